This design comes from an exercise in tuning for small area, a short achievable clock period and few clock cycles per item on the open sky130 flow, not from production work.
RTL that was checked went through simulation tests only; none was proved equivalent to the original.
Order is by start time. A run may have started before the one above it ended, and the first run may already hold edits.
The series may have gaps, and a smaller design here may also do less where the tests do not look.
No functional check of the RTL was part of runs 2 to 7, 10 to 14, 16 and 21.
Power figures rest on the tool's default switching activity, not on a simulated workload.

`flow/design.v`:
```
`timescale 1ns / 1ps
module SHA256(
  input clk,
  input [2:0] P,
  input [255:0] passwd_hash,  
  input [71:0] start,  
  output [71:0] hash,
  output done  
    );
localparam [2:0] S_MAIN_INIT = 0, S_MAIN_BTN = 1, S_MAIN_CALCULATE = 2,
                 S_MAIN_SHOW = 3;
reg [31:0] H0;
reg [31:0] H1;
reg [31:0] H2;
reg [31:0] H3;
reg [31:0] H4;
reg [31:0] H5;
reg [31:0] H6;
reg [31:0] H7;
reg [31:0] K [0:63];
reg [31:0] W [0:63];
reg [31:0] a, b, c, d, e, f, g, h;
reg [31:0] temp1, temp2;
reg cnt;
reg [71:0] curnum;
reg [255:0] H_out;
integer i;
assign done = (i==131);
assign hash = curnum;
always @(posedge clk) begin
  if (P == S_MAIN_INIT) begin
    curnum <= start;
    i <= 0;
    a <= 32'h6a09e667; b <= 32'hbb67ae85; c <= 32'h3c6ef372; d <= 32'ha54ff53a;
    e <= 32'h510e527f; f <= 32'h9b05688c; g <= 32'h1f83d9ab; h <= 32'h5be0cd19;
    cnt <= 0;
    H_out <= 0;
    H0 <= 32'h6a09e667;
    H1 <= 32'hbb67ae85;
    H2 <= 32'h3c6ef372;
    H3 <= 32'ha54ff53a;
    H4 <= 32'h510e527f;
    H5 <= 32'h9b05688c;
    H6 <= 32'h1f83d9ab;
    H7 <= 32'h5be0cd19;
    K[ 0] <= 32'h428a2f98;
    K[ 1] <= 32'h71374491;
    K[ 2] <= 32'hb5c0fbcf;
    K[ 3] <= 32'he9b5dba5;
    K[ 4] <= 32'h3956c25b;
    K[ 5] <= 32'h59f111f1;
    K[ 6] <= 32'h923f82a4;
    K[ 7] <= 32'hab1c5ed5;
    K[ 8] <= 32'hd807aa98;
    K[ 9] <= 32'h12835b01;
    K[10] <= 32'h243185be;
    K[11] <= 32'h550c7dc3;
    K[12] <= 32'h72be5d74;
    K[13] <= 32'h80deb1fe;
    K[14] <= 32'h9bdc06a7;
    K[15] <= 32'hc19bf174;
    K[16] <= 32'he49b69c1;
    K[17] <= 32'hefbe4786;
    K[18] <= 32'h0fc19dc6;
    K[19] <= 32'h240ca1cc;
    K[20] <= 32'h2de92c6f;
    K[21] <= 32'h4a7484aa;
    K[22] <= 32'h5cb0a9dc;
    K[23] <= 32'h76f988da;
    K[24] <= 32'h983e5152;
    K[25] <= 32'ha831c66d;
    K[26] <= 32'hb00327c8;
    K[27] <= 32'hbf597fc7;
    K[28] <= 32'hc6e00bf3;
    K[29] <= 32'hd5a79147;
    K[30] <= 32'h06ca6351;
    K[31] <= 32'h14292967;
    K[32] <= 32'h27b70a85;
    K[33] <= 32'h2e1b2138;
    K[34] <= 32'h4d2c6dfc;
    K[35] <= 32'h53380d13;
    K[36] <= 32'h650a7354;
    K[37] <= 32'h766a0abb;
    K[38] <= 32'h81c2c92e;
    K[39] <= 32'h92722c85;
    K[40] <= 32'ha2bfe8a1;
    K[41] <= 32'ha81a664b;
    K[42] <= 32'hc24b8b70;
    K[43] <= 32'hc76c51a3;
    K[44] <= 32'hd192e819;
    K[45] <= 32'hd6990624;
    K[46] <= 32'hf40e3585;
    K[47] <= 32'h106aa070;
    K[48] <= 32'h19a4c116;
    K[49] <= 32'h1e376c08;
    K[50] <= 32'h2748774c;
    K[51] <= 32'h34b0bcb5;
    K[52] <= 32'h391c0cb3;
    K[53] <= 32'h4ed8aa4a;
    K[54] <= 32'h5b9cca4f;
    K[55] <= 32'h682e6ff3;
    K[56] <= 32'h748f82ee;
    K[57] <= 32'h78a5636f;
    K[58] <= 32'h84c87814;
    K[59] <= 32'h8cc70208;
    K[60] <= 32'h90befffa;
    K[61] <= 32'ha4506ceb;
    K[62] <= 32'hbef9a3f7;
    K[63] <= 32'hc67178f2;
  end else if(P == S_MAIN_CALCULATE && i<16) begin  
    W[0] <= curnum[71:40];
    W[1] <= curnum[39:8];
    W[2] <= {curnum[7:0],24'b100000000000000000000000};
    W[3] <= 32'd0;
    W[4] <= 32'd0;
    W[5] <= 32'd0;
    W[6] <= 32'd0;
    W[7] <= 32'd0;
    W[8] <= 32'd0;
    W[9] <= 32'd0;
    W[10] <= 32'd0;
    W[11] <= 32'd0;
    W[12] <= 32'd0;
    W[13] <= 32'd0;
    W[14] <= 32'd0;
    W[15] <= 32'b00000000_00000000_00000000_01001000;  
    i <= 16;
  end else if(P == S_MAIN_CALCULATE && i<64) begin  
    W[i] <= W[i-16] + 
            ({W[i-15][ 6:0], W[i-15][31: 7]} ^ {W[i-15][17:0], W[i-15][31:18]} ^ ((W[i-15] >>  3))) +  
            W[i- 7] +
            ({W[i- 2][16:0], W[i- 2][31:17]} ^ {W[i- 2][18:0], W[i- 2][31:19]} ^ ((W[i- 2] >> 10)));   
    i <= i+1;
  end else if(P == S_MAIN_CALCULATE && i<128) begin
    case(cnt)
    0:begin
      temp1 <= h + 
              ({e[5:0], e[31:6]} ^ {e[10:0], e[31:11]} ^ {e[24:0], e[31:25]}) +  
              ((e & f) ^ (~e & g)) +  
              W[i-64] + K[i-64];
      temp2 <= ({a[1:0], a[31:2]} ^ {a[12:0], a[31:13]} ^ {a[21:0], a[31:22]}) +  
              ((a & b) ^ (a & c) ^ (b & c));  
      cnt <= 1;
    end
    1:begin
      a <= temp1 + temp2;
      b <= a;
      c <= b;
      d <= c;
      e <= d + temp1;
      f <= e;
      g <= f;
      h <= g;
      cnt <= 0;
      i <= i+1;
    end
    endcase
  end else if(P == S_MAIN_CALCULATE && i==128) begin
            H0 <= H0 + a;
            H1 <= H1 + b;
            H2 <= H2 + c;
            H3 <= H3 + d;
            H4 <= H4 + e;
            H5 <= H5 + f;
            H6 <= H6 + g;
            H7 <= H7 + h;
            i  <= i+1;
  end else if(P == S_MAIN_CALCULATE && i==129) begin
    H_out <= {H0, H1, H2, H3, H4, H5, H6, H7};
    i <= i+1;
  end else if(P == S_MAIN_CALCULATE && i==130) begin
    if(passwd_hash == H_out) i <= 131;
    else begin
      i <= 0;
      H0 <= 32'h6a09e667;
      H1 <= 32'hbb67ae85;
      H2 <= 32'h3c6ef372;
      H3 <= 32'ha54ff53a;
      H4 <= 32'h510e527f;
      H5 <= 32'h9b05688c;
      H6 <= 32'h1f83d9ab;
      H7 <= 32'h5be0cd19;
      a <= 32'h6a09e667;
      b <= 32'hbb67ae85;
      c <= 32'h3c6ef372;
      d <= 32'ha54ff53a;
      e <= 32'h510e527f;
      f <= 32'h9b05688c;
      g <= 32'h1f83d9ab;
      h <= 32'h5be0cd19;
      cnt <= 0;
      if(curnum[7:0] == "9") begin  
        curnum[7:0] <= "0";
        if(curnum[15:8] == "9") begin
          curnum[15:8] <= "0";
            if(curnum[23:16] == "9") begin
            curnum[23:16] <= "0";
              if(curnum[31:24] == "9") begin
              curnum[31:24] <= "0";
                if(curnum[39:32] == "9") begin
                curnum[39:32] <= "0";
                  if(curnum[47:40] == "9") begin
                  curnum[47:40] <= "0";
                    if(curnum[55:48] == "9") begin
                    curnum[55:48] <= "0";
                      if(curnum[63:56] == "9") begin
                      curnum[63:56] <= "0";
                        if(curnum[71:64] == "9") begin
                        curnum[71:64] <= "0";
                      end else
                        curnum[71:64] <= curnum[71:64]+1;
                    end else
                      curnum[63:56] <= curnum[63:56]+1;
                  end else
                    curnum[55:48] <= curnum[55:48]+1;
                end else
                  curnum[47:40] <= curnum[47:40]+1;
              end else
                curnum[39:32] <= curnum[39:32]+1;
            end else
              curnum[31:24] <= curnum[31:24]+1;
          end else
            curnum[23:16] <= curnum[23:16]+1;
        end else
          curnum[15:8] <= curnum[15:8]+1;
      end else 
        curnum <= curnum+1;
    end 
  end
end
endmodule
```
`flow/run.sh`:
```
#!/bin/bash
# synth_recipe.tcl (not shown) runs the flow's synth.tcl, then flattens the netlist and writes it again
# the make line also repeats each setting of config.mk as NAME=value (left out here)
make -C /OpenROAD-flow-scripts/flow DESIGN_CONFIG=/design/flow/config.mk WORK_HOME=/design/flow/orfs CLKGATE_MAP_FILE= SYNTH_SCRIPT=/design/flow/synth_recipe.tcl finish
```
`flow/config.mk`:
```
export PLATFORM = sky130hd
export DESIGN_NAME = SHA256
export DESIGN_NICKNAME = SHA256
export VERILOG_FILES = /design/flow/design.v
export SDC_FILE = /design/flow/constraint.sdc
export NUM_CORES = 4
export LEC_CHECK = 0
export CAP_MARGIN = 20
export CORE_MARGIN = 2
export CORE_UTILIZATION = 40
export SLEW_MARGIN = 20
export SYNTH_MEMORY_MAX_BITS = 8192
```
`flow/constraint.sdc`:
```
create_clock -name core_clock -period 15.0 [get_ports {clk}]
set_input_delay 3.0000 -clock core_clock [delete_from_list [all_inputs] [get_ports {clk}]]
set_output_delay 3.0000 -clock core_clock [all_outputs]
set_load 0.01 [all_outputs]
```
==> results of run 1 <==
## cell families after synthesis
family / synth area share
and+or+nand+nor: 0.0706
AOI/OAI and AO/OA: 0.0793
buffers and inverters: 0.0318
xor gates and xnor gates: 0.0433
adders and majority gates: 0.0505
DFF: 0.453
muxes: 0.272
## placed cells by master, fill, tap and decap left out, types with 44 or more instances in the layout
| cell | count |
|---|---|
| o21bai_1 | 44 |
| nor2_4 | 49 |
| o22a_1 | 103 |
| xor2_1 | 285 |
| nand2_1 | 1196 |
| mux2i_1 | 306 |
| and3_1 | 70 |
| clkdlybuf4s50_1 | 404 |
| a22o_1 | 80 |
| a211oi_1 | 63 |
| nand4_1 | 118 |
| nor3_1 | 89 |
| nand2b_1 | 68 |
| clkinv_2 | 62 |
| a21oi_1 | 747 |
| nand3_1 | 115 |
| edfxtp_1 | 2184 |
| fa_1 | 165 |
| a21o_1 | 206 |
| ha_1 | 435 |
| o21a_1 | 61 |
| clkbuf_16 | 337 |
| a22oi_1 | 67 |
| nor2b_1 | 62 |
| mux4_2 | 2003 |
| nor2_1 | 889 |
| buf_4 | 296 |
| inv_1 | 336 |
| xnor2_1 | 556 |
| nor4_1 | 63 |
| o22ai_1 | 95 |
| dfxtp_1 | 795 |
| a31oi_1 | 60 |
| o21ai_0 | 436 |
## final cells by class
type                            count  area [µm²]
Inverter                          352        1330
Tap cell                         5952        7450
Antenna cell                       12        30.0
Clock buffer                      390        8810
Timing Repair Buffer              730        6860
Multi-Input combinational cell   9042       93900
Sequential cell                  2985       81600
Clock inverter                    207        2240
Fill cell                       39985      247000
## per-layer routing
layer	up-vias	global-route usage	wire, µm
met3	1819	0.0739	82900
met2	8999	0.451	305000
met5	-	0	144
met1	65990	0.388	253000
li1	52607	-	-
met4	22	0.212	61600
## worst reg2reg max path, stage by stage (launching register included)
cell	delay [ns]
dfxtp_4	0.94
buf_12	0.56
buf_4	1.07
buf_4	0.84
mux4_2	0.65
mux4_2	0.50
mux4_2	0.61
xor2_1	0.20
xnor2_1	0.33
fa_1	0.50
fa_1	0.49
inv_1	0.04
ha_1	0.34
nor2b_1	0.17
o2111a_1	0.25
o31ai_1	0.26
a21oi_1	0.27
a31oi_1	0.46
o21ai_1	0.18
o311a_1	0.34
a31o_2	0.29
o41ai_2	0.33
xor2_2	0.93
inv_1	0.68
buf_16	0.35
## per-stage QoR
step	area [µm²]	instances	hold WS (ns)	util
2_1_floorplan	180000	13334	0.430	-
3_3_place_gp	191000	19053	0.446	0.426
3_5_place_dp	191000	19058	0.452	0.426
4_1_cts	202000	19655	0.461	0.450
5_1_grt	202000	19662	0.483	0.451
6_report	202000	19670	0.459	0.451
## path summary, 6_finish.rpt
path / start / end / cells after the start
worst min register to register: H_out[237]$_SDFFE_PP0P_ / H_out[237]$_SDFFE_PP0P_ / 2
worst max register to register: i[0]$_SDFFE_PP0P_ / W[54][29]$_DFFE_PP_ / 24
worst min-delay path: H_out[237]$_SDFFE_PP0P_ / H_out[237]$_SDFFE_PP0P_ / 2
worst max-delay path: i[0]$_SDFFE_PP0P_ / W[54][29]$_DFFE_PP_ / 24
==> impl_metrics.csv, run 1 <==
group,metric,value,unit
placed_design,dp_hpwl,479000,µm
route,drtIter0Drc,18023,
route,drt-pass1-iter-count,7,
synth,synth.top_cell.area_share,0.364,
synth,synth-seq-area-share,0.453,
cts,clockBufferDepth,4,
cts,cts_made_buffers,329,
sta,tightest_slew,1.28,ns
critical_path,cp_top_family,"buffers and inverters",
cts,cts_sinks,2985,
synth,syn-instance-count,13334,
route,vias,129437,
synth,synth.area.top_cells,"edfxtp_1 (36%), mux4_2 (25%), dfxtp_1 (8.9%), ha_1 (3.0%), xnor2_1 (2.8%)",
global_routing,antenna_found_initial,26,
sta,finClkSkew,0.0500,ns
sta,setup_tns,0,ns
placed_design,place.gp.congestion,1.00,
synth,synth.top_cells.by_count,"edfxtp_1 (2184), mux4_2 (2003), nand2_1 (1216)",
critical_path,cp_common_cell,"mux4_2",
hold_path,hold_class,"flop to flop",
sta,fmax,84.6,MHz
floorplanning,die-width,675,µm
route,wire_per_inst,35.7,µm
sta,min_period,11.83,ns
synth,synth_edf_count,2184,
critical_path,crit_path_start_kind,"flop",
global_routing,track_usage,0.302,
layout,drive_gt1_frac,0.228,
cts,cts_root_buf,"clkbuf_16",
run_status,status,"timing/DRC/antenna clean",
global_routing,grt_pass1_wl,973000,µm
layout,largest_reg_flops,2048,
synth,async_flop_share,0,
synth,synthMostInstantiatedCell,"edfxtp_1",
synth,syn_avg_cell_area,13.5,µm²
critical_path,cp_cell_sequence,"buf_12, buf_4, buf_4, mux4_2, mux4_2, mux4_2, xor2_1, xnor2_1, fa_1, fa_1, inv_1, ha_1, nor2b_1, o2111a_1, o31ai_1, a21oi_1, a31oi_1, o21ai_1, o311a_1, a31o_2, o41ai_2, xor2_2, inv_1, buf_16",
sta,min_period_over_period,0.788,
placed_design,port_buffers,404,
route,drc_errors,0,
sta,slew_headroom,0.147,
critical_path,path_buf_inv,6,
synth,ys_warn_count,2,
critical_path,path_max_fanout,89,
critical_path,required,15.71,ns
cts,cts_tree,"yes",
layout,reg_top3,"W: 2048 flops, H_out: 256 flops, curnum: 72 flops",
floorplanning,die_h,675,µm
cts,hold_buffers,0,
floorplanning,ioPinCount,405,
cts,clkLatencyLatePin,0.99,ns
layout,area_growth,12.2,%
cts,postCtsSetupBuffers,0,
route,wirelength,703000,µm
placed_design,place_ws,3.28,ns
floorplanning,core_area,449000,µm²
floorplanning,dieArea,456000,µm²
critical_path,slowest_stage,"dfxtp_4",
cts,cts_max_level,5,
critical_path,r2r_slack,3.17,ns
global_routing,grt_pass1_vias,122570,
global_routing,grt-ovfl-total,0,
critical_path,cp-end-kind,"flop",
synth,synth-seq-cells,2985,
synth,yosys.area.top_type,"edfxtp_1",
cts,cts.clk_slew.worst_paths,0.06,ns
layout,regMostFlops,"W",
flow_run,cap_violations,0,
floorplanning,start_util,0.402,
sta,slew_violations,0,
synth,synth.distinct_cells,97,
synth,synth_ff_type,"edfxtp_1",
sta,rsz0062_at_grt,"no",
sta,hold_viol_final,0,
cts,post_cts_resized,0,
sta,setup_viol,0,
layout,fin_nets,14375,
route,viasPerCell,6.58,
sta,finalWorstSetupSlack,3.17,ns
global_routing,grt_max_degree,204,
critical_path,arrival,12.54,ns
synth,synth_area,180000,µm²
critical_path,cpPeakStageDelay,0.94,ns
route,ant_nets,0,
floorplanning,fp-row-count,246,
critical_path,crit_type,"flop to flop",
Testbench counts, summed over its fixed seeds: cycles 579,252, items 3,217.
Power of run 1 is not shown: default switching activity piles up to over one toggle a cycle in this logic, so the estimate is an artifact.
==> run 2: changes to the inputs <==
==> flow/design.v (replaced) <==
`timescale 1ns / 1ps
module SHA256(
  input clk,
  input [2:0] P,
  input [255:0] passwd_hash,
  input [71:0] start,
  output [71:0] hash,
  output done
);
localparam [31:0] IV0 = 32'h6a09e667, IV1 = 32'hbb67ae85, IV2 = 32'h3c6ef372, IV3 = 32'ha54ff53a,
                  IV4 = 32'h510e527f, IV5 = 32'h9b05688c, IV6 = 32'h1f83d9ab, IV7 = 32'h5be0cd19;
localparam [1:0] S_LOAD = 2'd0, S_RUN = 2'd1, S_DONE = 2'd2;
function [31:0] kconst(input [5:0] n);
  case (n)
    6'd0: kconst = 32'h9e6afcb1;
    6'd1: kconst = 32'h71374491; 6'd2: kconst = 32'hb5c0fbcf; 6'd3: kconst = 32'he9b5dba5;
    6'd4: kconst = 32'h3956c25b; 6'd5: kconst = 32'h59f111f1; 6'd6: kconst = 32'h923f82a4; 6'd7: kconst = 32'hab1c5ed5;
    6'd8: kconst = 32'hd807aa98; 6'd9: kconst = 32'h12835b01; 6'd10: kconst = 32'h243185be; 6'd11: kconst = 32'h550c7dc3;
    6'd12: kconst = 32'h72be5d74; 6'd13: kconst = 32'h80deb1fe; 6'd14: kconst = 32'h9bdc06a7; 6'd15: kconst = 32'hc19bf174;
    6'd16: kconst = 32'he49b69c1; 6'd17: kconst = 32'hefbe4786; 6'd18: kconst = 32'h0fc19dc6; 6'd19: kconst = 32'h240ca1cc;
    6'd20: kconst = 32'h2de92c6f; 6'd21: kconst = 32'h4a7484aa; 6'd22: kconst = 32'h5cb0a9dc; 6'd23: kconst = 32'h76f988da;
    6'd24: kconst = 32'h983e5152; 6'd25: kconst = 32'ha831c66d; 6'd26: kconst = 32'hb00327c8; 6'd27: kconst = 32'hbf597fc7;
    6'd28: kconst = 32'hc6e00bf3; 6'd29: kconst = 32'hd5a79147; 6'd30: kconst = 32'h06ca6351; 6'd31: kconst = 32'h14292967;
    6'd32: kconst = 32'h27b70a85; 6'd33: kconst = 32'h2e1b2138; 6'd34: kconst = 32'h4d2c6dfc; 6'd35: kconst = 32'h53380d13;
    6'd36: kconst = 32'h650a7354; 6'd37: kconst = 32'h766a0abb; 6'd38: kconst = 32'h81c2c92e; 6'd39: kconst = 32'h92722c85;
    6'd40: kconst = 32'ha2bfe8a1; 6'd41: kconst = 32'ha81a664b; 6'd42: kconst = 32'hc24b8b70; 6'd43: kconst = 32'hc76c51a3;
    6'd44: kconst = 32'hd192e819; 6'd45: kconst = 32'hd6990624; 6'd46: kconst = 32'hf40e3585; 6'd47: kconst = 32'h106aa070;
    6'd48: kconst = 32'h19a4c116; 6'd49: kconst = 32'h1e376c08; 6'd50: kconst = 32'h2748774c; 6'd51: kconst = 32'h34b0bcb5;
    6'd52: kconst = 32'h391c0cb3; 6'd53: kconst = 32'h4ed8aa4a; 6'd54: kconst = 32'h5b9cca4f; 6'd55: kconst = 32'h682e6ff3;
    6'd56: kconst = 32'h748f82ee; 6'd57: kconst = 32'h78a5636f; 6'd58: kconst = 32'h84c87814; 6'd59: kconst = 32'h8cc70208;
    6'd60: kconst = 32'h90befffa; 6'd61: kconst = 32'ha4506ceb; 6'd62: kconst = 32'hbef9a3f7; default: kconst = 32'hc67178f2;
  endcase
endfunction
function eqsum(input [31:0] x, input [31:0] y, input [31:0] p);
  reg [31:0] cy;
  begin
    cy = (x & y) | ((x | y) & ~p);
    eqsum = ((x ^ y ^ p) == {cy[30:0], 1'b0});
  end
endfunction
function [35:0] incdig(input [35:0] x);
  integer k;
  reg cyin;
  begin
    cyin = 1'b1;
    for (k = 0; k < 9; k = k + 1) begin
      if (cyin) begin
        if (x[4*k +: 4] == 4'd9) incdig[4*k +: 4] = 4'd0;
        else begin incdig[4*k +: 4] = x[4*k +: 4] + 4'd1; cyin = 1'b0; end
      end else incdig[4*k +: 4] = x[4*k +: 4];
    end
  end
endfunction
reg [35:0] dig;            
reg [31:0] a, b, c, d, e, f, g, hk;
reg [511:0] w;             
reg [6:0] n;               
reg [5:0] rc;              
reg [1:0] st;
reg first;
reg done_r;
assign done = done_r;
assign hash = {4'h3, dig[35:32], 4'h3, dig[31:28], 4'h3, dig[27:24], 4'h3, dig[23:20],
               4'h3, dig[19:16], 4'h3, dig[15:12], 4'h3, dig[11:8], 4'h3, dig[7:4],
               4'h3, dig[3:0]};
wire init = (P == 3'd0);
wire step = (P == 3'd2) && (rc == 6'd0);
wire rot  = !init && !step;
wire ld   = (st == S_LOAD);
wire [35:0] nxt = first ? dig : incdig(dig);
wire [31:0] w0n = {4'h3, nxt[35:32], 4'h3, nxt[31:28], 4'h3, nxt[27:24], 4'h3, nxt[23:20]};
wire [31:0] w1  = {4'h3, dig[19:16], 4'h3, dig[15:12], 4'h3, dig[11:8], 4'h3, dig[7:4]};
wire [31:0] w2  = {4'h3, dig[3:0], 24'h800000};
wire [31:0] wm16 = w[31:0], wm15 = w[63:32], wm7 = w[319:288], wm2 = w[479:448];
wire [31:0] sg0 = {wm15[6:0], wm15[31:7]} ^ {wm15[17:0], wm15[31:18]} ^ (wm15 >> 3);
wire [31:0] sg1 = {wm2[16:0], wm2[31:17]} ^ {wm2[18:0], wm2[31:19]} ^ (wm2 >> 10);
wire [31:0] sch = sg1 + wm7 + sg0 + wm16;
reg [31:0] msg;
always @(*) begin
  case (n)
    7'd1: msg = w1;
    7'd2: msg = w2;
    7'd15: msg = 32'h00000048;
    default: msg = 32'd0;
  endcase
end
wire [31:0] went = ld ? w0n : (n < 7'd16 ? msg : sch);
wire [31:0] gm = ld ? 32'd0 : g;
wire [31:0] hk_sum = gm + kconst(ld ? 6'd0 : n[5:0]) + went;
wire [31:0] S1 = {e[5:0], e[31:6]} ^ {e[10:0], e[31:11]} ^ {e[24:0], e[31:25]};
wire [31:0] S0 = {a[1:0], a[31:2]} ^ {a[12:0], a[31:13]} ^ {a[21:0], a[31:22]};
wire [31:0] ch = (e & f) ^ (~e & g);
wire [31:0] mj = (a & b) ^ (a & c) ^ (b & c);
wire [31:0] t1 = hk + S1 + ch;
wire [31:0] e_new = d + t1;
wire [31:0] a_new = t1 + S0 + mj;
reg [31:0] pa, pe, ia, ie;
always @(*) begin
  case (n[1:0])
    2'd2: begin pa = passwd_hash[159:128]; ia = IV3; pe = passwd_hash[31:0];   ie = IV7; end
    2'd3: begin pa = passwd_hash[191:160]; ia = IV2; pe = passwd_hash[63:32];  ie = IV6; end
    2'd0: begin pa = passwd_hash[223:192]; ia = IV1; pe = passwd_hash[95:64];  ie = IV5; end
    default: begin pa = passwd_hash[255:224]; ia = IV0; pe = passwd_hash[127:96]; ie = IV4; end
  endcase
end
wire hit = eqsum(a, ia, pa) && eqsum(e, ie, pe);
always @(posedge clk) begin
  a <= ld ? IV0 : (rot ? d : a_new);
  b <= ld ? IV1 : a;
  c <= ld ? IV2 : b;
  d <= ld ? IV3 : c;
  e <= ld ? IV4 : (rot ? g : e_new);
  f <= ld ? IV5 : e;
  g <= ld ? IV6 : f;
  if (!rot) hk <= hk_sum;
  w <= {(rot ? w[31:0] : went), w[511:32]};
  if (init) rc <= 6'd0;
  else if (rot) rc <= (rc == 6'd47) ? 6'd0 : rc + 6'd1;
  if (init) begin
    dig <= {start[67:64], start[59:56], start[51:48], start[43:40], start[35:32],
            start[27:24], start[19:16], start[11:8], start[3:0]};
    first <= 1'b1;
    st <= S_LOAD;
    done_r <= 1'b0;
  end else if (step) begin
    case (st)
      S_LOAD: begin
        dig <= nxt;
        first <= 1'b0;
        n <= 7'd1;
        st <= S_RUN;
      end
      S_RUN: begin
        n <= n + 7'd1;
        if (n >= 7'd62) begin
          if (!hit) st <= S_LOAD;
          else if (n == 7'd65) begin
            st <= S_DONE;
            done_r <= 1'b1;
          end
        end
      end
      default: ;
    endcase
  end
end
endmodule
==> impl_metrics.csv, run 2 <==
group,metric,value,unit
run_status,status,"timing/DRC/antenna clean",
floorplanning,die_h,331,µm
critical_path,cp_common_cell,"inv_1",
critical_path,path_max_fanout,50,
synth,synth.top_cells.by_count,"dfxtp_1 (746), inv_1 (438), nand2_1 (378)",
route,drt-pass1-iter-count,6,
layout,area_growth,17.8,%
cts,cts_made_buffers,87,
layout,drive_gt1_frac,0.0532,
layout,final_common_cell,"dfxtp_1",
synth,syn-instance-count,4495,
critical_path,cp_cell_sequence,"or2_4, nand2_1, inv_1, ha_1, inv_1, ha_1, a211oi_1, a21oi_1, o21ai_0, fa_1, inv_1, ha_1, inv_1, fa_1, nor2b_1, o31a_1, o21bai_1, a31oi_1, a221o_1, a21oi_1, a311oi_1, a211oi_1, xnor2_1, xnor2_1",
global_routing,grt_pass1_wl,218000,µm
sta,min_period,8.43,ns
synth,synth_area,42900,µm²
sta,tightest_slew,1.18,ns
floorplanning,start_util,0.402,
layout,reg_top3,"w: 512 flops, dig: 36 flops",
floorplanning,ioPinCount,405,
layout,largest_reg_flops,512,
placed_design,port_buffers,332,
cts,cts_sinks,821,
layout,regMostFlops,"w",
route,drc_errors,0,
placed_design,dp_hpwl,120000,µm
cts,postCtsSetupBuffers,0,
floorplanning,dieArea,110000,µm²
sta,finalWorstSetupSlack,6.57,ns
layout,ff_latch_area,17200,µm²
sta,rsz0062_at_grt,"no",
synth,synth.top_cell.area_share,0.348,
cts,cts_max_level,3,
cts,clkLatencyLatePin,0.69,ns
hold_path,hold_class,"flop to flop",
floorplanning,fp-row-count,120,
sta,slew_violations,0,
sta,slew_headroom,0.203,
synth,synth-seq-cells,821,
sta,fmax,119,MHz
global_routing,grt_pass1_vias,31413,
floorplanning,core_area,107000,µm²
flow_run,cap_violations,0,
synth,synth.distinct_cells,91,
synth,synthMuxAreaShare,0.0118,
critical_path,cp_top_family,"compound AO/OA/AOI/OAI gates",
synth,synth-simple-area-share,0.112,
synth,synth-seq-area-share,0.401,
critical_path,arrival,8.86,ns
sta,hold_viol_final,0,
synth,syn_avg_cell_area,9.53,µm²
critical_path,crit_type,"flop to flop",
synth,synth-compound-area-share,0.151,
route,viasPerCell,5.41,
critical_path,crit_path_start_kind,"flop",
layout,fillerInstances,10152,
placed_design,place_area,47400,µm²
route,ant_nets,0,
sta,setup_tns,0,ns
route,drtIter0Drc,4247,
layout,fin_area,50500,µm²
sta,finClkSkew,0.0522,ns
global_routing,antenna_found_initial,19,
synth,yosys.area.top_type,"dfxtp_1",
global_routing,grt-ovfl-total,0,
route,vias,33747,
placed_design,place.gp.congestion,0.982,
synth,synth.area.top_cells,"dfxtp_1 (35%), fa_1 (9.9%), xnor2_1 (6.6%), ha_1 (6.2%), edfxtp_1 (5.3%)",
synth,synth_top_family_by_area,"adder cells",
synth,synthAdderAreaFrac,0.163,
cts,clockBufferDepth,3,
global_routing,grt_max_degree,130,
synth,synth_edf_count,75,
synth,synthMostInstantiatedCell,"dfxtp_1",
sta,min_period_over_period,0.562,
synth,async_flop_share,0,
cts,post_cts_resized,0,
layout,final_cell_mix,"dfxtp_1 (746), inv_1 (436), nand2_1 (377), clkdlybuf4s50_1 (332), xnor2_1 (321)",
route,wirelength,153000,µm
critical_path,path_buf_inv,4,
sta,hold_ws,0.310,ns
cts,hold_buffers,0,
global_routing,track_usage,0.271,
synth,yosys.area_share.xor_xnor,0.0978,
synth,synth_ff_type,"dfxtp_1",
placed_design,place_ws,6.77,ns
floorplanning,die-width,331,µm
layout,multiInputGateArea,23200,µm²
route,wire_per_inst,24.5,µm
cts,cts_root_buf,"clkbuf_16",
sta,setup_viol,0,
cts,cts_tree,"yes",
critical_path,cp-end-kind,"flop",
synth,ys_warn_count,1,
critical_path,slowest_stage,"o21ai_0",
layout,fin_nets,5513,
cts,cts.clk_slew.worst_paths,0.06,ns
critical_path,required,15.44,ns
critical_path,cpPeakStageDelay,0.76,ns
-- run 2: cell types whose count changed in the layout (fill, tap and decap cells not counted), moves of 269 or more --
cell	delta
mux4_2	-2002
nor2_1	-626
nand2_1	-819
mux2i_1	-269
edfxtp_1	-2109
a21oi_1	-455
-- run 2: logic make-up (layout without fill, tap and decap cells) --
| kind of cell | count (synthesis) | count (layout) |
|---|---|---|
| XOR/XNOR | 477 | 477 |
| AO/OA/AOI/OAI | 1007 | 1007 |
| buffers and inverters | 681 | 981 |
| flip-flops | 821 | 821 |
| AND/OR/NAND/NOR | 1026 | 1026 |
| other | 2 | 44 |
| adder cells (fa/ha/maj) | 434 | 434 |
| multiplexers | 47 | 47 |
-- run 2: path summary, 6_finish.rpt --
kind / from / endpoint / slack [ns] / depth (start not counted)
worst min-delay path: w[117]$_DFF_P_ / w[85]$_DFF_P_ / 0.31 / 0
worst max register to register: st[0]$_SDFFE_PP0P_ / hk[31]$_DFFE_PN_ / 6.57 / 24
worst max-delay path: st[0]$_SDFFE_PP0P_ / hk[31]$_DFFE_PN_ / 6.57 / 24
worst min register to register: w[117]$_DFF_P_ / w[85]$_DFF_P_ / 0.31 / 0
-- run 2: routing by layer --
layer	part of all wire	GRT usage
met5	0.00022	0
met4	0.021	0.0556
met3	0.10	0.0662
met2	0.40	0.383
met1	0.47	0.415
-- run 2: layout make-up --
type,count,area share
clock buffer,114,0.0473
antenna,8,0.000397
multi-input combinational,3027,0.459
inverter,440,0.0328
clock inverter,49,0.0128
sequential,821,0.340
timing repair buffer,378,0.0729
tap,1403,0.0348
-- run 2: worst reg2reg max path, cell delays in order, from the launching register on --
cell,delay [ns]
dfxtp_1,0.62
or2_4,0.59
nand2_1,0.43
inv_1,0.43
ha_1,0.56
inv_1,0.26
ha_1,0.45
a211oi_1,0.26
a21oi_1,0.07
o21ai_0,0.76
fa_1,0.53
inv_1,0.07
ha_1,0.16
inv_1,0.06
fa_1,0.46
nor2b_1,0.19
o31a_1,0.21
o21bai_1,0.10
a31oi_1,0.38
a221o_1,0.40
a21oi_1,0.17
a311oi_1,0.53
a211oi_1,0.20
xnor2_1,0.18
xnor2_1,0.13
-- run 2: metrics by stage --
step,util,instances
floorplan,-,4529
global placement,0.445,6068
detailed placement,0.445,6068
CTS,0.473,6231
global route,0.473,6233
finish,0.474,6240
Power of run 2 is left out for the same reason.
==> run 3: changes to the inputs <==
==> flow/design.v (replaced) <==
`timescale 1ns / 1ps
module SHA256(
  input clk,
  input [2:0] P,
  input [255:0] passwd_hash,
  input [71:0] start,
  output [71:0] hash,
  output done
);
localparam [31:0] IV0 = 32'h6a09e667, IV1 = 32'hbb67ae85, IV2 = 32'h3c6ef372, IV3 = 32'ha54ff53a,
                  IV4 = 32'h510e527f, IV5 = 32'h9b05688c, IV6 = 32'h1f83d9ab, IV7 = 32'h5be0cd19;
localparam [1:0] S_LOAD = 2'd0, S_RUN = 2'd1, S_DONE = 2'd2;
localparam [2047:0] KT = {
  32'hc67178f2, 32'hbef9a3f7, 32'ha4506ceb, 32'h90befffa,
  32'h8cc70208, 32'h84c87814, 32'h78a5636f, 32'h748f82ee,
  32'h682e6ff3, 32'h5b9cca4f, 32'h4ed8aa4a, 32'h391c0cb3,
  32'h34b0bcb5, 32'h2748774c, 32'h1e376c08, 32'h19a4c116,
  32'h106aa070, 32'hf40e3585, 32'hd6990624, 32'hd192e819,
  32'hc76c51a3, 32'hc24b8b70, 32'ha81a664b, 32'ha2bfe8a1,
  32'h92722c85, 32'h81c2c92e, 32'h766a0abb, 32'h650a7354,
  32'h53380d13, 32'h4d2c6dfc, 32'h2e1b2138, 32'h27b70a85,
  32'h14292967, 32'h06ca6351, 32'hd5a79147, 32'hc6e00bf3,
  32'hbf597fc7, 32'hb00327c8, 32'ha831c66d, 32'h983e5152,
  32'h76f988da, 32'h5cb0a9dc, 32'h4a7484aa, 32'h2de92c6f,
  32'h240ca1cc, 32'h0fc19dc6, 32'hefbe4786, 32'he49b69c1,
  32'hc19bf174, 32'h9bdc06a7, 32'h80deb1fe, 32'h72be5d74,
  32'h550c7dc3, 32'h243185be, 32'h12835b01, 32'hd807aa98,
  32'hab1c5ed5, 32'h923f82a4, 32'h59f111f1, 32'h3956c25b,
  32'he9b5dba5, 32'hb5c0fbcf, 32'h71374491, 32'h9e6afcb1};
function eqsum(input [31:0] x, input [31:0] y, input [31:0] p);
  reg [31:0] cy;
  begin
    cy = (x & y) | ((x | y) & ~p);
    eqsum = ((x ^ y ^ p) == {cy[30:0], 1'b0});
  end
endfunction
function [35:0] incdig(input [35:0] x);
  integer k;
  reg cyin;
  begin
    cyin = 1'b1;
    for (k = 0; k < 9; k = k + 1) begin
      if (cyin) begin
        if (x[4*k +: 4] == 4'd9) incdig[4*k +: 4] = 4'd0;
        else begin incdig[4*k +: 4] = x[4*k +: 4] + 4'd1; cyin = 1'b0; end
      end else incdig[4*k +: 4] = x[4*k +: 4];
    end
  end
endfunction
reg [35:0] dig;            
reg [31:0] a, b, c, d, e, f, g, hk;
reg [511:0] w;             
reg [6:0] n;               
reg [5:0] rc;              
reg [1:0] st;
reg first;
reg done_r;
assign done = done_r;
assign hash = {4'h3, dig[35:32], 4'h3, dig[31:28], 4'h3, dig[27:24], 4'h3, dig[23:20],
               4'h3, dig[19:16], 4'h3, dig[15:12], 4'h3, dig[11:8], 4'h3, dig[7:4],
               4'h3, dig[3:0]};
wire init = (P == 3'd0);
wire step = (P == 3'd2) && (rc == 6'd0);
wire rot  = !init && !step;
wire ld   = (st == S_LOAD);
wire [35:0] nxt = first ? dig : incdig(dig);
wire [31:0] w0n = {4'h3, nxt[35:32], 4'h3, nxt[31:28], 4'h3, nxt[27:24], 4'h3, nxt[23:20]};
wire [31:0] w1n = {4'h3, nxt[19:16], 4'h3, nxt[15:12], 4'h3, nxt[11:8], 4'h3, nxt[7:4]};
wire [31:0] w2  = {4'h3, dig[3:0], 24'h800000};
wire [31:0] wm15 = w[31:0], wm14 = w[63:32], wm6 = w[319:288], wm1 = w[479:448];
wire [31:0] sg0 = {wm14[6:0], wm14[31:7]} ^ {wm14[17:0], wm14[31:18]} ^ (wm14 >> 3);
wire [31:0] sg1 = {wm1[16:0], wm1[31:17]} ^ {wm1[18:0], wm1[31:19]} ^ (wm1 >> 10);
wire [31:0] sch = sg1 + wm6 + sg0 + wm15;
reg [31:0] msg;
always @(*) begin
  case (n)
    7'd1: msg = w2;
    7'd14: msg = 32'h00000048;
    default: msg = 32'd0;
  endcase
end
wire [31:0] went = ld ? w1n : (n < 7'd15 ? msg : sch);
wire [31:0] gm = ld ? 32'd0 : g;
wire [31:0] wn = ld ? w0n : w[511:480];
wire [31:0] hk_sum = gm + KT[{n[5:0], 5'd0} +: 32] + wn;
wire [31:0] S1 = {e[5:0], e[31:6]} ^ {e[10:0], e[31:11]} ^ {e[24:0], e[31:25]};
wire [31:0] S0 = {a[1:0], a[31:2]} ^ {a[12:0], a[31:13]} ^ {a[21:0], a[31:22]};
wire [31:0] ch = (e & f) ^ (~e & g);
wire [31:0] mj = (a & b) ^ (a & c) ^ (b & c);
wire [31:0] t1s = hk ^ S1 ^ ch;
wire [31:0] t1c = {(hk[30:0] & S1[30:0]) | (hk[30:0] & ch[30:0]) | (S1[30:0] & ch[30:0]), 1'b0};
wire [31:0] es = t1s ^ t1c ^ d;
wire [31:0] ec = {(t1s[30:0] & t1c[30:0]) | (t1s[30:0] & d[30:0]) | (t1c[30:0] & d[30:0]), 1'b0};
wire [31:0] e_new = es + ec;
wire [31:0] x2s = t1s ^ t1c ^ S0;
wire [31:0] x2c = {(t1s[30:0] & t1c[30:0]) | (t1s[30:0] & S0[30:0]) | (t1c[30:0] & S0[30:0]), 1'b0};
wire [31:0] x3s = x2s ^ x2c ^ mj;
wire [31:0] x3c = {(x2s[30:0] & x2c[30:0]) | (x2s[30:0] & mj[30:0]) | (x2c[30:0] & mj[30:0]), 1'b0};
wire [31:0] a_new = x3s + x3c;
reg [31:0] pa, pe, ia, ie;
always @(*) begin
  case (n[1:0])
    2'd2: begin pa = passwd_hash[159:128]; ia = IV3; pe = passwd_hash[31:0];   ie = IV7; end
    2'd3: begin pa = passwd_hash[191:160]; ia = IV2; pe = passwd_hash[63:32];  ie = IV6; end
    2'd0: begin pa = passwd_hash[223:192]; ia = IV1; pe = passwd_hash[95:64];  ie = IV5; end
    default: begin pa = passwd_hash[255:224]; ia = IV0; pe = passwd_hash[127:96]; ie = IV4; end
  endcase
end
wire hit = eqsum(a, ia, pa) && eqsum(e, ie, pe);
always @(posedge clk) begin
  a <= ld ? IV0 : (rot ? d : a_new);
  b <= ld ? IV1 : a;
  c <= ld ? IV2 : b;
  d <= ld ? IV3 : c;
  e <= ld ? IV4 : (rot ? g : e_new);
  f <= ld ? IV5 : e;
  g <= ld ? IV6 : f;
  if (!rot) hk <= hk_sum;
  w[511:480] <= rot ? w[31:0] : went;
  w[479:448] <= ld ? w0n : w[511:480];
  w[447:0] <= w[479:32];
  if (init) rc <= 6'd0;
  else if (rot) rc <= (rc == 6'd47) ? 6'd0 : rc + 6'd1;
  if (init) begin
    dig <= {start[67:64], start[59:56], start[51:48], start[43:40], start[35:32],
            start[27:24], start[19:16], start[11:8], start[3:0]};
    first <= 1'b1;
    n <= 7'd0;
    st <= S_LOAD;
    done_r <= 1'b0;
  end else if (step) begin
    case (st)
      S_LOAD: begin
        dig <= nxt;
        first <= 1'b0;
        n <= 7'd1;
        st <= S_RUN;
      end
      S_RUN: begin
        if (n >= 7'd62 && !hit) begin
          st <= S_LOAD;
          n <= 7'd0;
        end else begin
          n <= n + 7'd1;
          if (n == 7'd65) begin
            st <= S_DONE;
            done_r <= 1'b1;
          end
        end
      end
      default: ;
    endcase
  end
end
endmodule
==> impl_metrics.csv, run 3 <==
group,metric,value,unit
placed_design,place_ws,8.04,ns
layout,fin_nets,5293,
synth,synth_area,42300,µm²
synth,synthMostInstantiatedCell,"dfxtp_1",
floorplanning,ioPinCount,405,
cts,cts_max_level,3,
sta,fmax,143,MHz
layout,final_common_cell,"dfxtp_1",
synth,async_flop_share,0,
critical_path,path_max_fanout,27,
synth,ys_warn_count,1,
route,drtIter0Drc,2999,
route,vias,32191,
synth,synthAdderAreaFrac,0.181,
cts,postCtsSetupBuffers,0,
sta,hold_viol_final,0,
synth,yosys.area_share.xor_xnor,0.0894,
global_routing,antenna_found_initial,7,
synth,synth-seq-cells,821,
sta,setup_tns,0,ns
floorplanning,dieArea,108000,µm²
critical_path,cp_top_family,"adder cells",
floorplanning,die-width,329,µm
critical_path,crit_type,"flop to flop",
synth,synth.top_cells.by_count,"dfxtp_1 (753), inv_1 (369), xnor2_1 (321)",
floorplanning,die_h,329,µm
critical_path,path_buf_inv,3,
placed_design,post-place-cells,5838,
cts,cts_made_buffers,85,
critical_path,cp_cell_sequence,"buf_4, inv_1, ha_2, nor2_1, nor3_1, a211oi_1, nor4_2, fa_1, inv_1, ha_1, fa_1, a21o_1, a21oi_2, o21ai_0, a31o_2, o2111a_1, nor4_2, o31ai_1, a21oi_1, xnor2_1",
layout,drive_gt1_frac,0.0504,
synth,synth_top_family_by_area,"adder cells",
synth,synth.area.top_cells,"dfxtp_1 (36%), fa_1 (13%), xnor2_1 (6.6%), edfxtp_1 (4.8%), ha_1 (4.7%)",
cts,clkLatencyLatePin,0.67,ns
synth,synth.distinct_cells,92,
global_routing,grt_pass1_vias,31611,
global_routing,grt_max_degree,204,
layout,area_growth,17.2,%
sta,min_period,6.97,ns
cts,cts.clk_slew.worst_paths,0.07,ns
cts,cts_tree,"yes",
cts,clockBufferDepth,3,
global_routing,track_usage,0.265,
sta,finClkSkew,0.0565,ns
layout,reg_top3,"w: 512 flops, dig: 36 flops",
route,wl_met2,68300,µm
cts,post_cts_resized,0,
synth,synth_edf_count,68,
hold_path,hold_class,"flop to flop",
synth,synth-compound-area-share,0.141,
route,drc_errors,0,
synth,syn_avg_cell_area,9.84,µm²
critical_path,arrival,7.36,ns
flow_run,cap_violations,0,
layout,largest_reg_flops,512,
route,wl_met3,10800,µm
synth,synth-seq-area-share,0.404,
placed_design,port_buffers,332,
sta,min_period_over_period,0.465,
cts,cts_sinks,821,
route,wirelength,146000,µm
route,maxUsedRoutingLayer,"met4",
route,wire_per_inst,24.3,µm
synth,synth_ff_type,"dfxtp_1",
floorplanning,core_area,105000,µm²
layout,regMostFlops,"w",
route,viasPerCell,5.37,
global_routing,grt_pass1_wl,210000,µm
layout,layout.cells.non_filler,5994,
route,ant_nets,0,
cts,cts_root_buf,"clkbuf_16",
sta,tightest_slew,1.07,ns
synth,syn-instance-count,4301,
sta,finalWorstSetupSlack,8.03,ns
layout,final_cell_mix,"dfxtp_1 (750), inv_1 (369), clkdlybuf4s50_1 (332), xnor2_1 (321), nand2_1 (320)",
global_routing,grt-ovfl-total,0,
floorplanning,fp-row-count,119,
sta,slew_headroom,0.283,
critical_path,crit_path_start_kind,"flop",
route,met1_length,62500,µm
synth,yosys.area.top_type,"dfxtp_1",
floorplanning,start_util,0.403,
placed_design,dp_hpwl,114000,µm
synth,synthMuxAreaShare,0.0118,
synth,synth.top_cell.area_share,0.356,
sta,slew_violations,0,
critical_path,cp-end-kind,"flop",
critical_path,cpPeakStageDelay,0.96,ns
cts,hold_buffers,0,
route,drt-pass1-iter-count,6,
critical_path,required,15.39,ns
critical_path,slowest_stage,"ha_2",
run_status,status,"timing/DRC/antenna clean",
placed_design,place.gp.congestion,0.980,
sta,rsz0062_at_grt,"no",
sta,setup_viol,0,
synth,synth-simple-area-share,0.113,
==> run 3: changes by cell type after synthesis, moves of 17 or more <==
cell	delta
o21ai_0	-77
o21bai_1	-18
nor2_1	-17
ha_1	-56
nand2_1	-58
xor2_1	-44
maj3_1	+23
nand2b_1	+27
fa_1	+57
inv_1	-69
==> run 3: cell type report <==
type                    instances  area, µm²
fillers                      9956      55500
flip-flops and latches        821      17100
repair buffers                371       3630
multi-input cells            2880      22900
inverters                     375       1410
diodes                          4       10.0
well taps                    1391       1740
clock buffers                 113       2350
clock inverters                39        478
==> run 3: path summary, 6_finish.rpt <==
| kind | start | cells past startpoint | to | slack, ns |
|---|---|---|---|---|
| min | w[373]$_DFF_P_ | 0 | w[341]$_DFF_P_ | 0.31 |
| max | n[0]$_SDFFE_PP0P_ | 20 | hk[29]$_DFFE_PN_ | 8.03 |
| max reg2reg | n[0]$_SDFFE_PP0P_ | 20 | hk[29]$_DFFE_PN_ | 8.03 |
| min reg2reg | w[373]$_DFF_P_ | 0 | w[341]$_DFF_P_ | 0.31 |
==> run 3: logic make-up (layout without fill, tap and decap cells) <==
kind of cell | Yosys count | after routing
AOI/OAI and AO/OA | 910 | 910
buffers and inverters | 634 | 898
other | 2 | 40
xor gates and xnor gates | 432 | 432
muxes | 45 | 45
adders and majority gates | 458 | 458
DFF | 821 | 821
and+or+nand+nor | 999 | 999
==> run 3: per-stage QoR <==
| step | util | hold slack [ns] | instance area, µm² |
|---|---|---|---|
| 2_1_floorplan | - | 0.310 | 42500 |
| 3_3_place_gp | 0.445 | 0.310 | 46800 |
| 4_1_cts | 0.472 | 0.302 | 49600 |
| 3_5_place_dp | 0.445 | 0.312 | 46800 |
| 5_1_grt | 0.472 | 0.305 | 49600 |
| 6_report | 0.472 | 0.308 | 49600 |
==> run 3: layer usage <==
layer  vias up  GRT usage
met5         -          0
met3       209     0.0403
met4         0     0.0752
met1     15722      0.358
li1      14890          -
met2      1370      0.439
Power of run 3 is left out for the same reason.
==> run 4: changes to the inputs <==
--- a/flow/design.v
+++ b/flow/design.v
@@ -52,17 +52,15 @@
 reg [511:0] w;             
 reg [6:0] n;               
 reg [5:0] rc;              
-reg [1:0] st;
-reg first;
+reg mv;                    
+reg ld, run, dn, first;
 reg done_r;
 assign done = done_r;
 assign hash = {4'h3, dig[35:32], 4'h3, dig[31:28], 4'h3, dig[27:24], 4'h3, dig[23:20],
                4'h3, dig[19:16], 4'h3, dig[15:12], 4'h3, dig[11:8], 4'h3, dig[7:4],
                4'h3, dig[3:0]};
 wire init = (P == 3'd0);
-wire step = (P == 3'd2) && (rc == 6'd0);
-wire rot  = !init && !step;
-wire ld   = (st == S_LOAD);
+wire srch = (P == 3'd2);
 wire [35:0] nxt = first ? dig : incdig(dig);
 wire [31:0] w0n = {4'h3, nxt[35:32], 4'h3, nxt[31:28], 4'h3, nxt[27:24], 4'h3, nxt[23:20]};
 wire [31:0] w1n = {4'h3, nxt[19:16], 4'h3, nxt[15:12], 4'h3, nxt[11:8], 4'h3, nxt[7:4]};
@@ -107,49 +105,55 @@
   endcase
 end
 wire hit = eqsum(a, ia, pa) && eqsum(e, ie, pe);
+wire fin = mv && run && (n == 7'd65) && hit;
 always @(posedge clk) begin
-  a <= ld ? IV0 : (rot ? d : a_new);
+  a <= ld ? IV0 : (mv ? a_new : d);
   b <= ld ? IV1 : a;
   c <= ld ? IV2 : b;
   d <= ld ? IV3 : c;
-  e <= ld ? IV4 : (rot ? g : e_new);
+  e <= ld ? IV4 : (mv ? e_new : g);
   f <= ld ? IV5 : e;
   g <= ld ? IV6 : f;
-  if (!rot) hk <= hk_sum;
-  w[511:480] <= rot ? w[31:0] : went;
+  if (mv) hk <= hk_sum;
+  w[511:480] <= mv ? went : w[31:0];
   w[479:448] <= ld ? w0n : w[511:480];
   w[447:0] <= w[479:32];
-  if (init) rc <= 6'd0;
-  else if (rot) rc <= (rc == 6'd47) ? 6'd0 : rc + 6'd1;
   if (init) begin
+    rc <= 6'd47;
+    mv <= 1'b0;
     dig <= {start[67:64], start[59:56], start[51:48], start[43:40], start[35:32],
             start[27:24], start[19:16], start[11:8], start[3:0]};
     first <= 1'b1;
     n <= 7'd0;
-    st <= S_LOAD;
+    ld <= 1'b1;
+    run <= 1'b0;
+    dn <= 1'b0;
     done_r <= 1'b0;
-  end else if (step) begin
-    case (st)
-      S_LOAD: begin
+  end else begin
+    mv <= srch && (mv || rc == 6'd47);
+    if (!mv) rc <= (rc == 6'd47) ? 6'd0 : rc + 6'd1;
+    if (srch && (dn || fin)) done_r <= 1'b1;
+    if (mv) begin
+      if (ld) begin
         dig <= nxt;
         first <= 1'b0;
         n <= 7'd1;
-        st <= S_RUN;
-      end
-      S_RUN: begin
+        ld <= 1'b0;
+        run <= 1'b1;
+      end else if (run) begin
         if (n >= 7'd62 && !hit) begin
-          st <= S_LOAD;
+          ld <= 1'b1;
+          run <= 1'b0;
           n <= 7'd0;
         end else begin
           n <= n + 7'd1;
           if (n == 7'd65) begin
-            st <= S_DONE;
-            done_r <= 1'b1;
+            run <= 1'b0;
+            dn <= 1'b1;
           end
         end
       end
-      default: ;
-    endcase
+    end
   end
 end
 endmodule
==> flow/flow/run.sh (new file) <==
#!/bin/bash
# Standard ORFS layout, with repair_timing aiming for more setup slack than the clock needs.
set -euo pipefail
bash standard.sh SETUP_SLACK_MARGIN=10 finish > standard.log 2>&1
==> flow/standard.sh (new file) <==
#!/bin/bash
# synth_recipe.tcl (not shown) runs the flow's synth.tcl, then flattens the netlist and writes it again
# the make line also repeats each setting of config.mk as NAME=value (left out here)
make -C /OpenROAD-flow-scripts/flow DESIGN_CONFIG=/design/flow/config.mk WORK_HOME=/design/flow/orfs CLKGATE_MAP_FILE= SYNTH_SCRIPT=/design/flow/synth_recipe.tcl "${@:-finish}"
removed: flow/run.sh
==> impl_metrics.csv, run 4 <==
group,metric,value,unit
global_routing,grt-ovfl-total,0,
run_status,status,"timing/DRC/antenna clean",
synth,syn_avg_cell_area,9.86,µm²
route,vias,32930,
layout,drive_gt1_frac,0.126,
sta,slew_headroom,0.267,
critical_path,arrival,6.81,ns
cts,cts.clk_slew.worst_paths,0.07,ns
critical_path,required,15.60,ns
cts,cts_max_level,3,
critical_path,rr_worst_depth,16,
sta,setup_viol,0,
sta,min_period,6.22,ns
power,power.density,240,nW/µm²
synth,synth.top_cell.area_share,0.355,
sta,setup_tns,0,ns
placed_design,post-place-cells,5866,
floorplanning,dieArea,109000,µm²
synth,synth.top_cells.by_count,"dfxtp_1 (755), inv_1 (376), nand2_1 (303)",
layout,reg_top3,"w: 512 flops, dig: 36 flops",
hold_path,hold_class,"flop to flop",
critical_path,cp-end-kind,"flop",
route,wirelength,146000,µm
floorplanning,ioPinCount,405,
critical_path,cp-startpoint,"passwd_hash[46]",
layout,final_cell_mix,"dfxtp_1 (728), inv_1 (355), clkdlybuf4s50_1 (318), nand2_1 (302), xnor2_1 (274)",
power,irDropWorstVdd,0.000221,V
route,wire_per_inst,24.0,µm
synth,synth.distinct_cells,101,
cts,clockBufferDepth,3,
synth,ys_warn_count,1,
global_routing,track_usage,0.262,
synth,synth_edf_count,68,
floorplanning,core_area,105000,µm²
critical_path,crit_path_start_kind,"input port",
placed_design,dp_hpwl,111000,µm
layout,final_common_cell,"dfxtp_1",
global_routing,grt_pass1_wl,209000,µm
cts,cts_sinks,823,
synth,yosys.area.top_type,"dfxtp_1",
global_routing,antenna_found_initial,10,
critical_path,reg2reg_from,"n[1]$_SDFFE_PP0P_",
sta,finClkSkew,0.0417,ns
synth,syn-instance-count,4321,
route,drt-pass1-iter-count,20,
layout,largest_reg_flops,512,
layout,regMostFlops,"w",
layout,fin_nets,5384,
route,drc_errors,0,
cts,cts_tree,"yes",
sta,min_period_over_period,0.414,
cts,cts_root_buf,"clkbuf_16",
critical_path,r2r-end,"n[6]$_SDFFE_PP0P_",
route,ant_nets,0,
floorplanning,fp-row-count,119,
synth,synth-seq-cells,823,
sta,rsz0062_at_grt,"yes",
floorplanning,die-width,330,µm
synth,async_flop_share,0,
power,p_total,12.4,mW
placed_design,port_buffers,332,
global_routing,grt_pass1_vias,31599,
synth,synth_area,42600,µm²
synth,synth-seq-area-share,0.403,
floorplanning,die_h,330,µm
sta,fmax,161,MHz
layout,layout.cells.non_filler,6089,
cts,clkLatencyLatePin,0.67,ns
flow_run,cap_violations,0,
critical_path,setup.worst_path.end,"n[6]$_SDFFE_PP0P_",
sta,hold_viol_final,0,
hold_path,worstHoldPathCells,0,
placed_design,place.gp.congestion,1.00,
power,power_leakage,21.0,nW
route,drtIter0Drc,3060,
floorplanning,start_util,0.404,
sta,slew_violations,0,
sta,tightest_slew,1.10,ns
critical_path,crit_type,"input port to flop",
sta,hold_ws,0.314,ns
critical_path,r2r_slack,9.43,ns
synth,synth_ff_type,"dfxtp_1",
critical_path,path_max_fanout,4,
synth,synthMostInstantiatedCell,"dfxtp_1",
layout,area_growth,21.4,%
synth,synth.area.top_cells,"dfxtp_1 (35%), fa_1 (13%), xnor2_1 (5.9%), edfxtp_1 (4.8%), ha_1 (4.5%)",
global_routing,grt_max_degree,109,
cts,cts_made_buffers,85,
route,viasPerCell,5.41,
[run 4: cell types whose count changed after synthesis, moves of 12 or more]
cell | before | now
xnor2_1 | 321 | 287
nand3_1 | 64 | 44
mux2i_1 | 41 | 68
a21o_1 | 60 | 47
xor2_1 | 111 | 123
nor2_1 | 249 | 267
clkbuf_1 | 192 | 174
nand2_1 | 320 | 303
nand2b_1 | 112 | 36
and2_1 | 72 | 10
or2_2 | 4 | 92
buf_1 | 30 | 44
nor2b_1 | 24 | 92
[run 4: cells by family after synthesis]
family,after synthesis,share of synthesized area
other,2,0.000176
muxes,78,0.0199
buffers and inverters,646,0.0606
xor gates and xnor gates,411,0.0847
and+or+nand+nor,993,0.113
adders and majority gates,453,0.179
DFF,823,0.403
AOI/OAI and AO/OA,915,0.140
[run 4: worst min path at each step]
| stage | start | endpoint |
|---|---|---|
| floorplan | w[132]$_DFF_P_ | w[100]$_DFF_P_ |
| global placement | w[204]$_DFF_P_ | w[172]$_DFF_P_ |
| detailed placement | w[165]$_DFF_P_ | w[133]$_DFF_P_ |
| CTS | w[91]$_DFF_P_ | w[59]$_DFF_P_ |
| global route | w[84]$_DFF_P_ | w[52]$_DFF_P_ |
| finish | w[91]$_DFF_P_ | w[59]$_DFF_P_ |
[run 4: per-stage QoR]
step / cell area (µm²) / utilization / setup WS, ns
floorplan: 42800 / - / 9.07
global placement: 47100 / 0.447 / 7.42
detailed placement: 47100 / 0.447 / 7.43
CTS: 51100 / 0.485 / 8.82
global route: 51700 / 0.491 / 8.70
finish: 51700 / 0.491 / 8.78
[run 4: metal layers]
metal | GRT usage | routed length (µm)
met3 | 0.0499 | 12300
met2 | 0.406 | 64600
met1 | 0.372 | 65200
met5 | 0 | 12
met4 | 0.0756 | 3700
[run 4: what timing repair did]
item                                    4_1_cts  5_1_grt
resized for setup                           193      118
endpoints found under the setup margin       60       47
pin swaps                                    57       87
hold buffers                                  0        0
gates cloned                                  2        0
setup buffers                                43       23
[run 4: layout make-up]
| type | instances | area [µm²] |
|---|---|---|
| fill | 9801 | 53700 |
| antenna | 3 | 7.51 |
| sequential | 823 | 17200 |
| timing repair buffer | 450 | 4440 |
| clock buffer | 118 | 2520 |
| multi-input combinational | 2886 | 24000 |
| clock inverter | 34 | 268 |
| inverter | 384 | 1490 |
| tap | 1391 | 1740 |
[run 4: critical path, stage by stage]
cell and delay [ns]:
clkdlybuf4s50_1 0.41, a222oi_1 0.76, a21oi_1 0.21, ha_1 0.35
xor2_1 0.14, nor4_1 0.33, nand2_1 0.15, nor4_4 0.33
a31oi_4 0.21, or2_4 0.30, or4_1 0.46, a21oi_1 0.14
[run 4: where the power goes]
| group | internal, mW | switching (mW) | total [mW] | leakage (nW) |
|---|---|---|---|---|
| combinational | 3.14 | 4.39 | 7.54 | 12.8 |
| sequential | 2.52 | 0.247 | 2.77 | 6.83 |
| clock | 1.20 | 0.899 | 2.10 | 1.38 |
| total | 6.86 | 5.54 | 12.4 | 21.0 |
==> run 5: changes to the inputs <==
==> flow/flow/run.sh (replaced) <==
#!/bin/bash
# Standard ORFS layout, with repair_timing aiming for more setup slack than the clock needs.
set -euo pipefail
bash standard.sh SETUP_SLACK_MARGIN=11 finish > standard.log 2>&1
==> impl_metrics.csv, run 5 <==
group,metric,value,unit
hold_path,worstHoldPathCells,0,
critical_path,required,15.57,ns
synth,synthMuxAreaShare,0.0199,
global_routing,antenna_found_initial,8,
floorplanning,dieArea,109000,µm²
layout,final_cell_mix,"dfxtp_1 (700), inv_1 (340), nand2_1 (298), fa_1 (252)",
route,wirelength,151000,µm
synth,async_flop_share,0,
synth,synth_edf_count,68,
synth,synthAdderAreaFrac,0.179,
floorplanning,die_h,330,µm
synth,synth.top_cell.area_share,0.355,
sta,min_period_over_period,0.403,
synth,synth-simple-area-share,0.113,
placed_design,place.gp.congestion,0.964,
placed_design,port_buffers,332,
route,wire_per_inst,24.1,µm
critical_path,slowest_stage,"a222oi_1",
layout,reg_top3,"w: 512 flops, dig: 36 flops",
critical_path,cp-end-kind,"flop",
critical_path,cp_common_cell,"nor4_4",
synth,synth-seq-cells,823,
cts,clockBufferDepth,3,
route,drt-pass1-iter-count,29,
cts,clkLatencyLatePin,0.66,ns
global_routing,track_usage,0.270,
critical_path,path_max_fanout,3,
synth,synth_top_family_by_area,"adder cells",
global_routing,grt_pass1_vias,32618,
layout,regMostFlops,"w",
placed_design,place_ws,7.45,ns
route,vias,33796,
synth,syn-instance-count,4321,
floorplanning,fp-row-count,119,
cts,cts.clk_slew.worst_paths,0.07,ns
cts,hold_buffers,0,
critical_path,rr_worst_depth,21,
synth,synthMostInstantiatedCell,"dfxtp_1",
floorplanning,core_area,105000,µm²
cts,cts_max_level,3,
layout,drive_gt1_frac,0.221,
synth,synth.top_cells.by_count,"dfxtp_1 (755), inv_1 (376), nand2_1 (303)",
sta,finalWorstSetupSlack,8.96,ns
cts,cts_sinks,823,
sta,min_period,6.04,ns
synth,synth-compound-area-share,0.140,
hold_path,hold_class,"flop to flop",
critical_path,cpPeakStageDelay,0.76,ns
sta,slew_headroom,0.244,
synth,yosys.area.top_type,"dfxtp_1",
route,ant_nets,0,
synth,synth-seq-area-share,0.403,
synth,ys_warn_count,1,
sta,setup_tns,0,ns
sta,slew_violations,0,
global_routing,grt_max_degree,86,
synth,synth_area,42600,µm²
cts,cts_tree,"yes",
sta,setup_viol,0,
global_routing,grt_pass1_wl,215000,µm
critical_path,cp_cell_sequence,"buf_2, a222oi_1, a21oi_2, fa_2, xnor2_2, nor4_4, nand4_1, nor4_4, a31oi_4, or2_4, or4_1, a21oi_1",
route,drc_errors,0,
route,viasPerCell,5.41,
layout,fin_nets,5539,
cts,cts_root_buf,"clkbuf_16",
cts,cts_made_buffers,80,
sta,fmax,166,MHz
critical_path,arrival,6.62,ns
sta,tightest_slew,1.13,ns
run_status,status,"timing/DRC/antenna clean",
floorplanning,ioPinCount,405,
synth,synth.distinct_cells,101,
floorplanning,start_util,0.404,
layout,area_growth,29.1,%
synth,syn_avg_cell_area,9.86,µm²
layout,final_common_cell,"dfxtp_1",
placed_design,dp_hpwl,111000,µm
sta,hold_viol_final,0,
critical_path,crit_path_start_kind,"input port",
synth,synth.area.top_cells,"dfxtp_1 (35%), fa_1 (13%), xnor2_1 (5.9%), edfxtp_1 (4.8%), ha_1 (4.5%)",
global_routing,grt-ovfl-total,0,
critical_path,crit_type,"input port to flop",
critical_path,r2r_slack,9.56,ns
route,drtIter0Drc,3407,
synth,synth_ff_type,"dfxtp_1",
synth,yosys.area_share.xor_xnor,0.0847,
sta,finClkSkew,0.0456,ns
sta,rsz0062_at_grt,"yes",
layout,largest_reg_flops,512,
floorplanning,die-width,330,µm
flow_run,cap_violations,0,
## run 5: cell counts after synthesis
No cell type changed its count.
## run 5: worst max-delay path, delay by kind of cell
family                   cells  cell delay (ns)
buffers and inverters        1             0.13
AND/OR/NAND/NOR              5             1.60
AO/OA/AOI/OAI                4             1.25
adder cells (fa/ha/maj)      1             0.42
XOR/XNOR                     1             0.17
## run 5: layout make-up
class / count / area [µm²]
Antenna cell: 9 / 22.5
Clock buffer: 110 / 2330
Clock inverter: 33 / 343
Fill cell: 9431 / 50400
Inverter: 384 / 1510
Multi-Input combinational cell: 2888 / 25700
Sequential cell: 823 / 17300
Tap cell: 1391 / 1740
Timing Repair Buffer: 608 / 5990
## run 5: routing by layer
layer  share of wire  global-route usage  vias to the layer above
li1                -                   -                    15485
met1            0.43               0.370                    16526
met2            0.45               0.422                     1517
met3           0.090              0.0614                      266
met4           0.031              0.0845                        2
met5        0.000080                   0                        -
## run 5: path summary, 6_finish.rpt
| path | from | to |
|---|---|---|
| hold reg to reg | w[91]$_DFF_P_ | w[59]$_DFF_P_ |
| hold / removal | w[91]$_DFF_P_ | w[59]$_DFF_P_ |
| setup reg to reg | n[0]$_SDFFE_PP0P_ | hk[28]$_DFFE_PP_ |
| setup / recovery | passwd_hash[54] | n[6]$_SDFFE_PP0P_ |
## run 5: repair_timing
item                       in CTS  in global routing
gates cloned                    6                  0
setup endpoints to repair     222                168
buffers inserted              167                 61
resized for setup             617                321
pin swaps                     213                229
hold endpoints to repair        0                  0
## run 5: cell families (layout without fill, tap and decap cells)
family / after synthesis / count (layout)
adders and majority gates: 453 / 453
and+or+nand+nor: 993 / 995
xor gates and xnor gates: 411 / 411
other: 2 / 45
buffers and inverters: 646 / 1135
muxes: 78 / 78
AOI/OAI and AO/OA: 915 / 915
DFF: 823 / 823
## run 5: per-stage QoR
step | std cells | util | instance area (µm²) | hold slack (ns)
4_1_cts | 6176 | 0.506 | 53300 | 0.322
3_3_place_gp | 5860 | 0.450 | 47500 | 0.310
5_1_grt | 6239 | 0.521 | 55000 | 0.323
2_1_floorplan | 4355 | - | 43400 | 0.310
6_report | 6246 | 0.522 | 55000 | 0.321
3_5_place_dp | 5860 | 0.450 | 47500 | 0.312
Power of run 5 is not shown: the default activity estimate is doubtful for this run.
==> run 6: changes to the inputs <==
--- a/flow/design.v
+++ b/flow/design.v
@@ -53,7 +53,10 @@
 reg [6:0] n;               
 reg [5:0] rc;              
 reg mv;                    
-reg ld, run, dn, first;
+reg [5:0] cr;              
+reg ld;                    
+reg run, dn, first, vok;
+reg [7:0] hp;              
 reg done_r;
 assign done = done_r;
 assign hash = {4'h3, dig[35:32], 4'h3, dig[31:28], 4'h3, dig[27:24], 4'h3, dig[23:20],
@@ -61,6 +64,8 @@
                4'h3, dig[3:0]};
 wire init = (P == 3'd0);
 wire srch = (P == 3'd2);
+wire hit = &hp;            
+wire lq = ld || (run && n == 7'd63 && !hit);
 wire [35:0] nxt = first ? dig : incdig(dig);
 wire [31:0] w0n = {4'h3, nxt[35:32], 4'h3, nxt[31:28], 4'h3, nxt[27:24], 4'h3, nxt[23:20]};
 wire [31:0] w1n = {4'h3, nxt[19:16], 4'h3, nxt[15:12], 4'h3, nxt[11:8], 4'h3, nxt[7:4]};
@@ -77,10 +82,11 @@
     default: msg = 32'd0;
   endcase
 end
-wire [31:0] went = ld ? w1n : (n < 7'd15 ? msg : sch);
-wire [31:0] gm = ld ? 32'd0 : g;
-wire [31:0] wn = ld ? w0n : w[511:480];
-wire [31:0] hk_sum = gm + KT[{n[5:0], 5'd0} +: 32] + wn;
+wire [31:0] went = lq ? w1n : (n < 7'd15 ? msg : sch);
+wire [31:0] gm = lq ? 32'd0 : g;
+wire [31:0] wn = lq ? w0n : w[511:480];
+wire [5:0] ki = lq ? 6'd0 : n[5:0];
+wire [31:0] hk_sum = gm + KT[{ki, 5'd0} +: 32] + wn;
 wire [31:0] S1 = {e[5:0], e[31:6]} ^ {e[10:0], e[31:11]} ^ {e[24:0], e[31:25]};
 wire [31:0] S0 = {a[1:0], a[31:2]} ^ {a[12:0], a[31:13]} ^ {a[21:0], a[31:22]};
 wire [31:0] ch = (e & f) ^ (~e & g);
@@ -104,23 +110,27 @@
     default: begin pa = passwd_hash[255:224]; ia = IV0; pe = passwd_hash[127:96]; ie = IV4; end
   endcase
 end
-wire hit = eqsum(a, ia, pa) && eqsum(e, ie, pe);
-wire fin = mv && run && (n == 7'd65) && hit;
+wire [31:0] cya = (a & ia) | ((a | ia) & ~pa);
+wire [31:0] ma = ~(a ^ ia ^ pa ^ {cya[30:0], 1'b0});
+wire [31:0] cye = (e & ie) | ((e | ie) & ~pe);
+wire [31:0] me = ~(e ^ ie ^ pe ^ {cye[30:0], 1'b0});
 always @(posedge clk) begin
-  a <= ld ? IV0 : (mv ? a_new : d);
-  b <= ld ? IV1 : a;
-  c <= ld ? IV2 : b;
-  d <= ld ? IV3 : c;
-  e <= ld ? IV4 : (mv ? e_new : g);
-  f <= ld ? IV5 : e;
-  g <= ld ? IV6 : f;
+  a <= lq ? IV0 : (mv ? a_new : d);
+  b <= lq ? IV1 : a;
+  c <= lq ? IV2 : b;
+  d <= lq ? IV3 : c;
+  e <= lq ? IV4 : (mv ? e_new : g);
+  f <= lq ? IV5 : e;
+  g <= lq ? IV6 : f;
   if (mv) hk <= hk_sum;
   w[511:480] <= mv ? went : w[31:0];
-  w[479:448] <= ld ? w0n : w[511:480];
+  w[479:448] <= lq ? w0n : w[511:480];
   w[447:0] <= w[479:32];
+  if (mv) hp <= {&ma[31:24], &ma[23:16], &ma[15:8], &ma[7:0], &me[31:24], &me[23:16], &me[15:8], &me[7:0]};
   if (init) begin
     rc <= 6'd47;
     mv <= 1'b0;
+    cr <= 6'd0;
     dig <= {start[67:64], start[59:56], start[51:48], start[43:40], start[35:32],
             start[27:24], start[19:16], start[11:8], start[3:0]};
     first <= 1'b1;
@@ -130,26 +140,27 @@
     dn <= 1'b0;
     done_r <= 1'b0;
   end else begin
-    mv <= srch && (mv || rc == 6'd47);
+    cr <= cr + {5'd0, srch} - {5'd0, mv};
+    mv <= (mv || rc == 6'd47) && (srch || cr > {5'd0, mv});
     if (!mv) rc <= (rc == 6'd47) ? 6'd0 : rc + 6'd1;
-    if (srch && (dn || fin)) done_r <= 1'b1;
+    if (srch && (dn || (mv && run && n == 7'd66 && vok && hit))) done_r <= 1'b1;
     if (mv) begin
-      if (ld) begin
+      if (lq) begin
         dig <= nxt;
         first <= 1'b0;
         n <= 7'd1;
         ld <= 1'b0;
         run <= 1'b1;
       end else if (run) begin
-        if (n >= 7'd62 && !hit) begin
-          ld <= 1'b1;
+        n <= n + 7'd1;
+        if (n == 7'd64) vok <= hit;
+        else vok <= vok && hit;
+        if (n == 7'd66) begin
           run <= 1'b0;
-          n <= 7'd0;
-        end else begin
-          n <= n + 7'd1;
-          if (n == 7'd65) begin
-            run <= 1'b0;
-            dn <= 1'b1;
+          if (vok && hit) dn <= 1'b1;
+          else begin
+            ld <= 1'b1;
+            n <= 7'd0;
           end
         end
       end
==> flow/run.sh (new file) <==
#!/bin/bash
# synth_recipe.tcl (not shown) runs the flow's synth.tcl, then flattens the netlist and writes it again
# the make line also repeats each setting of config.mk as NAME=value (left out here)
make -C /OpenROAD-flow-scripts/flow DESIGN_CONFIG=/design/flow/config.mk WORK_HOME=/design/flow/orfs CLKGATE_MAP_FILE= SYNTH_SCRIPT=/design/flow/synth_recipe.tcl finish
removed: flow/flow/run.sh
removed: flow/standard.sh
==> impl_metrics.csv, run 6 <==
group,metric,value,unit
synth,syn_avg_cell_area,9.78,µm²
synth,synth_edf_count,77,
layout,reg_top3,"w: 512 flops, dig: 36 flops",
synth,async_flop_share,0,
synth,synth-seq-cells,838,
synth,synthMostInstantiatedCell,"dfxtp_1",
sta,hold_viol_final,0,
placed_design,place.gp.congestion,0.977,
placed_design,dp_hpwl,119000,µm
global_routing,grt_pass1_vias,32889,
layout,layout.cells.non_filler,6172,
cts,postCtsSetupBuffers,0,
sta,finalWorstSetupSlack,6.58,ns
layout,multiInputGateArea,23600,µm²
critical_path,cp-end-kind,"flop",
floorplanning,start_util,0.402,
synth,synth-simple-area-share,0.112,
sta,slew_headroom,0.234,
cts,clockBufferDepth,3,
sta,slew_violations,0,
global_routing,grt-ovfl-total,0,
sta,min_period_over_period,0.561,
floorplanning,ioPinCount,405,
synth,synth.top_cell.area_share,0.350,
placed_design,post-place-cells,6005,
layout,fillerInstances,10215,
sta,rsz0062_at_grt,"no",
synth,synth-seq-area-share,0.403,
synth,synthAdderAreaFrac,0.179,
route,wirelength,156000,µm
layout,final_common_cell,"dfxtp_1",
sta,tightest_slew,1.14,ns
synth,yosys.area.top_type,"dfxtp_1",
flow_run,cap_violations,0,
cts,cts_tree,"yes",
layout,largest_reg_flops,512,
cts,cts.clk_slew.worst_paths,0.06,ns
run_status,status,"timing/DRC/antenna clean",
route,viasPerCell,5.62,
layout,drive_gt1_frac,0.0529,
synth,synth_ff_type,"dfxtp_1",
layout,fin_nets,5448,
floorplanning,die_h,334,µm
global_routing,grt_pass1_wl,226000,µm
route,ant_nets,0,
critical_path,arrival,8.83,ns
sta,setup_viol,0,
sta,setup_tns,0,ns
critical_path,required,15.41,ns
route,drtIter0Drc,3899,
cts,clkLatencyLatePin,0.67,ns
route,vias,34682,
sta,min_period,8.42,ns
cts,post_cts_resized,0,
synth,synth.top_cells.by_count,"dfxtp_1 (761), inv_1 (365), xnor2_1 (309)",
cts,cts_max_level,3,
synth,synth.area.top_cells,"dfxtp_1 (35%), fa_1 (12%), xnor2_1 (6.2%), edfxtp_1 (5.3%), ha_1 (4.8%)",
synth,syn-instance-count,4452,
cts,cts_made_buffers,86,
route,drc_errors,0,
placed_design,port_buffers,332,
critical_path,crit_type,"flop to flop",
floorplanning,core_area,108000,µm²
synth,synth_top_family_by_area,"adder cells",
global_routing,track_usage,0.276,
synth,ys_warn_count,1,
hold_path,hold_class,"flop to flop",
cts,hold_buffers,0,
sta,finClkSkew,0.0222,ns
floorplanning,die-width,334,µm
synth,synth_area,43600,µm²
placed_design,place_ws,6.87,ns
global_routing,grt_max_degree,82,
route,wire_per_inst,25.3,µm
layout,regMostFlops,"w",
cts,cts_root_buf,"clkbuf_16",
sta,fmax,119,MHz
synth,synth-compound-area-share,0.142,
layout,ff_latch_area,17600,µm²
critical_path,crit_path_start_kind,"flop",
synth,synthMuxAreaShare,0.0131,
global_routing,antenna_found_initial,14,
floorplanning,dieArea,112000,µm²
layout,final_cell_mix,"dfxtp_1 (757), inv_1 (362), clkdlybuf4s50_1 (332), xnor2_1 (309), nand2_1 (297)",
cts,cts_sinks,838,
route,drt-pass1-iter-count,7,
synth,yosys.area_share.xor_xnor,0.0895,
floorplanning,fp-row-count,121,
layout,area_growth,17.3,%
critical_path,path_max_fanout,46,
synth,synth.distinct_cells,88,
[run 6: cell types whose count changed after synthesis, sizes merged, moves of 21 or more]
cell	change
buf	-24
xnor2	+21
nand3	+25
or2	-88
or3	+68
clkbuf	+56
nor2b	-68
and3	+71
nor2	+21
[run 6: path summary, 6_finish.rpt]
path | slack, ns | endpoint | depth (start not counted) | from
worst max-delay path | 6.58 | hk[29]$_DFFE_PP_ | 26 | hp[0]$_DFFE_PP_
worst min-delay path | 0.32 | w[372]$_DFF_P_ | 0 | w[404]$_DFF_P_
worst max register to register | 6.58 | hk[29]$_DFFE_PP_ | 26 | hp[0]$_DFFE_PP_
worst min register to register | 0.32 | w[372]$_DFF_P_ | 0 | w[404]$_DFF_P_
[run 6: area by class of cell]
type                            count  area share
Clock inverter                     35     0.00788
Multi-Input combinational cell   2983       0.461
Timing Repair Buffer              399      0.0749
Sequential cell                   838       0.344
Antenna cell                       12    0.000588
Clock buffer                      120      0.0499
Inverter                          371      0.0273
Tap cell                         1414      0.0346
[run 6: kinds of logic after synthesis]
kind of cell | after synthesis
DFF | 838
and+or+nand+nor | 1023
adders and majority gates | 469
buffers and inverters | 665
other | 2
xor gates and xnor gates | 445
muxes | 57
AOI/OAI and AO/OA | 953
[run 6: critical path: stages, from the launching register on]
cell and delay, ns:
edfxtp_1 0.33, nand4_1 0.49, o211a_2 0.50, nor2_4 0.09, buf_4 0.55, nand2_1 0.39, buf_4 0.35, clkinv_1 0.07
buf_4 0.39, nand2_1 0.14, a21oi_1 0.38, nor2_1 0.10, nor3_1 0.21, a31oi_1 0.20, fa_1 0.64, inv_1 0.04
ha_1 0.21, fa_1 0.48, a211oi_1 0.35, o211ai_1 0.24, a32o_1 0.32, a221o_1 0.40, o22ai_1 0.36, o21ai_0 0.30
a21oi_1 0.31, o21ai_0 0.13, xnor2_1 0.13
[run 6: layer usage]
| layer | up-vias | GRT usage | wire, µm |
|---|---|---|---|
| met5 | - | 0 | 48 |
| met4 | 6 | 0.0746 | 4020 |
| met3 | 214 | 0.0493 | 15000 |
| met2 | 1628 | 0.400 | 65500 |
| met1 | 17222 | 0.416 | 71600 |
| li1 | 15612 | - | - |
[run 6: per-stage QoR]
step / area [µm²] / hold slack, ns / utilization
2_1_floorplan: 43700 / 0.310 / -
3_3_place_gp: 48100 / 0.310 / 0.444
3_5_place_dp: 48100 / 0.312 / 0.444
4_1_cts: 51100 / 0.314 / 0.471
5_1_grt: 51100 / 0.321 / 0.471
6_report: 51100 / 0.319 / 0.471
Power of run 6 is left out: the tool's default activity adds up to more than one toggle a clock period on the data nets, which glitch-free logic cannot reach.
==> run 7: changes to the inputs <==
==> flow/flow/run.sh (new file) <==
#!/bin/bash
# Standard ORFS layout, with repair_timing aiming for more setup slack than the clock needs.
set -euo pipefail
bash standard.sh SETUP_SLACK_MARGIN=10 finish > standard.log 2>&1
==> flow/standard.sh (new file) <==
#!/bin/bash
# synth_recipe.tcl (not shown) runs the flow's synth.tcl, then flattens the netlist and writes it again
# the make line also repeats each setting of config.mk as NAME=value (left out here)
make -C /OpenROAD-flow-scripts/flow DESIGN_CONFIG=/design/flow/config.mk WORK_HOME=/design/flow/orfs CLKGATE_MAP_FILE= SYNTH_SCRIPT=/design/flow/synth_recipe.tcl "${@:-finish}"
removed: flow/run.sh
==> impl_metrics.csv, run 7 <==
group,metric,value,unit
cts,cts.clk_slew.worst_paths,0.06,ns
synth,synthMostInstantiatedCell,"dfxtp_1",
synth,synth.top_cells.by_count,"dfxtp_1 (761), inv_1 (365), xnor2_1 (309)",
sta,min_period_over_period,0.406,
synth,async_flop_share,0,
route,drtIter0Drc,4154,
synth,synth_ff_type,"dfxtp_1",
sta,slew_violations,0,
floorplanning,ioPinCount,405,
placed_design,dp_hpwl,116000,µm
route,viasPerCell,5.60,
critical_path,arrival,6.49,ns
global_routing,track_usage,0.276,
synth,synth_edf_count,77,
layout,utilization,0.490,
synth,syn_avg_cell_area,9.78,µm²
critical_path,path_max_fanout,6,
critical_path,cp-end-kind,"flop",
synth,synth-seq-cells,838,
layout,final_common_cell,"dfxtp_1",
route,wire_per_inst,25.1,µm
route,wirelength,157000,µm
layout,final_cell_mix,"dfxtp_1 (738), inv_1 (350), clkdlybuf4s50_1 (332), xnor2_1 (302), nand2_1 (289)",
cts,clockBufferDepth,3,
critical_path,crit_path_start_kind,"flop",
layout,area_growth,21.9,%
hold_path,hold_class,"flop to flop",
layout,fin_nets,5529,
synth,synth.area.top_cells,"dfxtp_1 (35%), fa_1 (12%), xnor2_1 (6.2%), edfxtp_1 (5.3%), ha_1 (4.8%)",
floorplanning,fp-row-count,121,
global_routing,grt_pass1_wl,227000,µm
global_routing,grt-ovfl-total,0,
route,met1_length,69700,µm
run_status,status,"timing/DRC/antenna clean",
cts,cts_made_buffers,87,
cts,hold_buffers,0,
sta,fmax,164,MHz
global_routing,grt_pass1_vias,33489,
route,drt-pass1-iter-count,9,
cts,cts_max_level,3,
layout,regMostFlops,"w",
floorplanning,die_h,334,µm
global_routing,grt_max_degree,84,
synth,syn-instance-count,4452,
critical_path,required,15.40,ns
layout,ff_latch_area,17600,µm²
flow_run,cap_violations,0,
layout,fillerInstances,10003,
route,wl_met2,66500,µm
synth,synth_area,43600,µm²
floorplanning,start_util,0.402,
synth,synth.distinct_cells,88,
layout,multiInputGateArea,24400,µm²
floorplanning,die-width,334,µm
layout,reg_top3,"w: 512 flops, dig: 36 flops",
synth,synth.top_cell.area_share,0.350,
layout,drive_gt1_frac,0.105,
sta,hold_viol_final,0,
cts,cts_tree,"yes",
route,ant_nets,0,
layout,layout.cells.non_filler,6252,
placed_design,post-place-cells,5999,
sta,min_period,6.09,ns
placed_design,place.gp.congestion,0.979,
route,vias,35026,
floorplanning,core_area,108000,µm²
cts,clkLatencyLatePin,0.68,ns
sta,setup_viol,0,
sta,rsz0062_at_grt,"yes",
route,drc_errors,0,
synth,yosys.area.top_type,"dfxtp_1",
cts,cts_root_buf,"clkbuf_16",
cts,cts_sinks,838,
sta,finClkSkew,0.0409,ns
critical_path,crit_type,"flop to flop",
layout,largest_reg_flops,512,
sta,tightest_slew,1.09,ns
floorplanning,dieArea,112000,µm²
sta,slew_headroom,0.270,
global_routing,antenna_found_initial,14,
sta,setup_tns,0,ns
route,wl_met3,15600,µm
placed_design,port_buffers,332,
synth,synth-seq-area-share,0.403,
route,maxUsedRoutingLayer,"met5",
synth,ys_warn_count,1,
[run 7: cell counts after synthesis]
No cell type changed its count.
[run 7: worst paths after layout]
path,startpoint,end,slack [ns],cells past startpoint
setup / recovery,n[1]$_SDFFE_PP0P_,hk[27]$_DFFE_PP_,8.91,27
hold / removal,w[130]$_DFF_P_,w[98]$_DFF_P_,0.31,0
setup reg to reg,n[1]$_SDFFE_PP0P_,hk[27]$_DFFE_PP_,8.91,27
hold reg to reg,w[130]$_DFF_P_,w[98]$_DFF_P_,0.31,0
[run 7: repair_timing]
action	CTS	global route
buffers inserted	62	22
resized for setup	149	83
gates cloned	2	0
endpoints found under the setup margin	49	36
pin swaps	42	42
[run 7: routing by layer]
metal | vias to the layer above | global-route usage
met3 | 286 | 0.0631
met2 | 1698 | 0.403
li1 | 15758 | -
met5 | - | 0
met1 | 17280 | 0.400
met4 | 4 | 0.0891
[run 7: worst max-delay path, cell delays in order, from the launching register on]
cell and delay, ns:
dfxtp_4 0.35, buf_12 0.12, ha_4 0.15, and3b_1 0.18
o211a_4 0.18, nor2_4 0.35, nand2_8 0.12, ha_4 0.32
buf_12 0.15, nor2_4 0.11, nand2_2 0.09, nand3_2 0.09
a21oi_2 0.06, nor3_2 0.26, a31oi_4 0.11, fa_1 0.60
inv_2 0.05, ha_4 0.16, fa_2 0.38, a211oi_4 0.29
o211ai_1 0.17, a32o_2 0.33, a221o_1 0.41, o22ai_4 0.29
o21ai_4 0.11, a21oi_2 0.19, buf_4 0.14, xnor2_1 0.05
[run 7: kinds of logic (layout without fill, tap and decap cells)]
family | Yosys count | in the layout | synth area share
and+or+nand+nor | 1023 | 1023 | 0.112
AOI/OAI and AO/OA | 953 | 953 | 0.142
DFF | 838 | 838 | 0.403
buffers and inverters | 665 | 1010 | 0.0604
adders and majority gates | 469 | 469 | 0.179
xor gates and xnor gates | 445 | 445 | 0.0895
muxes | 57 | 57 | 0.0131
other | 2 | 43 | 0.000172
[run 7: metrics by stage]
step | instance area [µm²] | hold slack [ns] | setup slack, ns
6_report | 53100 | 0.309 | 8.91
3_5_place_dp | 48200 | 0.312 | 7.22
2_1_floorplan | 43900 | 0.310 | 9.61
3_3_place_gp | 48200 | 0.310 | 7.16
4_1_cts | 52600 | 0.316 | 9.12
5_1_grt | 53100 | 0.313 | 8.74
[run 7: layout make-up]
| class | instances | area share |
|---|---|---|
| Inverter | 371 | 0.0268 |
| Antenna cell | 7 | 0.000330 |
| Clock inverter | 50 | 0.0113 |
| Multi-Input combinational cell | 2983 | 0.461 |
| Clock buffer | 110 | 0.0471 |
| Sequential cell | 838 | 0.332 |
| Tap cell | 1414 | 0.0333 |
| Timing Repair Buffer | 479 | 0.0889 |
Power of run 7 is left out for the same reason.
==> run 8: changes to the inputs <==
--- a/flow/design.v
+++ b/flow/design.v
@@ -26,7 +26,7 @@
   32'hc19bf174, 32'h9bdc06a7, 32'h80deb1fe, 32'h72be5d74,
   32'h550c7dc3, 32'h243185be, 32'h12835b01, 32'hd807aa98,
   32'hab1c5ed5, 32'h923f82a4, 32'h59f111f1, 32'h3956c25b,
-  32'he9b5dba5, 32'hb5c0fbcf, 32'h71374491, 32'h9e6afcb1};
+  32'he9b5dba5, 32'hb5c0fbcf, 32'h71374491, 32'h428a2f98};
 function eqsum(input [31:0] x, input [31:0] y, input [31:0] p);
   reg [31:0] cy;
   begin
@@ -83,10 +83,8 @@
   endcase
 end
 wire [31:0] went = lq ? w1n : (n < 7'd15 ? msg : sch);
-wire [31:0] gm = lq ? 32'd0 : g;
-wire [31:0] wn = lq ? w0n : w[511:480];
-wire [5:0] ki = lq ? 6'd0 : n[5:0];
-wire [31:0] hk_sum = gm + KT[{ki, 5'd0} +: 32] + wn;
+wire [31:0] hk_sum = g + KT[{n[5:0], 5'd0} +: 32] + w[511:480];
+wire [31:0] hk_ld = {4'h0, nxt[35:32], 4'h0, nxt[31:28], 4'h0, nxt[27:24], 4'h0, nxt[23:20]} + 32'hce9b2ce1;
 wire [31:0] S1 = {e[5:0], e[31:6]} ^ {e[10:0], e[31:11]} ^ {e[24:0], e[31:25]};
 wire [31:0] S0 = {a[1:0], a[31:2]} ^ {a[12:0], a[31:13]} ^ {a[21:0], a[31:22]};
 wire [31:0] ch = (e & f) ^ (~e & g);
@@ -122,7 +120,7 @@
   e <= lq ? IV4 : (mv ? e_new : g);
   f <= lq ? IV5 : e;
   g <= lq ? IV6 : f;
-  if (mv) hk <= hk_sum;
+  if (mv) hk <= lq ? hk_ld : hk_sum;
   w[511:480] <= mv ? went : w[31:0];
   w[479:448] <= lq ? w0n : w[511:480];
   w[447:0] <= w[479:32];
==> flow/flow/run.sh (replaced) <==
#!/bin/bash
# Standard ORFS layout, with repair_timing aiming for more setup slack than the clock needs.
set -euo pipefail
bash standard.sh SETUP_SLACK_MARGIN=10.5 finish > standard.log 2>&1
--- a/flow/config.mk
+++ b/flow/config.mk
@@ -7,6 +7,6 @@
 export LEC_CHECK = 0
 export CAP_MARGIN = 20
 export CORE_MARGIN = 2
-export CORE_UTILIZATION = 40
+export CORE_UTILIZATION = 55
 export SLEW_MARGIN = 20
 export SYNTH_MEMORY_MAX_BITS = 8192
==> impl_metrics.csv, run 8 <==
group,metric,value,unit
run_status,status,"timing/DRC/antenna clean",
critical_path,arrival,5.48,ns
synth,synth.distinct_cells,85,
layout,fillerInstances,6130,
critical_path,cp-end-kind,"flop",
cts,cts_made_buffers,84,
layout,largest_reg_flops,512,
floorplanning,dieArea,80800,µm²
global_routing,grt-ovfl-total,0,
synth,synthMostInstantiatedCell,"dfxtp_1",
critical_path,required,15.36,ns
hold_path,hold_class,"flop to flop",
placed_design,post-place-cells,5582,
sta,fmax,195,MHz
layout,regMostFlops,"w",
sta,rsz0062_at_grt,"yes",
layout,final_cell_mix,"dfxtp_1 (706), xnor2_1 (309), inv_1 (308), nor2_1 (293), nand2_1 (262)",
sta,tightest_slew,1.18,ns
floorplanning,fp-row-count,102,
route,drt-pass1-iter-count,8,
layout,fin_nets,5544,
floorplanning,core_area,77600,µm²
floorplanning,ioPinCount,405,
hold_path,worstHoldPathCells,0,
synth,synth-seq-cells,838,
route,drtIter0Drc,3758,
placed_design,dp_hpwl,112000,µm
route,wirelength,153000,µm
route,vias,34803,
flow_run,cap_violations,0,
synth,synth_ff_type,"dfxtp_1",
synth,synth.top_cells.by_count,"dfxtp_1 (761), xnor2_1 (351), inv_1 (326)",
synth,synth.top_cell.area_share,0.353,
cts,hold_buffers,0,
sta,slew_violations,0,
synth,syn_avg_cell_area,9.82,µm²
cts,cts.clk_slew.worst_paths,0.07,ns
cts,cts_root_buf,"clkbuf_16",
route,drc_errors,0,
sta,slew_headroom,0.195,
global_routing,grt_pass1_wl,218000,µm
global_routing,grt_pass1_vias,32951,
synth,yosys.area.top_type,"dfxtp_1",
route,viasPerCell,5.89,
global_routing,antenna_found_initial,8,
cts,cts_tree,"yes",
cts,clockBufferDepth,3,
global_routing,grt_max_degree,81,
synth,synth.area.top_cells,"dfxtp_1 (35%), fa_1 (11%), xnor2_1 (7.1%), edfxtp_1 (5.4%), ha_1 (5.1%)",
layout,layout.cells.non_filler,5904,
cts,cts_max_level,3,
critical_path,crit_path_start_kind,"flop",
sta,setup_tns,0,ns
sta,min_period_over_period,0.341,
synth,ys_warn_count,1,
placed_design,port_buffers,332,
floorplanning,die_h,284,µm
cts,cts_sinks,838,
layout,final_common_cell,"dfxtp_1",
critical_path,path_max_fanout,4,
synth,synth-seq-area-share,0.406,
layout,area_growth,25.1,%
layout,drive_gt1_frac,0.153,
route,wire_per_inst,26.0,µm
synth,async_flop_share,0,
synth,syn-instance-count,4400,
sta,min_period,5.12,ns
sta,setup_viol,0,
sta,hold_viol_final,0,
floorplanning,start_util,0.557,
global_routing,track_usage,0.367,
route,ant_nets,0,
sta,finClkSkew,0.0350,ns
synth,synth_edf_count,77,
critical_path,crit_type,"flop to flop",
cts,clkLatencyLatePin,0.66,ns
placed_design,place.gp.congestion,1.03,
synth,synth_area,43200,µm²
layout,reg_top3,"w: 512 flops, dig: 36 flops",
critical_path,rr_worst_depth,21,
floorplanning,die-width,284,µm
[run 8: changes by cell type after synthesis, sizes merged, moves of 33 or more]
| cell | delta |
|---|---|
| or3 | -81 |
| clkbuf | -41 |
| xnor2 | +42 |
| nand2b | +74 |
| and3 | -67 |
| inv | -38 |
| o21ai | +33 |
| and2 | +60 |
[run 8: worst max-delay path, cell delays in order (launching register included)]
cell and delay, ns:
dfxtp_4 0.38, buf_6 0.13, ha_4 0.17, clkinvlp_4 0.08, buf_12 0.15, buf_4 0.18
ha_4 0.20, o22ai_1 0.10, a221oi_2 0.52, o21ai_2 0.15, fa_1 0.55, ha_4 0.22
a21oi_2 0.23, nor2b_2 0.11, o311ai_4 0.34, a32oi_2 0.23, a32o_2 0.37, o21ai_4 0.21
a21oi_4 0.10, a31oi_2 0.16, xor2_1 0.16, nand2_1 0.07
[run 8: per-layer routing]
| layer | up-vias | wire [µm] | track usage |
|---|---|---|---|
| met2 | 1897 | 64300 | 0.534 |
| li1 | 15647 | - | - |
| met3 | 278 | 19000 | 0.108 |
| met1 | 16975 | 64300 | 0.520 |
| met5 | - | 38 | 0 |
| met4 | 6 | 5630 | 0.125 |
[run 8: area by class of cell]
class	instances	area, µm²	share of cell area
sequential	838	17700	0.327
multi-input combinational	3003	25600	0.473
inverter	331	1340	0.0248
clock inverter	32	443	0.00819
timing repair buffer	535	5290	0.0979
antenna	4	10.0	0.000185
timing repair inverter	1	8.76	0.000162
tap	1040	1300	0.0241
clock buffer	120	2420	0.0448
[run 8: worst paths after layout]
| check | to | slack, ns | start |
|---|---|---|---|
| setup / recovery | hk[23]$_SDFFCE_PN1P_ | 9.88 | n[1]$_SDFFE_PP0P_ |
| hold reg to reg | w[332]$_DFF_P_ | 0.30 | w[364]$_DFF_P_ |
| setup reg to reg | hk[23]$_SDFFCE_PN1P_ | 9.88 | n[1]$_SDFFE_PP0P_ |
| hold / removal | w[332]$_DFF_P_ | 0.30 | w[364]$_DFF_P_ |
[run 8: timing repair]
item,4_1_cts,5_1_grt
setup endpoints to repair,168,74
pin swaps,134,203
cloned,6,0
hold endpoints to repair,0,0
resized for setup,378,268
setup buffers,123,37
[run 8: logic make-up (layout without fill, tap and decap cells)]
| family | count (synthesis) | in the layout | synth area share |
|---|---|---|---|
| simple gates | 993 | 994 | 0.109 |
| compound gates | 953 | 953 | 0.142 |
| flops | 838 | 838 | 0.406 |
| buf+inv | 594 | 1019 | 0.0549 |
| xor+xnor | 492 | 492 | 0.0997 |
| fa+ha+maj | 466 | 466 | 0.174 |
| mux | 62 | 62 | 0.0144 |
| other cells | 2 | 40 | 0.000174 |
[run 8: metrics by stage]
stage / util / instance area (µm²) / setup WS, ns / hold WS [ns]
2_1_floorplan: - / 43800 / 10.41 / 0.310
3_3_place_gp: 0.612 / 47500 / 8.83 / 0.309
3_5_place_dp: 0.612 / 47500 / 8.83 / 0.312
4_1_cts: 0.679 / 52700 / 10.05 / 0.310
5_1_grt: 0.697 / 54100 / 9.84 / 0.307
6_report: 0.697 / 54100 / 9.88 / 0.303
Testbench counts for the RTL of run 8, summed over its fixed seeds: cycles 203,823, items 3,217.
Power of run 8 is left out for the same reason.
==> run 9: changes to the inputs <==
--- a/flow/config.mk
+++ b/flow/config.mk
@@ -7,6 +7,6 @@
 export LEC_CHECK = 0
 export CAP_MARGIN = 20
 export CORE_MARGIN = 2
-export CORE_UTILIZATION = 55
+export CORE_UTILIZATION = 40
 export SLEW_MARGIN = 20
 export SYNTH_MEMORY_MAX_BITS = 8192
==> impl_metrics.csv, run 9 <==
group,metric,value,unit
run_status,status,"timing/DRC/antenna clean",
synth,synth-seq-cells,838,
layout,drive_gt1_frac,0.155,
sta,min_period,5.02,ns
route,wl_met3,13200,µm
hold_path,hold_class,"flop to flop",
global_routing,antenna_found_initial,3,
layout,final_common_cell,"dfxtp_1",
critical_path,path_buf_inv,5,
route,maxUsedRoutingLayer,"met5",
global_routing,track_usage,0.253,
layout,reg_top3,"w: 512 flops, dig: 36 flops",
floorplanning,die_h,333,µm
cts,clockBufferDepth,3,
cts,cts_tree,"yes",
sta,min_period_over_period,0.335,
route,drc_errors,0,
floorplanning,dieArea,111000,µm²
synth,syn_avg_cell_area,9.82,µm²
floorplanning,core_area,107000,µm²
route,drt-pass1-iter-count,8,
global_routing,grt_max_degree,184,
route,wirelength,145000,µm
route,ant_nets,0,
sta,hold_ws,0.308,ns
layout,regMostFlops,"w",
placed_design,port_buffers,332,
route,viasPerCell,5.44,
cts,cts_made_buffers,81,
global_routing,grt_pass1_wl,209000,µm
route,vias,34161,
critical_path,crit_path_start_kind,"flop",
synth,synth_area,43200,µm²
cts,cts_root_buf,"clkbuf_16",
layout,final_cell_mix,"dfxtp_1 (704), xnor2_1 (315), inv_1 (305), nor2_1 (301), clkdlybuf4s50_1 (271)",
critical_path,cpPeakStageDelay,0.57,ns
route,met1_length,65600,µm
synth,yosys.area.top_type,"dfxtp_1",
critical_path,cp_top_family,"compound AO/OA/AOI/OAI gates",
floorplanning,ioPinCount,405,
sta,setup_viol,0,
route,wire_per_inst,23.1,µm
sta,slew_violations,0,
flow_run,cap_violations,0,
cts,cts_sinks,838,
critical_path,path_max_fanout,8,
synth,synth_edf_count,77,
sta,tightest_slew,1.12,ns
global_routing,grt_pass1_vias,32316,
synth,ys_warn_count,1,
cts,cts_max_level,3,
placed_design,dp_hpwl,107000,µm
synth,synth.area.top_cells,"dfxtp_1 (35%), fa_1 (11%), xnor2_1 (7.1%), edfxtp_1 (5.4%), ha_1 (5.1%)",
floorplanning,start_util,0.404,
floorplanning,die-width,333,µm
sta,slew_headroom,0.251,
synth,synth.top_cells.by_count,"dfxtp_1 (761), xnor2_1 (351), inv_1 (326)",
critical_path,crit_type,"flop to flop",
layout,fillerInstances,9718,
route,wl_met2,62100,µm
critical_path,required,15.37,ns
route,drtIter0Drc,3109,
synth,synth_ff_type,"dfxtp_1",
global_routing,grt-ovfl-total,0,
critical_path,cp_cell_sequence,"buf_12, inv_12, ha_4, clkinvlp_4, buf_12, buf_12, ha_4, nor3_2, a21oi_1, a32oi_2, o21ai_4, fa_1, ha_4, a21oi_2, o22ai_2, or4_1, a31oi_4, o41ai_4, a21o_1, nand4_1, nand2_2, a2111oi_2, o31ai_2",
critical_path,slowest_stage,"fa_1",
layout,fin_nets,5553,
layout,area_growth,25.9,%
placed_design,place.gp.congestion,0.938,
critical_path,arrival,5.40,ns
cts,cts.clk_slew.worst_paths,0.06,ns
sta,hold_viol_final,0,
synth,synth-seq-area-share,0.406,
critical_path,cp-end-kind,"flop",
sta,rsz0062_at_grt,"yes",
synth,async_flop_share,0,
synth,synthMostInstantiatedCell,"dfxtp_1",
synth,synth.top_cell.area_share,0.353,
layout,largest_reg_flops,512,
sta,setup_tns,0,ns
synth,syn-instance-count,4400,
floorplanning,fp-row-count,120,
sta,finClkSkew,0.0590,ns
synth,synth.distinct_cells,85,
sta,fmax,199,MHz
cts,clkLatencyLatePin,0.68,ns
run 9: cell types whose count changed in the layout (fill, tap and decap cells not counted), moves of 6 or more:
| cell | delta |
|---|---|
| a21oi_2 | +8 |
| clkdlybuf4s50_1 | +23 |
| nor2_2 | -10 |
| nor2_1 | +8 |
| buf_4 | +15 |
| xnor2_1 | +6 |
| clkbuf_1 | -6 |
| a21oi_1 | -8 |
| dlymetal6s2s_1 | -16 |
run 9: logic make-up after synthesis:
kind of cell | count (synthesis) | synth area share
AO/OA/AOI/OAI | 953 | 0.142
XOR/XNOR | 492 | 0.0997
adder cells (fa/ha/maj) | 466 | 0.174
buffers and inverters | 594 | 0.0549
flip-flops | 838 | 0.406
multiplexers | 62 | 0.0144
other | 2 | 0.000174
AND/OR/NAND/NOR | 993 | 0.109
run 9: what timing repair did:
action,in CTS,in global routing
endpoints found under the setup margin,155,115
hold buffers,0,0
pin swaps,130,158
gates cloned,3,2
setup buffers,121,54
hold endpoints to repair,0,0
gates resized for setup,358,235
run 9: layer usage:
layer / GRT usage / vias to the layer above
li1: - / 15700
met5: 0 / -
met3: 0.0497 / 236
met4: 0.0695 / 2
met2: 0.380 / 1483
met1: 0.369 / 16740
run 9: stage by stage:
stage	worst slack [ns]	util	area (µm²)	std cells
floorplan	10.41	-	43800	4434
finish	9.98	0.508	54400	6274
detailed placement	8.73	0.448	48000	5943
CTS	9.97	0.495	53000	6216
global placement	8.68	0.448	48000	5943
global route	9.87	0.508	54400	6272
run 9: final cells by class:
class,count,area [µm²],share of cell area
Antenna cell,2,5.00,0.0000920
Clock buffer,112,2320,0.0427
Clock inverter,37,490,0.00902
Inverter,331,1340,0.0246
Multi-Input combinational cell,3004,25500,0.469
Sequential cell,838,17700,0.325
Tap cell,1403,1760,0.0323
Timing Repair Buffer,546,5260,0.0968
Timing Repair inverter,1,8.76,0.000161
run 9: path summary, 6_finish.rpt:
path                                   startpoint                    to  slack [ns]  cells past startpoint
worst max-delay path            n[0]$_SDFFE_PP0P_  hk[30]$_SDFFCE_PN1P_        9.98                     23
worst min-delay path               w[244]$_DFF_P_        w[212]$_DFF_P_        0.31                      0
worst max register to register  n[0]$_SDFFE_PP0P_  hk[30]$_SDFFCE_PN1P_        9.98                     23
worst min register to register     w[244]$_DFF_P_        w[212]$_DFF_P_        0.31                      0
Power of run 9 is left out for the same reason.
==> run 10: changes to the inputs <==
--- a/flow/design.v
+++ b/flow/design.v
@@ -48,7 +48,7 @@
   end
 endfunction
 reg [35:0] dig;            
-reg [31:0] a, b, c, d, e, f, g, hk;
+reg [31:0] a, b, c, d, e, f, g, hk, kr;
 reg [511:0] w;             
 reg [6:0] n;               
 reg [5:0] rc;              
@@ -83,7 +83,8 @@
   endcase
 end
 wire [31:0] went = lq ? w1n : (n < 7'd15 ? msg : sch);
-wire [31:0] hk_sum = g + KT[{n[5:0], 5'd0} +: 32] + w[511:480];
+wire [31:0] hk_sum = g + kr + w[511:480];
+wire [5:0] kn = mv ? (lq ? 6'd1 : n[5:0] + 6'd1) : n[5:0];
 wire [31:0] hk_ld = {4'h0, nxt[35:32], 4'h0, nxt[31:28], 4'h0, nxt[27:24], 4'h0, nxt[23:20]} + 32'hce9b2ce1;
 wire [31:0] S1 = {e[5:0], e[31:6]} ^ {e[10:0], e[31:11]} ^ {e[24:0], e[31:25]};
 wire [31:0] S0 = {a[1:0], a[31:2]} ^ {a[12:0], a[31:13]} ^ {a[21:0], a[31:22]};
@@ -121,6 +122,7 @@
   f <= lq ? IV5 : e;
   g <= lq ? IV6 : f;
   if (mv) hk <= lq ? hk_ld : hk_sum;
+  kr <= KT[{kn, 5'd0} +: 32];
   w[511:480] <= mv ? went : w[31:0];
   w[479:448] <= lq ? w0n : w[511:480];
   w[447:0] <= w[479:32];
==> impl_metrics.csv, run 10 <==
group,metric,value,unit
global_routing,track_usage,0.257,
cts,cts.clk_slew.worst_paths,0.07,ns
flow_run,cap_violations,0,
placed_design,port_buffers,332,
synth,synth.area.top_cells,"dfxtp_1 (36%), fa_1 (11%), xnor2_1 (6.9%), edfxtp_1 (5.2%), ha_1 (4.9%)",
layout,drive_gt1_frac,0.121,
critical_path,r2r-end,"a[31]$_SDFF_PN0_",
hold_path,hold_class,"flop to flop",
critical_path,rr_worst_depth,20,
critical_path,required,15.51,ns
critical_path,slowest_stage,"fa_2",
cts,hold_buffers,0,
route,vias,34177,
sta,setup_viol,0,
synth,synth_area,44100,µm²
layout,reg_top3,"w: 512 flops, dig: 36 flops",
sta,hold_viol_final,0,
sta,min_period_over_period,0.317,
synth,async_flop_share,0,
global_routing,grt_pass1_vias,32655,
synth,synth.top_cells.by_count,"dfxtp_1 (793), xnor2_1 (347), nor2_1 (330)",
cts,cts_made_buffers,89,
route,wire_per_inst,23.4,µm
synth,synth_ff_type,"dfxtp_1",
cts,cts_root_buf,"clkbuf_16",
cts,cts_sinks,870,
placed_design,place.gp.congestion,0.957,
critical_path,cp_top_family,"adder cells",
critical_path,path_buf_inv,2,
floorplanning,start_util,0.404,
global_routing,antenna_found_initial,5,
hold_path,hold_end,"w[79]$_DFF_P_",
layout,fin_nets,5537,
synth,synth.distinct_cells,92,
critical_path,cp_cell_sequence,"xnor2_4, xnor2_2, fa_2, xnor2_2, xor2_1, fa_1, inv_2, ha_4, inv_2, fa_2, nor2b_4, o31ai_4, a211oi_4, a211o_1, a21oi_4, a211oi_4, o41ai_4, mux2i_1, xnor2_1, a21oi_1",
route,ant_nets,0,
cts,cts_tree,"yes",
route,drtIter0Drc,3385,
critical_path,cpPeakStageDelay,0.51,ns
synth,yosys.area.top_type,"dfxtp_1",
layout,final_cell_mix,"dfxtp_1 (742), nor2_1 (324), xnor2_1 (318), inv_1 (300), a21oi_1 (280)",
layout,fillerInstances,9990,
placed_design,dp_hpwl,109000,µm
cts,clockBufferDepth,3,
global_routing,grt-ovfl-total,0,
synth,ys_warn_count,1,
hold_path,hold_start,"w[111]$_DFF_P_",
global_routing,grt_pass1_wl,215000,µm
floorplanning,fp-row-count,121,
sta,min_period,4.75,ns
synth,synthMostInstantiatedCell,"dfxtp_1",
synth,synth-seq-cells,870,
sta,rsz0062_at_grt,"yes",
floorplanning,die_h,336,µm
sta,tightest_slew,1.06,ns
critical_path,r2r_slack,10.25,ns
synth,syn_avg_cell_area,9.89,µm²
floorplanning,ioPinCount,405,
critical_path,crit_path_start_kind,"flop",
sta,finClkSkew,0.0546,ns
hold_path,worstHoldPathCells,0,
cts,cts_max_level,3,
sta,setup_tns,0,ns
critical_path,path_max_fanout,3,
critical_path,crit_type,"flop to flop",
sta,slew_violations,0,
route,drc_errors,0,
global_routing,grt_max_degree,111,
sta,slew_headroom,0.290,
layout,largest_reg_flops,512,
critical_path,reg2reg_from,"e[12]$_SDFF_PN1_",
route,drt-pass1-iter-count,6,
critical_path,cp-end-kind,"flop",
layout,area_growth,22.6,%
synth,synth-seq-area-share,0.413,
sta,fmax,210,MHz
layout,regMostFlops,"w",
cts,clkLatencyLatePin,0.69,ns
synth,synth_edf_count,77,
critical_path,arrival,5.26,ns
synth,syn-instance-count,4460,
floorplanning,core_area,109000,µm²
synth,synth.top_cell.area_share,0.360,
run_status,status,"timing/DRC/antenna clean",
route,wirelength,148000,µm
floorplanning,dieArea,113000,µm²
route,viasPerCell,5.38,
floorplanning,die-width,336,µm
layout,final_common_cell,"dfxtp_1",
-- run 10: metal layers --
layer  GRT usage  part of all wire
met4      0.0915             0.037
met3      0.0438             0.092
met1       0.368              0.45
met2       0.389              0.43
met5           0           0.00018
-- run 10: cell families after synthesis --
family,Yosys count,share of synthesized area
simple gates,1032,0.113
compound gates,977,0.143
other cells,2,0.000170
buf+inv,574,0.0532
fa+ha+maj,458,0.168
flops,870,0.413
xor+xnor,489,0.0971
mux,58,0.0132
-- run 10: final cells by class --
| class | instances | area [µm²] | share of cell area |
|---|---|---|---|
| multi-input cells | 3051 | 25000 | 0.463 |
| flip-flops and latches | 870 | 18300 | 0.339 |
| repair buffers | 467 | 4460 | 0.0826 |
| clock buffers | 128 | 2720 | 0.0504 |
| well taps | 1476 | 1850 | 0.0342 |
| inverters | 314 | 1200 | 0.0222 |
| clock inverters | 37 | 458 | 0.00847 |
| diodes | 4 | 10.0 | 0.000185 |
-- run 10: timing repair --
action / in CTS / in global routing
gates cloned: 2 / 2
pin swaps: 80 / 149
gates resized for setup: 237 / 204
setup endpoints to repair: 173 / 108
buffers inserted: 63 / 36
-- run 10: through the flow --
stage	utilization	hold WS [ns]	instance area [µm²]	std cells	worst slack, ns
finish	0.495	0.304	54000	6347	10.25
global route	0.495	0.303	54000	6345	10.17
CTS	0.486	0.306	53000	6305	10.18
detailed placement	0.446	0.312	48600	6075	9.13
global placement	0.446	0.310	48600	6075	9.18
floorplan	-	0.310	44300	4494	10.44
-- run 10: worst max-delay path by stage --
stage                                start                to  slack, ns  cells after the start
after floorplan           passwd_hash[222]   hp[7]$_DFFE_PP_      10.44                      7
after global placement    e[27]$_SDFF_PN0_  a[28]$_SDFF_PN0_       9.18                     17
after detailed placement  e[27]$_SDFF_PN0_  a[28]$_SDFF_PN0_       9.13                     17
after CTS                 e[26]$_SDFF_PN0_  a[31]$_SDFF_PN0_      10.18                     20
after global routing      e[15]$_SDFF_PN0_  a[17]$_SDFF_PN0_      10.17                     18
final                     e[12]$_SDFF_PN1_  a[31]$_SDFF_PN0_      10.25                     20
Power of run 10 is left out for the same reason.
==> run 11: changes to the inputs <==
--- a/flow/design.v
+++ b/flow/design.v
@@ -73,7 +73,12 @@
 wire [31:0] wm15 = w[31:0], wm14 = w[63:32], wm6 = w[319:288], wm1 = w[479:448];
 wire [31:0] sg0 = {wm14[6:0], wm14[31:7]} ^ {wm14[17:0], wm14[31:18]} ^ (wm14 >> 3);
 wire [31:0] sg1 = {wm1[16:0], wm1[31:17]} ^ {wm1[18:0], wm1[31:19]} ^ (wm1 >> 10);
-wire [31:0] sch = sg1 + wm6 + sg0 + wm15;
+wire [31:0] q1s = sg1 ^ wm6 ^ sg0;
+wire [31:0] q1c = {(sg1[30:0] & wm6[30:0]) | (sg1[30:0] & sg0[30:0]) | (wm6[30:0] & sg0[30:0]), 1'b0};
+wire [31:0] q2s = q1s ^ q1c ^ wm15;
+wire [31:0] q2c = {(q1s[30:0] & q1c[30:0]) | (q1s[30:0] & wm15[30:0]) | (q1c[30:0] & wm15[30:0]), 1'b0};
+wire [31:0] sch;
+add32 u_sch (.x(q2s), .y(q2c), .s(sch));
 reg [31:0] msg;
 always @(*) begin
   case (n)
@@ -83,7 +88,11 @@
   endcase
 end
 wire [31:0] went = lq ? w1n : (n < 7'd15 ? msg : sch);
-wire [31:0] hk_sum = g + kr + w[511:480];
+wire [31:0] wk = w[511:480];
+wire [31:0] hs = g ^ kr ^ wk;
+wire [31:0] hc = {(g[30:0] & kr[30:0]) | (g[30:0] & wk[30:0]) | (kr[30:0] & wk[30:0]), 1'b0};
+wire [31:0] hk_sum;
+add32 u_hk (.x(hs), .y(hc), .s(hk_sum));
 wire [5:0] kn = mv ? (lq ? 6'd1 : n[5:0] + 6'd1) : n[5:0];
 wire [31:0] hk_ld = {4'h0, nxt[35:32], 4'h0, nxt[31:28], 4'h0, nxt[27:24], 4'h0, nxt[23:20]} + 32'hce9b2ce1;
 wire [31:0] S1 = {e[5:0], e[31:6]} ^ {e[10:0], e[31:11]} ^ {e[24:0], e[31:25]};
@@ -94,12 +103,14 @@
 wire [31:0] t1c = {(hk[30:0] & S1[30:0]) | (hk[30:0] & ch[30:0]) | (S1[30:0] & ch[30:0]), 1'b0};
 wire [31:0] es = t1s ^ t1c ^ d;
 wire [31:0] ec = {(t1s[30:0] & t1c[30:0]) | (t1s[30:0] & d[30:0]) | (t1c[30:0] & d[30:0]), 1'b0};
-wire [31:0] e_new = es + ec;
+wire [31:0] e_new;
+add32 u_e (.x(es), .y(ec), .s(e_new));
 wire [31:0] x2s = t1s ^ t1c ^ S0;
 wire [31:0] x2c = {(t1s[30:0] & t1c[30:0]) | (t1s[30:0] & S0[30:0]) | (t1c[30:0] & S0[30:0]), 1'b0};
 wire [31:0] x3s = x2s ^ x2c ^ mj;
 wire [31:0] x3c = {(x2s[30:0] & x2c[30:0]) | (x2s[30:0] & mj[30:0]) | (x2c[30:0] & mj[30:0]), 1'b0};
-wire [31:0] a_new = x3s + x3c;
+wire [31:0] a_new;
+add32 u_a (.x(x3s), .y(x3c), .s(a_new));
 reg [31:0] pa, pe, ia, ie;
 always @(*) begin
   case (n[1:0])
@@ -168,3 +179,27 @@
   end
 end
 endmodule
+module add32(
+  input [31:0] x,
+  input [31:0] y,
+  output [31:0] s
+);
+wire [31:0] p0 = x ^ y;
+wire [31:0] g0 = x & y;
+reg [31:0] gg, pp, gn, pn;
+integer i, l;
+always @(*) begin
+  gg = g0; pp = p0;
+  for (l = 0; l < 5; l = l + 1) begin
+    gn = gg; pn = pp;
+    for (i = 0; i < 32; i = i + 1) begin
+      if ((i >> l) & 1) begin
+        gn[i] = gg[i] | (pp[i] & gg[((i >> l) << l) - 1]);
+        pn[i] = pp[i] & pp[((i >> l) << l) - 1];
+      end
+    end
+    gg = gn; pp = pn;
+  end
+end
+assign s = p0 ^ {gg[30:0], 1'b0};
+endmodule
==> flow/flow/run.sh (replaced) <==
#!/bin/bash
# Standard ORFS layout, with repair_timing aiming for more setup slack than the clock needs.
set -euo pipefail
bash standard.sh SETUP_SLACK_MARGIN=11 finish > standard.log 2>&1
--- a/flow/config.mk
+++ b/flow/config.mk
@@ -9,4 +9,5 @@
 export CORE_MARGIN = 2
 export CORE_UTILIZATION = 40
 export SLEW_MARGIN = 20
+export SYNTH_HIERARCHICAL = 1
 export SYNTH_MEMORY_MAX_BITS = 8192
==> impl_metrics.csv, run 11 <==
group,metric,value,unit
run_status,status,"timing/DRC/antenna clean",
sta,fmax,218,MHz
floorplanning,dieArea,112000,µm²
layout,reg_top3,"w: 512 flops, dig: 36 flops",
layout,area_growth,24.7,%
layout,fin_nets,5315,
layout,fin_area,54400,µm²
sta,tightest_slew,1.05,ns
floorplanning,ioPinCount,405,
critical_path,required,15.52,ns
synth,synth-seq-cells,870,
route,viasPerCell,5.41,
synth,synth.top_cell.area_share,0.364,
global_routing,track_usage,0.243,
cts,cts_made_buffers,91,
global_routing,grt_pass1_vias,30728,
synth,syn_avg_cell_area,10.5,µm²
layout,final_cell_mix,"dfxtp_1 (708), nor2_1 (281), fa_1 (260), xnor2_1 (256), nand2_1 (248)",
synth,yosys.area.top_type,"dfxtp_1",
layout,utilization,0.501,
route,ant_nets,0,
synth,synth.top_cells.by_count,"dfxtp_1 (793), xnor2_1 (333), nor2_1 (298)",
hold_path,hold_end,"w[54]$_DFF_P_",
global_routing,grt_max_degree,94,
sta,min_period,4.59,ns
hold_path,worstHoldPathCells,0,
layout,drive_gt1_frac,0.199,
global_routing,grt_pass1_wl,203000,µm
sta,setup_viol,0,
critical_path,r2r_slack,10.41,ns
floorplanning,die-width,334,µm
floorplanning,fp-row-count,121,
synth,synth_area,43600,µm²
synth,synth_edf_count,77,
synth,synth.area.top_cells,"dfxtp_1 (36%), fa_1 (13%), xnor2_1 (6.7%), edfxtp_1 (5.3%), ha_1 (5.0%)",
placed_design,place.gp.congestion,0.979,
critical_path,r2r-end,"w[507]$_DFF_P_",
placed_design,dp_hpwl,102000,µm
sta,rsz0062_at_grt,"yes",
route,drt-pass1-iter-count,8,
cts,clkLatencyLatePin,0.69,ns
synth,syn-instance-count,4172,
route,wirelength,140000,µm
flow_run,cap_violations,0,
floorplanning,core_area,109000,µm²
placed_design,port_buffers,332,
cts,cts_sinks,870,
cts,cts_root_buf,"clkbuf_16",
layout,regMostFlops,"w",
critical_path,reg2reg_from,"w[475]$_DFF_P_",
sta,hold_viol_final,0,
hold_path,hold_class,"flop to flop",
synth,synth_ff_type,"dfxtp_1",
hold_path,hold_start,"w[86]$_DFF_P_",
sta,min_period_over_period,0.306,
synth,synth-seq-area-share,0.417,
critical_path,arrival,5.11,ns
sta,setup_tns,0,ns
route,drc_errors,0,
critical_path,path_max_fanout,4,
cts,cts_tree,"yes",
layout,final_common_cell,"dfxtp_1",
floorplanning,die_h,334,µm
critical_path,crit_path_start_kind,"flop",
layout,largest_reg_flops,512,
synth,async_flop_share,0,
sta,hold_ws,0.311,ns
cts,hold_buffers,0,
sta,slew_headroom,0.297,
cts,cts.clk_slew.worst_paths,0.06,ns
cts,cts_max_level,3,
placed_design,place_area,48200,µm²
critical_path,cp-end-kind,"flop",
floorplanning,start_util,0.402,
synth,ys_warn_count,8,
sta,slew_violations,0,
global_routing,grt-ovfl-total,0,
layout,fillerInstances,9662,
route,vias,32525,
route,drtIter0Drc,3417,
critical_path,rr_worst_depth,15,
synth,synthMostInstantiatedCell,"dfxtp_1",
cts,clockBufferDepth,3,
route,wire_per_inst,23.3,µm
critical_path,crit_type,"flop to flop",
sta,finClkSkew,0.0454,ns
global_routing,antenna_found_initial,6,
synth,synth.distinct_cells,90,
[run 11: metrics by stage]
step,std cells,setup slack (ns)
final,6013,10.41
after global routing,6012,10.35
after CTS,5938,10.37
after detailed placement,5698,9.42
after global placement,5698,9.44
after floorplan,4210,10.43
[run 11: per-layer routing]
metal  GRT usage  part of all wire
met3      0.0404             0.077
met5           0           0.00014
met4      0.0729             0.033
met2       0.368              0.44
met1       0.352              0.45
[run 11: kinds of logic after synthesis]
group / after synthesis / synth area share
compound gates: 800 / 0.127
simple gates: 935 / 0.104
xor+xnor: 450 / 0.0903
other cells: 2 / 0.000172
buf+inv: 514 / 0.0486
fa+ha+maj: 491 / 0.188
flops: 870 / 0.417
mux: 110 / 0.0253
[run 11: timing repair]
| item | in CTS | in global routing |
|---|---|---|
| gates cloned | 1 | 0 |
| gates resized for setup | 665 | 286 |
| setup buffers | 73 | 74 |
| endpoints found under the setup margin | 234 | 149 |
| pin swaps | 249 | 246 |
[run 11: layout make-up]
| type | instances | area (µm²) | area share |
|---|---|---|---|
| Tap cell | 1414 | 1770 | 0.0325 |
| Timing Repair Buffer | 515 | 4570 | 0.0839 |
| Inverter | 220 | 848 | 0.0156 |
| Multi-Input combinational cell | 2827 | 25500 | 0.469 |
| Clock inverter | 40 | 562 | 0.0103 |
| Sequential cell | 870 | 18400 | 0.339 |
| Clock buffer | 126 | 2710 | 0.0499 |
| Antenna cell | 1 | 2.50 | 0.0000460 |
[run 11: modules after synthesis, one instance, submodules excluded]
module | area (µm²) | flip-flops and latches | cells inside | times used
add32 | 1270 | 0 | 152 | 4
SHA256 | 38500 | 870 | 3564 | 1
[run 11: how the worst max path moves through the flow]
| stage | startpoint | endpoint | slack (ns) | cells past startpoint |
|---|---|---|---|---|
| 3_5_place_dp | passwd_hash[90] | hp[3]$_DFFE_PP_ | 9.42 | 7 |
| 6_report | w[475]$_DFF_P_ | w[507]$_DFF_P_ | 10.41 | 15 |
| 4_1_cts | w[468]$_SDFF_PN1_ | w[507]$_DFF_P_ | 10.37 | 15 |
| 2_1_floorplan | passwd_hash[222] | hp[7]$_DFFE_PP_ | 10.43 | 7 |
| 3_3_place_gp | passwd_hash[90] | hp[3]$_DFFE_PP_ | 9.44 | 7 |
| 5_1_grt | e[22]$_SDFF_PN0_ | a[31]$_SDFF_PN0_ | 10.35 | 17 |
[run 11: critical path, cell delays in order, from the launching register on]
cell,delay (ns)
dfxtp_4,0.41
xnor2_2,0.16
xnor2_2,0.21
fa_1,0.47
fa_1,0.45
ha_1,0.35
and3_1,0.25
and3_1,0.20
a32oi_2,0.26
o21ai_4,0.13
a21boi_2,0.17
inv_1,0.07
a41o_1,0.24
xor2_1,0.15
a222oi_1,0.68
o21ai_1,0.20
Power of run 11 is left out for the same reason.
==> run 12: changes to the inputs <==
--- a/flow/design.v
+++ b/flow/design.v
@@ -184,22 +184,5 @@
   input [31:0] y,
   output [31:0] s
 );
-wire [31:0] p0 = x ^ y;
-wire [31:0] g0 = x & y;
-reg [31:0] gg, pp, gn, pn;
-integer i, l;
-always @(*) begin
-  gg = g0; pp = p0;
-  for (l = 0; l < 5; l = l + 1) begin
-    gn = gg; pn = pp;
-    for (i = 0; i < 32; i = i + 1) begin
-      if ((i >> l) & 1) begin
-        gn[i] = gg[i] | (pp[i] & gg[((i >> l) << l) - 1]);
-        pn[i] = pp[i] & pp[((i >> l) << l) - 1];
-      end
-    end
-    gg = gn; pp = pn;
-  end
-end
-assign s = p0 ^ {gg[30:0], 1'b0};
+assign s = x + y;
 endmodule
==> impl_metrics.csv, run 12 <==
group,metric,value,unit
sta,slew_violations,0,
layout,final_common_cell,"dfxtp_1",
sta,min_period,4.45,ns
cts,clockBufferDepth,3,
layout,fin_nets,5605,
sta,hold_viol_final,0,
global_routing,antenna_found_initial,9,
global_routing,grt-ovfl-total,0,
sta,finClkSkew,0.0383,ns
synth,synth_edf_count,77,
hold_path,hold_class,"flop to flop",
critical_path,cp-end-kind,"flop",
placed_design,place.gp.congestion,0.920,
placed_design,port_buffers,332,
synth,ys_warn_count,7,
layout,area_growth,23.8,%
route,drt-pass1-iter-count,9,
global_routing,groute.layer.met1.usage,0.378,
layout,ff_latch_area,18400,µm²
cts,cts_max_level,3,
cts,hold_buffers,0,
global_routing,track_usage,0.264,
synth,synth-seq-area-share,0.400,
cts,cts_sinks,870,
layout,largest_reg_flops,512,
cts,cts_root_buf,"clkbuf_16",
cts,cts_made_buffers,90,
global_routing,grt_max_degree,87,
synth,synth.top_cell.area_share,0.349,
layout,regMostFlops,"w",
critical_path,crit_path_start_kind,"input port",
synth,synth_ff_type,"dfxtp_1",
route,wirelength,157000,µm
floorplanning,start_util,0.403,
floorplanning,ioPinCount,405,
floorplanning,fp-row-count,123,
floorplanning,core_area,113000,µm²
floorplanning,die-width,341,µm
layout,fin_area,56300,µm²
cts,clkLatencyLatePin,0.70,ns
sta,fmax,225,MHz
synth,syn_avg_cell_area,10.1,µm²
sta,slew_headroom,0.389,
global_routing,top_usage_layer,"met2",
synth,synth_area,45400,µm²
cts,cts_tree,"yes",
critical_path,path_max_fanout,1,
global_routing,grt_pass1_wl,228000,µm
global_routing,use_met2,0.401,
synth,syn-instance-count,4503,
layout,reg_top3,"w: 512 flops, dig: 36 flops",
route,ant_nets,0,
synth,async_flop_share,0,
layout,fillerInstances,10265,
placed_design,place_area,49900,µm²
flow_run,cap_violations,0,
synth,synth.distinct_cells,103,
layout,multiInputGateArea,27800,µm²
route,viasPerCell,5.50,
placed_design,post-place-cells,6105,
route,drtIter0Drc,3680,
critical_path,crit_type,"input port to flop",
sta,min_period_over_period,0.296,
layout,layout.cells.non_filler,6410,
cts,cts.clk_slew.worst_paths,0.06,ns
critical_path,required,15.44,ns
sta,setup_viol,0,
floorplanning,dieArea,116000,µm²
synth,synth-seq-cells,870,
global_routing,grt_pass1_vias,33724,
synth,synthMostInstantiatedCell,"dfxtp_1",
layout,drive_gt1_frac,0.193,
sta,tightest_slew,0.913,ns
synth,synth.top_cells.by_count,"dfxtp_1 (793), nor2_1 (332), xnor2_1 (332)",
placed_design,dp_hpwl,119000,µm
synth,synth.area.top_cells,"dfxtp_1 (35%), fa_1 (12%), xnor2_1 (6.4%), edfxtp_1 (5.1%), ha_1 (4.8%)",
run_status,status,"timing/DRC/antenna clean",
sta,setup_tns,0,ns
route,vias,35225,
synth,yosys.area.top_type,"dfxtp_1",
layout,final_cell_mix,"dfxtp_1 (710), nor2_1 (323), nand2_1 (315), xnor2_1 (288), a21oi_1 (257)",
route,wire_per_inst,24.5,µm
route,drc_errors,0,
global_routing,use_met3,0.0432,
critical_path,arrival,4.88,ns
sta,rsz0062_at_grt,"yes",
floorplanning,die_h,341,µm
-- run 12: cell types whose count changed in the layout (fill, tap and decap cells not counted), moves of 41 or more --
cell | previous run | this run
or3_1 | 94 | 5
nand2b_1 | 12 | 98
and3_1 | 96 | 21
and2_1 | 7 | 74
nand2_1 | 248 | 315
a21oi_1 | 197 | 257
nor2_1 | 281 | 323
inv_1 | 183 | 142
-- run 12: cells by family after synthesis --
group	count (synthesis)	synth area share
adder cells (fa/ha/maj)	477	0.174
AND/OR/NAND/NOR	1113	0.118
buffers and inverters	481	0.0458
flip-flops	870	0.400
AO/OA/AOI/OAI	983	0.148
other	2	0.000165
multiplexers	114	0.0252
XOR/XNOR	463	0.0892
-- run 12: Yosys stat by module (local to each module, per instance) --
module | flip-flops and latches | cells | cell area [µm²]
SHA256 | 870 | 3531 | 38500
add32 | 0 | 243 | 1750
-- run 12: per-layer routing --
| layer | share of wire | vias up | routed length, µm |
|---|---|---|---|
| met2 | 0.43 | 1323 | 68400 |
| met5 | 0.000083 | - | 13 |
| met3 | 0.071 | 301 | 11100 |
| li1 | - | 16169 | - |
| met1 | 0.45 | 17430 | 70800 |
| met4 | 0.044 | 2 | 6960 |
-- run 12: worst max-delay path, stage by stage --
cell and delay, ns:
buf_6 0.09, a222oi_1 0.80, a21oi_1 0.23, fa_1 0.51
xnor2_1 0.14, nand4_1 0.07, nor2_1 0.04
-- run 12: what timing repair did --
action,in CTS,in global routing
gates cloned,1,0
endpoints found under the setup margin,299,201
pin swaps,287,265
resized for setup,802,319
setup buffers,88,42
-- run 12: path summary, 6_finish.rpt --
path	to	slack (ns)	start	depth (start not counted)
worst max-delay path	hp[1]$_DFFE_PP_	10.55	passwd_hash[77]	7
worst min-delay path	w[77]$_DFF_P_	0.31	w[109]$_DFF_P_	0
worst max register to register	a[31]$_SDFF_PN0_	10.58	e[13]$_SDFF_PN0_	17
worst min register to register	w[77]$_DFF_P_	0.31	w[109]$_DFF_P_	0
-- run 12: per-stage QoR --
step | hold WS (ns) | utilization | worst slack, ns
after global placement | 0.310 | 0.443 | 9.26
after CTS | 0.309 | 0.487 | 10.55
after global routing | 0.325 | 0.499 | 10.46
after floorplan | 0.310 | - | 10.43
after detailed placement | 0.312 | 0.443 | 9.38
final | 0.305 | 0.499 | 10.55
-- run 12: area by class of cell --
cell class / count / area share
Multi-Input combinational cell: 3191 / 0.494
Sequential cell: 870 / 0.327
Timing Repair Buffer: 495 / 0.0774
Clock buffer: 120 / 0.0460
Tap cell: 1500 / 0.0334
Inverter: 180 / 0.0125
Clock inverter: 50 / 0.00979
Antenna cell: 4 / 0.000178
Power of run 12 is left out for the same reason.
==> run 13: changes to the inputs <==
--- a/flow/design.v
+++ b/flow/design.v
@@ -184,5 +184,22 @@
   input [31:0] y,
   output [31:0] s
 );
-assign s = x + y;
+wire [31:0] p0 = x ^ y;
+wire [31:0] g0 = x & y;
+reg [31:0] gg, pp, gn, pn;
+integer i, l;
+always @(*) begin
+  gg = g0; pp = p0;
+  for (l = 0; l < 5; l = l + 1) begin
+    gn = gg; pn = pp;
+    for (i = 0; i < 32; i = i + 1) begin
+      if ((i >> l) & 1) begin
+        gn[i] = gg[i] | (pp[i] & gg[((i >> l) << l) - 1]);
+        pn[i] = pp[i] & pp[((i >> l) << l) - 1];
+      end
+    end
+    gg = gn; pp = pn;
+  end
+end
+assign s = p0 ^ {gg[30:0], 1'b0};
 endmodule
==> flow/flow/run.sh (replaced) <==
#!/bin/bash
# Standard ORFS layout, with repair_timing aiming for more setup slack than the clock needs,
# and clock tree synthesis without dummy loads.
set -euo pipefail
bash standard.sh SETUP_SLACK_MARGIN=11 "CTS_ARGS=-sink_clustering_enable -repair_clock_nets -dont_use_dummy_load" finish > standard.log 2>&1
==> impl_metrics.csv, run 13 <==
group,metric,value,unit
route,wirelength,139000,µm
layout,final_common_cell,"dfxtp_1",
route,viasPerCell,5.45,
layout,fillerInstances,9742,
floorplanning,core_area,109000,µm²
critical_path,crit_type,"input port to flop",
floorplanning,start_util,0.402,
critical_path,cp-end-kind,"flop",
placed_design,place.gp.congestion,0.979,
global_routing,grt_pass1_wl,202000,µm
synth,synth.top_cell.area_share,0.364,
sta,slew_violations,0,
sta,finClkSkew,0.0774,ns
layout,reg_top3,"w: 512 flops, dig: 36 flops",
synth,synth_ff_type,"dfxtp_1",
route,ant_nets,0,
layout,fin_nets,5318,
sta,min_period,4.55,ns
critical_path,cp_cell_sequence,"buf_6, a222oi_1, a21oi_2, fa_2, xor2_1, nand4_1, nor2_1",
synth,async_flop_share,0,
placed_design,port_buffers,332,
cts,cts_tree,"yes",
layout,largest_reg_flops,512,
critical_path,cp_top_family,"compound AO/OA/AOI/OAI gates",
cts,clkLatencyLatePin,0.68,ns
cts,cts_max_level,3,
synth,synth.top_cells.by_count,"dfxtp_1 (793), xnor2_1 (333), nor2_1 (298)",
critical_path,required,15.48,ns
route,drc_errors,0,
critical_path,arrival,5.03,ns
global_routing,track_usage,0.242,
layout,drive_gt1_frac,0.186,
floorplanning,die-width,334,µm
layout,regMostFlops,"w",
global_routing,grt_pass1_vias,30709,
sta,rsz0062_at_grt,"yes",
synth,synth-seq-cells,870,
global_routing,grt_max_degree,94,
cts,cts_made_buffers,91,
floorplanning,ioPinCount,405,
critical_path,crit_path_start_kind,"input port",
route,wire_per_inst,23.5,µm
synth,synth-seq-area-share,0.417,
critical_path,slowest_stage,"a222oi_1",
cts,cts.clk_slew.worst_paths,0.06,ns
layout,final_cell_mix,"dfxtp_1 (711), nor2_1 (279), xnor2_1 (269), fa_1 (261), nand2_1 (247)",
critical_path,path_buf_inv,1,
synth,syn-instance-count,4172,
hold_path,hold_class,"flop to flop",
cts,cts_root_buf,"clkbuf_16",
sta,fmax,220,MHz
synth,synth.distinct_cells,90,
critical_path,cpPeakStageDelay,0.87,ns
synth,synthMostInstantiatedCell,"dfxtp_1",
sta,setup_viol,0,
synth,synth.area.top_cells,"dfxtp_1 (36%), fa_1 (13%), xnor2_1 (6.7%), edfxtp_1 (5.3%), ha_1 (5.0%)",
route,vias,32351,
route,drt-pass1-iter-count,10,
sta,tightest_slew,1.03,ns
critical_path,path_max_fanout,1,
flow_run,cap_violations,0,
sta,hold_viol_final,0,
floorplanning,die_h,334,µm
synth,ys_warn_count,8,
cts,cts_sinks,870,
placed_design,dp_hpwl,102000,µm
synth,synth_edf_count,77,
sta,setup_tns,0,ns
floorplanning,fp-row-count,121,
floorplanning,dieArea,112000,µm²
run_status,status,"timing/DRC/antenna clean",
route,drtIter0Drc,3504,
synth,yosys.area.top_type,"dfxtp_1",
sta,slew_headroom,0.313,
global_routing,grt-ovfl-total,0,
sta,min_period_over_period,0.303,
cts,hold_buffers,0,
synth,synth_area,43600,µm²
cts,clockBufferDepth,3,
layout,area_growth,22.5,%
synth,syn_avg_cell_area,10.5,µm²
global_routing,antenna_found_initial,7,
[run 13: cell types whose count changed in the layout (fill, tap and decap cells not counted), sizes merged, moves of 34 or more]
| cell | delta |
|---|---|
| or3 | +88 |
| nand2b | -87 |
| and3 | +74 |
| a21oi | -71 |
| and2 | -66 |
| nand2 | -65 |
| clkbuf | -48 |
| nor2 | -38 |
| nor3 | -34 |
[run 13: path summary, 6_finish.rpt]
check | to | start | slack [ns] | cells after the start
max reg2reg | w[507]$_DFF_P_ | w[468]$_SDFF_PN1_ | 10.47 | 16
min reg2reg | w[293]$_DFF_P_ | w[325]$_DFF_P_ | 0.28 | 0
max | hp[1]$_DFFE_PP_ | passwd_hash[79] | 10.45 | 7
min | w[293]$_DFF_P_ | w[325]$_DFF_P_ | 0.28 | 0
[run 13: per-layer routing]
metal	share of wire	wire length [µm]	vias up	global-route usage
li1	-	-	14927	-
met1	0.45	63100	15849	0.352
met2	0.44	61800	1321	0.371
met3	0.074	10300	246	0.0393
met4	0.030	4180	8	0.0680
met5	0.00033	46	-	0
[run 13: layout make-up]
cell class,count,area [µm²],area share
antenna,1,2.50,0.0000468
multi-input combinational,2827,25500,0.477
timing repair buffer,518,4660,0.0872
sequential,870,18400,0.345
inverter,220,846,0.0158
tap,1414,1770,0.0331
clock buffer,91,2280,0.0426
[run 13: cell families (layout without fill, tap and decap cells)]
kind of cell    after synthesis  in the layout  synth area share
compound gates              800            800             0.127
buf+inv                     514            829            0.0486
other cells                   2             41          0.000172
mux                         110            110            0.0253
simple gates                935            936             0.104
xor+xnor                    450            450            0.0903
fa+ha+maj                   491            491             0.188
flops                       870            870             0.417
[run 13: what timing repair did]
item,CTS,global route
setup endpoints to repair,235,142
buffers inserted,94,56
gates cloned,1,0
pin swaps,267,242
gates resized for setup,690,247
[run 13: modules after synthesis (local to each module, per instance)]
module  cell area (µm²)  copies in the design  flip-flops and latches
add32              1270                     4                       0
SHA256            38500                     1                     870
[run 13: per-stage QoR]
step,util,setup WS [ns],hold slack [ns],cells,area (µm²)
2_1_floorplan,-,10.43,0.310,4210,44100
3_3_place_gp,0.444,9.44,0.310,5698,48200
3_5_place_dp,0.444,9.42,0.312,5698,48200
4_1_cts,0.480,10.44,0.269,5884,52100
5_1_grt,0.492,10.35,0.268,5940,53500
6_report,0.492,10.45,0.283,5941,53500
Power of run 13 is left out for the same reason.
==> run 14: changes to the inputs <==
==> flow/flow/run.sh (replaced) <==
#!/bin/bash
# Standard ORFS layout, with repair_timing aiming for more setup slack than the clock needs,
# and clock tree synthesis without dummy loads.
set -euo pipefail
bash standard.sh SETUP_SLACK_MARGIN=11 "CTS_ARGS=-sink_clustering_enable -repair_clock_nets -dont_use_dummy_load -sink_clustering_size 30 -sink_clustering_max_diameter 50" finish > standard.log 2>&1
==> impl_metrics.csv, run 14 <==
group,metric,value,unit
run_status,status,"timing/DRC/antenna clean",
sta,hold_viol_final,0,
critical_path,setup.worst_path.end,"w[507]$_DFF_P_",
global_routing,grt_max_degree,94,
cts,cts_tree,"yes",
layout,regMostFlops,"w",
route,wirelength,139000,µm
layout,largest_reg_flops,512,
sta,fmax,212,MHz
floorplanning,ioPinCount,405,
sta,slew_headroom,0.304,
global_routing,grt-ovfl-total,0,
flow_run,cap_violations,0,
synth,synth.top_cells.by_count,"dfxtp_1 (793), xnor2_1 (333), nor2_1 (298)",
sta,hold_ws,0.263,ns
placed_design,place.gp.congestion,0.979,
synth,async_flop_share,0,
sta,finClkSkew,0.124,ns
critical_path,cpPeakStageDelay,0.68,ns
layout,area_growth,20.7,%
placed_design,port_buffers,332,
cts,clkLatencyLatePin,0.72,ns
cts,clockBufferDepth,3,
synth,syn-instance-count,4172,
synth,synth.distinct_cells,90,
global_routing,antenna_found_initial,7,
synth,synth-seq-cells,870,
sta,min_period_over_period,0.314,
floorplanning,start_util,0.402,
route,drt-pass1-iter-count,7,
critical_path,cp_common_cell,"fa_1",
layout,reg_top3,"w: 512 flops, dig: 36 flops",
synth,synth_area,43600,µm²
layout,n_antenna_cell,0,
critical_path,slowest_stage,"a222oi_1",
critical_path,cp-startpoint,"w[40]$_DFF_P_",
layout,layout.cells.non_filler,5914,
sta,setup_viol,0,
critical_path,required,15.46,ns
route,drc_errors,0,
critical_path,r2r-end,"w[507]$_DFF_P_",
placed_design,place_area,48200,µm²
cts,cts_max_level,3,
route,wire_per_inst,23.5,µm
floorplanning,core_area,109000,µm²
critical_path,crit_path_start_kind,"flop",
cts,hold_buffers,0,
synth,synth.area.top_cells,"dfxtp_1 (36%), fa_1 (13%), xnor2_1 (6.7%), edfxtp_1 (5.3%), ha_1 (5.0%)",
synth,syn_avg_cell_area,10.5,µm²
route,viasPerCell,5.47,
floorplanning,die-width,334,µm
layout,final_cell_mix,"dfxtp_1 (717), xnor2_1 (292), nor2_1 (282), fa_1 (266), nand2_1 (250)",
placed_design,post-place-cells,5698,
global_routing,track_usage,0.241,
placed_design,dp_hpwl,102000,µm
sta,rsz0062_at_grt,"yes",
critical_path,r2r_slack,10.29,ns
sta,min_period,4.71,ns
sta,tightest_slew,1.04,ns
synth,ys_warn_count,8,
layout,final_common_cell,"dfxtp_1",
synth,synth-seq-area-share,0.417,
synth,synthMostInstantiatedCell,"dfxtp_1",
critical_path,rr_worst_depth,15,
hold_path,hold_class,"flop to flop",
critical_path,cp_cell_sequence,"xnor2_4, xnor2_2, fa_1, fa_1, fa_2, a211oi_2, o211ai_1, a32oi_1, o21ai_2, a21boi_2, inv_2, a41o_1, xor2_1, a222oi_1, o21ai_1",
global_routing,grt_pass1_wl,202000,µm
synth,yosys.area.top_type,"dfxtp_1",
route,ant_nets,0,
route,drtIter0Drc,3503,
layout,drive_gt1_frac,0.168,
critical_path,cp-end-kind,"flop",
layout,fin_area,52700,µm²
global_routing,grt_pass1_vias,30504,
route,vias,32334,
critical_path,crit_type,"flop to flop",
cts,cts_sinks,870,
critical_path,path_max_fanout,3,
sta,slew_violations,0,
critical_path,arrival,5.17,ns
floorplanning,fp-row-count,121,
floorplanning,die_h,334,µm
synth,synth_edf_count,77,
cts,cts_made_buffers,93,
sta,setup_tns,0,ns
synth,synth.top_cell.area_share,0.364,
floorplanning,dieArea,112000,µm²
synth,synth_ff_type,"dfxtp_1",
cts,cts_root_buf,"clkbuf_16",
layout,fin_nets,5292,
critical_path,reg2reg_from,"w[40]$_DFF_P_",
cts,cts.clk_slew.worst_paths,0.08,ns
==> run 14: cell types whose count changed in the layout (fill, tap and decap cells not counted), sizes merged <==
cell / delta
buf: -25
clkbuf: +3
clkdlybuf4s15: +1
clkdlybuf4s50: -5
clkinv: -1
diode: -1
dlygate4sd2: +8
dlymetal6s2s: -8
inv: +1
==> run 14: per-layer routing <==
layer  GRT usage  share of wire
met4      0.0707          0.032
met2       0.369           0.44
met3      0.0368          0.072
met1       0.351           0.46
met5           0        0.00024
==> run 14: worst max-delay path: cells and delay by family, from the launching register on <==
kind	cells	cell delay, ns
buffers and inverters	1	0.06
XOR/XNOR	3	0.50
AO/OA/AOI/OAI	8	2.11
adder cells (fa/ha/maj)	3	1.39
flip-flops	1	0.39
==> run 14: what timing repair did <==
item,4_1_cts,5_1_grt
resized for setup,661,199
pin swaps,272,245
cloned,1,0
setup endpoints to repair,234,139
setup buffers,79,43
==> run 14: cell families (layout without fill, tap and decap cells) <==
group                    count (synthesis)  in the layout  synth area share
multiplexers                           110            110            0.0253
other                                    2             40          0.000172
XOR/XNOR                               450            450            0.0903
flip-flops                             870            870             0.417
buffers and inverters                  514            803            0.0486
adder cells (fa/ha/maj)                491            491             0.188
AO/OA/AOI/OAI                          800            800             0.127
AND/OR/NAND/NOR                        935            936             0.104
==> run 14: per-module statistics from Yosys (local to each module, per instance) <==
module	cells inside	times used	area, µm²	flip-flops and latches
SHA256	3564	1	38500	870
add32	152	4	1270	0
==> run 14: worst min path at each step <==
stage	from	to	slack, ns	depth (start not counted)
after floorplan	w[132]$_DFF_P_	w[100]$_DFF_P_	0.31	0
after global placement	w[112]$_DFF_P_	w[80]$_DFF_P_	0.31	0
after detailed placement	w[418]$_DFF_P_	w[386]$_DFF_P_	0.31	0
after CTS	w[427]$_DFF_P_	w[395]$_DFF_P_	0.26	0
after global routing	w[427]$_DFF_P_	w[395]$_DFF_P_	0.27	0
final	w[443]$_DFF_P_	w[411]$_DFF_P_	0.26	0
==> run 14: area by class of cell <==
cell class | count | area [µm²]
clock buffer | 93 | 2330
fill | 9829 | 55900
inverter | 220 | 843
multi-input combinational | 2827 | 25000
sequential | 870 | 18400
tap | 1414 | 1770
timing repair buffer | 490 | 4350
==> run 14: through the flow <==
stage | utilization | setup slack, ns
2_1_floorplan | - | 10.43
3_3_place_gp | 0.444 | 9.44
3_5_place_dp | 0.444 | 9.42
4_1_cts | 0.476 | 10.32
5_1_grt | 0.485 | 10.13
6_report | 0.485 | 10.29
Power of run 14 is left out for the same reason.
==> run 15: changes to the inputs <==
--- a/flow/design.v
+++ b/flow/design.v
@@ -64,8 +64,7 @@
                4'h3, dig[3:0]};
 wire init = (P == 3'd0);
 wire srch = (P == 3'd2);
-wire hit = &hp;            
-wire lq = ld || (run && n == 7'd63 && !hit);
+wire lq = ld || (run && n == 7'd62 && !hite);
 wire [35:0] nxt = first ? dig : incdig(dig);
 wire [31:0] w0n = {4'h3, nxt[35:32], 4'h3, nxt[31:28], 4'h3, nxt[27:24], 4'h3, nxt[23:20]};
 wire [31:0] w1n = {4'h3, nxt[19:16], 4'h3, nxt[15:12], 4'h3, nxt[11:8], 4'h3, nxt[7:4]};
@@ -114,16 +113,20 @@
 reg [31:0] pa, pe, ia, ie;
 always @(*) begin
   case (n[1:0])
-    2'd2: begin pa = passwd_hash[159:128]; ia = IV3; pe = passwd_hash[31:0];   ie = IV7; end
-    2'd3: begin pa = passwd_hash[191:160]; ia = IV2; pe = passwd_hash[63:32];  ie = IV6; end
-    2'd0: begin pa = passwd_hash[223:192]; ia = IV1; pe = passwd_hash[95:64];  ie = IV5; end
-    default: begin pa = passwd_hash[255:224]; ia = IV0; pe = passwd_hash[127:96]; ie = IV4; end
+    2'd1: begin pe = passwd_hash[31:0];  ie = IV7; pa = passwd_hash[255:224]; ia = IV0; end
+    2'd2: begin pe = passwd_hash[63:32]; ie = IV6; pa = passwd_hash[159:128]; ia = IV3; end
+    2'd3: begin pe = passwd_hash[95:64]; ie = IV5; pa = passwd_hash[191:160]; ia = IV2; end
+    default: begin pe = passwd_hash[127:96]; ie = IV4; pa = passwd_hash[223:192]; ia = IV1; end
   endcase
 end
 wire [31:0] cya = (a & ia) | ((a | ia) & ~pa);
 wire [31:0] ma = ~(a ^ ia ^ pa ^ {cya[30:0], 1'b0});
-wire [31:0] cye = (e & ie) | ((e | ie) & ~pe);
-wire [31:0] me = ~(e ^ ie ^ pe ^ {cye[30:0], 1'b0});
+wire [31:0] zs = es ^ ec ^ ie;
+wire [31:0] zc = {(es[30:0] & ec[30:0]) | (es[30:0] & ie[30:0]) | (ec[30:0] & ie[30:0]), 1'b0};
+wire [31:0] cye = (zs & zc) | ((zs | zc) & ~pe);
+wire [31:0] me = ~(zs ^ zc ^ pe ^ {cye[30:0], 1'b0});
+wire hite = &hp[3:0];      
+wire hita = &hp[7:4];      
 always @(posedge clk) begin
   a <= lq ? IV0 : (mv ? a_new : d);
   b <= lq ? IV1 : a;
@@ -154,7 +157,7 @@
     cr <= cr + {5'd0, srch} - {5'd0, mv};
     mv <= (mv || rc == 6'd47) && (srch || cr > {5'd0, mv});
     if (!mv) rc <= (rc == 6'd47) ? 6'd0 : rc + 6'd1;
-    if (srch && (dn || (mv && run && n == 7'd66 && vok && hit))) done_r <= 1'b1;
+    if (srch && (dn || (mv && run && n == 7'd66 && vok && hita))) done_r <= 1'b1;
     if (mv) begin
       if (lq) begin
         dig <= nxt;
@@ -164,11 +167,11 @@
         run <= 1'b1;
       end else if (run) begin
         n <= n + 7'd1;
-        if (n == 7'd64) vok <= hit;
-        else vok <= vok && hit;
+        if (n == 7'd62) vok <= 1'b1;
+        else if (n <= 7'd65) vok <= vok && hite && hita;
         if (n == 7'd66) begin
           run <= 1'b0;
-          if (vok && hit) dn <= 1'b1;
+          if (vok && hita) dn <= 1'b1;
           else begin
             ld <= 1'b1;
             n <= 7'd0;
@@ -184,22 +187,17 @@
   input [31:0] y,
   output [31:0] s
 );
+wire [31:0] g0 = x & y;
 wire [31:0] p0 = x ^ y;
-wire [31:0] g0 = x & y;
-reg [31:0] gg, pp, gn, pn;
-integer i, l;
-always @(*) begin
-  gg = g0; pp = p0;
-  for (l = 0; l < 5; l = l + 1) begin
-    gn = gg; pn = pp;
-    for (i = 0; i < 32; i = i + 1) begin
-      if ((i >> l) & 1) begin
-        gn[i] = gg[i] | (pp[i] & gg[((i >> l) << l) - 1]);
-        pn[i] = pp[i] & pp[((i >> l) << l) - 1];
-      end
-    end
-    gg = gn; pp = pn;
-  end
-end
-assign s = p0 ^ {gg[30:0], 1'b0};
+wire [31:0] g1 = g0 | (32'haaaaaaaa & p0 & {g0[30], 1'b0, g0[28], 1'b0, g0[26], 1'b0, g0[24], 1'b0, g0[22], 1'b0, g0[20], 1'b0, g0[18], 1'b0, g0[16], 1'b0, g0[14], 1'b0, g0[12], 1'b0, g0[10], 1'b0, g0[8], 1'b0, g0[6], 1'b0, g0[4], 1'b0, g0[2], 1'b0, g0[0], 1'b0});
+wire [31:0] p1 = p0 & (~32'haaaaaaaa | {p0[30], 1'b0, p0[28], 1'b0, p0[26], 1'b0, p0[24], 1'b0, p0[22], 1'b0, p0[20], 1'b0, p0[18], 1'b0, p0[16], 1'b0, p0[14], 1'b0, p0[12], 1'b0, p0[10], 1'b0, p0[8], 1'b0, p0[6], 1'b0, p0[4], 1'b0, p0[2], 1'b0, p0[0], 1'b0});
+wire [31:0] g2 = g1 | (32'hcccccccc & p1 & {g1[29], g1[29], 1'b0, 1'b0, g1[25], g1[25], 1'b0, 1'b0, g1[21], g1[21], 1'b0, 1'b0, g1[17], g1[17], 1'b0, 1'b0, g1[13], g1[13], 1'b0, 1'b0, g1[9], g1[9], 1'b0, 1'b0, g1[5], g1[5], 1'b0, 1'b0, g1[1], g1[1], 1'b0, 1'b0});
+wire [31:0] p2 = p1 & (~32'hcccccccc | {p1[29], p1[29], 1'b0, 1'b0, p1[25], p1[25], 1'b0, 1'b0, p1[21], p1[21], 1'b0, 1'b0, p1[17], p1[17], 1'b0, 1'b0, p1[13], p1[13], 1'b0, 1'b0, p1[9], p1[9], 1'b0, 1'b0, p1[5], p1[5], 1'b0, 1'b0, p1[1], p1[1], 1'b0, 1'b0});
+wire [31:0] g3 = g2 | (32'hf0f0f0f0 & p2 & {g2[27], g2[27], g2[27], g2[27], 1'b0, 1'b0, 1'b0, 1'b0, g2[19], g2[19], g2[19], g2[19], 1'b0, 1'b0, 1'b0, 1'b0, g2[11], g2[11], g2[11], g2[11], 1'b0, 1'b0, 1'b0, 1'b0, g2[3], g2[3], g2[3], g2[3], 1'b0, 1'b0, 1'b0, 1'b0});
+wire [31:0] p3 = p2 & (~32'hf0f0f0f0 | {p2[27], p2[27], p2[27], p2[27], 1'b0, 1'b0, 1'b0, 1'b0, p2[19], p2[19], p2[19], p2[19], 1'b0, 1'b0, 1'b0, 1'b0, p2[11], p2[11], p2[11], p2[11], 1'b0, 1'b0, 1'b0, 1'b0, p2[3], p2[3], p2[3], p2[3], 1'b0, 1'b0, 1'b0, 1'b0});
+wire [31:0] g4 = g3 | (32'hff00ff00 & p3 & {g3[23], g3[23], g3[23], g3[23], g3[23], g3[23], g3[23], g3[23], 1'b0, 1'b0, 1'b0, 1'b0, 1'b0, 1'b0, 1'b0, 1'b0, g3[7], g3[7], g3[7], g3[7], g3[7], g3[7], g3[7], g3[7], 1'b0, 1'b0, 1'b0, 1'b0, 1'b0, 1'b0, 1'b0, 1'b0});
+wire [31:0] p4 = p3 & (~32'hff00ff00 | {p3[23], p3[23], p3[23], p3[23], p3[23], p3[23], p3[23], p3[23], 1'b0, 1'b0, 1'b0, 1'b0, 1'b0, 1'b0, 1'b0, 1'b0, p3[7], p3[7], p3[7], p3[7], p3[7], p3[7], p3[7], p3[7], 1'b0, 1'b0, 1'b0, 1'b0, 1'b0, 1'b0, 1'b0, 1'b0});
+wire [31:0] g5 = g4 | (32'hffff0000 & p4 & {g4[15], g4[15], g4[15], g4[15], g4[15], g4[15], g4[15], g4[15], g4[15], g4[15], g4[15], g4[15], g4[15], g4[15], g4[15], g4[15], 1'b0, 1'b0, 1'b0, 1'b0, 1'b0, 1'b0, 1'b0, 1'b0, 1'b0, 1'b0, 1'b0, 1'b0, 1'b0, 1'b0, 1'b0, 1'b0});
+wire [31:0] p5 = p4 & (~32'hffff0000 | {p4[15], p4[15], p4[15], p4[15], p4[15], p4[15], p4[15], p4[15], p4[15], p4[15], p4[15], p4[15], p4[15], p4[15], p4[15], p4[15], 1'b0, 1'b0, 1'b0, 1'b0, 1'b0, 1'b0, 1'b0, 1'b0, 1'b0, 1'b0, 1'b0, 1'b0, 1'b0, 1'b0, 1'b0, 1'b0});
+assign s = p0 ^ {g5[30:0], 1'b0};
 endmodule
==> flow/flow/run.sh (replaced) <==
#!/bin/bash
# Standard ORFS layout, with repair_timing aiming for more setup slack than the clock needs,
# and clock tree synthesis without dummy loads.
set -euo pipefail
bash standard.sh SETUP_SLACK_MARGIN=11 "CTS_ARGS=-sink_clustering_enable -repair_clock_nets -dont_use_dummy_load" finish > standard.log 2>&1
==> impl_metrics.csv, run 15 <==
group,metric,value,unit
flow_run,cap_violations,0,
cts,cts_max_level,3,
layout,final_common_cell,"dfxtp_1",
sta,min_period_over_period,0.313,
sta,setup_viol,0,
floorplanning,fp-row-count,122,
sta,finClkSkew,0.0843,ns
synth,synth.top_cell.area_share,0.357,
critical_path,reg2reg_from,"e[12]$_SDFF_PN1_",
layout,regMostFlops,"w",
route,drtIter0Drc,3297,
synth,synth-seq-cells,870,
route,drc_errors,0,
cts,cts_made_buffers,89,
floorplanning,core_area,111000,µm²
floorplanning,ioPinCount,405,
sta,hold_ws,0.291,ns
synth,syn_avg_cell_area,10.6,µm²
route,wire_per_inst,24.0,µm
synth,syn-instance-count,4204,
floorplanning,die-width,338,µm
synth,synth.distinct_cells,105,
cts,clockBufferDepth,3,
hold_path,hold_end,"w[371]$_DFF_P_",
global_routing,grt_pass1_vias,31837,
route,vias,32688,
synth,async_flop_share,0,
layout,drive_gt1_frac,0.190,
layout,fillerInstances,10213,
sta,slew_headroom,0.283,
critical_path,required,15.52,ns
sta,rsz0062_at_grt,"yes",
global_routing,track_usage,0.253,
global_routing,grt-ovfl-total,0,
placed_design,place.gp.congestion,0.954,
sta,tightest_slew,1.08,ns
layout,area_growth,21.9,%
synth,synth_edf_count,77,
synth,ys_warn_count,7,
route,ant_nets,0,
synth,synth.top_cells.by_count,"dfxtp_1 (793), xnor2_1 (314), fa_1 (313)",
global_routing,grt_max_degree,138,
global_routing,antenna_found_initial,6,
cts,hold_buffers,0,
hold_path,hold_class,"flop to flop",
critical_path,r2r_slack,10.31,ns
sta,setup_tns,0,ns
layout,largest_reg_flops,512,
route,drt-pass1-iter-count,10,
route,wirelength,146000,µm
critical_path,crit_path_start_kind,"flop",
critical_path,arrival,5.22,ns
placed_design,dp_hpwl,108000,µm
floorplanning,die_h,338,µm
placed_design,port_buffers,332,
layout,final_cell_mix,"dfxtp_1 (717), fa_1 (279), nor2_1 (271), xnor2_1 (264), inv_1 (259)",
cts,clkLatencyLatePin,0.68,ns
route,viasPerCell,5.37,
sta,fmax,213,MHz
synth,synth_ff_type,"dfxtp_1",
floorplanning,start_util,0.403,
critical_path,cp-end-kind,"flop",
critical_path,r2r-end,"a[31]$_SDFF_PN0_",
synth,synth_area,44500,µm²
hold_path,worstHoldPathCells,0,
layout,fin_nets,5414,
cts,cts.clk_slew.worst_paths,0.07,ns
layout,reg_top3,"w: 512 flops, dig: 36 flops",
sta,hold_viol_final,0,
synth,synth-seq-area-share,0.409,
sta,slew_violations,0,
cts,cts_tree,"yes",
synth,synth.area.top_cells,"dfxtp_1 (36%), fa_1 (14%), xnor2_1 (6.2%), edfxtp_1 (5.2%), ha_1 (4.9%)",
cts,cts_root_buf,"clkbuf_16",
hold_path,hold_start,"w[403]$_DFF_P_",
synth,synthMostInstantiatedCell,"dfxtp_1",
synth,yosys.area.top_type,"dfxtp_1",
sta,min_period,4.69,ns
critical_path,rr_worst_depth,18,
run_status,status,"timing/DRC/antenna clean",
cts,cts_sinks,870,
critical_path,path_max_fanout,4,
critical_path,crit_type,"flop to flop",
floorplanning,dieArea,114000,µm²
global_routing,grt_pass1_wl,212000,µm
-- run 15: worst max-delay path by stage --
stage                                 start                to  slack (ns)  cells after the start
final                      e[12]$_SDFF_PN1_  a[31]$_SDFF_PN0_       10.31                     18
after global routing        e[8]$_SDFF_PN0_  a[31]$_SDFF_PN0_       10.19                     20
after CTS                   e[7]$_SDFF_PN0_  a[30]$_SDFF_PN1_       10.45                     20
after detailed placement    passwd_hash[68]   hp[0]$_DFFE_PP_        9.41                      7
after global placement    n[0]$_SDFFE_PP0P_     kr[1]$_DFF_P_        9.39                     13
after floorplan             passwd_hash[94]   hp[3]$_DFFE_PP_       10.36                      8
-- run 15: layout make-up --
class,instances,area (µm²),area share
inverter,286,1080,0.0200
timing repair buffer,527,4650,0.0858
tap,1488,1860,0.0343
multi-input combinational,2822,26000,0.480
clock buffer,89,2230,0.0411
sequential,870,18400,0.339
antenna,3,7.51,0.000138
-- run 15: worst max-delay path, cell delays in order (launching register included) --
cell,delay (ns)
dfxtp_4,0.37
xnor2_2,0.16
xnor2_2,0.24
fa_2,0.54
fa_1,0.52
fa_1,0.43
fa_2,0.39
a211oi_4,0.25
o211ai_1,0.13
buf_4,0.19
a32oi_4,0.26
o21ai_4,0.13
buf_4,0.16
a21boi_4,0.19
o21ai_2,0.12
a211oi_2,0.22
xnor2_1,0.09
mux2i_1,0.13
nor2_1,0.05
-- run 15: kinds of logic after synthesis --
kind of cell | after synthesis | synth area share
adders and majority gates | 518 | 0.197
xor gates and xnor gates | 452 | 0.0890
and+or+nand+nor | 928 | 0.103
other | 2 | 0.000169
AOI/OAI and AO/OA | 776 | 0.125
muxes | 104 | 0.0243
DFF | 870 | 0.409
buffers and inverters | 554 | 0.0536
-- run 15: what timing repair did --
item	in CTS	in global routing
endpoints found under the setup margin	306	135
pin swaps	373	230
gates resized for setup	800	184
buffers inserted	115	46
gates cloned	6	0
-- run 15: per-stage QoR --
step                utilization  setup slack [ns]  area, µm²  cells
CTS                       0.481             10.45      53100   6036
global route              0.491             10.19      54200   6082
finish                    0.491             10.31      54200   6085
global placement          0.445              9.39      49200   5826
detailed placement        0.445              9.41      49200   5826
floorplan                     -             10.36      45200   4242
-- run 15: per-module statistics from Yosys, one instance, submodules excluded --
module / cell area, µm² / cells inside
SHA256: 39400 / 3600
add32: 1270 / 151
-- run 15: layer usage --
layer / global-route usage / vias to the layer above / share of wire
li1: - / 14903 / -
met1: 0.363 / 16230 / 0.45
met2: 0.395 / 1298 / 0.45
met3: 0.0345 / 255 / 0.072
met4: 0.0804 / 2 / 0.034
met5: 0 / - / 0.000068
Testbench counts for the RTL of run 15, summed over its fixed seeds: cycles 200,798, items 3,217.
Power of run 15 is left out for the same reason.
==> run 16: changes to the inputs <==
--- a/flow/design.v
+++ b/flow/design.v
@@ -187,17 +187,5 @@
   input [31:0] y,
   output [31:0] s
 );
-wire [31:0] g0 = x & y;
-wire [31:0] p0 = x ^ y;
-wire [31:0] g1 = g0 | (32'haaaaaaaa & p0 & {g0[30], 1'b0, g0[28], 1'b0, g0[26], 1'b0, g0[24], 1'b0, g0[22], 1'b0, g0[20], 1'b0, g0[18], 1'b0, g0[16], 1'b0, g0[14], 1'b0, g0[12], 1'b0, g0[10], 1'b0, g0[8], 1'b0, g0[6], 1'b0, g0[4], 1'b0, g0[2], 1'b0, g0[0], 1'b0});
-wire [31:0] p1 = p0 & (~32'haaaaaaaa | {p0[30], 1'b0, p0[28], 1'b0, p0[26], 1'b0, p0[24], 1'b0, p0[22], 1'b0, p0[20], 1'b0, p0[18], 1'b0, p0[16], 1'b0, p0[14], 1'b0, p0[12], 1'b0, p0[10], 1'b0, p0[8], 1'b0, p0[6], 1'b0, p0[4], 1'b0, p0[2], 1'b0, p0[0], 1'b0});
-wire [31:0] g2 = g1 | (32'hcccccccc & p1 & {g1[29], g1[29], 1'b0, 1'b0, g1[25], g1[25], 1'b0, 1'b0, g1[21], g1[21], 1'b0, 1'b0, g1[17], g1[17], 1'b0, 1'b0, g1[13], g1[13], 1'b0, 1'b0, g1[9], g1[9], 1'b0, 1'b0, g1[5], g1[5], 1'b0, 1'b0, g1[1], g1[1], 1'b0, 1'b0});
-wire [31:0] p2 = p1 & (~32'hcccccccc | {p1[29], p1[29], 1'b0, 1'b0, p1[25], p1[25], 1'b0, 1'b0, p1[21], p1[21], 1'b0, 1'b0, p1[17], p1[17], 1'b0, 1'b0, p1[13], p1[13], 1'b0, 1'b0, p1[9], p1[9], 1'b0, 1'b0, p1[5], p1[5], 1'b0, 1'b0, p1[1], p1[1], 1'b0, 1'b0});
-wire [31:0] g3 = g2 | (32'hf0f0f0f0 & p2 & {g2[27], g2[27], g2[27], g2[27], 1'b0, 1'b0, 1'b0, 1'b0, g2[19], g2[19], g2[19], g2[19], 1'b0, 1'b0, 1'b0, 1'b0, g2[11], g2[11], g2[11], g2[11], 1'b0, 1'b0, 1'b0, 1'b0, g2[3], g2[3], g2[3], g2[3], 1'b0, 1'b0, 1'b0, 1'b0});
-wire [31:0] p3 = p2 & (~32'hf0f0f0f0 | {p2[27], p2[27], p2[27], p2[27], 1'b0, 1'b0, 1'b0, 1'b0, p2[19], p2[19], p2[19], p2[19], 1'b0, 1'b0, 1'b0, 1'b0, p2[11], p2[11], p2[11], p2[11], 1'b0, 1'b0, 1'b0, 1'b0, p2[3], p2[3], p2[3], p2[3], 1'b0, 1'b0, 1'b0, 1'b0});
-wire [31:0] g4 = g3 | (32'hff00ff00 & p3 & {g3[23], g3[23], g3[23], g3[23], g3[23], g3[23], g3[23], g3[23], 1'b0, 1'b0, 1'b0, 1'b0, 1'b0, 1'b0, 1'b0, 1'b0, g3[7], g3[7], g3[7], g3[7], g3[7], g3[7], g3[7], g3[7], 1'b0, 1'b0, 1'b0, 1'b0, 1'b0, 1'b0, 1'b0, 1'b0});
-wire [31:0] p4 = p3 & (~32'hff00ff00 | {p3[23], p3[23], p3[23], p3[23], p3[23], p3[23], p3[23], p3[23], 1'b0, 1'b0, 1'b0, 1'b0, 1'b0, 1'b0, 1'b0, 1'b0, p3[7], p3[7], p3[7], p3[7], p3[7], p3[7], p3[7], p3[7], 1'b0, 1'b0, 1'b0, 1'b0, 1'b0, 1'b0, 1'b0, 1'b0});
-wire [31:0] g5 = g4 | (32'hffff0000 & p4 & {g4[15], g4[15], g4[15], g4[15], g4[15], g4[15], g4[15], g4[15], g4[15], g4[15], g4[15], g4[15], g4[15], g4[15], g4[15], g4[15], 1'b0, 1'b0, 1'b0, 1'b0, 1'b0, 1'b0, 1'b0, 1'b0, 1'b0, 1'b0, 1'b0, 1'b0, 1'b0, 1'b0, 1'b0, 1'b0});
-wire [31:0] p5 = p4 & (~32'hffff0000 | {p4[15], p4[15], p4[15], p4[15], p4[15], p4[15], p4[15], p4[15], p4[15], p4[15], p4[15], p4[15], p4[15], p4[15], p4[15], p4[15], 1'b0, 1'b0, 1'b0, 1'b0, 1'b0, 1'b0, 1'b0, 1'b0, 1'b0, 1'b0, 1'b0, 1'b0, 1'b0, 1'b0, 1'b0, 1'b0});
-assign s = p0 ^ {g5[30:0], 1'b0};
+assign s = x + y;
 endmodule
==> impl_metrics.csv, run 16 <==
group,metric,value,unit
placed_design,port_buffers,332,
layout,final_cell_mix,"dfxtp_1 (702), nor2_1 (310), nand2_1 (283), xnor2_1 (264), fa_1 (261)",
sta,setup_tns,0,ns
placed_design,dp_hpwl,125000,µm
critical_path,cpPeakStageDelay,0.73,ns
critical_path,slowest_stage,"a222oi_1",
critical_path,worst-path-stages,7,
critical_path,required,15.43,ns
hold_path,hold_class,"flop to flop",
critical_path,crit_path_start_kind,"input port",
critical_path,arrival,5.21,ns
synth,syn-instance-count,4589,
route,drc_errors,0,
synth,ys_warn_count,7,
run_status,status,"timing/DRC/antenna clean",
layout,area_growth,24.9,%
route,drtIter0Drc,4179,
cts,cts_made_buffers,89,
layout,regMostFlops,"w",
synth,synth_ff_type,"dfxtp_1",
floorplanning,fp-row-count,124,
layout,drive_gt1_frac,0.196,
synth,synth.area.top_cells,"dfxtp_1 (34%), fa_1 (13%), xnor2_1 (6.1%), edfxtp_1 (5.0%), ha_1 (4.8%)",
placed_design,place.gp.congestion,0.968,
sta,finClkSkew,0.0646,ns
synth,yosys.area.top_type,"dfxtp_1",
route,ant_nets,0,
sta,hold_viol_final,0,
synth,synthMostInstantiatedCell,"dfxtp_1",
synth,synth.top_cells.by_count,"dfxtp_1 (793), nor2_1 (326), a21oi_1 (324)",
sta,min_period_over_period,0.319,
synth,synth.top_cell.area_share,0.343,
global_routing,use_met3,0.0427,
floorplanning,die_h,344,µm
route,viasPerCell,5.57,
global_routing,top_usage_layer,"met2",
sta,fmax,209,MHz
cts,cts.clk_slew.worst_paths,0.06,ns
route,vias,36313,
floorplanning,ioPinCount,405,
sta,min_period,4.79,ns
layout,utilization,0.504,
synth,synth-seq-cells,870,
critical_path,path_buf_inv,1,
floorplanning,dieArea,118000,µm²
critical_path,cp_cell_sequence,"buf_8, a222oi_1, a21oi_2, fa_1, xor2_2, nand4_1, nor2_4",
flow_run,cap_violations,0,
global_routing,grt_pass1_vias,35200,
global_routing,grt-ovfl-total,0,
critical_path,cp-end-kind,"flop",
route,drt-pass1-iter-count,11,
global_routing,grt_pass1_wl,238000,µm
layout,reg_top3,"w: 512 flops, dig: 36 flops",
cts,clkLatencyLatePin,0.66,ns
synth,async_flop_share,0,
cts,cts_max_level,3,
global_routing,track_usage,0.273,
route,wire_per_inst,25.3,µm
cts,cts_root_buf,"clkbuf_16",
sta,slew_headroom,0.338,
route,wirelength,165000,µm
cts,cts_sinks,870,
synth,synth_edf_count,77,
synth,syn_avg_cell_area,10.1,µm²
cts,hold_buffers,0,
cts,cts_tree,"yes",
floorplanning,core_area,115000,µm²
global_routing,grt_max_degree,168,
sta,tightest_slew,0.979,ns
sta,rsz0062_at_grt,"yes",
hold_path,worstHoldPathCells,0,
synth,synth-seq-area-share,0.393,
global_routing,antenna_found_initial,6,
sta,slew_violations,0,
global_routing,use_met2,0.417,
layout,fin_nets,5817,
synth,synth_area,46200,µm²
critical_path,rr_worst_depth,16,
synth,synth.distinct_cells,93,
floorplanning,die-width,344,µm
sta,setup_viol,0,
critical_path,cp_top_family,"compound AO/OA/AOI/OAI gates",
floorplanning,start_util,0.404,
global_routing,groute.layer.met1.usage,0.396,
layout,final_common_cell,"dfxtp_1",
cts,clockBufferDepth,3,
critical_path,path_max_fanout,1,
critical_path,crit_type,"input port to flop",
layout,largest_reg_flops,512,
==> run 16: cell types whose count changed in the layout (fill, tap and decap cells not counted), moves of 25 or more <==
cell and delta:
clkdlybuf4s50_1 +58, dlymetal6s2s_1 +71, nand2_1 +71, dlygate4sd2_1 -55, nor2_1 +39, nand4_1 +31
buf_4 +38, o21ai_0 +41, ha_1 -25, clkdlybuf4s15_1 -39, a21oi_1 +72
==> run 16: metal layers <==
metal	up-vias	wire length [µm]	part of all wire
met5	-	26	0.00016
met4	4	5710	0.035
met3	272	12100	0.073
met2	1527	72400	0.44
met1	18028	74700	0.45
li1	16482	-	-
==> run 16: through the flow <==
step / hold WS, ns / instances / instance area (µm²) / setup WS [ns]
global placement: 0.309 / 6220 / 50900 / 9.05
finish: 0.307 / 6525 / 57700 / 10.21
detailed placement: 0.312 / 6220 / 50900 / 9.09
global route: 0.309 / 6521 / 57700 / 10.31
floorplan: 0.310 / 4627 / 46800 / 10.36
CTS: 0.305 / 6455 / 55800 / 10.33
==> run 16: final cells by class <==
type | instances | area, µm²
diodes | 4 | 10.0
clock buffers | 89 | 2230
fillers | 10336 | 56800
inverters | 267 | 1020
multi-input cells | 3202 | 28700
flip-flops and latches | 870 | 18400
well taps | 1512 | 1890
repair buffers | 581 | 5450
==> run 16: kinds of logic (layout without fill, tap and decap cells) <==
kind of cell | Yosys count | in the layout | synth area share
AO/OA/AOI/OAI | 991 | 992 | 0.147
XOR/XNOR | 464 | 464 | 0.0879
adder cells (fa/ha/maj) | 506 | 506 | 0.183
buffers and inverters | 557 | 937 | 0.0503
flip-flops | 870 | 870 | 0.393
multiplexers | 108 | 108 | 0.0246
other | 2 | 44 | 0.000162
AND/OR/NAND/NOR | 1091 | 1092 | 0.114
==> run 16: Yosys stat by module, one instance, submodules excluded <==
module	area [µm²]	cells inside	times used	flip-flops and latches
add32	1750	243	4	0
SHA256	39200	3617	1	870
==> run 16: final timing paths <==
kind / startpoint / to / slack (ns)
max reg2reg: e[12]$_SDFF_PN1_ / a[24]$_SDFF_PN0_ / 10.52
max: passwd_hash[43] / hp[1]$_DFFE_PP_ / 10.21
min: w[80]$_DFF_P_ / w[48]$_DFF_P_ / 0.31
min reg2reg: w[80]$_DFF_P_ / w[48]$_DFF_P_ / 0.31
==> run 16: what timing repair did <==
item	in CTS	in global routing
hold endpoints to repair	0	0
gates resized for setup	682	366
cloned	2	0
pin swaps	211	313
endpoints found under the setup margin	236	131
buffers inserted	144	66
==> run 16: worst reg2reg max path, cell delays in order (launching register included) <==
cell      delay (ns)
dfxtp_4         0.39
xnor2_4         0.15
xnor2_2         0.23
fa_2            0.54
fa_1            0.50
fa_1            0.53
fa_2            0.45
a211oi_4        0.32
o21bai_4        0.10
a21oi_4         0.22
a21o_4          0.21
buf_6           0.12
o31ai_4         0.08
a21oi_2         0.19
xnor2_1         0.15
mux2i_1         0.10
nor2_1          0.13
Power of run 16 is left out for the same reason.
==> run 17: changes to the inputs <==
==> flow/design.v: back to that of run 15 <==
==> flow/flow/run.sh (replaced) <==
#!/bin/bash
# Standard ORFS layout, with repair_timing aiming for more setup slack than the clock needs,
# and clock tree synthesis without dummy loads.
set -euo pipefail
bash standard.sh SETUP_SLACK_MARGIN=10.6 "CTS_ARGS=-sink_clustering_enable -repair_clock_nets -dont_use_dummy_load" finish > standard.log 2>&1
==> impl_metrics.csv, run 17 <==
group,metric,value,unit
run_status,status,"timing/DRC/antenna clean",
global_routing,groute.layer.met1.usage,0.366,
cts,clockBufferDepth,3,
synth,yosys.area_share.xor_xnor,0.0890,
synth,synth_top_family_by_area,"adder cells",
global_routing,use_met2,0.389,
global_routing,grt-ovfl-total,0,
floorplanning,start_util,0.403,
cts,hold_buffers,0,
layout,final_common_cell,"dfxtp_1",
sta,min_period_over_period,0.309,
layout,ff_latch_area,18300,µm²
route,wirelength,145000,µm
global_routing,antenna_found_initial,3,
synth,synth.top_cell.area_share,0.357,
layout,utilization,0.483,
hold_path,hold_start,"w[365]$_DFF_P_",
global_routing,grt_max_degree,156,
floorplanning,dieArea,114000,µm²
synth,synth-seq-area-share,0.409,
synth,syn_avg_cell_area,10.6,µm²
cts,cts_sinks,870,
cts,cts_made_buffers,90,
sta,finClkSkew,0.0659,ns
synth,synth-seq-cells,870,
layout,reg_top3,"w: 512 flops, dig: 36 flops",
global_routing,use_met3,0.0368,
route,drc_errors,0,
layout,fillerInstances,10242,
synth,synth_edf_count,77,
synth,synth_area,44500,µm²
synth,syn-instance-count,4204,
route,vias,32319,
flow_run,cap_violations,0,
sta,rsz0062_at_grt,"yes",
layout,multiInputGateArea,25300,µm²
global_routing,grt_pass1_wl,210000,µm
sta,fmax,216,MHz
cts,cts_tree,"yes",
synth,synth-compound-area-share,0.125,
route,drt-pass1-iter-count,6,
floorplanning,ioPinCount,405,
critical_path,crit_type,"flop to flop",
global_routing,grt_pass1_vias,31322,
critical_path,cp-end-kind,"flop",
sta,setup_tns,0,ns
critical_path,cp-startpoint,"e[9]$_SDFF_PN1_",
critical_path,crit_path_start_kind,"flop",
global_routing,track_usage,0.251,
layout,largest_reg_flops,512,
synth,async_flop_share,0,
layout,area_growth,20.0,%
synth,synthAdderAreaFrac,0.197,
synth,synth.area.top_cells,"dfxtp_1 (36%), fa_1 (14%), xnor2_1 (6.2%), edfxtp_1 (5.2%), ha_1 (4.9%)",
floorplanning,die-width,338,µm
floorplanning,fp-row-count,122,
cts,clkLatencyLatePin,0.67,ns
cts,cts.clk_slew.worst_paths,0.06,ns
synth,ys_warn_count,7,
layout,final_cell_mix,"dfxtp_1 (721), fa_1 (297), xnor2_1 (286), nor2_1 (271), inv_1 (268)",
layout,n_antenna_cell,0,
route,drtIter0Drc,3158,
placed_design,dp_hpwl,109000,µm
sta,setup_viol,0,
placed_design,place_area,48900,µm²
floorplanning,core_area,111000,µm²
synth,synth.top_cells.by_count,"dfxtp_1 (793), xnor2_1 (314), fa_1 (313)",
layout,fin_nets,5349,
sta,min_period,4.64,ns
route,wire_per_inst,24.0,µm
floorplanning,die_h,338,µm
layout,drive_gt1_frac,0.140,
layout,layout.cells.non_filler,6017,
placed_design,port_buffers,332,
sta,hold_viol_final,0,
synth,yosys.area.top_type,"dfxtp_1",
critical_path,arrival,5.18,ns
synth,synthMostInstantiatedCell,"dfxtp_1",
synth,synth_ff_type,"dfxtp_1",
global_routing,top_usage_layer,"met2",
critical_path,reg2reg_from,"e[9]$_SDFF_PN1_",
sta,slew_headroom,0.253,
hold_path,hold_class,"flop to flop",
route,viasPerCell,5.37,
sta,slew_violations,0,
placed_design,place.gp.congestion,0.967,
synth,synth.distinct_cells,105,
cts,cts_root_buf,"clkbuf_16",
route,ant_nets,0,
synth,synthMuxAreaShare,0.0243,
cts,cts_max_level,3,
critical_path,required,15.54,ns
sta,tightest_slew,1.12,ns
critical_path,path_max_fanout,5,
synth,synth-simple-area-share,0.103,
layout,regMostFlops,"w",
placed_design,post-place-cells,5827,
layout,fin_area,53400,µm²
## run 17: kinds of logic (layout without fill, tap and decap cells)
family | count (synthesis) | count (layout)
and+or+nand+nor | 928 | 930
DFF | 870 | 870
AOI/OAI and AO/OA | 776 | 776
buffers and inverters | 554 | 839
adders and majority gates | 518 | 518
xor gates and xnor gates | 452 | 452
muxes | 104 | 104
other | 2 | 40
## run 17: metal layers
metal	routed length [µm]	up-vias
met5	32	-
met4	4170	4
met3	10400	212
met2	64400	1241
met1	65700	16119
li1	-	14743
## run 17: worst max-delay path, cell delays in order (launching register included)
cell and delay (ns):
dfxtp_4 0.40, mux2_2 0.37, fa_1 0.57, inv_1 0.07
fa_1 0.47, inv_1 0.05, fa_1 0.50, ha_4 0.33
nand2_2 0.09, a2111oi_4 0.46, a32oi_2 0.21, o21ai_4 0.15
and4_1 0.25, o21a_2 0.16, o21ai_2 0.06, a221oi_2 0.27
nand2_1 0.09, o211ai_1 0.08
## run 17: Yosys stat by module (local to each module, per instance)
module	times used	flops+latches	cells	cell area [µm²]
SHA256	1	870	3600	39400
add32	4	0	151	1270
## run 17: layout make-up
type                            count  area share
Multi-Input combinational cell   2820       0.474
Tap cell                         1488      0.0349
Sequential cell                   870       0.344
Timing Repair Buffer              463      0.0848
Inverter                          286      0.0205
Clock buffer                       90      0.0422
## run 17: what timing repair did
action                                  CTS  global route
endpoints found under the setup margin  162            78
gates resized for setup                 290           294
setup buffers                            60            38
pin swaps                               122           285
cloned                                    2             0
## run 17: per-stage QoR
step           hold WS [ns]  setup WS, ns
2_1_floorplan         0.310         10.36
3_3_place_gp          0.310          9.52
3_5_place_dp          0.312          9.50
4_1_cts               0.306         10.38
5_1_grt               0.305         10.17
6_report              0.302         10.37
## run 17: path summary, 6_finish.rpt
| check | cells after the start | slack, ns | to |
|---|---|---|---|
| setup reg to reg | 17 | 10.37 | a[30]$_SDFF_PN1_ |
| hold / removal | 0 | 0.30 | w[333]$_DFF_P_ |
| setup / recovery | 17 | 10.37 | a[30]$_SDFF_PN1_ |
| hold reg to reg | 0 | 0.30 | w[333]$_DFF_P_ |
Testbench counts for the RTL of run 17, summed over its fixed seeds: cycles 200,798, items 3,217.
Power of run 17 is left out for the same reason.
==> run 18: changes to the inputs <==
==> flow/flow/run.sh (replaced) <==
#!/bin/bash
# Standard ORFS layout, with repair_timing aiming for more setup slack than the clock needs,
# and clock tree synthesis without dummy loads.
set -euo pipefail
bash standard.sh SETUP_SLACK_MARGIN=10.3 "CTS_ARGS=-sink_clustering_enable -repair_clock_nets -dont_use_dummy_load" finish > standard.log 2>&1
==> impl_metrics.csv, run 18 <==
group,metric,value,unit
floorplanning,fp-row-count,122,
synth,synth.top_cells.by_count,"dfxtp_1 (793), xnor2_1 (314), fa_1 (313)",
critical_path,cp-startpoint,"passwd_hash[77]",
synth,synthMostInstantiatedCell,"dfxtp_1",
cts,cts_root_buf,"clkbuf_16",
sta,min_period_over_period,0.315,
cts,clockBufferDepth,3,
global_routing,grt_max_degree,178,
synth,async_flop_share,0,
cts,hold_buffers,0,
critical_path,reg2reg_from,"e[8]$_SDFF_PN0_",
sta,slew_headroom,0.311,
route,drc_errors,0,
floorplanning,die-width,338,µm
placed_design,place.gp.congestion,0.952,
floorplanning,core_area,111000,µm²
cts,cts_sinks,870,
critical_path,cp-end-kind,"flop",
synth,synth_ff_type,"dfxtp_1",
critical_path,arrival,5.22,ns
sta,rsz0062_at_grt,"yes",
critical_path,setup.worst_path.end,"hp[1]$_DFFE_PP_",
sta,finClkSkew,0.0683,ns
layout,reg_top3,"w: 512 flops, dig: 36 flops",
synth,synth.area.top_cells,"dfxtp_1 (36%), fa_1 (14%), xnor2_1 (6.2%), edfxtp_1 (5.2%), ha_1 (4.9%)",
sta,slew_violations,0,
cts,cts_tree,"yes",
layout,area_growth,16.9,%
hold_path,hold_class,"flop to flop",
sta,tightest_slew,1.03,ns
synth,synth.top_cell.area_share,0.357,
synth,syn-instance-count,4204,
layout,drive_gt1_frac,0.0912,
synth,synth-seq-area-share,0.409,
route,drt-pass1-iter-count,11,
critical_path,crit_type,"input port to flop",
sta,min_period,4.73,ns
synth,ys_warn_count,7,
cts,clkLatencyLatePin,0.66,ns
placed_design,port_buffers,332,
route,drtIter0Drc,2936,
sta,hold_viol_final,0,
global_routing,antenna_found_initial,6,
floorplanning,start_util,0.403,
cts,cts_made_buffers,90,
route,viasPerCell,5.33,
synth,synth-seq-cells,870,
layout,regMostFlops,"w",
route,ant_nets,0,
critical_path,required,15.50,ns
cts,cts.clk_slew.worst_paths,0.06,ns
critical_path,rr_worst_depth,18,
route,wirelength,143000,µm
layout,fin_nets,5293,
layout,final_common_cell,"dfxtp_1",
sta,setup_tns,0,ns
flow_run,cap_violations,0,
critical_path,path_max_fanout,1,
global_routing,track_usage,0.248,
global_routing,grt_pass1_vias,30935,
layout,fillerInstances,10372,
run_status,status,"timing/DRC/antenna clean",
global_routing,grt_pass1_wl,206000,µm
global_routing,grt-ovfl-total,0,
critical_path,r2r-end,"a[30]$_SDFF_PN1_",
floorplanning,die_h,338,µm
placed_design,dp_hpwl,109000,µm
layout,final_cell_mix,"dfxtp_1 (748), xnor2_1 (306), fa_1 (302), clkdlybuf4s50_1 (300), inv_1 (281)",
critical_path,r2r_slack,10.29,ns
layout,largest_reg_flops,512,
floorplanning,dieArea,114000,µm²
synth,synth.distinct_cells,105,
synth,yosys.area.top_type,"dfxtp_1",
cts,cts_max_level,3,
critical_path,crit_path_start_kind,"input port",
synth,syn_avg_cell_area,10.6,µm²
sta,fmax,212,MHz
route,wire_per_inst,23.9,µm
synth,synth_edf_count,77,
route,vias,31793,
sta,setup_viol,0,
synth,synth_area,44500,µm²
floorplanning,ioPinCount,405,
## run 18: cell count changes in the layout (fill, tap and decap cells not counted), sizes merged
cell,delta
nand2,-2
buf,-64
dlymetal6s2s,-83
clkinvlp,-1
bufinv,-1
clkdlybuf4s50,+138
clkdlybuf4s15,-28
clkinv,+1
clkbuf,-14
diode,+3
inv,+1
dlygate4sd2,-3
## run 18: how the worst min path moves through the flow
stage	from	endpoint	slack, ns	depth (start not counted)
after detailed placement	w[165]$_DFF_P_	w[133]$_DFF_P_	0.31	0
after floorplan	w[132]$_DFF_P_	w[100]$_DFF_P_	0.31	0
final	w[382]$_DFF_P_	w[350]$_DFF_P_	0.31	0
after CTS	w[425]$_DFF_P_	w[393]$_DFF_P_	0.31	0
after global routing	w[373]$_DFF_P_	w[341]$_DFF_P_	0.32	0
after global placement	w[256]$_DFF_P_	w[224]$_DFF_P_	0.31	0
## run 18: cell type report
cell class,count,area [µm²],share of cell area
Clock buffer,90,2250,0.0433
Multi-Input combinational cell,2818,24600,0.472
Antenna cell,3,7.51,0.000144
Sequential cell,870,18300,0.351
Tap cell,1488,1860,0.0358
Inverter,286,1080,0.0207
Timing Repair Buffer,409,3970,0.0763
## run 18: timing repair
action,in CTS,in global routing
pin swaps,16,94
setup buffers,27,20
setup endpoints to repair,117,50
resized for setup,80,101
## run 18: stage by stage
stage / std cells / setup WS (ns) / hold slack [ns] / area, µm² / util
6_report: 5964 / 10.27 / 0.308 / 52000 / 0.471
5_1_grt: 5962 / 10.13 / 0.317 / 52000 / 0.471
4_1_cts: 5941 / 10.29 / 0.310 / 51500 / 0.466
3_5_place_dp: 5824 / 9.11 / 0.312 / 48800 / 0.442
3_3_place_gp: 5824 / 9.13 / 0.310 / 48800 / 0.442
2_1_floorplan: 4242 / 10.34 / 0.310 / 44700 / -
## run 18: logic make-up (layout without fill, tap and decap cells)
logic type | after synthesis | count (layout) | share of synthesized area
simple gates | 928 | 928 | 0.103
flops | 870 | 870 | 0.409
compound gates | 776 | 776 | 0.125
buf+inv | 554 | 785 | 0.0536
fa+ha+maj | 518 | 518 | 0.197
xor+xnor | 452 | 452 | 0.0890
mux | 104 | 104 | 0.0243
other cells | 2 | 43 | 0.000169
## run 18: Yosys stat by module (local to each module, per instance)
| module | cells | copies in the design |
|---|---|---|
| SHA256 | 3600 | 1 |
| add32 | 151 | 4 |
## run 18: worst max-delay path: stages
cell	delay, ns
clkdlybuf4s50_1	0.40
a222oi_1	0.70
a21oi_1	0.21
fa_1	0.57
xor2_1	0.13
nand4_1	0.09
nor2_1	0.12
## run 18: layer usage
| layer | routed length (µm) | vias to the layer above | track usage |
|---|---|---|---|
| met2 | 63400 | 1159 | 0.385 |
| met3 | 10800 | 237 | 0.0420 |
| li1 | - | 14626 | - |
| met5 | 41 | - | 0 |
| met4 | 4250 | 6 | 0.0689 |
| met1 | 64300 | 15765 | 0.354 |
Power of run 18 is left out for the same reason.
==> run 19: changes to the inputs <==
==> flow/flow/run.sh (replaced) <==
#!/bin/bash
# Standard ORFS layout, with repair_timing aiming for more setup slack than the clock needs,
# and clock tree synthesis without dummy loads.
set -euo pipefail
bash standard.sh SETUP_SLACK_MARGIN=10.1 "CTS_ARGS=-sink_clustering_enable -repair_clock_nets -dont_use_dummy_load" finish > standard.log 2>&1
==> impl_metrics.csv, run 19 <==
group,metric,value,unit
synth,synth_ff_type,"dfxtp_1",
layout,ff_latch_area,18200,µm²
synth,yosys.area.top_type,"dfxtp_1",
route,ant_nets,0,
critical_path,cpPeakStageDelay,0.60,ns
synth,synth-seq-cells,870,
global_routing,grt_pass1_wl,207000,µm
placed_design,place.gp.congestion,0.958,
cts,cts_made_buffers,93,
synth,synth.area.top_cells,"dfxtp_1 (36%), fa_1 (14%), xnor2_1 (6.2%), edfxtp_1 (5.2%), ha_1 (4.9%)",
route,viasPerCell,5.32,
global_routing,grt-ovfl-total,0,
synth,synth-seq-area-share,0.409,
critical_path,path_buf_inv,1,
critical_path,slowest_stage,"fa_1",
synth,synthMostInstantiatedCell,"dfxtp_1",
flow_run,cap_violations,0,
sta,rsz0062_at_grt,"yes",
critical_path,cp_top_family,"adder cells",
route,drtIter0Drc,3060,
synth,synth_edf_count,77,
layout,drive_gt1_frac,0.0734,
route,drt-pass1-iter-count,7,
cts,cts_tree,"yes",
sta,tightest_slew,1.04,ns
critical_path,crit_type,"input port to flop",
synth,synth_area,44500,µm²
floorplanning,fp-row-count,122,
critical_path,cp_cell_sequence,"clkdlybuf4s50_1, a222oi_1, a21oi_1, fa_1, xor2_1, nand3_1, nor3_1",
sta,min_period_over_period,0.326,
floorplanning,dieArea,114000,µm²
sta,min_period,4.89,ns
layout,regMostFlops,"w",
cts,cts_max_level,3,
layout,reg_top3,"w: 512 flops, dig: 36 flops",
layout,final_cell_mix,"dfxtp_1 (760), clkdlybuf4s50_1 (328), xnor2_1 (306), fa_1 (306)",
cts,cts.clk_slew.worst_paths,0.06,ns
layout,fillerInstances,10360,
cts,cts_root_buf,"clkbuf_16",
synth,syn_avg_cell_area,10.6,µm²
synth,syn-instance-count,4204,
route,wirelength,143000,µm
route,wire_per_inst,24.1,µm
cts,clockBufferDepth,3,
sta,fmax,205,MHz
layout,fin_nets,5262,
sta,slew_violations,0,
critical_path,path_max_fanout,1,
critical_path,r2r_slack,10.21,ns
sta,hold_viol_final,0,
floorplanning,die_h,338,µm
layout,largest_reg_flops,512,
floorplanning,die-width,338,µm
floorplanning,start_util,0.403,
sta,setup_tns,0,ns
cts,clkLatencyLatePin,0.68,ns
synth,synth.top_cells.by_count,"dfxtp_1 (793), xnor2_1 (314), fa_1 (313)",
placed_design,dp_hpwl,110000,µm
run_status,status,"timing/DRC/antenna clean",
floorplanning,ioPinCount,405,
cts,cts_sinks,870,
placed_design,port_buffers,332,
global_routing,track_usage,0.248,
global_routing,antenna_found_initial,10,
sta,slew_headroom,0.307,
layout,multiInputGateArea,24300,µm²
sta,hold_ws,0.303,ns
sta,setup_viol,0,
synth,synth.distinct_cells,105,
critical_path,arrival,5.33,ns
global_routing,grt_pass1_vias,30606,
route,vias,31531,
floorplanning,core_area,111000,µm²
sta,finClkSkew,0.0990,ns
layout,area_growth,15.7,%
synth,synth.top_cell.area_share,0.357,
synth,ys_warn_count,7,
global_routing,grt_max_degree,167,
route,drc_errors,0,
hold_path,hold_class,"flop to flop",
critical_path,required,15.44,ns
layout,final_common_cell,"dfxtp_1",
critical_path,crit_path_start_kind,"input port",
synth,async_flop_share,0,
critical_path,cp-end-kind,"flop",
==> run 19: cell count changes in the layout (fill, tap and decap cells not counted), moves of 4 or more <==
| cell | change |
|---|---|
| ha_4 | -10 |
| ha_1 | +8 |
| dfxtp_2 | -6 |
| buf_4 | -33 |
| dlygate4sd2_1 | -13 |
| clkdlybuf4s50_1 | +28 |
| dfxtp_1 | +12 |
| dfxtp_4 | -6 |
| a21oi_2 | -12 |
| dlymetal6s2s_1 | -15 |
| fa_1 | +4 |
| fa_2 | -4 |
| a21oi_1 | +13 |
==> run 19: modules after synthesis (local to each module, per instance) <==
module / copies in the design / cells / flip-flops and latches / cell area [µm²]
add32: 4 / 151 / 0 / 1270
SHA256: 1 / 3600 / 870 / 39400
==> run 19: worst paths after layout <==
check,start,to,cells past startpoint
worst max-delay path,passwd_hash[26],hp[3]$_DFFE_PP_,7
worst min-delay path,w[179]$_DFF_P_,w[147]$_DFF_P_,0
worst max register to register,e[9]$_SDFF_PN1_,a[23]$_SDFF_PN0_,17
worst min register to register,w[179]$_DFF_P_,w[147]$_DFF_P_,0
==> run 19: per-layer routing <==
layer,vias up,GRT usage,share of wire
li1,14573,-,-
met1,15553,0.357,0.46
met2,1200,0.384,0.44
met3,199,0.0422,0.071
met4,6,0.0680,0.026
met5,-,0,0.00030
==> run 19: cell families after synthesis <==
family | share of synthesized area
other | 0.000169
multiplexers | 0.0243
flip-flops | 0.409
adder cells (fa/ha/maj) | 0.197
AO/OA/AOI/OAI | 0.125
XOR/XNOR | 0.0890
buffers and inverters | 0.0536
AND/OR/NAND/NOR | 0.103
==> run 19: cell type report <==
class / count / area share
multi-input cells: 2819 / 0.472
flip-flops and latches: 870 / 0.354
repair buffers: 374 / 0.0713
clock buffers: 93 / 0.0452
well taps: 1488 / 0.0362
inverters: 286 / 0.0210
diodes: 1 / 0.0000486
==> run 19: repair_timing <==
action / in CTS / in global routing
gates cloned: 0 / 1
pin swaps: 4 / 20
setup endpoints to repair: 54 / 65
resized for setup: 11 / 72
buffers inserted: 6 / 4
hold buffers: 0 / 0
==> run 19: stage by stage <==
step / std cells / area, µm² / util / setup WS [ns]
after global routing: 5930 / 51500 / 0.466 / 10.08
after floorplan: 4242 / 44600 / - / 10.12
after CTS: 5925 / 51200 / 0.464 / 9.98
final: 5931 / 51500 / 0.466 / 10.11
after global placement: 5826 / 48800 / 0.442 / 9.32
after detailed placement: 5826 / 48800 / 0.442 / 9.31
Power of run 19 is left out for the same reason.
==> run 20: changes to the inputs <==
==> flow/flow/run.sh (replaced) <==
#!/bin/bash
# Standard ORFS layout, with repair_timing aiming for more setup slack than the clock needs,
# and clock tree synthesis without dummy loads.
set -euo pipefail
bash standard.sh SETUP_SLACK_MARGIN=10.3 "CTS_ARGS=-sink_clustering_enable -repair_clock_nets -dont_use_dummy_load" finish > standard.log 2>&1
--- a/flow/config.mk
+++ b/flow/config.mk
@@ -7,7 +7,7 @@
 export LEC_CHECK = 0
 export CAP_MARGIN = 20
 export CORE_MARGIN = 2
-export CORE_UTILIZATION = 40
+export CORE_UTILIZATION = 50
 export SLEW_MARGIN = 20
 export SYNTH_HIERARCHICAL = 1
 export SYNTH_MEMORY_MAX_BITS = 8192
==> impl_metrics.csv, run 20 <==
group,metric,value,unit
cts,cts_max_level,3,
cts,cts_made_buffers,91,
critical_path,cp-startpoint,"e[12]$_SDFF_PN1_",
cts,cts_tree,"yes",
synth,synth_area,44500,µm²
sta,hold_ws,0.266,ns
global_routing,antenna_found_initial,4,
synth,synth.distinct_cells,105,
global_routing,track_usage,0.304,
layout,area_growth,16.6,%
synth,synth-seq-area-share,0.409,
floorplanning,core_area,88200,µm²
cts,clkLatencyLatePin,0.67,ns
critical_path,path_buf_inv,3,
placed_design,place.gp.congestion,0.945,
synth,ys_warn_count,7,
layout,final_cell_mix,"dfxtp_1 (730), clkdlybuf4s50_1 (310), xnor2_1 (298), fa_1 (293), nor2_1 (280)",
global_routing,grt_pass1_vias,30985,
critical_path,crit_path_start_kind,"flop",
placed_design,dp_hpwl,107000,µm
sta,finClkSkew,0.0836,ns
hold_path,hold_start,"w[283]$_DFF_P_",
synth,synth_ff_type,"dfxtp_1",
sta,rsz0062_at_grt,"yes",
cts,cts_sinks,870,
global_routing,grt_pass1_wl,204000,µm
synth,synthMostInstantiatedCell,"dfxtp_1",
floorplanning,ioPinCount,405,
layout,fin_area,51900,µm²
layout,final_common_cell,"dfxtp_1",
layout,fin_nets,5298,
sta,hold_viol_final,0,
critical_path,cp_common_cell,"fa_1",
critical_path,slowest_stage,"fa_2",
route,vias,31887,
route,wirelength,140000,µm
route,viasPerCell,5.65,
flow_run,cap_violations,0,
critical_path,required,15.53,ns
global_routing,grt-ovfl-total,0,
global_routing,grt_max_degree,147,
critical_path,cp_cell_sequence,"mux2_4, fa_2, inv_2, fa_1, inv_1, fa_1, ha_4, nand4_4, a2111oi_4, buf_4, a32oi_4, o21ai_4, and4_1, o21a_2, o21ai_2, a221oi_2, nand2_1, o211ai_1",
sta,tightest_slew,1.00,ns
sta,fmax,214,MHz
layout,drive_gt1_frac,0.101,
synth,synth-seq-cells,870,
floorplanning,fp-row-count,109,
floorplanning,dieArea,91400,µm²
critical_path,cp-end-kind,"flop",
critical_path,cp_top_family,"adder cells",
cts,clockBufferDepth,3,
placed_design,post-place-cells,5500,
route,wire_per_inst,24.7,µm
route,drt-pass1-iter-count,7,
sta,min_period,4.68,ns
floorplanning,die_h,302,µm
critical_path,reg2reg_from,"e[12]$_SDFF_PN1_",
floorplanning,start_util,0.504,
synth,synth.top_cell.area_share,0.357,
floorplanning,die-width,302,µm
critical_path,crit_type,"flop to flop",
synth,synth.top_cells.by_count,"dfxtp_1 (793), xnor2_1 (314), fa_1 (313)",
critical_path,cpPeakStageDelay,0.67,ns
cts,cts.clk_slew.worst_paths,0.06,ns
route,ant_nets,0,
sta,setup_tns,0,ns
placed_design,port_buffers,332,
synth,synth.area.top_cells,"dfxtp_1 (36%), fa_1 (14%), xnor2_1 (6.2%), edfxtp_1 (5.2%), ha_1 (4.9%)",
sta,slew_violations,0,
route,drc_errors,0,
placed_design,place_area,48400,µm²
sta,min_period_over_period,0.312,
synth,syn-instance-count,4204,
layout,layout.cells.non_filler,5645,
layout,fillerInstances,7543,
layout,largest_reg_flops,512,
synth,async_flop_share,0,
sta,setup_viol,0,
synth,syn_avg_cell_area,10.6,µm²
run_status,status,"timing/DRC/antenna clean",
cts,cts_root_buf,"clkbuf_16",
critical_path,path_max_fanout,3,
sta,slew_headroom,0.331,
critical_path,arrival,5.21,ns
hold_path,hold_class,"flop to flop",
layout,reg_top3,"w: 512 flops, dig: 36 flops",
route,drtIter0Drc,3256,
layout,regMostFlops,"w",
synth,yosys.area.top_type,"dfxtp_1",
synth,synth_edf_count,77,
run 20: stage by stage:
step | util | worst slack, ns
floorplan | - | 10.34
detailed placement | 0.549 | 9.45
global placement | 0.549 | 9.47
global route | 0.588 | 10.14
CTS | 0.580 | 10.30
finish | 0.588 | 10.32
run 20: final timing paths:
path / to / slack (ns) / depth (start not counted)
min reg2reg: w[251]$_DFF_P_ / 0.27 / 0
max: a[30]$_SDFF_PN1_ / 10.32 / 18
max reg2reg: a[30]$_SDFF_PN1_ / 10.32 / 18
min: w[251]$_DFF_P_ / 0.27 / 0
run 20: kinds of logic after synthesis:
| group | synth area share |
|---|---|
| and+or+nand+nor | 0.103 |
| DFF | 0.409 |
| AOI/OAI and AO/OA | 0.125 |
| buffers and inverters | 0.0536 |
| adders and majority gates | 0.197 |
| xor gates and xnor gates | 0.0890 |
| muxes | 0.0243 |
| other | 0.000169 |
run 20: final cells by class:
| type | instances | area [µm²] | area share |
|---|---|---|---|
| flip-flops and latches | 870 | 18300 | 0.353 |
| clock buffers | 91 | 2280 | 0.0439 |
| diodes | 2 | 5.00 | 0.0000964 |
| repair buffers | 413 | 4030 | 0.0777 |
| inverters | 286 | 1080 | 0.0209 |
| well taps | 1165 | 1460 | 0.0281 |
| multi-input cells | 2818 | 24700 | 0.476 |
run 20: worst register-to-register path, stage by stage (launching register included):
cell       delay, ns
dfxtp_4         0.37
mux2_4          0.31
fa_2            0.67
inv_2           0.05
fa_1            0.48
inv_1           0.06
fa_1            0.51
ha_4            0.31
nand4_4         0.12
a2111oi_4       0.33
buf_4           0.21
a32oi_4         0.12
o21ai_4         0.16
and4_1          0.27
o21a_2          0.17
o21ai_2         0.06
a221oi_2        0.21
nand2_1         0.08
o211ai_1        0.11
run 20: what timing repair did:
action / in CTS / in global routing
buffers inserted: 28 / 24
cloned: 0 / 0
gates resized for setup: 95 / 134
pin swaps: 21 / 70
hold buffers: 0 / 0
endpoints found under the setup margin: 72 / 58
run 20: modules after synthesis, one instance, submodules excluded:
module  copies in the design  cells  flops+latches  area [µm²]
add32                      4    151              0        1270
SHA256                     1   3600            870       39400
run 20: layer usage:
layer	global-route usage	routed length (µm)	vias to the layer above	share of wire
li1	-	-	14628	-
met1	0.437	63200	15765	0.45
met2	0.466	61400	1264	0.44
met3	0.0557	10400	226	0.075
met4	0.0932	4610	4	0.033
met5	0	29	-	0.00021
Power of run 20 is left out for the same reason.
==> run 21: changes to the inputs <==
--- a/flow/design.v
+++ b/flow/design.v
@@ -98,16 +98,18 @@
 wire [31:0] S0 = {a[1:0], a[31:2]} ^ {a[12:0], a[31:13]} ^ {a[21:0], a[31:22]};
 wire [31:0] ch = (e & f) ^ (~e & g);
 wire [31:0] mj = (a & b) ^ (a & c) ^ (b & c);
-wire [31:0] t1s = hk ^ S1 ^ ch;
-wire [31:0] t1c = {(hk[30:0] & S1[30:0]) | (hk[30:0] & ch[30:0]) | (S1[30:0] & ch[30:0]), 1'b0};
-wire [31:0] es = t1s ^ t1c ^ d;
-wire [31:0] ec = {(t1s[30:0] & t1c[30:0]) | (t1s[30:0] & d[30:0]) | (t1c[30:0] & d[30:0]), 1'b0};
+wire [31:0] u1s = hk ^ ch ^ d;
+wire [31:0] u1c = {(hk[30:0] & ch[30:0]) | (hk[30:0] & d[30:0]) | (ch[30:0] & d[30:0]), 1'b0};
+wire [31:0] es = u1s ^ u1c ^ S1;
+wire [31:0] ec = {(u1s[30:0] & u1c[30:0]) | (u1s[30:0] & S1[30:0]) | (u1c[30:0] & S1[30:0]), 1'b0};
 wire [31:0] e_new;
 add32 u_e (.x(es), .y(ec), .s(e_new));
-wire [31:0] x2s = t1s ^ t1c ^ S0;
-wire [31:0] x2c = {(t1s[30:0] & t1c[30:0]) | (t1s[30:0] & S0[30:0]) | (t1c[30:0] & S0[30:0]), 1'b0};
-wire [31:0] x3s = x2s ^ x2c ^ mj;
-wire [31:0] x3c = {(x2s[30:0] & x2c[30:0]) | (x2s[30:0] & mj[30:0]) | (x2c[30:0] & mj[30:0]), 1'b0};
+wire [31:0] v1s = hk ^ ch ^ mj;
+wire [31:0] v1c = {(hk[30:0] & ch[30:0]) | (hk[30:0] & mj[30:0]) | (ch[30:0] & mj[30:0]), 1'b0};
+wire [31:0] x2s = v1s ^ v1c ^ S1;
+wire [31:0] x2c = {(v1s[30:0] & v1c[30:0]) | (v1s[30:0] & S1[30:0]) | (v1c[30:0] & S1[30:0]), 1'b0};
+wire [31:0] x3s = x2s ^ x2c ^ S0;
+wire [31:0] x3c = {(x2s[30:0] & x2c[30:0]) | (x2s[30:0] & S0[30:0]) | (x2c[30:0] & S0[30:0]), 1'b0};
 wire [31:0] a_new;
 add32 u_a (.x(x3s), .y(x3c), .s(a_new));
 reg [31:0] pa, pe, ia, ie;
==> impl_metrics.csv, run 21 <==
group,metric,value,unit
cts,hold_buffers,0,
sta,min_period_over_period,0.315,
synth,synth-seq-area-share,0.403,
sta,slew_violations,0,
synth,synth_top_family_by_area,"adder cells",
run_status,status,"timing/DRC/antenna clean",
cts,cts_sinks,870,
cts,cts_made_buffers,90,
placed_design,dp_hpwl,114000,µm
synth,yosys.area_share.xor_xnor,0.0887,
layout,largest_reg_flops,512,
layout,final_common_cell,"dfxtp_1",
global_routing,grt_max_degree,99,
cts,cts_tree,"yes",
sta,fmax,212,MHz
layout,final_cell_mix,"dfxtp_1 (727), fa_1 (340), xnor2_1 (325), inv_1 (305), clkdlybuf4s50_1 (299)",
cts,cts_root_buf,"clkbuf_16",
synth,synthAdderAreaFrac,0.207,
global_routing,grt_pass1_wl,213000,µm
route,vias,31903,
layout,regMostFlops,"w",
synth,synth.distinct_cells,94,
critical_path,arrival,5.19,ns
critical_path,path_buf_inv,1,
floorplanning,die_h,304,µm
floorplanning,dieArea,92700,µm²
cts,clockBufferDepth,3,
critical_path,crit_type,"input port to flop",
synth,synth-simple-area-share,0.102,
cts,cts_max_level,3,
layout,fin_nets,5398,
global_routing,track_usage,0.314,
synth,synth_area,45100,µm²
layout,area_growth,15.6,%
sta,finClkSkew,0.0756,ns
synth,async_flop_share,0,
synth,yosys.area.top_type,"dfxtp_1",
floorplanning,core_area,89700,µm²
synth,synth.top_cells.by_count,"dfxtp_1 (793), fa_1 (344), xnor2_1 (332)",
route,drc_errors,0,
layout,reg_top3,"w: 512 flops, dig: 36 flops",
synth,synth_ff_type,"dfxtp_1",
route,wirelength,146000,µm
floorplanning,fp-row-count,110,
sta,tightest_slew,1.06,ns
sta,hold_viol_final,0,
synth,syn-instance-count,4295,
synth,synthMuxAreaShare,0.0252,
synth,synth-seq-cells,870,
synth,synthMostInstantiatedCell,"dfxtp_1",
sta,rsz0062_at_grt,"yes",
placed_design,port_buffers,332,
sta,slew_headroom,0.292,
synth,synth.top_cell.area_share,0.352,
route,viasPerCell,5.57,
critical_path,crit_path_start_kind,"input port",
critical_path,cpPeakStageDelay,0.59,ns
critical_path,path_max_fanout,1,
floorplanning,start_util,0.503,
sta,min_period,4.72,ns
critical_path,r2r_slack,10.35,ns
global_routing,grt_pass1_vias,31450,
critical_path,required,15.47,ns
critical_path,cp_top_family,"compound AO/OA/AOI/OAI gates",
sta,setup_tns,0,ns
cts,clkLatencyLatePin,0.67,ns
global_routing,antenna_found_initial,11,
cts,cts.clk_slew.worst_paths,0.06,ns
synth,ys_warn_count,7,
route,drt-pass1-iter-count,8,
synth,synth.area.top_cells,"dfxtp_1 (35%), fa_1 (15%), xnor2_1 (6.4%), edfxtp_1 (5.1%), ha_1 (4.8%)",
synth,synth-compound-area-share,0.121,
route,ant_nets,0,
flow_run,cap_violations,0,
critical_path,cp_cell_sequence,"clkdlybuf4s50_1, a222oi_1, a21oi_1, fa_1, xor2_1, nand4_1, nor2_2",
global_routing,grt-ovfl-total,0,
synth,syn_avg_cell_area,10.5,µm²
synth,synth_edf_count,77,
critical_path,slowest_stage,"fa_1",
placed_design,place.gp.congestion,0.961,
critical_path,cp-end-kind,"flop",
layout,drive_gt1_frac,0.0888,
sta,setup_viol,0,
route,wire_per_inst,25.5,µm
floorplanning,ioPinCount,405,
floorplanning,die-width,304,µm
hold_path,hold_class,"flop to flop",
route,drtIter0Drc,3305,
[run 21: changes by cell type after synthesis, moves of 9 or more]
cell and delta:
buf_4 -18, nand2_1 +18, nor3_1 +9, fa_1 +31, o21ai_0 -10, xnor2_1 +18
clkbuf_1 +42, xor2_1 -13, inv_1 +24
[run 21: metal layers]
layer,share of wire,vias to the layer above,global-route usage
met5,0.00014,-,0
met4,0.039,4,0.109
met3,0.070,209,0.0524
met1,0.46,15644,0.462
li1,-,14856,-
met2,0.43,1190,0.469
[run 21: per-module statistics from Yosys (local to each module, per instance)]
module | times used | cells inside
SHA256 | 1 | 3691
add32 | 4 | 151
[run 21: repair_timing]
| item | CTS | global route |
|---|---|---|
| resized for setup | 85 | 120 |
| endpoints found under the setup margin | 95 | 85 |
| buffers inserted | 24 | 9 |
| pin swaps | 33 | 74 |
| endpoints found under the hold margin | 0 | 0 |
[run 21: worst paths after layout]
kind / from / to / cells past startpoint
worst max register to register: e[17]$_SDFF_PN1_ / a[23]$_SDFF_PN0_ / 17
worst min-delay path: w[256]$_DFF_P_ / w[224]$_DFF_P_ / 0
worst min register to register: w[256]$_DFF_P_ / w[224]$_DFF_P_ / 0
worst max-delay path: passwd_hash[36] / hp[0]$_DFFE_PP_ / 7
[run 21: layout make-up]
cell class / instances / area, µm²
antenna: 3 / 7.51
clock buffer: 90 / 2250
fill: 7777 / 37600
inverter: 311 / 1180
multi-input combinational: 2875 / 25100
sequential: 870 / 18300
tap: 1176 / 1470
timing repair buffer: 401 / 3830
[run 21: cells by family after synthesis]
group           after synthesis
other cells                   2
flops                       870
mux                         110
xor+xnor                    457
simple gates                940
buf+inv                     588
compound gates              781
fa+ha+maj                   547
[run 21: stage by stage]
step	hold WS, ns	util	cell area (µm²)	cells	worst slack (ns)
global route	0.289	0.581	52100	5723	10.14
detailed placement	0.312	0.548	49200	5600	9.42
finish	0.289	0.581	52100	5726	10.28
floorplan	0.310	-	45300	4333	10.34
global placement	0.309	0.548	49200	5600	9.37
CTS	0.276	0.577	51700	5714	10.25
Power of run 21 is left out for the same reason.
==> run 22: changes to the inputs <==
--- a/flow/design.v
+++ b/flow/design.v
@@ -98,18 +98,16 @@
 wire [31:0] S0 = {a[1:0], a[31:2]} ^ {a[12:0], a[31:13]} ^ {a[21:0], a[31:22]};
 wire [31:0] ch = (e & f) ^ (~e & g);
 wire [31:0] mj = (a & b) ^ (a & c) ^ (b & c);
-wire [31:0] u1s = hk ^ ch ^ d;
-wire [31:0] u1c = {(hk[30:0] & ch[30:0]) | (hk[30:0] & d[30:0]) | (ch[30:0] & d[30:0]), 1'b0};
-wire [31:0] es = u1s ^ u1c ^ S1;
-wire [31:0] ec = {(u1s[30:0] & u1c[30:0]) | (u1s[30:0] & S1[30:0]) | (u1c[30:0] & S1[30:0]), 1'b0};
+wire [31:0] t1s = hk ^ S1 ^ ch;
+wire [31:0] t1c = {(hk[30:0] & S1[30:0]) | (hk[30:0] & ch[30:0]) | (S1[30:0] & ch[30:0]), 1'b0};
+wire [31:0] es = t1s ^ t1c ^ d;
+wire [31:0] ec = {(t1s[30:0] & t1c[30:0]) | (t1s[30:0] & d[30:0]) | (t1c[30:0] & d[30:0]), 1'b0};
 wire [31:0] e_new;
 add32 u_e (.x(es), .y(ec), .s(e_new));
-wire [31:0] v1s = hk ^ ch ^ mj;
-wire [31:0] v1c = {(hk[30:0] & ch[30:0]) | (hk[30:0] & mj[30:0]) | (ch[30:0] & mj[30:0]), 1'b0};
-wire [31:0] x2s = v1s ^ v1c ^ S1;
-wire [31:0] x2c = {(v1s[30:0] & v1c[30:0]) | (v1s[30:0] & S1[30:0]) | (v1c[30:0] & S1[30:0]), 1'b0};
-wire [31:0] x3s = x2s ^ x2c ^ S0;
-wire [31:0] x3c = {(x2s[30:0] & x2c[30:0]) | (x2s[30:0] & S0[30:0]) | (x2c[30:0] & S0[30:0]), 1'b0};
+wire [31:0] x2s = t1s ^ t1c ^ S0;
+wire [31:0] x2c = {(t1s[30:0] & t1c[30:0]) | (t1s[30:0] & S0[30:0]) | (t1c[30:0] & S0[30:0]), 1'b0};
+wire [31:0] x3s = x2s ^ x2c ^ mj;
+wire [31:0] x3c = {(x2s[30:0] & x2c[30:0]) | (x2s[30:0] & mj[30:0]) | (x2c[30:0] & mj[30:0]), 1'b0};
 wire [31:0] a_new;
 add32 u_a (.x(x3s), .y(x3c), .s(a_new));
 reg [31:0] pa, pe, ia, ie;
--- a/flow/config.mk
+++ b/flow/config.mk
@@ -7,7 +7,7 @@
 export LEC_CHECK = 0
 export CAP_MARGIN = 20
 export CORE_MARGIN = 2
-export CORE_UTILIZATION = 50
+export CORE_UTILIZATION = 60
 export SLEW_MARGIN = 20
 export SYNTH_HIERARCHICAL = 1
 export SYNTH_MEMORY_MAX_BITS = 8192
==> impl_metrics.csv, run 22 <==
group,metric,value,unit
route,wire_per_inst,25.7,µm
route,drt-pass1-iter-count,8,
global_routing,grt-ovfl-total,0,
synth,synth-seq-area-share,0.409,
critical_path,reg2reg_from,"e[13]$_SDFF_PN0_",
layout,drive_gt1_frac,0.0985,
cts,hold_buffers,0,
synth,ys_warn_count,7,
global_routing,antenna_found_initial,7,
layout,fin_nets,5298,
sta,setup_tns,0,ns
synth,synth.top_cell.area_share,0.357,
synth,async_flop_share,0,
sta,finClkSkew,0.0957,ns
synth,synth-simple-area-share,0.103,
synth,synth_ff_type,"dfxtp_1",
synth,synth.distinct_cells,105,
synth,synth.top_cells.by_count,"dfxtp_1 (793), xnor2_1 (314), fa_1 (313)",
route,wirelength,140000,µm
synth,synth-seq-cells,870,
global_routing,track_usage,0.361,
critical_path,arrival,5.15,ns
critical_path,cp-end-kind,"flop",
sta,hold_viol_final,0,
synth,yosys.area_share.xor_xnor,0.0890,
sta,min_period,4.73,ns
route,ant_nets,0,
floorplanning,fp-row-count,99,
synth,synth.area.top_cells,"dfxtp_1 (36%), fa_1 (14%), xnor2_1 (6.2%), edfxtp_1 (5.2%), ha_1 (4.9%)",
cts,clockBufferDepth,3,
critical_path,cpPeakStageDelay,0.49,ns
floorplanning,dieArea,76400,µm²
flow_run,cap_violations,0,
critical_path,cp_cell_sequence,"clkdlybuf4s50_1, a222oi_1, nand2_1, o21ai_0, fa_1, xor2_1, nand4_1, nor3_1",
synth,synthMostInstantiatedCell,"dfxtp_1",
global_routing,grt_pass1_vias,32135,
sta,rsz0062_at_grt,"yes",
floorplanning,die-width,276,µm
placed_design,post-place-cells,5296,
layout,area_growth,15.6,%
cts,clkLatencyLatePin,0.66,ns
floorplanning,ioPinCount,405,
synth,synthAdderAreaFrac,0.197,
layout,regMostFlops,"w",
sta,tightest_slew,1.15,ns
critical_path,required,15.42,ns
layout,final_cell_mix,"dfxtp_1 (736), clkdlybuf4s50_1 (320), xnor2_1 (302), fa_1 (295), nor2_1 (282)",
synth,synth_edf_count,77,
run_status,status,"timing/DRC/antenna clean",
route,viasPerCell,5.99,
cts,cts_root_buf,"clkbuf_16",
placed_design,place.gp.congestion,1.00,
floorplanning,die_h,276,µm
synth,yosys.area.top_type,"dfxtp_1",
layout,layout.cells.non_filler,5439,
layout,final_common_cell,"dfxtp_1",
synth,synthMuxAreaShare,0.0243,
critical_path,r2r-end,"a[30]$_SDFF_PN1_",
critical_path,slowest_stage,"fa_1",
critical_path,crit_type,"input port to flop",
layout,reg_top3,"w: 512 flops, dig: 36 flops",
cts,cts.clk_slew.worst_paths,0.06,ns
route,vias,32596,
placed_design,dp_hpwl,105000,µm
synth,synth-compound-area-share,0.125,
route,drc_errors,0,
layout,largest_reg_flops,512,
critical_path,setup.worst_path.end,"hp[7]$_DFFE_PP_",
synth,syn-instance-count,4204,
cts,cts_sinks,870,
sta,slew_headroom,0.233,
cts,cts_max_level,3,
synth,synth_area,44500,µm²
floorplanning,start_util,0.608,
sta,min_period_over_period,0.315,
critical_path,crit_path_start_kind,"input port",
critical_path,cp-startpoint,"passwd_hash[185]",
sta,fmax,211,MHz
synth,syn_avg_cell_area,10.6,µm²
global_routing,grt_max_degree,152,
cts,cts_tree,"yes",
sta,slew_violations,0,
hold_path,hold_class,"flop to flop",
sta,setup_viol,0,
critical_path,path_max_fanout,1,
placed_design,port_buffers,332,
layout,fillerInstances,5409,
cts,cts_made_buffers,86,
critical_path,rr_worst_depth,18,
critical_path,r2r_slack,10.32,ns
floorplanning,core_area,73200,µm²
synth,synth_top_family_by_area,"adder cells",
global_routing,grt_pass1_wl,205000,µm
route,drtIter0Drc,3691,
==> run 22: cell types whose count changed after synthesis, sizes merged, moves of 7 or more <==
cell / before / now
o311ai: 19 / 12
nand2: 239 / 224
buf: 88 / 121
clkbuf: 189 / 147
nor2: 277 / 284
a211oi: 36 / 29
xnor2: 332 / 314
xor2: 125 / 138
nor3: 47 / 39
fa: 344 / 313
inv: 310 / 286
mux2i: 81 / 73
o21ai: 146 / 155
==> run 22: worst min-delay path by stage <==
| stage | from | end | slack [ns] | cells after the start |
|---|---|---|---|---|
| after floorplan | w[132]$_DFF_P_ | w[100]$_DFF_P_ | 0.31 | 0 |
| after global placement | w[265]$_DFF_P_ | w[233]$_DFF_P_ | 0.31 | 0 |
| after detailed placement | w[137]$_DFF_P_ | w[105]$_DFF_P_ | 0.31 | 0 |
| after CTS | w[381]$_DFF_P_ | w[349]$_DFF_P_ | 0.24 | 0 |
| after global routing | w[381]$_DFF_P_ | w[349]$_DFF_P_ | 0.26 | 0 |
| final | w[381]$_DFF_P_ | w[349]$_DFF_P_ | 0.26 | 0 |
==> run 22: routing by layer <==
| layer | global-route usage | routed length [µm] | share of wire | vias up |
|---|---|---|---|---|
| li1 | - | - | - | 14617 |
| met1 | 0.512 | 59000 | 0.42 | 16026 |
| met2 | 0.543 | 60800 | 0.44 | 1648 |
| met3 | 0.0643 | 13000 | 0.093 | 303 |
| met4 | 0.157 | 6900 | 0.049 | 2 |
| met5 | 0 | 13 | 0.000093 | - |
==> run 22: cell type report <==
type | instances | area [µm²] | share of cell area
sequential | 870 | 18300 | 0.356
timing repair buffer | 418 | 4010 | 0.0779
inverter | 286 | 1080 | 0.0209
tap | 959 | 1200 | 0.0233
multi-input combinational | 2818 | 24700 | 0.480
antenna | 2 | 5.00 | 0.0000973
clock buffer | 86 | 2150 | 0.0418
==> run 22: repair_timing <==
item	in CTS	in global routing
setup endpoints to repair	52	48
pin swaps	14	87
gates cloned	0	0
setup buffers	19	36
gates resized for setup	84	117
==> run 22: per-module statistics from Yosys (local to each module, per instance) <==
module,cells inside,copies in the design
add32,151,4
SHA256,3600,1
==> run 22: kinds of logic after synthesis <==
| group | count (synthesis) |
|---|---|
| compound gates | 776 |
| xor+xnor | 452 |
| fa+ha+maj | 518 |
| buf+inv | 554 |
| flops | 870 |
| mux | 104 |
| other cells | 2 |
| simple gates | 928 |
==> run 22: critical path, delay by kind of cell <==
| family | cells | cell delay (ns) |
|---|---|---|
| compound gates | 2 | 0.58 |
| buf+inv | 1 | 0.47 |
| fa+ha+maj | 1 | 0.49 |
| simple gates | 3 | 0.45 |
| xor+xnor | 1 | 0.15 |
==> run 22: stage by stage <==
| stage | util | worst slack (ns) | hold WS, ns | cell area, µm² |
|---|---|---|---|---|
| finish | 0.703 | 10.27 | 0.262 | 51500 |
| global route | 0.703 | 10.17 | 0.257 | 51500 |
| CTS | 0.692 | 10.26 | 0.245 | 50700 |
| detailed placement | 0.658 | 9.58 | 0.312 | 48200 |
| global placement | 0.658 | 9.63 | 0.310 | 48200 |
| floorplan | - | 10.34 | 0.310 | 44700 |
Testbench counts for the RTL of run 22, summed over its fixed seeds: cycles 200,798, items 3,217.
Power of run 22 is left out for the same reason.
==> run 23: changes to the inputs <==
--- a/flow/config.mk
+++ b/flow/config.mk
@@ -7,7 +7,7 @@
 export LEC_CHECK = 0
 export CAP_MARGIN = 20
 export CORE_MARGIN = 2
-export CORE_UTILIZATION = 60
+export CORE_UTILIZATION = 65
 export SLEW_MARGIN = 20
 export SYNTH_HIERARCHICAL = 1
 export SYNTH_MEMORY_MAX_BITS = 8192
==> impl_metrics.csv, run 23 <==
group,metric,value,unit
run_status,status,"timing/DRC/antenna clean",
critical_path,r2r_slack,10.20,ns
sta,finClkSkew,0.0751,ns
sta,tightest_slew,1.11,ns
synth,syn_avg_cell_area,10.6,µm²
route,wire_per_inst,26.9,µm
layout,largest_reg_flops,512,
global_routing,grt-ovfl-total,0,
route,drc_errors,0,
global_routing,antenna_found_initial,6,
cts,cts_sinks,870,
cts,clkLatencyLatePin,0.65,ns
global_routing,track_usage,0.395,
sta,rsz0062_at_grt,"yes",
cts,cts_tree,"yes",
synth,synth.top_cell.area_share,0.357,
global_routing,top_usage_layer,"met2",
route,wirelength,144000,µm
critical_path,cp_cell_sequence,"clkdlybuf4s50_1, a222oi_1, a21oi_1, fa_1, xor2_1, nand3_1, nor3_2",
sta,slew_violations,0,
global_routing,use_met3,0.0881,
placed_design,place_ws,9.44,ns
route,vias,33484,
layout,final_cell_mix,"dfxtp_1 (726), clkdlybuf4s50_1 (320), xnor2_1 (300), fa_1 (295), nor2_1 (279)",
global_routing,grt_pass1_vias,32817,
sta,fmax,206,MHz
floorplanning,dieArea,70600,µm²
sta,hold_viol_final,0,
synth,synth.top_cells.by_count,"dfxtp_1 (793), xnor2_1 (314), fa_1 (313)",
route,drtIter0Drc,4433,
cts,cts.clk_slew.worst_paths,0.07,ns
floorplanning,die_h,266,µm
critical_path,cpPeakStageDelay,0.60,ns
placed_design,place_area,48100,µm²
synth,synthMostInstantiatedCell,"dfxtp_1",
synth,synth-seq-area-share,0.409,
synth,synth-seq-cells,870,
layout,fin_nets,5300,
hold_path,hold_class,"flop to flop",
synth,synth_ff_type,"dfxtp_1",
flow_run,cap_violations,0,
cts,cts_max_level,3,
sta,setup_viol,0,
synth,synth_area,44500,µm²
global_routing,grt_pass1_wl,206000,µm
floorplanning,ioPinCount,405,
synth,async_flop_share,0,
synth,synth_edf_count,77,
synth,synth.area.top_cells,"dfxtp_1 (36%), fa_1 (14%), xnor2_1 (6.2%), edfxtp_1 (5.2%), ha_1 (4.9%)",
layout,layout.cells.non_filler,5355,
placed_design,dp_hpwl,103000,µm
placed_design,place.gp.congestion,0.999,
sta,finalWorstSetupSlack,10.16,ns
cts,cts_root_buf,"clkbuf_16",
critical_path,reg2reg_from,"e[12]$_SDFF_PN1_",
layout,area_growth,15.4,%
floorplanning,start_util,0.659,
placed_design,port_buffers,332,
layout,drive_gt1_frac,0.101,
layout,regMostFlops,"w",
floorplanning,die-width,266,µm
floorplanning,fp-row-count,95,
cts,cts_made_buffers,85,
route,drt-pass1-iter-count,9,
placed_design,post-place-cells,5208,
critical_path,cp-end-kind,"flop",
synth,ys_warn_count,7,
critical_path,path_max_fanout,1,
sta,setup_tns,0,ns
layout,final_common_cell,"dfxtp_1",
critical_path,slowest_stage,"a21oi_1",
critical_path,crit_path_start_kind,"input port",
critical_path,crit_type,"input port to flop",
sta,min_period,4.84,ns
critical_path,setup.worst_path.end,"hp[3]$_DFFE_PP_",
synth,yosys.area.top_type,"dfxtp_1",
critical_path,arrival,5.25,ns
critical_path,required,15.41,ns
layout,fin_area,51400,µm²
global_routing,use_met2,0.612,
global_routing,groute.layer.met1.usage,0.534,
sta,slew_headroom,0.254,
critical_path,r2r-end,"a[30]$_SDFF_PN1_",
critical_path,cp-startpoint,"passwd_hash[93]",
synth,synth.distinct_cells,105,
global_routing,grt_max_degree,186,
synth,syn-instance-count,4204,
floorplanning,core_area,67500,µm²
critical_path,rr_worst_depth,19,
route,viasPerCell,6.25,
sta,min_period_over_period,0.323,
cts,clockBufferDepth,3,
layout,reg_top3,"w: 512 flops, dig: 36 flops",
route,ant_nets,0,
[run 23: changes by cell type in the layout (fill, tap and decap cells not counted), moves of 3 or more]
cell / before / now
dfxtp_2: 34 / 42
nor2_1: 282 / 279
dfxtp_1: 736 / 726
ha_1: 151 / 155
[run 23: critical path: cells and delay by family]
family	cells	cell delay, ns
buffers and inverters	1	0.46
and+or+nand+nor	2	0.38
AOI/OAI and AO/OA	2	0.69
adders and majority gates	1	0.53
xor gates and xnor gates	1	0.19
[run 23: how the worst min path moves through the flow]
stage	slack, ns	cells after the start	to	from
after global routing	0.29	0	w[390]$_DFF_P_	w[422]$_DFF_P_
after CTS	0.28	0	w[199]$_DFF_P_	w[231]$_DFF_P_
final	0.28	0	w[199]$_DFF_P_	w[231]$_DFF_P_
after global placement	0.31	0	w[146]$_DFF_P_	w[178]$_DFF_P_
after floorplan	0.31	0	w[100]$_DFF_P_	w[132]$_DFF_P_
after detailed placement	0.31	0	w[115]$_DFF_P_	w[147]$_DFF_P_
[run 23: cell families after synthesis]
| group | count (synthesis) | share of synthesized area |
|---|---|---|
| XOR/XNOR | 452 | 0.0890 |
| flip-flops | 870 | 0.409 |
| buffers and inverters | 554 | 0.0536 |
| multiplexers | 104 | 0.0243 |
| other | 2 | 0.000169 |
| adder cells (fa/ha/maj) | 518 | 0.197 |
| AND/OR/NAND/NOR | 928 | 0.103 |
| AO/OA/AOI/OAI | 776 | 0.125 |
[run 23: per-stage QoR]
stage                     utilization  hold slack [ns]
after floorplan                     -            0.310
after global placement          0.712            0.310
after detailed placement        0.712            0.312
after CTS                       0.751            0.276
after global routing            0.761            0.286
final                           0.761            0.282
[run 23: area by class of cell]
| type | instances | area [µm²] |
|---|---|---|
| Timing Repair Buffer | 420 | 4050 |
| Tap cell | 873 | 1090 |
| Sequential cell | 870 | 18300 |
| Antenna cell | 2 | 5.00 |
| Clock buffer | 85 | 2130 |
| Inverter | 286 | 1090 |
| Fill cell | 4557 | 16100 |
| Multi-Input combinational cell | 2819 | 24700 |
[run 23: what timing repair did]
| item | CTS | global route |
|---|---|---|
| cloned | 1 | 0 |
| pin swaps | 19 | 93 |
| setup buffers | 26 | 33 |
| hold buffers | 0 | 0 |
| resized for setup | 92 | 127 |
| setup endpoints to repair | 75 | 60 |
[run 23: metal layers]
metal,vias up,share of wire
li1,14659,-
met3,409,0.10
met2,1951,0.45
met5,-,0.00041
met1,16455,0.40
met4,10,0.055
[run 23: per-module statistics from Yosys, one instance, submodules excluded]
| module | flops+latches | area, µm² |
|---|---|---|
| SHA256 | 870 | 39400 |
| add32 | 0 | 1270 |
Power of run 23 is left out for the same reason.

-- what the ideal ports hide --
In the flow no input, the clock included, has a driving cell. The finished layouts below were timed again as built, in two steps.
Step 1: set_driving_cell puts a clkbuf_16 on clk and a buf_2 on each other input, an assumption about the parent block.
Step 2 adds t to the input delays and takes it off the output delays; t is the mean of the earliest and latest rising clock arrival at the registers after step 1. Input paths then give back, and output paths get back, about the clock's delay inside the block.
a / b / c = ideal ports / drivers / drivers and shift; a / b = the first two.
| run | t, ns | setup slack, ns | clock arrival spread, ns | slew at the worst register clock pin (ns) | cell pins on the clock port's net |
|---|---|---|---|---|---|
| run 1 | 1.074 | 3.174 / 3.174 / 3.174 | 0.050 / 0.050 | 0.07 / 0.07 | 1 |
| run 2 | 0.754 | 6.574 / 6.574 / 6.574 | 0.056 / 0.056 | 0.08 / 0.08 | 1 |
| run 3 | 0.704 | 8.031 / 8.031 / 8.031 | 0.057 / 0.056 | 0.07 / 0.07 | 1 |
| run 4 | 0.716 | 8.784 / 8.760 / 8.044 | 0.043 / 0.044 | 0.07 / 0.07 | 1 |
| run 5 | 0.697 | 8.959 / 8.989 / 8.292 | 0.046 / 0.046 | 0.07 / 0.07 | 1 |
| run 6 | 0.739 | 6.582 / 6.582 / 6.582 | 0.022 / 0.022 | 0.07 / 0.07 | 1 |
| run 7 | 0.740 | 8.910 / 8.910 / 8.910 | 0.043 / 0.042 | 0.07 / 0.07 | 1 |
| run 8 | 0.716 | 9.881 / 9.881 / 9.699 | 0.035 / 0.035 | 0.07 / 0.07 | 1 |
| run 9 | 0.715 | 9.976 / 9.976 / 9.787 | 0.060 / 0.059 | 0.07 / 0.07 | 1 |
| run 10 | 0.724 | 10.247 / 10.247 / 9.824 | 0.059 / 0.059 | 0.07 / 0.07 | 1 |
| run 11 | 0.740 | 10.406 / 10.406 / 9.784 | 0.052 / 0.053 | 0.07 / 0.07 | 1 |
| run 12 | 0.742 | 10.554 / 10.505 / 9.841 | 0.040 / 0.040 | 0.07 / 0.07 | 1 |
| run 13 | 0.718 | 10.451 / 10.466 / 9.770 | 0.078 / 0.079 | 0.06 / 0.06 | 1 |
| run 14 | 0.721 | 10.291 / 10.291 / 9.738 | 0.129 / 0.129 | 0.10 / 0.10 | 1 |
| run 15 | 0.710 | 10.309 / 10.309 / 9.901 | 0.088 / 0.088 | 0.07 / 0.07 | 1 |
| run 16 | 0.698 | 10.214 / 10.230 / 9.532 | 0.066 / 0.066 | 0.06 / 0.06 | 1 |
| run 17 | 0.703 | 10.365 / 10.365 / 9.838 | 0.067 / 0.068 | 0.07 / 0.07 | 1 |
| run 18 | 0.702 | 10.273 / 10.285 / 9.592 | 0.068 / 0.068 | 0.07 / 0.07 | 1 |
| run 19 | 0.700 | 10.110 / 10.091 / 9.452 | 0.100 / 0.100 | 0.07 / 0.07 | 1 |
| run 20 | 0.704 | 10.316 / 10.297 / 9.690 | 0.084 / 0.083 | 0.06 / 0.06 | 1 |
| run 21 | 0.706 | 10.281 / 10.297 / 9.600 | 0.076 / 0.076 | 0.06 / 0.06 | 1 |
| run 22 | 0.678 | 10.270 / 10.279 / 9.637 | 0.105 / 0.105 | 0.07 / 0.07 | 1 |
| run 23 | 0.683 | 10.156 / 10.186 / 9.502 | 0.078 / 0.079 | 0.07 / 0.07 | 1 |
After both steps setup and hold are still met in every run listed. The setup slack of run 4, which loses most, moves by -0.024 ns with the drivers and by -0.740 ns with both steps.
